Context: an optimization exercise on an open-source flow, tuned for small area. The choices shown serve that exercise and are no tape-out recipe. The RTL was checked by simulation tests, not by an equivalence proof against the original design. The runs stand in the order in which they began. Some may have run side by side, so a run need not build on the results above it, and the first need not be the original design. Not every run is shown, and edits may drop behaviour that the tests do not exercise. The clock cells of runs 5 to 18 come from the design's own scripts or RTL, not from TritonCTS. The clock port is modelled as an ideal driver, which makes a skipped or thinned clock tree look cheaper than it is; a real chip needs a root buffer or a tree. No activity file was given, so power comes from the tool's default toggle rates.

### flow/design.v
`timescale 1ns / 1ps
module clockDivider(
    input i_clk,
    input i_reset,
    output o_clk_1kHz,
    output o_tick_1kHz
    );
    reg r_clk;
    reg [31:0] r_counter;
    assign o_clk_1kHz = r_clk;
    assign o_tick_1kHz = (r_counter == 5 - 1) && !r_clk;
    always @(posedge i_clk or posedge i_reset) begin
        if (i_reset) begin
            r_clk <= 0;
            r_counter <= 0;
        end
        else begin
            if (r_counter == 5 - 1) begin
                r_counter <= 0;
                r_clk <= ~r_clk;
            end
            else  begin
                r_counter <= r_counter + 1;
            end
        end
    end
endmodule
`timescale 1ns / 1ps
module clockDivider_10Hz(
    input i_clk,
    input i_reset,
    output o_clk_10Hz,
    output o_tick_10Hz
    );
    reg r_clk;
    reg [31:0] r_counter;
    assign o_clk_10Hz = r_clk;
    assign o_tick_10Hz = (r_counter == 100 - 1) && !r_clk;
    always @(posedge i_clk or posedge i_reset) begin
        if (i_reset) begin
            r_clk <= 0;
            r_counter <= 0;
        end
        else begin
            if (r_counter == 100 - 1) begin
                r_counter <= 0;
                r_clk <= ~r_clk;
            end
            else  begin
                r_counter <= r_counter + 1;
            end
        end
    end
endmodule
`timescale 1ns / 1ps
module counterFND(
    input i_clk,
    input i_en,
    input i_reset,
    output [1:0] o_counter
    );
    reg [1:0] r_counter;
    assign o_counter = r_counter;
    always @(posedge i_clk or posedge i_reset) begin
        if (i_reset) begin
            r_counter <= 0;
        end
        else if (i_en) begin
            r_counter <= r_counter + 1;
        end
    end
endmodule
`timescale 1ns / 1ps
module counterData(
    input i_clk,
    input i_en,
    input i_reset,
    output [13:0] o_value
    );
    reg [13:0] r_value;
    assign o_value = r_value;
    always @(posedge i_clk or posedge i_reset) begin
        if (i_reset) begin
            r_value <= 0;
        end
        else if (i_en) begin
            r_value <= r_value + 1;
        end        
    end
endmodule
`timescale 1ns / 1ps
module decoder2x4(
    input [1:0] i_counter,
    output [3:0] o_fndDigit
    );
    reg [3:0] r_fndDigit;
    assign o_fndDigit = r_fndDigit;
    always @(*) begin
        case (i_counter)
            2'b00 : r_fndDigit = 4'b1110;
            2'b01 : r_fndDigit = 4'b1101;
            2'b10 : r_fndDigit = 4'b1011;
            2'b11 : r_fndDigit = 4'b0111;
            default : r_fndDigit = 4'b1111;
        endcase
    end
endmodule
`timescale 1ns / 1ps
module digitDivider(
    input [13:0] i_value,
    output [3:0] o_1000, o_100, o_10, o_1
    );
    assign o_1 = i_value % 10;
    assign o_10 = i_value / 10 % 10;
    assign o_100 = i_value / 100 % 10;
    assign o_1000 = i_value /1000 % 10;
endmodule
`timescale 1ns / 1ps
module MUX4(
    input [3:0] i_1000, i_100, i_10, i_1,
    input [1:0] i_counter,
    output [3:0] o_data
    );
    reg [3:0] r_data;
    assign o_data = r_data;
    always @(*) begin
        case (i_counter)    
            2'b00: r_data = i_1;
            2'b01: r_data = i_10;
            2'b10: r_data = i_100;
            2'b11: r_data = i_1000;
        endcase
    end     
endmodule
`timescale 1ns / 1ps
module BCDtoFNDdecoder(
    input [3:0] i_data,
    output [7:0] o_fndData
    );
    reg [7:0] r_fndData;
    assign o_fndData = r_fndData;
    always @(*) begin
        case (i_data)
            4'h0 : r_fndData = 8'hc0;
            4'h1 : r_fndData = 8'hf9;
            4'h2 : r_fndData = 8'ha4;
            4'h3 : r_fndData = 8'hb0;
            4'h4 : r_fndData = 8'h99;
            4'h5 : r_fndData = 8'h92;
            4'h6 : r_fndData = 8'h82;
            4'h7 : r_fndData = 8'hf8;
            4'h8 : r_fndData = 8'h80;
            4'h9 : r_fndData = 8'h90;
            4'ha : r_fndData = 8'h7f; 
            default: r_fndData = 8'hff;  
        endcase
    end
endmodule
`timescale 1ns / 1ps
module upCounter(
    input i_clk,
    input i_reset,
    output [3:0] o_fndDigit,
    output [7:0] o_fndData
    );
    wire w_clk_1kHz, w_clk_10Hz;
    wire w_tick_1kHz, w_tick_10Hz;
    wire [1:0] w_counter;
    wire [13:0] w_value;
    wire [3:0] w_1000, w_100, w_10, w_1, w_data;
    clockDivider clkDiv(
        .i_clk(i_clk),
        .i_reset(i_reset),
        .o_clk_1kHz(w_clk_1kHz),
        .o_tick_1kHz(w_tick_1kHz)
    );
    counterFND cntFnd(
        .i_clk(i_clk),
        .i_en(w_tick_1kHz),
        .i_reset(i_reset),
        .o_counter(w_counter)
    );
    decoder2x4 deco2x4(
        .i_counter(w_counter),
        .o_fndDigit(o_fndDigit)
    );
    clockDivider_10Hz clkDiv10(
        .i_clk(i_clk),
        .i_reset(i_reset),
        .o_clk_10Hz(w_clk_10Hz),
        .o_tick_10Hz(w_tick_10Hz)
    );
    counterData cntData(
        .i_clk(i_clk),
        .i_en(w_tick_10Hz),
        .i_reset(i_reset),
        .o_value(w_value)
    );
    digitDivider digDiv(
        .i_value(w_value),
        .o_1(w_1),
        .o_10(w_10),
        .o_100(w_100),
        .o_1000(w_1000)
    );
    MUX4 mux(
        .i_1(w_1),
        .i_10(w_10),
        .i_100(w_100),
        .i_1000(w_1000),
        .i_counter(w_counter),
        .o_data(w_data)
    );
    BCDtoFNDdecoder bcdFndDeco(
        .i_data(w_data),
        .o_fndData(o_fndData)
    );
endmodule
### flow/run.sh
#!/bin/bash
# synth_recipe.tcl (not shown) runs the flow's synth.tcl, then flattens the netlist and writes it again
# the make line also repeats each setting of config.mk as NAME=value (left out here)
make -C /OpenROAD-flow-scripts/flow DESIGN_CONFIG=/design/flow/config.mk WORK_HOME=/design/flow/orfs CLKGATE_MAP_FILE= SYNTH_SCRIPT=/design/flow/synth_recipe.tcl finish
### flow/config.mk
export PLATFORM = sky130hd
export DESIGN_NAME = upCounter
export DESIGN_NICKNAME = upCounter
export VERILOG_FILES = /design/flow/design.v
export SDC_FILE = /design/flow/constraint.sdc
export NUM_CORES = 4
export LEC_CHECK = 0
export CAP_MARGIN = 20
export CORE_MARGIN = 2
export CORE_UTILIZATION = 40
export SLEW_MARGIN = 20
### flow/constraint.sdc
create_clock -name core_clock -period 120.0 [get_ports {i_clk}]
set_input_delay 24.0000 -clock core_clock [delete_from_list [all_inputs] [get_ports {i_clk}]]
set_output_delay 24.0000 -clock core_clock [all_outputs]
set_load 0.01 [all_outputs]
==> impl_metrics.ini, run 1 <==
[floorplanning]
dieArea_mm2 = 0.0735
initial_core_util = 0.406
core_area_mm2 = 0.0703
boundaryPins = 14
die-height_um = 271
die_w_um = 271
rows = 97

[logic_synthesis]
synth_top_area_cell = ha_1
syn_area_mm2 = 0.0285
synthCells = 4064
yosysMostFrequentCell = nor2_1
synth_area_per_cell_um2 = 7.02
synth_common_cells = nor2_1, nand2_1, a21oi_1
yosys.cell_types.count = 166
yosysSeqAreaShare = 0.0719
synth_area_leaders = ha_1, dfrtp_1, xnor2_1
yosys_warnings = 7
synth_seq_cells = 82
ys.flop_type = dfrtp_1
synthArstFlopShare = 1.00
synth_edf_count = 0
synth_top_area_share = 0.103

[worst_setup_path]
worstSetupStartpointType = flop
critPathLaunch = cntFnd.r_counter[0]
worstRegToRegCells = 12
critPathSlowestCell = nor3_1
slowest_delay_ps = 880
r2r_slack_ps = 116890
worst_path_most_repeated_cell = nor2_1
r2r_start = clkDiv10.r_counter[0]
endpoint = o_fndData[6]
critical_path.max_fanout = 37
cp-end-kind = output port
regToRegEndpoint = cntData.r_value[13]
cp.required_ps = 96000
crit_arrival_ps = 76750
worst-setup-path-type = reg2out

[cells_and_area]
layout-drive-gt1-share = 0.0807
fill_cells = 7363
antennaDiodeCount = 0
final_nets = 4236
syn2layout_area_growth_pct = 4.02

[routing]
wl_met3_um = 4590
via_per_inst = 6.20
first_pass_iters = 6
drtIter0Drc = 2620
dr_wl_met2_um = 38300
drt-total-wl_um = 86700
routedWlPerCell_um = 17.5
vias = 30647
met1_length_um = 42600
drc = 0
route.antenna.remaining_nets = 0
highest_layer = met4

[timing]
hold_viol_final = 0
setup_viol = 0
worst_pin_slew_ps = 1080
timing_max_transition_violations_final = 0
max_freq_mhz = 9.93
fin_crit_ps = 100750
tns_ps = 0
maxSlewHeadroom = 0.261
rsz0062_at_grt = false
fin_skew_ps = 12.1
period_share = 0.840

[cts]
cts.path.max_buffers = 2
clockRootBuffer = clkbuf_16
clock-sinks = 82
post_cts_resize_count = 0
cts_htree_levels = 3
path_clk_slew_ps = 70
cts_setup_buffers = 0
insertion_delay_ps = 360
cts_buffers = 9
cts_tree = built
ctsHoldBuffers = 0

[grt]
track_usage = 0.225
antenna_found_initial = 0
grt_overflow = 0
grt_max_degree = 54
grt_pass1_vias = 27718
grt_first_pass_wirelength_um = 142000

[placed_design]
port_buffers = 13
hpwlAfterDp_um = 67900
gp_congestion = 0.942

[status]
outcome = finished clean

[hold_path]
hold_class = reg2reg

[job]
max-cap-violations = 0
==> placed cells by master, fill, tap and decap left out, types with 26 or more instances in the layout <==
cell,instances
nor2_1,448
nand2_1,414
a21oi_1,301
ha_1,234
o21ai_0,227
xnor2_1,219
nand3_1,157
nor3_1,149
inv_1,112
xor2_1,87
dfrtp_1,82
o21a_1,70
a21o_1,65
nand4_1,63
and3_1,62
a31oi_1,59
or3_1,55
mux2i_1,55
nand2b_1,52
nor4_1,50
o31ai_1,50
o211ai_1,49
a211oi_1,46
nor2b_1,45
mux2_2,43
or2_2,38
and2_1,35
o21ai_1,31
o22ai_1,30
buf_4,28
and4_1,26
==> flip-flops by register name, summed over array words and instances (netlist names) <==
signal	flops
clkDiv.r_counter	32
clkDiv10.r_counter	32
cntData.r_value	14
cntFnd.r_counter	2
clkDiv.r_clk	1
clkDiv10.r_clk	1
==> cell type report <==
cell class | instances | area [um^2] | area share
Sequential cell | 82 | 2050 | 0.0692
Multi-Input combinational cell | 3746 | 25400 | 0.855
Timing Repair Buffer | 41 | 340 | 0.0115
Tap cell | 940 | 1180 | 0.0396
Inverter | 119 | 449 | 0.0151
Clock inverter | 7 | 71.3 | 0.00240
Clock buffer | 9 | 225 | 0.00759
==> cell families after synthesis <==
kind of cell,after synthesis,synth area share
buf+inv,253,0.0419
mux,106,0.0403
compound gates,1305,0.324
flops,82,0.0719
xor+xnor,308,0.0954
simple gates,1773,0.323
other cells,1,0.000131
fa+ha+maj,236,0.103
==> metrics by stage <==
step | instance area [um^2] | instances | util | hold WS [ps] | worst slack [ps]
2_1_floorplan | 28600 | 4081 | - | 443 | 33970
3_3_place_gp | 29400 | 4928 | 0.418 | 460 | 22440
3_5_place_dp | 29400 | 4928 | 0.418 | 459 | 20710
4_1_cts | 29700 | 4944 | 0.422 | 474 | 20060
5_1_grt | 29700 | 4944 | 0.422 | 481 | 11560
6_report | 29700 | 4944 | 0.422 | 471 | 19250
==> metal layers <==
| metal | vias to the layer above | track usage |
|---|---|---|
| met2 | 951 | 0.364 |
| met1 | 14298 | 0.326 |
| met3 | 103 | 0.0178 |
| met5 | - | 0 |
| li1 | 15295 | - |
| met4 | 0 | 0.0407 |
==> critical path, delay by kind of cell, from the launching register on <==
kind	cells	cell delay, ps
buffers and inverters	8	1950
AO/OA/AOI/OAI	112	24790
XOR/XNOR	1	110
AND/OR/NAND/NOR	132	35410
multiplexers	10	3780
adder cells (fa/ha/maj)	30	9830
flip-flops	1	420
==> worst min path at each step <==
| stage | from | endpoint | cells past startpoint |
|---|---|---|---|
| finish | clkDiv10.r_counter[31] | clkDiv10.r_counter[31] | 1 |
| global placement | clkDiv10.r_clk | clkDiv10.r_clk | 1 |
| detailed placement | clkDiv10.r_clk | clkDiv10.r_clk | 1 |
| global route | clkDiv10.r_clk | clkDiv10.r_clk | 1 |
| CTS | clkDiv10.r_clk | clkDiv10.r_clk | 1 |
| floorplan | clkDiv.r_clk | clkDiv.r_clk | 1 |
Power of run 1 is not shown: the default activity estimate is doubtful for this run.
==> inputs of run 2 (changes only) <==
==> flow/design.v (replaced) <==
`timescale 1ns / 1ps
module clockDivider(
    input i_clk,
    input i_reset,
    output [1:0] o_counter,
    output o_tick
    );
    reg [2:0] r_s;
    reg       r_p;
    reg [1:0] r_k;
    reg [2:0] r_c;
    wire w_sEnd  = r_s[2] & ~r_s[1];
    wire w_kStep = w_sEnd & ~r_p;
    wire w_cStep = w_kStep & r_k[1] & r_k[0];
    assign o_counter = r_k;
    assign o_tick = w_sEnd & r_p & r_k[1] & ~r_k[0] & r_c[1] & ~r_c[2];
    always @(posedge i_clk or posedge i_reset) begin
        if (i_reset) begin
            r_s <= 0;
            r_p <= 0;
            r_k <= 0;
            r_c <= 0;
        end
        else begin
            r_s <= {r_s[1:0], ~(r_s[2] | r_s[1])};
            r_p <= r_p ^ w_sEnd;
            r_k <= {r_k[1] ^ (w_kStep & r_k[0]), r_k[0] ^ w_kStep};
            if (w_cStep)
                r_c <= {r_c[1:0], ~(r_c[2] | r_c[1])};
        end
    end
endmodule
`timescale 1ns / 1ps
`timescale 1ns / 1ps
`timescale 1ns / 1ps
module bcdDigit(
    input i_clk,
    input i_reset,
    input i_en,
    input i_clr,
    output [3:0] o_d,
    output o_carry
    );
    reg [3:0] r_d;
    assign o_d = r_d;
    assign o_carry = i_en & r_d[3] & r_d[0];
    wire [3:0] w_next;
    assign w_next[0] = r_d[0] ^ i_en;
    assign w_next[1] = r_d[1] ^ (i_en & r_d[0] & ~r_d[3]);
    assign w_next[2] = r_d[2] ^ (i_en & r_d[0] & r_d[1]);
    assign w_next[3] = r_d[3] ^ (i_en & r_d[0] & (r_d[3] | (r_d[2] & r_d[1])));
    always @(posedge i_clk or posedge i_reset) begin
        if (i_reset)
            r_d <= 0;
        else
            r_d <= i_clr ? 4'd0 : w_next;
    end
endmodule
module counterData(
    input i_clk,
    input i_en,
    input i_reset,
    output [3:0] o_1000, o_100, o_10, o_1
    );
    reg  r_ov;
    wire w_c1, w_c10, w_c100, w_c1000;
    wire w_wrap = i_en & r_ov & (o_1000 == 6) & (o_100 == 3) & (o_10 == 8) & (o_1 == 3);
    bcdDigit dig1   (.i_clk(i_clk), .i_reset(i_reset), .i_en(i_en),   .i_clr(w_wrap), .o_d(o_1),    .o_carry(w_c1));
    bcdDigit dig10  (.i_clk(i_clk), .i_reset(i_reset), .i_en(w_c1),   .i_clr(w_wrap), .o_d(o_10),   .o_carry(w_c10));
    bcdDigit dig100 (.i_clk(i_clk), .i_reset(i_reset), .i_en(w_c10),  .i_clr(w_wrap), .o_d(o_100),  .o_carry(w_c100));
    bcdDigit dig1000(.i_clk(i_clk), .i_reset(i_reset), .i_en(w_c100), .i_clr(w_wrap), .o_d(o_1000), .o_carry(w_c1000));
    always @(posedge i_clk or posedge i_reset) begin
        if (i_reset)
            r_ov <= 0;
        else
            r_ov <= (r_ov | w_c1000) & ~w_wrap;
    end
endmodule
`timescale 1ns / 1ps
module decoder2x4(
    input [1:0] i_counter,
    output [3:0] o_fndDigit
    );
    reg [3:0] r_fndDigit;
    assign o_fndDigit = r_fndDigit;
    always @(*) begin
        case (i_counter)
            2'b00 : r_fndDigit = 4'b1110;
            2'b01 : r_fndDigit = 4'b1101;
            2'b10 : r_fndDigit = 4'b1011;
            2'b11 : r_fndDigit = 4'b0111;
        endcase
    end
endmodule
`timescale 1ns / 1ps
`timescale 1ns / 1ps
module MUX4(
    input [3:0] i_1000, i_100, i_10, i_1,
    input [1:0] i_counter,
    output [3:0] o_data
    );
    reg [3:0] r_data;
    assign o_data = r_data;
    always @(*) begin
        case (i_counter)
            2'b00: r_data = i_1;
            2'b01: r_data = i_10;
            2'b10: r_data = i_100;
            2'b11: r_data = i_1000;
        endcase
    end
endmodule
`timescale 1ns / 1ps
module BCDtoFNDdecoder(
    input [3:0] i_data,
    output [7:0] o_fndData
    );
    reg [7:0] r_fndData;
    assign o_fndData = r_fndData;
    always @(*) begin
        case (i_data)
            4'h0 : r_fndData = 8'hc0;
            4'h1 : r_fndData = 8'hf9;
            4'h2 : r_fndData = 8'ha4;
            4'h3 : r_fndData = 8'hb0;
            4'h4 : r_fndData = 8'h99;
            4'h5 : r_fndData = 8'h92;
            4'h6 : r_fndData = 8'h82;
            4'h7 : r_fndData = 8'hf8;
            4'h8 : r_fndData = 8'h80;
            4'h9 : r_fndData = 8'h90;
            default: r_fndData = 8'hxx;
        endcase
    end
endmodule
`timescale 1ns / 1ps
module upCounter(
    input i_clk,
    input i_reset,
    output [3:0] o_fndDigit,
    output [7:0] o_fndData
    );
    wire       w_scanTick, w_countTick;
    wire [1:0] w_counter;
    wire [3:0] w_1000, w_100, w_10, w_1, w_data;
    clockDivider clkDiv(
        .i_clk(i_clk),
        .i_reset(i_reset),
        .o_counter(w_counter),
        .o_tick(w_countTick)
    );
    decoder2x4 deco2x4(
        .i_counter(w_counter),
        .o_fndDigit(o_fndDigit)
    );
    counterData cntData(
        .i_clk(i_clk),
        .i_en(w_countTick),
        .i_reset(i_reset),
        .o_1(w_1),
        .o_10(w_10),
        .o_100(w_100),
        .o_1000(w_1000)
    );
    MUX4 mux(
        .i_1(w_1),
        .i_10(w_10),
        .i_100(w_100),
        .i_1000(w_1000),
        .i_counter(w_counter),
        .o_data(w_data)
    );
    BCDtoFNDdecoder bcdFndDeco(
        .i_data(w_data),
        .o_fndData(o_fndData)
    );
endmodule
--- a/flow/config.mk
+++ b/flow/config.mk
@@ -9,3 +9,4 @@
 export CORE_MARGIN = 2
 export CORE_UTILIZATION = 40
+export CTS_BUF_LIST = sky130_fd_sc_hd__clkbuf_16
 export SLEW_MARGIN = 20
==> run 2 against run 1 <==
Register-to-register slack improved by 930 ps. Via count decreased by 97%. Design area decreased by 94%. Synthesized cell count decreased by 97%. Clock-buffer cell count decreased by 6. Wire length decreased by 97%. Cell count decreased by 96%. Fmax increased to 3.8 times the previous value. Synthesized area decreased by 95%. Flip-flop and latch count decreased by 56. First-iteration DRC count decreased by 99.7%. Worst setup slack improved by 74000 ps. Critical path type unchanged. Largest cell class unchanged.
==> impl_metrics.ini, run 2 <==
[status]
outcome = finished clean

[timing]
timing_max_transition_violations_final = 0
max_freq_mhz = 37.6
period_share = 0.222
tns_ps = 0
setup_viol = 0
hold_viol_final = 0
rsz0062_at_grt = false
fin_skew_ps = 6.57
fin_crit_ps = 26620

[cts]
clock-sinks = 26
path_clk_slew_ps = 70
cts_buffers = 3
clockRootBuffer = clkbuf_16
cts_tree = built
cts_setup_buffers = 0
post_cts_resize_count = 0
cts_htree_levels = 1
ctsHoldBuffers = 0
insertion_delay_ps = 260
cts.path.max_buffers = 2

[worst_setup_path]
regToRegEndpoint = cntData.dig1000.r_d[1]
worstRegToRegCells = 8
crit_arrival_ps = 2620
critPathLaunch = clkDiv.r_k[1]
cp-end-kind = output port
worstSetupStartpointType = flop
cp.required_ps = 96000
r2r_start = clkDiv.r_k[1]
endpoint = o_fndData[3]
worst-setup-path-type = reg2out
r2r_slack_ps = 117820
critical_path.max_fanout = 10

[job]
max-cap-violations = 0

[logic_synthesis]
synthCells = 136
synth_edf_count = 0
yosysSeqAreaShare = 0.449
yosys_warnings = 6
ys.flop_type = dfrtp_1
synth_top_area_share = 0.449
synth_area_leaders = dfrtp_1, ha_1, mux4_2
synth_seq_cells = 26
synthArstFlopShare = 1.00
synth_top_area_cell = dfrtp_1
yosys.cell_types.count = 33
yosysMostFrequentCell = dfrtp_1
synth_common_cells = dfrtp_1, nor2_1, ha_1
syn_area_mm2 = 0.00145
synth_area_per_cell_um2 = 10.6

[placed_design]
hpwlAfterDp_um = 2010
gp_congestion = 0.845
port_buffers = 12

[routing]
via_per_inst = 5.07
drt-total-wl_um = 2770
vias = 989
drc = 0
route.antenna.remaining_nets = 0
first_pass_iters = 4
drtIter0Drc = 8
routedWlPerCell_um = 14.2

[floorplanning]
boundaryPins = 14
dieArea_mm2 = 0.00412
rows = 21
die_w_um = 64.2
initial_core_util = 0.424
die-height_um = 64.2
core_area_mm2 = 0.00342

[cells_and_area]
syn2layout_area_growth_pct = 16.4
antennaDiodeCount = 0
final_nets = 164
layout-drive-gt1-share = 0.0872
layout_commonest_cell = dfrtp_1
final_cell_mix = dfrtp_1, nor2_1, ha_1, clkdlybuf4s50_1, nand2_1

[grt]
track_usage = 0.155
grt_pass1_vias = 1044
grt_first_pass_wirelength_um = 5040
grt_max_degree = 27
grt_overflow = 0
antenna_found_initial = 0

[hold_path]
hold_class = reg2reg
whs_path_depth = 0
run 2: changes by cell type after synthesis, moves of 106 or more:
cell     before  now
nor3_1      149    2
a21oi_1     301    2
nand2_1     414   11
xnor2_1     219    5
nor2_1      448   14
o21ai_0     227    2
nand3_1     157    4
ha_1        235   12
inv_1       115    9
run 2: critical path, cell delays in order (launching register included):
cell and delay [ps]:
dfrtp_1 580, mux4_2 610, inv_1 130, ha_1 250, a211oi_1 210, clkdlybuf4s50_1 570
run 2: cell families (layout without fill, tap and decap cells):
kind of cell / after synthesis / in the layout / share of synthesized area
AND/OR/NAND/NOR: 58 / 58 / 0.212
XOR/XNOR: 9 / 9 / 0.0544
multiplexers: 9 / 9 / 0.0994
AO/OA/AOI/OAI: 8 / 8 / 0.0320
buffers and inverters: 13 / 26 / 0.0467
other: 1 / 1 / 0.00259
flip-flops: 26 / 26 / 0.449
adder cells (fa/ha/maj): 12 / 12 / 0.104
run 2: per-stage QoR:
step / cell area [um^2] / util / std cells / hold slack, ps / setup slack (ps)
floorplan: 1450 / - / 136 / 331 / 94320
finish: 1690 / 0.493 / 195 / 362 / 93380
global route: 1690 / 0.493 / 195 / 374 / 93180
detailed placement: 1590 / 0.466 / 190 / 354 / 93640
CTS: 1670 / 0.489 / 194 / 369 / 93360
global placement: 1590 / 0.466 / 190 / 342 / 93740
run 2: worst min path at each step:
| stage | startpoint | to | slack (ps) |
|---|---|---|---|
| 3_3_place_gp | clkDiv.r_s[0] | clkDiv.r_s[1] | 340 |
| 5_1_grt | clkDiv.r_s[0] | clkDiv.r_s[1] | 370 |
| 4_1_cts | clkDiv.r_s[0] | clkDiv.r_s[1] | 370 |
| 2_1_floorplan | clkDiv.r_s[0] | clkDiv.r_s[1] | 330 |
| 3_5_place_dp | clkDiv.r_s[0] | clkDiv.r_s[1] | 350 |
| 6_report | clkDiv.r_s[0] | clkDiv.r_s[1] | 360 |
run 2: per-layer routing:
layer  global-route usage  part of all wire  routed length [um]  vias up
li1                     -                 -                   -      476
met1                0.218              0.49                1350      476
met2                0.249              0.46                1280       30
met3               0.0264             0.036                  99        7
met4               0.0426             0.018                  49        0
met5                    0                 0                   0        -
run 2: layout make-up:
class                   instances  area [um^2]
clock buffers                   3         75.1
fillers                       304         1730
well taps                      46         57.6
inverters                       9         33.8
flip-flops and latches         26          651
multi-input cells              97          729
clock inverters                 1         3.75
repair buffers                 13          135
Power of run 2 is not shown: the default activity estimate is doubtful for this run.
==> inputs of run 3 (changes only) <==
--- a/flow/config.mk
+++ b/flow/config.mk
@@ -9,4 +9,4 @@
 export CORE_MARGIN = 2
 export CORE_UTILIZATION = 40
-export CTS_BUF_LIST = sky130_fd_sc_hd__clkbuf_16
+export CTS_BUF_LIST = sky130_fd_sc_hd__clkbuf_8
 export SLEW_MARGIN = 20
==> run 3 against run 2 <==
Die area is the same. Via count grew 0.20%. First-iteration DRC count grew to 3.4 times the previous value. Worst setup slack lost 22 ps. Clock skew shrank 3.8 ps. Critical path type unchanged. Still clean. Synthesized area is the same. Design area shrank 2.3%. Largest cell class unchanged. Wire length shrank 2.3%. Synthesized cell count is the same.
==> impl_metrics.ini, run 3 <==
[status]
outcome = finished clean

[floorplanning]
rows = 21
core_area_mm2 = 0.00342
initial_core_util = 0.424
die_w_um = 64.2
boundaryPins = 14
dieArea_mm2 = 0.00412
die-height_um = 64.2

[logic_synthesis]
syn_area_mm2 = 0.00145
yosys.cell_types.count = 33
synth_edf_count = 0
synth_common_cells = dfrtp_1, nor2_1, ha_1
synthArstFlopShare = 1.00
ys.flop_type = dfrtp_1
synthCells = 136
synth_seq_cells = 26
synth_area_per_cell_um2 = 10.6
synth_top_area_cell = dfrtp_1
synth_top_area_share = 0.449
yosys_warnings = 6
yosysSeqAreaShare = 0.449
yosysMostFrequentCell = dfrtp_1
synth_area_leaders = dfrtp_1, ha_1, mux4_2

[cells_and_area]
fin_cells = 194
layout-drive-gt1-share = 0.0878
layout_commonest_cell = dfrtp_1
syn2layout_area_growth_pct = 13.7
final_nets = 163
final_cell_mix = dfrtp_1, nor2_1, ha_1, clkdlybuf4s50_1, nand2_1
fill_cells = 312
antennaDiodeCount = 0

[timing]
fin_crit_ps = 26650
setup_viol = 0
period_share = 0.222
rsz0062_at_grt = false
max_freq_mhz = 37.5
fin_skew_ps = 2.75
maxSlewHeadroom = 0.372
tns_ps = 0
worst_pin_slew_ps = 937
hold_viol_final = 0
timing_max_transition_violations_final = 0

[hold_path]
whs_endpoint = clkDiv.r_s[1]
hold_class = reg2reg
whs_path_depth = 0
min-delay-start = clkDiv.r_s[0]

[worst_setup_path]
crit_chain = mux4_2, inv_1, ha_1, a211oi_1, clkdlybuf4s50_1
critical_path.max_fanout = 10
worst-setup-path-type = reg2out
critPathSlowestCell = mux4_2
crit_arrival_ps = 2650
slowest_delay_ps = 620
worstRegToRegCells = 8
r2r_start = clkDiv.r_k[1]
cp.required_ps = 96000
cp-end-kind = output port
r2r_slack_ps = 117810
worstSetupStartpointType = flop
regToRegEndpoint = cntData.dig1000.r_d[1]

[routing]
vias = 991
first_pass_iters = 4
routedWlPerCell_um = 14.0
drt-total-wl_um = 2710
drc = 0
via_per_inst = 5.11
drtIter0Drc = 27
route.antenna.remaining_nets = 0

[cts]
cts_setup_buffers = 0
path_clk_slew_ps = 90
cts_tree = built
cts.path.max_buffers = 2
clock-sinks = 26
cts_htree_levels = 1
cts_buffers = 3
insertion_delay_ps = 260
ctsHoldBuffers = 0
post_cts_resize_count = 0
clockRootBuffer = clkbuf_8

[placed_design]
hpwlAfterDp_um = 2010
dp.cells = 190
gp_congestion = 0.845
port_buffers = 12

[job]
max-cap-violations = 0

[grt]
antenna_found_initial = 0
track_usage = 0.149
grt_first_pass_wirelength_um = 4860
grt_max_degree = 27
grt_overflow = 0
grt_pass1_vias = 1049
-- run 3: worst max-delay path: cells and delay by family (launching register included) --
kind	cells	cell delay [ps]
adder cells (fa/ha/maj)	1	250
multiplexers	1	620
AO/OA/AOI/OAI	1	210
buffers and inverters	2	700
flip-flops	1	600
-- run 3: final cells by class --
cell class                 count  area (um^2)  share of cell area
sequential                    26          651               0.395
inverter                       9         33.8              0.0205
tap                           46         57.6              0.0350
multi-input combinational     97          729               0.443
timing repair buffer          12          120              0.0729
clock buffer                   4         55.1              0.0334
-- run 3: layer usage --
metal / share of wire / track usage
met5: 0 / 0
met2: 0.48 / 0.236
met1: 0.47 / 0.208
met4: 0.016 / 0.0585
met3: 0.037 / 0.0211
-- run 3: how the worst max path moves through the flow --
stage                        startpoint            to  slack [ps]  depth (start not counted)
after detailed placement  clkDiv.r_k[1]  o_fndData[3]       93640                          5
after CTS                 clkDiv.r_k[1]  o_fndData[3]       93330                          5
final                     clkDiv.r_k[1]  o_fndData[3]       93350                          5
after floorplan           clkDiv.r_k[1]  o_fndData[3]       94320                          5
after global placement    clkDiv.r_k[1]  o_fndData[3]       93740                          5
after global routing      clkDiv.r_k[1]  o_fndData[3]       93160                          5
-- run 3: through the flow --
stage               hold slack [ps]   util  cell area [um^2]  setup slack (ps)
floorplan                       331      -              1450             94320
global placement                342  0.466              1590             93740
detailed placement              354  0.466              1590             93640
CTS                             375  0.482              1650             93330
global route                    382  0.482              1650             93160
finish                          369  0.482              1650             93350
-- run 3: cells by family (layout without fill, tap and decap cells) --
family / count (synthesis) / after routing / share of synthesized area
and+or+nand+nor: 58 / 58 / 0.212
DFF: 26 / 26 / 0.449
buffers and inverters: 13 / 25 / 0.0467
adders and majority gates: 12 / 12 / 0.104
xor gates and xnor gates: 9 / 9 / 0.0544
muxes: 9 / 9 / 0.0994
AOI/OAI and AO/OA: 8 / 8 / 0.0320
other: 1 / 1 / 0.00259
Power of run 3 is not shown: the default activity estimate is doubtful for this run.
==> inputs of run 4 (changes only) <==
==> flow/flow/run.sh (new file) <==
#!/bin/bash
# Own layout flow: the standard synthesis, then the combinational logic between
# the registers re-mapped for area (every register cell and name kept), then
# the standard ORFS layout with 1x port buffers and a one-level clock tree.
set -euo pipefail
W=$(pwd)
R=$W/orfs/results/$FLOW_PLATFORM/upCounter/base
YOSYS=$(command -v yosys || echo $FLOW_HOME/../tools/install/yosys/bin/yosys)

bash standard.sh synth > synth.log 2>&1
cp "$R/1_2_yosys.v" "$W/std_synth.v"

"$YOSYS" -c flow/reopt.tcl > reopt.log 2>&1
cp "$W/reopt_synth.v" "$R/1_2_yosys.v"
rm -f "$R/1_synth.odb" "$R/1_synth.sdc"

export BUFFER_PORTS_ARGS="-buffer_cell sky130_fd_sc_hd__buf_1"
export CTS_ARGS="${CTS_ARGS_OVERRIDE:--sink_clustering_enable -repair_clock_nets -buf_list sky130_fd_sc_hd__clkbuf_8 -root_buf sky130_fd_sc_hd__clkbuf_8 -sink_clustering_size 40 -sink_clustering_max_diameter 200 -dont_use_dummy_load}"
bash standard.sh finish > finish.log 2>&1
==> flow/flow/reopt.tcl (new file) <==
# Re-map the standard synthesis's combinational logic for area. Registers are
# kept as black boxes, so their cells and instance names do not change.
set lib $::env(FLOW_HOME)/platforms/sky130hd/lib/sky130_fd_sc_hd__tt_025C_1v80.lib
yosys read_liberty -overwrite -ignore_miss_func $lib
yosys read_verilog std_synth.v
yosys hierarchy -top $::env(FLOW_TOP)
set fh [open $lib r]
set seq {}
while {[gets $fh line] >= 0} {
  if {[regexp {cell\s*\(\s*"?(sky130_fd_sc_hd__(df|dl|sdf|edf|sedf)\w+)"?\s*\)} $line -> c]} {
    lappend seq $c
  }
}
close $fh
foreach c [lsort -unique $seq] { yosys blackbox $c }
yosys flatten
yosys opt -purge
# the platform's don't-use cells, from its config.mk
set fh [open $::env(FLOW_HOME)/platforms/sky130hd/config.mk r]
set cfg [read $fh]
close $fh
regexp {DONT_USE_CELLS \+= \\(.*?)\n\s*#} $cfg -> du
set dont_use {}
foreach c [concat [regexp -all -inline {sky130_fd_sc_hd__\w+} $du] sky130_fd_sc_hd__ha_1 sky130_fd_sc_hd__fa_1] { lappend dont_use -dont_use $c }
puts "dont_use: $dont_use"
set fh [open abc_area.script w]
puts $fh "&get -n\n&st\n&deepsyn -T 20\n&put\ndch -f\namap\ntopo"
close $fh
yosys abc -liberty $lib {*}$dont_use -script abc_area.script
# cell definitions again (black boxes) so that the checks know the pin directions
yosys read_liberty -lib -overwrite $lib
yosys opt_clean -purge
yosys splitnets
yosys opt_clean -purge
yosys hilomap -singleton -hicell sky130_fd_sc_hd__conb_1 HI -locell sky130_fd_sc_hd__conb_1 LO
yosys insbuf -buf sky130_fd_sc_hd__buf_1 A X
yosys check -assert -mapped
yosys stat -liberty $lib
yosys write_verilog -noattr -nohex -nodec -selected reopt_synth.v
==> flow/standard.sh (new file) <==
#!/bin/bash
# synth_recipe.tcl (not shown) runs the flow's synth.tcl, then flattens the netlist and writes it again
# the make line also repeats each setting of config.mk as NAME=value (left out here)
make -C /OpenROAD-flow-scripts/flow DESIGN_CONFIG=/design/flow/config.mk WORK_HOME=/design/flow/orfs CLKGATE_MAP_FILE= SYNTH_SCRIPT=/design/flow/synth_recipe.tcl "${@:-finish}"
--- a/flow/config.mk
+++ b/flow/config.mk
@@ -9,4 +9,3 @@
 export CORE_MARGIN = 2
 export CORE_UTILIZATION = 40
-export CTS_BUF_LIST = sky130_fd_sc_hd__clkbuf_8
 export SLEW_MARGIN = 20
removed: flow/run.sh
==> run 4 against run 3 <==
Worst setup slack better by 300 ps. Synthesized cell count is 11% higher. Register-to-register slack worse by 450 ps. Cell count is 3.6% lower. Sequential share of layout area is 10 points higher. Critical path type unchanged.
==> impl_metrics.ini, run 4 <==
[status]
outcome = finished clean

[cts]
path_clk_slew_ps = 80
cts.path.max_buffers = 2
clockRootBuffer = clkbuf_8
post_cts_resize_count = 0
cts_buffers = 3
cts_tree = built
clock-sinks = 26
ctsHoldBuffers = 0
insertion_delay_ps = 270
cts_setup_buffers = 0
cts_htree_levels = 1

[cells_and_area]
fin_cells = 187
final_nets = 158
syn2layout_area_growth_pct = 6.72
layout-drive-gt1-share = 0.0195
layout_commonest_cell = nor2_1
antennaDiodeCount = 0
final_cell_mix = nor2_1, dfrtp_1, clkinv_1

[grt]
antenna_found_initial = 0
grt_first_pass_wirelength_um = 4040
grt_overflow = 0
grt_pass1_vias = 895
track_usage = 0.153
grt_max_degree = 27

[worst_setup_path]
critical_path.max_fanout = 6
critPathSlowestCell = dfrtp_1
worstSetupStartpointType = flop
cp.required_ps = 96000
critical-path-top-delay-family = compound AO/OA/AOI/OAI gates
worst_path_most_repeated_cell = nor2_1
worst-setup-path-type = reg2out
crit_arrival_ps = 2350
slowest_delay_ps = 380
cp-end-kind = output port
crit_chain = clkinv_1, nand2_1, o22ai_1, nor2_1, o21ai_0, o22ai_1, nor2_1, o21ai_0, clkinv_1, nor2_1, nor3_1, buf_1
crit_buf_inv = 3

[logic_synthesis]
synth_area_per_cell_um2 = 8.14
yosys_warnings = 6
synthCells = 151
syn_area_mm2 = 0.00123

[timing]
worst_pin_slew_ps = 908
timing_max_transition_violations_final = 0
hold_viol_final = 0
rsz0062_at_grt = false
fin_crit_ps = 26350
max_freq_mhz = 38.0
setup_ws_ps = 93650
maxSlewHeadroom = 0.391
tns_ps = 0
fin_skew_ps = 5.58
setup_viol = 0
period_share = 0.220

[placed_design]
gp_congestion = 0.877
port_buffers = 12
hpwlAfterDp_um = 1790
dp.cells = 184
place_ws_ps = 93950

[floorplanning]
die_w_um = 59.4
core_area_mm2 = 0.00298
initial_core_util = 0.413
boundaryPins = 14
dieArea_mm2 = 0.00353
rows = 20
die-height_um = 59.4

[routing]
drtIter0Drc = 94
routedWlPerCell_um = 12.6
drt-total-wl_um = 2350
vias = 1002
via_per_inst = 5.36
first_pass_iters = 4
route.antenna.remaining_nets = 0
drc = 0

[job]
max-cap-violations = 0

[hold_path]
hold_class = reg2reg
## run 4: per-stage QoR
stage          area (um^2)   util  hold WS (ps)
3_3_place_gp          1270  0.426           336
5_1_grt               1310  0.440           365
3_5_place_dp          1270  0.426           346
6_report              1310  0.440           357
2_1_floorplan         1230      -           331
4_1_cts               1310  0.440           360
## run 4: final cells by class
class	instances	area (um^2)
fill	311	1670
sequential	26	651
multi-input combinational	100	484
inverter	13	48.8
timing repair buffer	12	45.0
clock buffer	3	41.3
tap	33	41.3
## run 4: path summary, 6_finish.rpt
path	slack (ps)	start	to	cells past startpoint
min in group asynchronous	23780	i_reset	cntData.dig10.r_d[2]	2
max	93650	clkDiv.r_k[0]	o_fndData[6]	12
max in group asynchronous	95800	i_reset	cntData.dig100.r_d[2]	2
max reg2reg	117360	clkDiv.r_k[0]	cntData.dig1000.r_d[1]	11
min	360	clkDiv.r_s[0]	clkDiv.r_s[1]	0
min reg2reg	360	clkDiv.r_s[0]	clkDiv.r_s[1]	0
## run 4: layer usage
| layer | vias to the layer above | GRT usage | part of all wire |
|---|---|---|---|
| met2 | 38 | 0.221 | 0.41 |
| met1 | 449 | 0.220 | 0.50 |
| met3 | 5 | 0.0284 | 0.072 |
| li1 | 510 | - | - |
| met5 | - | 0 | 0 |
| met4 | 0 | 0.0682 | 0.019 |
Power of run 4 is not shown: the default activity estimate is doubtful for this run.
==> inputs of run 5 (changes only) <==
==> flow/flow/run.sh (replaced) <==
#!/bin/bash
# Own layout flow: the standard synthesis, then the combinational logic between
# the registers re-mapped for area (every register cell and name kept), then
# the standard ORFS layout with 1x port buffers and a clock tree of one buffer.
set -euo pipefail
W=$(pwd)
R=$W/orfs/results/$FLOW_PLATFORM/upCounter/base
YOSYS=$(command -v yosys || echo $FLOW_HOME/../tools/install/yosys/bin/yosys)
OPENROAD=$(command -v openroad || echo $FLOW_HOME/../tools/install/OpenROAD/bin/openroad)

bash standard.sh synth > synth.log 2>&1
cp "$R/1_2_yosys.v" "$W/std_synth.v"

"$YOSYS" -c flow/reopt.tcl > reopt.log 2>&1
cp "$W/reopt_synth.v" "$R/1_2_yosys.v"
rm -f "$R/1_synth.odb" "$R/1_synth.sdc"

export BUFFER_PORTS_ARGS="-buffer_cell sky130_fd_sc_hd__buf_1"
bash standard.sh place > place.log 2>&1

RESULTS="$R" CLOCK_PORT=i_clk CLOCK_BUF=${CLOCK_BUF:-sky130_fd_sc_hd__clkbuf_16} \
  "$OPENROAD" -no_init -exit flow/cts.tcl > cts.log 2>&1
cp "$R/4_1_cts.odb" "$R/4_cts.odb"

bash standard.sh finish > finish.log 2>&1
==> flow/flow/cts.tcl (new file) <==
# Clock tree of one buffer: the clock port drives a single clock buffer, placed
# at the centre of the registers, which drives every register's clock pin.
set plat $::env(FLOW_HOME)/platforms/sky130hd
set res $::env(RESULTS)
read_lef $plat/lef/sky130_fd_sc_hd.tlef
read_lef $plat/lef/sky130_fd_sc_hd_merged.lef
read_liberty $plat/lib/sky130_fd_sc_hd__tt_025C_1v80.lib
read_db $res/3_place.odb
read_sdc $res/3_place.sdc
source $plat/setRC.tcl

set block [ord::get_db_block]
set clknet [$block findNet $::env(CLOCK_PORT)]
set master [[ord::get_db] findMaster $::env(CLOCK_BUF)]
set inst [odb::dbInst_create $block $master clkbuf_root]
set newnet [odb::dbNet_create $block clknet_root]
$newnet setSigType CLOCK
$clknet setSigType CLOCK
set sx 0; set sy 0; set n 0
foreach it [$clknet getITerms] {
  set i [$it getInst]
  set loc [$i getLocation]
  incr sx [lindex $loc 0]; incr sy [lindex $loc 1]; incr n
  $it disconnect
  $it connect $newnet
}
[$inst findITerm A] connect $clknet
[$inst findITerm X] connect $newnet
$inst setLocation [expr {$sx / $n}] [expr {$sy / $n}]
$inst setPlacementStatus PLACED
puts "clock buffer $::env(CLOCK_BUF) drives $n sinks"

set_placement_padding -global -left 0 -right 0
detailed_placement
check_placement -verbose

set_propagated_clock [all_clocks]
estimate_parasitics -placement
set mx 0
foreach p [get_pins -hier */CLK] { set s [get_property $p slew_max]; if {$s > $mx} {set mx $s} }
puts "largest register clock slew (placement estimate): $mx"
report_checks -path_delay min -format full_clock_expanded
report_worst_slack -min
report_worst_slack -max

write_db $res/4_1_cts.odb
write_sdc -no_timestamp $res/4_cts.sdc
==> run 5 against run 4 <==
Still clean. Critical path depth unchanged. Clock skew shrank 2.7 ps. Synthesized area unchanged. First-iteration DRC count fell by 23%. Global-route usage down 1.2 points. Synthesized cell count unchanged. Critical path type unchanged. Highest routed layer is now met3.
==> impl_metrics.ini, run 5 <==
[status]
outcome = finished clean

[worst_setup_path]
critical-path-top-delay-family = compound AO/OA/AOI/OAI gates
critPathSlowestCell = dfrtp_1
cp-end-kind = output port
critical_path_depth = 12
worstSetupStartpointType = flop
critical_path.max_fanout = 6
worst-setup-path-type = reg2out
crit_arrival_ps = 2240
slowest_delay_ps = 380
worst_path_most_repeated_cell = nor2_1
worstRegToRegCells = 11
crit_buf_inv = 3
endpoint = o_fndData[6]
regToRegEndpoint = cntData.dig1000.r_d[1]
cp.required_ps = 96000
crit_chain = clkinv_1, nand2_1, o22ai_1, nor2_1, o21ai_0, o22ai_1, nor2_1, o21ai_0, clkinv_1, nor2_1, nor3_1, buf_1
r2r_slack_ps = 117370
critPathLaunch = clkDiv.r_k[0]
r2r_start = clkDiv.r_k[0]

[routing]
drt-total-wl_um = 2280
first_pass_iters = 4
route.antenna.remaining_nets = 0
vias = 994
routedWlPerCell_um = 12.3
drc = 0
via_per_inst = 5.37
drtIter0Drc = 72

[timing]
tns_ps = 0
period_share = 0.219
worst_pin_slew_ps = 927
timing_max_transition_violations_final = 0
fin_skew_ps = 2.87
setup_viol = 0
maxSlewHeadroom = 0.378
rsz0062_at_grt = false
hold_viol_final = 0
fin_crit_ps = 26240
max_freq_mhz = 38.1

[cells_and_area]
fill_cells = 313
multiInputGateArea_um2 = 484
fin_util = 0.435
regArea_um2 = 651
antennaDiodeCount = 0
layout-drive-gt1-share = 0.00658
final_cell_mix = nor2_1, dfrtp_1, clkinv_1
syn2layout_area_growth_pct = 5.40
layout_commonest_cell = nor2_1
final_nets = 156

[placed_design]
hpwlAfterDp_um = 1790
gp_congestion = 0.877
port_buffers = 12

[logic_synthesis]
synth_area_per_cell_um2 = 8.14
yosys_warnings = 6
synthCells = 151
syn_area_mm2 = 0.00123

[floorplanning]
initial_core_util = 0.413
die-height_um = 59.4
boundaryPins = 14
dieArea_mm2 = 0.00353
rows = 20
die_w_um = 59.4
core_area_mm2 = 0.00298

[grt]
track_usage = 0.141
grt_overflow = 0
antenna_found_initial = 0
grt_pass1_vias = 874
grt_max_degree = 27
grt_first_pass_wirelength_um = 4000

[job]
max-cap-violations = 0

[hold_path]
hold_class = reg2reg

[cts]
path_clk_slew_ps = 100
insertion_delay_ps = 160
run 5: cell type report:
cell class	count	area share
inverters	13	0.0377
multi-input cells	100	0.374
plain buffers	1	0.0193
well taps	33	0.0319
repair buffers	12	0.0348
flip-flops and latches	26	0.502
run 5: worst min-delay path by stage:
stage,from,end,slack (ps),cells past startpoint
global route,clkDiv.r_s[0],clkDiv.r_s[1],370,0
floorplan,clkDiv.r_s[0],clkDiv.r_s[1],330,0
global placement,clkDiv.r_s[0],clkDiv.r_s[1],340,0
finish,clkDiv.r_s[0],clkDiv.r_s[1],360,0
detailed placement,clkDiv.r_s[0],clkDiv.r_s[1],350,0
run 5: layer usage:
| metal | wire length (um) | up-vias | GRT usage |
|---|---|---|---|
| met2 | 960 | 22 | 0.226 |
| li1 | - | 508 | - |
| met1 | 1230 | 464 | 0.220 |
| met5 | 0 | - | 0 |
| met4 | 0 | 0 | 0.00325 |
| met3 | 96 | 0 | 0.00873 |
run 5: through the flow:
stage	area [um^2]	cells	setup slack [ps]	hold WS, ps
finish	1290	185	93760	360
global placement	1270	184	94100	336
floorplan	1230	151	94200	331
detailed placement	1270	184	93950	346
global route	1290	185	93470	367
Power of run 5 is not shown: the default activity estimate is doubtful for this run.
==> inputs of run 6 (changes only) <==
--- a/flow/flow/run.sh
+++ b/flow/flow/run.sh
@@ -2,5 +2,6 @@
 # Own layout flow: the standard synthesis, then the combinational logic between
 # the registers re-mapped for area (every register cell and name kept), then
-# the standard ORFS layout with 1x port buffers and a clock tree of one buffer.
+# the standard ORFS layout with 1x port buffers and a one-level clock tree
+# (the clock port drives two buffers, each driving half the registers).
 set -euo pipefail
 W=$(pwd)
@@ -19,5 +20,5 @@
 bash standard.sh place > place.log 2>&1
 
-RESULTS="$R" CLOCK_PORT=i_clk CLOCK_BUF=${CLOCK_BUF:-sky130_fd_sc_hd__clkbuf_16} \
+RESULTS="$R" CLOCK_PORT=i_clk CLOCK_BUF=sky130_fd_sc_hd__buf_12 CLOCK_NBUF=1 \
   "$OPENROAD" -no_init -exit flow/cts.tcl > cts.log 2>&1
 cp "$R/4_1_cts.odb" "$R/4_cts.odb"
==> flow/flow/cts.tcl (replaced) <==
# Clock tree of one level: the clock port drives CLOCK_NBUF clock buffers
# (cell CLOCK_BUF), each placed at the centre of its share of the registers
# (registers split into groups by position) and driving their clock pins.
set plat $::env(FLOW_HOME)/platforms/sky130hd
set res $::env(RESULTS)
read_lef $plat/lef/sky130_fd_sc_hd.tlef
read_lef $plat/lef/sky130_fd_sc_hd_merged.lef
read_liberty $plat/lib/sky130_fd_sc_hd__tt_025C_1v80.lib
read_db $res/3_place.odb
read_sdc $res/3_place.sdc
source $plat/setRC.tcl

set block [ord::get_db_block]
set clknet [$block findNet $::env(CLOCK_PORT)]
$clknet setSigType CLOCK
set master [[ord::get_db] findMaster $::env(CLOCK_BUF)]
set nbuf $::env(CLOCK_NBUF)

# sinks sorted by x (or by y for the second split), then cut into groups
set sinks {}
foreach it [$clknet getITerms] {
  set loc [[$it getInst] getLocation]
  lappend sinks [list $it [lindex $loc 0] [lindex $loc 1]]
}
set sinks [lsort -integer -index 1 $sinks]
set n [llength $sinks]
for {set b 0} {$b < $nbuf} {incr b} {
  set lo [expr {($n * $b) / $nbuf}]
  set hi [expr {($n * ($b + 1)) / $nbuf - 1}]
  set inst [odb::dbInst_create $block $master clkbuf_root_$b]
  set net [odb::dbNet_create $block clknet_root_$b]
  $net setSigType CLOCK
  set sx 0; set sy 0; set m 0
  foreach s [lrange $sinks $lo $hi] {
    set it [lindex $s 0]
    incr sx [lindex $s 1]; incr sy [lindex $s 2]; incr m
    $it disconnect
    $it connect $net
  }
  [$inst findITerm A] connect $clknet
  [$inst findITerm X] connect $net
  $inst setLocation [expr {$sx / $m}] [expr {$sy / $m}]
  $inst setPlacementStatus PLACED
  puts "clock buffer $b ($::env(CLOCK_BUF)) drives $m sinks"
}

set_placement_padding -global -left 0 -right 0
detailed_placement
check_placement -verbose

set_propagated_clock [all_clocks]
estimate_parasitics -placement
set mx 0
foreach p [get_pins -hier */CLK] { set s [get_property $p slew_max]; if {$s > $mx} {set mx $s} }
puts "largest register clock slew (placement estimate): $mx"
report_worst_slack -min
report_worst_slack -max

if {[info exists ::env(CTS_DRYRUN)]} { exit }
write_db $res/4_1_cts.odb
write_sdc -no_timestamp $res/4_cts.sdc
--- a/flow/config.mk
+++ b/flow/config.mk
@@ -8,4 +8,4 @@
 export CAP_MARGIN = 20
 export CORE_MARGIN = 2
-export CORE_UTILIZATION = 40
+export CORE_UTILIZATION = 70
 export SLEW_MARGIN = 20
==> run 6 against run 5 <==
Wire length shrank 6.0%. Hold slack gained 11 ps. Synthesized area did not move. Critical path depth did not move. Via count down 2.4%. Clock skew is 0.86 ps lower. Die area fell by 40%. Sequential share of layout area rose by 0.99 points.
==> impl_metrics.ini, run 6 <==
[job]
max-cap-violations = 0

[timing]
period_share = 0.219
maxSlewHeadroom = 0.399
timing_max_transition_violations_final = 0
tns_ps = 0
fin_skew_ps = 2.02
rsz0062_at_grt = false
hold_viol_final = 0
max_freq_mhz = 38.0
setup_ws_ps = 93710
worst_pin_slew_ps = 895
fin_crit_ps = 26290
setup_viol = 0

[placed_design]
hpwlAfterDp_um = 1690
gp_congestion = 0.885
port_buffers = 12
place_ws_ps = 93900

[cells_and_area]
layout-drive-gt1-share = 0.00658
final_cell_mix = nor2_1, dfrtp_1, clkinv_1
antennaDiodeCount = 0
final_nets = 156
multiInputGateArea_um2 = 484
regArea_um2 = 651
syn2layout_area_growth_pct = 3.36
fill_cells = 130
layout_commonest_cell = nor2_1
fin_util = 0.752

[grt]
grt_max_degree = 27
antenna_found_initial = 0
grt_pass1_vias = 828
track_usage = 0.233
grt_overflow = 0
grt_first_pass_wirelength_um = 3710

[hold_path]
hold_class = reg2reg

[floorplanning]
die-height_um = 45.9
initial_core_util = 0.727
boundaryPins = 14
dieArea_mm2 = 0.00211
core_area_mm2 = 0.00169
die_w_um = 45.9
rows = 15

[routing]
vias = 970
drt-total-wl_um = 2150
routedWlPerCell_um = 12.7
drtIter0Drc = 25
first_pass_iters = 4
route.antenna.remaining_nets = 0
via_per_inst = 5.74
drc = 0

[cts]
insertion_delay_ps = 130
path_clk_slew_ps = 100

[worst_setup_path]
worstSetupStartpointType = flop
crit_arrival_ps = 2290
critical_path.max_fanout = 6
cp.required_ps = 96000
cp-end-kind = output port
worst-setup-path-type = reg2out

[status]
outcome = finished clean

[logic_synthesis]
syn_area_mm2 = 0.00123
synthCells = 151
synth_area_per_cell_um2 = 8.14
yosys_warnings = 6
## run 6: critical path, stage by stage, from the launching register on
cell	delay [ps]
dfrtp_1	380
clkinv_1	120
nand2_1	200
o22ai_1	100
nor2_1	130
o21ai_0	150
o22ai_1	300
nor2_1	70
o21ai_0	230
clkinv_1	120
nor2_1	150
nor3_1	70
buf_1	140
## run 6: through the flow
step           cells  hold WS [ps]  instance area, um^2
5_1_grt          169           388                 1270
3_5_place_dp     168           336                 1250
2_1_floorplan    151           331                 1230
3_3_place_gp     168           341                 1250
6_report         169           371                 1270
## run 6: final timing paths
kind,from,to,slack [ps],cells after the start
setup reg to reg,clkDiv.r_k[0],cntData.dig1000.r_d[1],117340,11
setup / recovery,clkDiv.r_k[0],o_fndData[6],93710,12
hold / removal,clkDiv.r_s[0],clkDiv.r_s[1],370,0
hold reg to reg,clkDiv.r_s[0],clkDiv.r_s[1],370,0
min in group asynchronous,i_reset,clkDiv.r_s[0],23910,2
max in group asynchronous,i_reset,cntData.dig100.r_d[1],95680,2
## run 6: layout make-up
| class | count | share of cell area |
|---|---|---|
| Inverter | 13 | 0.0384 |
| Tap cell | 17 | 0.0167 |
| Sequential cell | 26 | 0.512 |
| Buffer | 1 | 0.0158 |
| Multi-Input combinational cell | 100 | 0.381 |
| Timing Repair Buffer | 12 | 0.0355 |
## run 6: routing by layer
| metal | GRT usage | vias to the layer above | wire length (um) |
|---|---|---|---|
| met4 | 0.0286 | 0 | 21 |
| li1 | - | 502 | - |
| met2 | 0.364 | 38 | 929 |
| met1 | 0.364 | 426 | 1060 |
| met5 | 0 | - | 0 |
| met3 | 0.0198 | 4 | 137 |
Power of run 6 is not shown: the default activity estimate is doubtful for this run.
==> inputs of run 7 (changes only) <==
==> flow/design.v (replaced) <==
`timescale 1ns / 1ps
module clockDivider(
    input i_clk,
    input i_reset,
    output [1:0] o_counter,
    output [1:0] o_phase,
    output o_start,
    output o_last
    );
    reg [2:0] r_s;
    reg [1:0] r_q;
    reg [1:0] r_k;
    reg [2:0] r_c;
    wire w_k2    = r_k[1] & ~r_k[0];
    wire w_kStep = r_s[2] & ~r_s[1] & ~r_q[0];
    wire w_cStep = r_s[1] & r_s[0] & ~r_q[1] & r_q[0] & w_k2;
    assign o_counter = r_k;
    assign o_phase = r_q;
    assign o_start = w_cStep & r_c[1] & r_c[0];
    assign o_last = r_s[2] & ~r_s[1] & r_q[1] & r_q[0] & w_k2 & r_c[2] & r_c[1];
    always @(posedge i_clk or posedge i_reset) begin
        if (i_reset) begin
            r_s <= 0;
            r_q <= 0;
            r_k <= 0;
            r_c <= 0;
        end
        else begin
            r_s <= {r_s[1:0], ~(r_s[2] | r_s[1])};
            r_q <= {r_q[1] ^ r_q[0], ~r_q[0]};
            r_k <= {r_k[1] ^ (w_kStep & r_k[0]), r_k[0] ^ w_kStep};
            if (w_cStep)
                r_c <= {r_c[1:0], ~(r_c[2] | r_c[1])};
        end
    end
endmodule
`timescale 1ns / 1ps
`timescale 1ns / 1ps
`timescale 1ns / 1ps
module bcdDigit(
    input [3:0] r_d,
    input i_en,
    output [3:0] o_next,
    output o_carry
    );
    wire w_t1 = i_en & r_d[0];
    wire w_x  = w_t1 & ~r_d[3];
    wire w_t2 = w_x & r_d[1];
    wire w_t3 = w_t2 & r_d[2];
    assign o_next[0] = r_d[0] ^ i_en;
    assign o_next[1] = r_d[1] ^ w_x;
    assign o_next[2] = r_d[2] ^ w_t2;
    assign o_next[3] = w_t1 ? w_t3 : r_d[3];
    assign o_carry = w_t1 & r_d[3];
endmodule
module counterData(
    input i_clk,
    input i_reset,
    input [1:0] i_phase,
    input i_start,
    input i_last,
    output [3:0] o_slot0, o_slot1, o_slot2, o_slot3
    );
    reg  [3:0] r_slot0, r_slot1, r_slot2, r_slot3;
    reg        r_carry;
    reg        r_ov;
    wire [3:0] w_next;
    wire       w_carry;
    assign o_slot0 = r_slot0;
    assign o_slot1 = r_slot1;
    assign o_slot2 = r_slot2;
    assign o_slot3 = r_slot3;
    wire w_ones = ~i_phase[1] & i_phase[0];
    wire w_cin  = i_start | (r_carry & ~w_ones);
    bcdDigit inc(.r_d(r_slot0), .i_en(w_cin), .o_next(w_next), .o_carry(w_carry));
    wire w_wrap = i_last & r_ov
                & ~r_slot0[2] & r_slot0[1] & r_slot0[0]     
                & r_slot1[2] & r_slot1[1]                   
                & r_slot2[2] & ~r_slot2[1] & ~r_slot2[0]    
                & r_slot3[3] & ~r_slot3[0];                 
    always @(posedge i_clk or posedge i_reset) begin
        if (i_reset) begin
            r_slot0 <= 0;
            r_slot1 <= 0;
            r_slot2 <= 0;
            r_slot3 <= 0;
            r_carry <= 0;
            r_ov <= 0;
        end
        else begin
            r_slot0 <= {r_slot1[3], r_slot1[2:1] & {2{~w_wrap}}, r_slot1[0]};
            r_slot1 <= {r_slot2[3], r_slot2[2] & ~w_wrap, r_slot2[1:0]};
            r_slot2 <= {r_slot3[3] & ~w_wrap, r_slot3[2:0]};
            r_slot3 <= {w_next[3:2], w_next[1:0] & {2{~w_wrap}}};
            r_carry <= w_carry;
            r_ov    <= (r_ov | (r_carry & w_ones)) & ~w_wrap;
        end
    end
endmodule
`timescale 1ns / 1ps
module decoder2x4(
    input [1:0] i_counter,
    output [3:0] o_fndDigit
    );
    reg [3:0] r_fndDigit;
    assign o_fndDigit = r_fndDigit;
    always @(*) begin
        case (i_counter)
            2'b00 : r_fndDigit = 4'b1110;
            2'b01 : r_fndDigit = 4'b1101;
            2'b10 : r_fndDigit = 4'b1011;
            2'b11 : r_fndDigit = 4'b0111;
        endcase
    end
endmodule
`timescale 1ns / 1ps
`timescale 1ns / 1ps
module MUX4(
    input [3:0] i_slot0, i_slot1, i_slot2, i_slot3,
    input [1:0] i_counter,
    input [1:0] i_phase,
    output [3:0] o_data
    );
    wire [1:0] w_sel = i_counter - i_phase + 2'd1;
    reg [3:0] r_data;
    assign o_data = r_data;
    always @(*) begin
        case (w_sel)
            2'b00: r_data = i_slot0;
            2'b01: r_data = i_slot1;
            2'b10: r_data = i_slot2;
            2'b11: r_data = i_slot3;
        endcase
    end
endmodule
`timescale 1ns / 1ps
module BCDtoFNDdecoder(
    input [3:0] i_data,
    output [7:0] o_fndData
    );
    reg [7:0] r_fndData;
    assign o_fndData = r_fndData;
    always @(*) begin
        case (i_data)
            4'h0 : r_fndData = 8'hc0;
            4'h1 : r_fndData = 8'hf9;
            4'h2 : r_fndData = 8'ha4;
            4'h3 : r_fndData = 8'hb0;
            4'h4 : r_fndData = 8'h99;
            4'h5 : r_fndData = 8'h92;
            4'h6 : r_fndData = 8'h82;
            4'h7 : r_fndData = 8'hf8;
            4'h8 : r_fndData = 8'h80;
            4'h9 : r_fndData = 8'h90;
            default: r_fndData = 8'hxx;
        endcase
    end
endmodule
`timescale 1ns / 1ps
module upCounter(
    input i_clk,
    input i_reset,
    output [3:0] o_fndDigit,
    output [7:0] o_fndData
    );
    wire       w_start, w_last;
    wire [1:0] w_counter, w_phase;
    wire [3:0] w_slot0, w_slot1, w_slot2, w_slot3, w_data;
    clockDivider clkDiv(
        .i_clk(i_clk),
        .i_reset(i_reset),
        .o_counter(w_counter),
        .o_phase(w_phase),
        .o_start(w_start),
        .o_last(w_last)
    );
    decoder2x4 deco2x4(
        .i_counter(w_counter),
        .o_fndDigit(o_fndDigit)
    );
    counterData cntData(
        .i_clk(i_clk),
        .i_reset(i_reset),
        .i_phase(w_phase),
        .i_start(w_start),
        .i_last(w_last),
        .o_slot0(w_slot0),
        .o_slot1(w_slot1),
        .o_slot2(w_slot2),
        .o_slot3(w_slot3)
    );
    MUX4 mux(
        .i_slot0(w_slot0),
        .i_slot1(w_slot1),
        .i_slot2(w_slot2),
        .i_slot3(w_slot3),
        .i_counter(w_counter),
        .i_phase(w_phase),
        .o_data(w_data)
    );
    BCDtoFNDdecoder bcdFndDeco(
        .i_data(w_data),
        .o_fndData(o_fndData)
    );
endmodule
--- a/flow/flow/run.sh
+++ b/flow/flow/run.sh
@@ -3,5 +3,5 @@
 # the registers re-mapped for area (every register cell and name kept), then
 # the standard ORFS layout with 1x port buffers and a one-level clock tree
-# (the clock port drives two buffers, each driving half the registers).
+# (the clock port drives one buffer, which drives every register).
 set -euo pipefail
 W=$(pwd)
--- a/flow/flow/reopt.tcl
+++ b/flow/flow/reopt.tcl
@@ -24,8 +24,36 @@
 foreach c [concat [regexp -all -inline {sky130_fd_sc_hd__\w+} $du] sky130_fd_sc_hd__ha_1 sky130_fd_sc_hd__fa_1] { lappend dont_use -dont_use $c }
 puts "dont_use: $dont_use"
-set fh [open abc_area.script w]
-puts $fh "&get -n\n&st\n&deepsyn -T 20\n&put\ndch -f\namap\ntopo"
-close $fh
-yosys abc -liberty $lib {*}$dont_use -script abc_area.script
+# Several ABC runs (different seeds of its deep synthesis); the smallest
+# mapping is kept. All of them compute the same logic.
+yosys design -save pre_abc
+set best_area 1e18
+set best_run ""
+set runs {}
+foreach map {amap {amap -m}} {
+  lappend runs "strash\ndch -f\n$map\ntopo"
+  foreach seed {1 2 3 4 5 6} {
+    lappend runs "&get -n\n&st\n&deepsyn -T 10 -S $seed\n&put\ndch -f\n$map\ntopo"
+  }
+}
+set i 0
+foreach script $runs {
+  yosys design -load pre_abc
+  set fh [open abc_area_$i.script w]
+  puts $fh $script
+  close $fh
+  yosys abc -liberty $lib {*}$dont_use -script abc_area_$i.script
+  yosys read_liberty -lib -overwrite $lib
+  set st [yosys tee -q -s result.string stat -liberty $lib]
+  regexp {Chip area for module '\\[^']*': ([0-9.]+)} $st -> area
+  puts "abc run $i: area $area"
+  if {$area < $best_area} {
+    set best_area $area
+    set best_run $i
+    yosys design -save best_abc
+  }
+  incr i
+}
+puts "kept abc run $best_run: area $best_area"
+yosys design -load best_abc
 # cell definitions again (black boxes) so that the checks know the pin directions
 yosys read_liberty -lib -overwrite $lib
--- a/flow/config.mk
+++ b/flow/config.mk
@@ -7,5 +7,6 @@
 export LEC_CHECK = 0
 export CAP_MARGIN = 20
-export CORE_MARGIN = 2
-export CORE_UTILIZATION = 70
+export CORE_AREA = 2.3 2.72 57.04 57.12
+export DIE_AREA = 0 0 59.42 59.42
+export PLACE_DENSITY = 0.9
 export SLEW_MARGIN = 20
==> run 7 against run 6 <==
Clock skew fell by 0.78 ps. Worst setup slack got worse by 780 ps. Cell count shrank 0.59%. First-iteration DRC count is 140% higher. Flip-flop and latch count up 2. Synthesized area decreased by 2.1%. Sequential share of layout area increased by 3.3 points. Die area up 68%.
==> impl_metrics.ini, run 7 <==
[status]
outcome = finished clean

[timing]
period_share = 0.226
timing_max_transition_violations_final = 0
hold_viol_final = 0
fin_skew_ps = 1.24
setup_ws_ps = 92920
worst_pin_slew_ps = 640
setup_viol = 0
rsz0062_at_grt = false
max_freq_mhz = 36.9
tns_ps = 0
maxSlewHeadroom = 0.572
fin_crit_ps = 27080

[grt]
antenna_found_initial = 0
grt_overflow = 0
grt_pass1_vias = 767
grt_max_degree = 29
track_usage = 0.125
grt_first_pass_wirelength_um = 3450

[cells_and_area]
final_cell_mix = dfrtp_1, clkinv_1, nor2_1
layout-drive-gt1-share = 0.0222
fin_util = 0.432
final_cell_area_mm2 = 0.00128
antennaDiodeCount = 0
final_nets = 139
layout_commonest_cell = dfrtp_1
syn2layout_area_growth_pct = 6.87

[power_and_ir_drop]
power-per-cell-area_mw_per_mm2 = 10.3
p_clk_frac = 0.265
combPwrFrac = 0.019
power.internal_uw = 10.8
p_sw_frac = 0.177
power.total_uw = 13.2
p_leak_nw = 0.551
switching_power_uw = 2.34
seqPwrFrac = 0.715
peakVddDrop_v = 0.00000537

[logic_synthesis]
syn_area_mm2 = 0.00120
synth_area_per_cell_um2 = 9.04
yosys_warnings = 5
synthCells = 133

[worst_setup_path]
worstRegToRegCells = 11
cp.required_ps = 96000
crit_arrival_ps = 3080
worst_path_most_repeated_cell = o21ai_0
crit_chain = o21ai_0, clkinv_1, a32oi_1, clkinv_1, a222oi_1, o21ai_0, nor2b_1, nor2_1, nor3_1, nand2_1, o21ai_0, nor3_1, buf_1
critical_path.max_fanout = 7
worstSetupStartpointType = flop
cp-end-kind = output port
regToRegEndpoint = cntData.r_slot3[2]
worst-setup-path-type = reg2out
crit_buf_inv = 3
critical-path-top-delay-family = compound AO/OA/AOI/OAI gates
r2r_start = clkDiv.r_q[0]
slowest_delay_ps = 450
critPathSlowestCell = dfrtp_1
r2r_slack_ps = 117880

[routing]
via_per_inst = 5.10
first_pass_iters = 4
drc = 0
routedWlPerCell_um = 12.4
route.antenna.remaining_nets = 0
drt-total-wl_um = 2080
drtIter0Drc = 59
vias = 857

[hold_path]
whs_endpoint = cntData.r_slot2[1]
whs_path_depth = 0
hold_class = reg2reg
min-delay-start = cntData.r_slot3[1]

[placed_design]
post_dp_cell_area_mm2 = 0.00124
place_ws_ps = 93140
hpwlAfterDp_um = 1670
port_buffers = 12
gp_congestion = 0.847

[floorplanning]
core_area_mm2 = 0.00298
dieArea_mm2 = 0.00353
boundaryPins = 14
initial_core_util = 0.404
die-height_um = 59.4
rows = 20
die_w_um = 59.4

[cts]
insertion_delay_ps = 130
path_clk_slew_ps = 100

[job]
max-cap-violations = 0
run 7: cell count changes in the layout (fill, tap and decap cells not counted), sizes merged, moves of 2 or more:
| cell | previous run | this run |
|---|---|---|
| a21oi | 7 | 2 |
| a222oi | 0 | 2 |
| a22oi | 0 | 3 |
| clkinv | 13 | 20 |
| dfrtp | 26 | 28 |
| nand2b | 2 | 0 |
| nor2 | 37 | 19 |
| nor2b | 2 | 6 |
| nor3 | 8 | 5 |
| o21a | 3 | 0 |
| o21ai | 6 | 8 |
| o22ai | 9 | 3 |
run 7: final cells by class:
cell class	count	area, um^2
fill	266	1690
sequential	28	701
multi-input combinational	73	388
inverter	20	75.1
timing repair buffer	13	60.1
tap	33	41.3
buffer	1	20.0
run 7: worst reg2reg max path: stages, from the launching register on:
cell and delay [ps]:
dfrtp_1 400, clkinv_1 160, nor2_1 270, nand3_1 110, nor2_1 240, nand2_1 110, o22ai_1 200, nand2_1 120
nor2_1 130, nand2_1 100, clkinv_1 70, a22oi_1 80
run 7: how the worst max path moves through the flow:
stage	start	end	depth (start not counted)
after global placement	clkDiv.r_k[1]	o_fndData[1]	13
after global routing	clkDiv.r_k[1]	o_fndData[1]	13
final	clkDiv.r_k[1]	o_fndData[1]	13
after floorplan	clkDiv.r_k[1]	o_fndData[1]	13
after detailed placement	clkDiv.r_k[1]	o_fndData[1]	13
run 7: layer usage:
metal / vias to the layer above / part of all wire / track usage
li1: 435 / - / -
met1: 398 / 0.46 / 0.168
met2: 18 / 0.49 / 0.212
met3: 6 / 0.033 / 0.0109
met4: 0 / 0.021 / 0.0390
met5: - / 0 / 0
run 7: metrics by stage:
stage	hold WS (ps)	std cells
final	384	168
after global routing	403	168
after detailed placement	362	166
after global placement	358	166
after floorplan	353	133
run 7: power groups by stage:
stage | logic [mW] | registers (mW) | clock network [mW]
after detailed placement | 0.000212 | 0.00962 | 0
after floorplan | 0.000164 | 0.00962 | 0
after global routing | 0.000298 | 0.00943 | 0.00395
final | 0.000255 | 0.00943 | 0.00350
after global placement | 0.000208 | 0.00962 | 0
==> inputs of run 8 (changes only) <==
--- a/flow/flow/run.sh
+++ b/flow/flow/run.sh
@@ -20,5 +20,5 @@
 bash standard.sh place > place.log 2>&1
 
-RESULTS="$R" CLOCK_PORT=i_clk CLOCK_BUF=sky130_fd_sc_hd__buf_12 CLOCK_NBUF=1 \
+RESULTS="$R" CLOCK_PORT=i_clk CLOCK_BUF=sky130_fd_sc_hd__buf_4 CLOCK_NBUF=2 \
   "$OPENROAD" -no_init -exit flow/cts.tcl > cts.log 2>&1
 cp "$R/4_1_cts.odb" "$R/4_cts.odb"
==> run 8 against run 7 <==
Global-route usage rose by 0.32 points. Wire length rose by 2.6%. Clock skew rose by 1.4 ps. Cell count rose by 0.60%. Core utilization fell by 0.17 points. Largest power group unchanged.
==> impl_metrics.ini, run 8 <==
[worst_setup_path]
cp-end-kind = output port
crit_arrival_ps = 3120
worst-setup-path-type = reg2out
cp.required_ps = 96000
worstSetupStartpointType = flop
worstRegToRegCells = 11
r2r_slack_ps = 117860
critical_path.max_fanout = 7
r2r_start = clkDiv.r_q[0]
regToRegEndpoint = cntData.r_slot3[2]

[hold_path]
whs_path_depth = 0
whs_endpoint = cntData.r_slot2[1]
min-delay-start = cntData.r_slot3[1]
hold_class = reg2reg

[job]
max-cap-violations = 0

[cells_and_area]
final_cell_area_mm2 = 0.00128
layout_commonest_cell = dfrtp_1
syn2layout_area_growth_pct = 6.45
regArea_um2 = 701
multiInputGateArea_um2 = 388
fill_cells = 268
layout-drive-gt1-share = 0.0294
final_nets = 140
antennaDiodeCount = 0
final_cell_mix = dfrtp_1, clkinv_1, nor2_1

[timing]
fin_crit_ps = 27120
fin_skew_ps = 2.64
maxSlewHeadroom = 0.553
worst_pin_slew_ps = 668
setup_viol = 0
whs_ps = 387
period_share = 0.226
tns_ps = 0
max_freq_mhz = 36.9
hold_viol_final = 0
timing_max_transition_violations_final = 0
rsz0062_at_grt = false

[grt]
track_usage = 0.128
antenna_found_initial = 0
grt_most_used_layer = met2
grtUsageMet2 = 0.218
grt_overflow = 0
met1_usage = 0.170
grt_pass1_vias = 806
grt_first_pass_wirelength_um = 3570
grt_use_met3 = 0.0131
grt_max_degree = 29

[cts]
insertion_delay_ps = 150
path_clk_slew_ps = 120

[routing]
via_per_inst = 5.13
route.antenna.remaining_nets = 0
routedWlPerCell_um = 12.6
drt-total-wl_um = 2140
vias = 867
first_pass_iters = 4
drtIter0Drc = 31
drc = 0

[power_and_ir_drop]
p_leak_nw = 0.551
power.total_uw = 12.8
power-per-cell-area_mw_per_mm2 = 9.97
peakVddDrop_v = 0.00000348

[floorplanning]
die_w_um = 59.4
rows = 20
core_area_mm2 = 0.00298
dieArea_mm2 = 0.00353
initial_core_util = 0.404
die-height_um = 59.4
boundaryPins = 14

[placed_design]
post_dp_cell_area_mm2 = 0.00124
port_buffers = 12
gp_congestion = 0.847
hpwlAfterDp_um = 1670

[status]
outcome = finished clean

[logic_synthesis]
yosys_warnings = 5
synth_area_per_cell_um2 = 9.04
syn_area_mm2 = 0.00120
synthCells = 133
## run 8: cell count changes in the layout (fill, tap and decap cells not counted), sizes merged
cell	previous run	this run
buf	14	15
## run 8: routing by layer
layer | share of wire | wire [um]
met5 | 0 | 0
met4 | 0.018 | 38
met3 | 0.035 | 74
met2 | 0.50 | 1060
met1 | 0.45 | 961
## run 8: power breakdown
| part | internal, mW | switching [mW] | total, mW |
|---|---|---|---|
| sequential | 0.00943 | 0 | 0.00943 |
| clock | 0.000885 | 0.00219 | 0.00307 |
| combinational | 0.0000545 | 0.000201 | 0.000255 |
## run 8: layout make-up
cell class | count | area share
flip-flops and latches | 28 | 0.547
repair buffers | 13 | 0.0469
multi-input cells | 73 | 0.303
plain buffers | 2 | 0.0117
inverters | 20 | 0.0587
well taps | 33 | 0.0323
## run 8: per-stage QoR
step           utilization  setup slack (ps)  cells
3_3_place_gp         0.418             93300    166
2_1_floorplan            -             93590    133
3_5_place_dp         0.418             93140    166
5_1_grt              0.430             92610    169
6_report             0.430             92880    169
## run 8: worst max path at each step
stage / from / endpoint
2_1_floorplan: clkDiv.r_k[1] / o_fndData[1]
3_3_place_gp: clkDiv.r_k[1] / o_fndData[1]
3_5_place_dp: clkDiv.r_k[1] / o_fndData[1]
5_1_grt: clkDiv.r_k[1] / o_fndData[1]
6_report: clkDiv.r_k[1] / o_fndData[1]
## run 8: critical path, stage by stage (launching register included)
cell	delay (ps)
dfrtp_1	460
o21ai_0	330
clkinv_1	140
a32oi_1	370
clkinv_1	170
a222oi_1	340
o21ai_0	250
nor2b_1	190
nor2_1	60
nor3_1	230
nand2_1	100
o21ai_0	120
nor3_1	70
buf_1	140
==> inputs of run 9 (changes only) <==
--- a/flow/flow/run.sh
+++ b/flow/flow/run.sh
@@ -13,5 +13,5 @@
 cp "$R/1_2_yosys.v" "$W/std_synth.v"
 
-"$YOSYS" -c flow/reopt.tcl > reopt.log 2>&1
+FLOW_RESET=i_reset "$YOSYS" -c flow/reopt.tcl > reopt.log 2>&1
 cp "$W/reopt_synth.v" "$R/1_2_yosys.v"
 rm -f "$R/1_synth.odb" "$R/1_synth.sdc"
@@ -20,5 +20,5 @@
 bash standard.sh place > place.log 2>&1
 
-RESULTS="$R" CLOCK_PORT=i_clk CLOCK_BUF=sky130_fd_sc_hd__buf_4 CLOCK_NBUF=2 \
+RESULTS="$R" CLOCK_PORT=i_clk CLOCK_BUF=sky130_fd_sc_hd__buf_12 CLOCK_NBUF=1 \
   "$OPENROAD" -no_init -exit flow/cts.tcl > cts.log 2>&1
 cp "$R/4_1_cts.odb" "$R/4_cts.odb"
--- a/flow/flow/reopt.tcl
+++ b/flow/flow/reopt.tcl
@@ -66,2 +66,15 @@
 yosys stat -liberty $lib
 yosys write_verilog -noattr -nohex -nodec -selected reopt_synth.v
+
+# Inverters: inv_2 has the area of clkinv_1 and drives more. The inverter of the
+# reset input drives every register's reset pin, so it gets inv_4.
+set fh [open reopt_synth.v r]
+set net [read $fh]
+close $fh
+set net [string map {"sky130_fd_sc_hd__clkinv_1 " "sky130_fd_sc_hd__inv_2 "} $net]
+set rst $::env(FLOW_RESET)
+set n [regsub -all "sky130_fd_sc_hd__inv_2 (\\S+\\s*\\(\\s*\\.A\\($rst\\)\\s*,)" $net {sky130_fd_sc_hd__inv_4 \1} net]
+puts "reset inverters resized: $n"
+set fh [open reopt_synth.v w]
+puts -nonewline $fh $net
+close $fh
==> run 9 against run 8 <==
Still clean on timing, DRC and antenna. Clock skew about the same. Wire length decreased by 3.3%. Global-route usage decreased by 0.86 points. Critical path depth unchanged. Clock power increased by 14%. Total power increased by 3.0%. Critical endpoint unchanged.
==> impl_metrics.ini, run 9 <==
[status]
outcome = finished clean

[timing]
period_share = 0.225
fin_crit_ps = 27010
hold_viol_final = 0
max_freq_mhz = 37.0
maxSlewHeadroom = 0.574
worst_pin_slew_ps = 638
setup_viol = 0
timing_max_transition_violations_final = 0
fin_skew_ps = 3.12
tns_ps = 0
rsz0062_at_grt = false

[logic_synthesis]
syn_area_mm2 = 0.00120
yosys_warnings = 5
synthCells = 133
synth_area_per_cell_um2 = 9.06

[cells_and_area]
fill_cells = 293
final_nets = 138
layout-drive-gt1-share = 0.164
antennaDiodeCount = 0
final_cell_mix = dfrtp_1, inv_2, nor2_1
fin_util = 0.427
layout_commonest_cell = dfrtp_1
syn2layout_area_growth_pct = 5.61

[hold_path]
hold_class = reg2reg
min-delay-start = clkDiv.r_s[0]

[floorplanning]
die_w_um = 59.4
boundaryPins = 14
dieArea_mm2 = 0.00353
core_area_mm2 = 0.00298
rows = 20
initial_core_util = 0.405
die-height_um = 59.4

[power_and_ir_drop]
power-per-cell-area_mw_per_mm2 = 10.3
peakVddDrop_v = 0.00000459
p_leak_nw = 0.581
power.total_uw = 13.1

[cts]
path_clk_slew_ps = 100
insertion_delay_ps = 130

[job]
max-cap-violations = 0

[grt]
grt_first_pass_wirelength_um = 3380
grt_overflow = 0
antenna_found_initial = 0
grt_pass1_vias = 785
grt_max_degree = 29
track_usage = 0.119

[worst_setup_path]
cp.required_ps = 96000
critical_path.max_fanout = 7
r2r_start = clkDiv.r_k[1]
critPathLaunch = clkDiv.r_k[1]
worstSetupStartpointType = flop
crit_arrival_ps = 3010
cp-end-kind = output port
worst-setup-path-type = reg2out

[routing]
vias = 887
routedWlPerCell_um = 12.4
drt-total-wl_um = 2060
route.antenna.remaining_nets = 0
drc = 0
first_pass_iters = 4
via_per_inst = 5.31
drtIter0Drc = 46

[placed_design]
port_buffers = 12
gp_congestion = 0.855
hpwlAfterDp_um = 1560
## run 9: routing by layer
metal  wire [um]  vias to the layer above  global-route usage
met5           0                        -                   0
met4          26                        0              0.0162
met3         115                        2              0.0109
met2        1010                       30               0.210
met1         910                      422               0.163
li1            -                      433                   -
## run 9: final cells by class
type	count	area, um^2	area share
Multi-Input combinational cell	73	388	0.305
Inverter	20	77.6	0.0610
Buffer	1	20.0	0.0157
Tap cell	33	41.3	0.0324
Timing Repair Buffer	12	45.0	0.0354
Sequential cell	28	701	0.551
## run 9: worst max-delay path, cell delays in order (launching register included)
cell and delay (ps):
dfrtp_1 450, o21ai_0 370, inv_2 60, a32oi_1 380
inv_2 80, a222oi_1 310, o21ai_0 280, nor2b_1 210
nor2_1 60, nor3_1 240, nand2_1 110, o21ai_0 130
nor3_1 70, buf_1 130
## run 9: through the flow
stage               worst slack, ps  hold slack [ps]  instance area [um^2]  cells
global route                  92760              398                  1270    167
finish                        92990              393                  1270    167
floorplan                     93670              353                  1200    133
global placement              93380              355                  1250    166
detailed placement            93270              367                  1250    166
## run 9: worst paths after layout
check                           cells after the start  slack [ps]                 end
worst max register to register                      5      117900  cntData.r_slot1[2]
worst min register to register                      0         390       clkDiv.r_s[1]
min in group asynchronous                           2       23820        cntData.r_ov
max in group asynchronous                           2       95930  cntData.r_slot0[0]
worst min-delay path                                0         390       clkDiv.r_s[1]
worst max-delay path                               13       92990        o_fndData[1]
## run 9: report_power, final
part | total (mW) | switching [mW] | leakage (nW) | internal (mW)
clock network | 0.00350 | 0.00214 | 0.00940 | 0.00136
logic | 0.000210 | 0.000195 | 0.199 | 0.0000151
registers | 0.00943 | 0 | 0.372 | 0.00943
==> inputs of run 10 (changes only) <==
--- a/flow/design.v
+++ b/flow/design.v
@@ -5,6 +5,5 @@
     output [1:0] o_counter,
     output [1:0] o_phase,
-    output o_start,
-    output o_last
+    output o_start
     );
     reg [2:0] r_s;
@@ -18,5 +17,4 @@
     assign o_phase = r_q;
     assign o_start = w_cStep & r_c[1] & r_c[0];
-    assign o_last = r_s[2] & ~r_s[1] & r_q[1] & r_q[0] & w_k2 & r_c[2] & r_c[1];
     always @(posedge i_clk or posedge i_reset) begin
         if (i_reset) begin
@@ -59,5 +57,4 @@
     input [1:0] i_phase,
     input i_start,
-    input i_last,
     output [3:0] o_slot0, o_slot1, o_slot2, o_slot3
     );
@@ -74,5 +71,5 @@
     wire w_cin  = i_start | (r_carry & ~w_ones);
     bcdDigit inc(.r_d(r_slot0), .i_en(w_cin), .o_next(w_next), .o_carry(w_carry));
-    wire w_wrap = i_last & r_ov
+    wire w_wrap = i_phase[1] & i_phase[0] & r_ov
                 & ~r_slot0[2] & r_slot0[1] & r_slot0[0]     
                 & r_slot1[2] & r_slot1[1]                   
@@ -139,21 +136,16 @@
     output [7:0] o_fndData
     );
-    reg [7:0] r_fndData;
-    assign o_fndData = r_fndData;
-    always @(*) begin
-        case (i_data)
-            4'h0 : r_fndData = 8'hc0;
-            4'h1 : r_fndData = 8'hf9;
-            4'h2 : r_fndData = 8'ha4;
-            4'h3 : r_fndData = 8'hb0;
-            4'h4 : r_fndData = 8'h99;
-            4'h5 : r_fndData = 8'h92;
-            4'h6 : r_fndData = 8'h82;
-            4'h7 : r_fndData = 8'hf8;
-            4'h8 : r_fndData = 8'h80;
-            4'h9 : r_fndData = 8'h90;
-            default: r_fndData = 8'hxx;
-        endcase
-    end
+    wire [3:0] d = i_data;
+    wire w_low = ~d[3] & ~d[2] & ~d[1];    
+    wire w_7   = d[2] & d[1] & d[0];       
+    wire w_a   = (w_low & d[0]) | (d[2] & ~d[1] & ~d[0]);    
+    assign o_fndData[0] = w_a;                                
+    assign o_fndData[1] = d[2] & (d[1] ^ d[0]);               
+    assign o_fndData[2] = ~d[2] & d[1] & ~d[0];               
+    assign o_fndData[3] = w_a | w_7;                          
+    assign o_fndData[4] = d[0] | (d[2] & ~d[1]);              
+    assign o_fndData[5] = (d[1] & d[0]) | (~d[3] & ~d[2] & (d[1] | d[0]));   
+    assign o_fndData[6] = w_low | w_7;                        
+    assign o_fndData[7] = 1'b1;                               
 endmodule
 `timescale 1ns / 1ps
@@ -164,5 +156,5 @@
     output [7:0] o_fndData
     );
-    wire       w_start, w_last;
+    wire       w_start;
     wire [1:0] w_counter, w_phase;
     wire [3:0] w_slot0, w_slot1, w_slot2, w_slot3, w_data;
@@ -172,6 +164,5 @@
         .o_counter(w_counter),
         .o_phase(w_phase),
-        .o_start(w_start),
-        .o_last(w_last)
+        .o_start(w_start)
     );
     decoder2x4 deco2x4(
@@ -184,5 +175,4 @@
         .i_phase(w_phase),
         .i_start(w_start),
-        .i_last(w_last),
         .o_slot0(w_slot0),
         .o_slot1(w_slot1),
--- a/flow/flow/reopt.tcl
+++ b/flow/flow/reopt.tcl
@@ -30,6 +30,7 @@
 set best_run ""
 set runs {}
-foreach map {amap {amap -m}} {
+foreach map {amap {amap -m} {amap -A 50 -F 10} {amap -m -A 50 -F 10}} {
   lappend runs "strash\ndch -f\n$map\ntopo"
+  lappend runs "strash\ndch -f -p\n$map\ntopo"
   foreach seed {1 2 3 4 5 6} {
     lappend runs "&get -n\n&st\n&deepsyn -T 10 -S $seed\n&put\ndch -f\n$map\ntopo"
==> run 10 against run 9 <==
Still clean. Global-route usage is 0.57 points higher. Sequential share of layout area is 1.1 points higher. Synthesized area is 2.1% lower.
==> impl_metrics.ini, run 10 <==
[power_and_ir_drop]
switching_power_uw = 2.45
p_sw_frac = 0.185
p_clk_frac = 0.273
combPwrFrac = 0.016
power.internal_uw = 10.8
p_leak_nw = 0.564
power-per-cell-area_mw_per_mm2 = 10.6
peakVddDrop_v = 0.00000621
seqPwrFrac = 0.711

[status]
outcome = finished clean

[grt]
grt_pass1_vias = 769
track_usage = 0.125
grt_max_degree = 29
grt_overflow = 0
antenna_found_initial = 0
grt_first_pass_wirelength_um = 3520

[cts]
path_clk_slew_ps = 100
insertion_delay_ps = 140

[timing]
max_freq_mhz = 37.4
hold_viol_final = 0
maxSlewHeadroom = 0.550
worst_pin_slew_ps = 670
fin_crit_ps = 26750
timing_max_transition_violations_final = 0
fin_skew_ps = 2.34
period_share = 0.223
rsz0062_at_grt = false
whs_ps = 389
tns_ps = 0
setup_viol = 0

[routing]
via_per_inst = 5.16
drtIter0Drc = 34
drt-total-wl_um = 2010
routedWlPerCell_um = 12.2
route.antenna.remaining_nets = 0
vias = 851
first_pass_iters = 4
drc = 0

[cells_and_area]
final_cell_area_mm2 = 0.00125
final_cell_mix = dfrtp_1, nor2_1, inv_2
layout-drive-gt1-share = 0.174
layout_commonest_cell = dfrtp_1
syn2layout_area_growth_pct = 5.73
final_nets = 136
antennaDiodeCount = 0
fin_cells = 165

[worst_setup_path]
critical_path.max_fanout = 5
cp-end-kind = output port
worstSetupStartpointType = flop
worst-setup-path-type = reg2out
crit_arrival_ps = 2750
r2r_slack_ps = 117750
cp.required_ps = 96000

[floorplanning]
die-height_um = 59.4
dieArea_mm2 = 0.00353
die_w_um = 59.4
boundaryPins = 14
initial_core_util = 0.396
core_area_mm2 = 0.00298
rows = 20

[placed_design]
post_dp_cell_area_mm2 = 0.00122
dp.cells = 164
port_buffers = 12
gp_congestion = 0.807
hpwlAfterDp_um = 1540

[logic_synthesis]
synthCells = 131
yosys_warnings = 4
syn_area_mm2 = 0.00118
synth_area_per_cell_um2 = 9.01

[hold_path]
hold_class = reg2reg

[job]
max-cap-violations = 0
run 10: changes by cell type in the layout (fill, tap and decap cells not counted), sizes merged, moves of 2 or more:
cell and delta:
a21oi +2, a222oi +2, a22oi -3, nand3 -2, nor2 +2, nor2b -5
nor4 +2, o21a +2, or2 -2
run 10: critical path, stage by stage, from the launching register on:
cell      delay (ps)
dfrtp_1          420
inv_2             80
o22ai_1          250
inv_2             70
a31o_1           270
nand2b_1         200
o21ai_0          490
inv_2             70
nor2_1           150
nor2_1            80
a21oi_1          140
o21ai_0          140
nor2_1           110
buf_1            150
run 10: path summary, 6_finish.rpt:
path,startpoint,depth (start not counted),end
max,clkDiv.r_k[1],13,o_fndData[0]
min,clkDiv.r_s[0],0,clkDiv.r_s[1]
max reg2reg,clkDiv.r_q[0],10,cntData.r_slot3[1]
min reg2reg,clkDiv.r_s[0],0,clkDiv.r_s[1]
max in group asynchronous,i_reset,2,cntData.r_slot0[0]
min in group asynchronous,i_reset,2,clkDiv.r_c[2]
run 10: layout make-up:
type	count	area [um^2]
buffer	1	20.0
fill	295	1730
inverter	21	81.3
multi-input combinational	70	359
sequential	28	701
tap	33	41.3
timing repair buffer	12	45.0
run 10: per-layer routing:
metal | up-vias | wire (um) | global-route usage
met4 | 0 | 13 | 0.00649
met3 | 2 | 120 | 0.00655
met1 | 404 | 948 | 0.202
met5 | - | 0 | 0
met2 | 24 | 926 | 0.195
li1 | 421 | - | -
run 10: metrics by stage:
| stage | setup WS (ps) | power [mW] | util |
|---|---|---|---|
| after floorplan | 93750 | 0.00978 | - |
| after global placement | 93510 | 0.00983 | 0.410 |
| after detailed placement | 93460 | 0.00984 | 0.410 |
| after global routing | 92900 | 0.0138 | 0.419 |
| final | 93250 | 0.0133 | 0.419 |
run 10: power groups by stage:
stage / Combinational (mW) / Sequential [mW] / Clock [mW]
2_1_floorplan: 0.000170 / 0.00961 / 0
3_3_place_gp: 0.000219 / 0.00961 / 0
3_5_place_dp: 0.000224 / 0.00961 / 0
5_1_grt: 0.000256 / 0.00943 / 0.00408
6_report: 0.000208 / 0.00943 / 0.00362
==> inputs of run 11 (changes only) <==
--- a/flow/design.v
+++ b/flow/design.v
@@ -13,5 +13,5 @@
     wire w_k2    = r_k[1] & ~r_k[0];
     wire w_kStep = r_s[2] & ~r_s[1] & ~r_q[0];
-    wire w_cStep = r_s[1] & r_s[0] & ~r_q[1] & r_q[0] & w_k2;
+    wire w_cStep = r_s[1] & r_s[0] & r_q[0] & w_k2;
     assign o_counter = r_k;
     assign o_phase = r_q;
@@ -72,8 +72,8 @@
     bcdDigit inc(.r_d(r_slot0), .i_en(w_cin), .o_next(w_next), .o_carry(w_carry));
     wire w_wrap = i_phase[1] & i_phase[0] & r_ov
-                & ~r_slot0[2] & r_slot0[1] & r_slot0[0]     
-                & r_slot1[2] & r_slot1[1]                   
-                & r_slot2[2] & ~r_slot2[1] & ~r_slot2[0]    
-                & r_slot3[3] & ~r_slot3[0];                 
+                & r_slot0[1] & r_slot0[0]      
+                & r_slot1[2] & r_slot1[1]      
+                & r_slot2[2]                   
+                & r_slot3[3];                  
     always @(posedge i_clk or posedge i_reset) begin
         if (i_reset) begin
==> run 11 against run 10 <==
Critical path type unchanged. Register-to-register slack improved by 400 ps. Cell count fell by 1.8%. Critical endpoint unchanged. Global-route usage fell by 1.5 points. Clock skew rose by 0.63 ps. Still clean on timing, DRC and antenna. Largest power group unchanged. Flip-flop and latch count did not move. Worst setup slack got worse by 150 ps.
==> impl_metrics.ini, run 11 <==
[power_and_ir_drop]
peakVddDrop_v = 0.00000487
power.total_uw = 13.2
power-per-cell-area_mw_per_mm2 = 10.7
p_leak_nw = 0.582

[timing]
fin_crit_ps = 26900
setup_ws_ps = 93100
hold_viol_final = 0
max_freq_mhz = 37.2
period_share = 0.224
maxSlewHeadroom = 0.652
worst_pin_slew_ps = 516
timing_max_transition_violations_final = 0
fin_skew_ps = 2.97
setup_viol = 0
tns_ps = 0
rsz0062_at_grt = false

[logic_synthesis]
synthCells = 128
synth_area_per_cell_um2 = 9.17
syn_area_mm2 = 0.00117
yosys_warnings = 4

[grt]
met1_usage = 0.149
grt_pass1_vias = 746
grt_most_used_layer = met2
grt_max_degree = 29
grt_overflow = 0
grt_use_met3 = 0.00655
track_usage = 0.110
grt_first_pass_wirelength_um = 3140
antenna_found_initial = 0
grtUsageMet2 = 0.195

[worst_setup_path]
crit_arrival_ps = 2900
r2r_start = clkDiv.r_k[0]
critical_path.max_fanout = 5
worstSetupStartpointType = flop
worstRegToRegCells = 12
worst-setup-path-type = reg2out
critPathLaunch = clkDiv.r_k[1]
cp.required_ps = 96000
cp-end-kind = output port

[cells_and_area]
layout_commonest_cell = dfrtp_1
antennaDiodeCount = 0
fin_cells = 162
final_nets = 133
syn2layout_area_growth_pct = 5.22
layout-drive-gt1-share = 0.186
final_cell_mix = dfrtp_1, inv_2, nor2_1

[floorplanning]
die-height_um = 59.4
dieArea_mm2 = 0.00353
core_area_mm2 = 0.00298
initial_core_util = 0.394
rows = 20
boundaryPins = 14
die_w_um = 59.4

[placed_design]
place_ws_ps = 93290
hpwlAfterDp_um = 1490
gp_congestion = 0.798
dp.cells = 161
port_buffers = 12

[routing]
drt-total-wl_um = 1870
route.antenna.remaining_nets = 0
drc = 0
first_pass_iters = 4
drtIter0Drc = 49
vias = 830
via_per_inst = 5.12
routedWlPerCell_um = 11.5

[cts]
path_clk_slew_ps = 100
insertion_delay_ps = 130

[job]
max-cap-violations = 0

[hold_path]
min-delay-start = cntData.r_slot2[3]
whs_path_depth = 0
hold_class = reg2reg

[status]
outcome = finished clean
## run 11: final timing paths
path | to | slack [ps]
max in group asynchronous | clkDiv.r_s[1] | 95950
setup reg to reg | cntData.r_slot3[2] | 118150
hold / removal | cntData.r_slot1[3] | 380
setup / recovery | o_fndData[0] | 93100
min in group asynchronous | cntData.r_slot1[1] | 23810
hold reg to reg | cntData.r_slot1[3] | 380
## run 11: worst max-delay path: stages, from the launching register on
cell      delay, ps
dfrtp_1         430
inv_2            70
o22ai_1         280
nor3_1           80
a31oi_1         260
inv_2            80
a222oi_1        240
o21ai_0         270
inv_2           110
nor2_1           70
o32ai_1         300
a21oi_1         100
o21ai_0         280
nor2_1           70
buf_1           140
## run 11: stage by stage
stage | instance area, um^2 | utilization | hold slack [ps]
finish | 1230 | 0.415 | 378
global route | 1230 | 0.415 | 400
detailed placement | 1210 | 0.408 | 357
global placement | 1210 | 0.408 | 355
floorplan | 1170 | - | 349
## run 11: power by group
group | internal, mW | switching [mW] | total (mW) | leakage, nW
clock network | 0.00136 | 0.00216 | 0.00352 | 0.00940
registers | 0.00943 | 0 | 0.00943 | 0.372
logic | 0.0000151 | 0.000190 | 0.000206 | 0.200
total | 0.0108 | 0.00235 | 0.0132 | 0.582
## run 11: final cells by class
| type | count | area, um^2 |
|---|---|---|
| fillers | 293 | 1740 |
| flip-flops and latches | 28 | 701 |
| multi-input cells | 65 | 339 |
| inverters | 23 | 88.8 |
| repair buffers | 12 | 45.0 |
| well taps | 33 | 41.3 |
| plain buffers | 1 | 20.0 |
## run 11: routing by layer
metal,wire (um),vias up
met5,0,-
met4,28,0
met3,47,2
met2,857,18
met1,934,387
li1,-,423
==> inputs of run 12 (changes only) <==
--- a/flow/design.v
+++ b/flow/design.v
@@ -4,21 +4,26 @@
     input i_reset,
     output [1:0] o_counter,
-    output [1:0] o_phase,
+    output [1:0] o_sel,
+    output o_thou,
+    output o_wrapt,
     output o_start
     );
     reg [2:0] r_s;
-    reg [1:0] r_q;
+    reg       r_p;
     reg [1:0] r_k;
     reg [2:0] r_c;
-    wire w_k2    = r_k[1] & ~r_k[0];
-    wire w_kStep = r_s[2] & ~r_s[1] & ~r_q[0];
-    wire w_cStep = r_s[1] & r_s[0] & r_q[0] & w_k2;
+    wire w_kStep = r_s[2] & ~r_s[1] & ~r_p;
+    wire w_cStep = r_s[1] & r_s[0] & r_p & r_k[1] & ~r_k[0];
+    wire w_x0 = ~(r_k[0] ^ r_s[0]);
+    wire w_x1 = ~(r_k[0] ^ r_s[1]);
+    assign o_thou  = ~r_p & w_x1;
+    assign o_wrapt = r_p & w_x0;
+    assign o_sel   = {r_k[1] ^ (r_p ? w_x0 : r_s[1]), ~(r_k[0] ^ r_p)};
     assign o_counter = r_k;
-    assign o_phase = r_q;
     assign o_start = w_cStep & r_c[1] & r_c[0];
     always @(posedge i_clk or posedge i_reset) begin
         if (i_reset) begin
             r_s <= 0;
-            r_q <= 0;
+            r_p <= 0;
             r_k <= 0;
             r_c <= 0;
@@ -26,5 +31,5 @@
         else begin
             r_s <= {r_s[1:0], ~(r_s[2] | r_s[1])};
-            r_q <= {r_q[1] ^ r_q[0], ~r_q[0]};
+            r_p <= ~r_p;
             r_k <= {r_k[1] ^ (w_kStep & r_k[0]), r_k[0] ^ w_kStep};
             if (w_cStep)
@@ -55,5 +60,6 @@
     input i_clk,
     input i_reset,
-    input [1:0] i_phase,
+    input i_thou,
+    input i_wrapt,
     input i_start,
     output [3:0] o_slot0, o_slot1, o_slot2, o_slot3
@@ -68,8 +74,8 @@
     assign o_slot2 = r_slot2;
     assign o_slot3 = r_slot3;
-    wire w_ones = ~i_phase[1] & i_phase[0];
-    wire w_cin  = i_start | (r_carry & ~w_ones);
+    wire w_thou = i_thou;
+    wire w_cin  = i_start | r_carry;
     bcdDigit inc(.r_d(r_slot0), .i_en(w_cin), .o_next(w_next), .o_carry(w_carry));
-    wire w_wrap = i_phase[1] & i_phase[0] & r_ov
+    wire w_wrap = i_wrapt & r_ov
                 & r_slot0[1] & r_slot0[0]      
                 & r_slot1[2] & r_slot1[1]      
@@ -90,6 +96,6 @@
             r_slot2 <= {r_slot3[3] & ~w_wrap, r_slot3[2:0]};
             r_slot3 <= {w_next[3:2], w_next[1:0] & {2{~w_wrap}}};
-            r_carry <= w_carry;
-            r_ov    <= (r_ov | (r_carry & w_ones)) & ~w_wrap;
+            r_carry <= w_carry & ~w_thou;
+            r_ov    <= (r_ov | (w_carry & w_thou)) & ~w_wrap;
         end
     end
@@ -115,9 +121,8 @@
 module MUX4(
     input [3:0] i_slot0, i_slot1, i_slot2, i_slot3,
-    input [1:0] i_counter,
-    input [1:0] i_phase,
+    input [1:0] i_sel,
     output [3:0] o_data
     );
-    wire [1:0] w_sel = i_counter - i_phase + 2'd1;
+    wire [1:0] w_sel = i_sel;
     reg [3:0] r_data;
     assign o_data = r_data;
@@ -156,6 +161,6 @@
     output [7:0] o_fndData
     );
-    wire       w_start;
-    wire [1:0] w_counter, w_phase;
+    wire       w_start, w_thou, w_wrapt;
+    wire [1:0] w_counter, w_sel;
     wire [3:0] w_slot0, w_slot1, w_slot2, w_slot3, w_data;
     clockDivider clkDiv(
@@ -163,5 +168,7 @@
         .i_reset(i_reset),
         .o_counter(w_counter),
-        .o_phase(w_phase),
+        .o_sel(w_sel),
+        .o_thou(w_thou),
+        .o_wrapt(w_wrapt),
         .o_start(w_start)
     );
@@ -173,5 +180,6 @@
         .i_clk(i_clk),
         .i_reset(i_reset),
-        .i_phase(w_phase),
+        .i_thou(w_thou),
+        .i_wrapt(w_wrapt),
         .i_start(w_start),
         .o_slot0(w_slot0),
@@ -185,6 +193,5 @@
         .i_slot2(w_slot2),
         .i_slot3(w_slot3),
-        .i_counter(w_counter),
-        .i_phase(w_phase),
+        .i_sel(w_sel),
         .o_data(w_data)
     );
==> run 12 against run 11 <==
Sequential share of layout area down 1.1 points. Combinational power is essentially flat. Largest power group unchanged. Still clean on timing, DRC and antenna. Cell count down 3.1%. Clock power hardly changed. Total power decreased by 2.6%.
==> impl_metrics.ini, run 12 <==
[status]
outcome = finished clean

[grt]
grt_max_degree = 28
grt_first_pass_wirelength_um = 3380
grt_overflow = 0
track_usage = 0.119
grt_pass1_vias = 779
antenna_found_initial = 0

[floorplanning]
initial_core_util = 0.387
rows = 20
dieArea_mm2 = 0.00353
boundaryPins = 14
die_w_um = 59.4
die-height_um = 59.4
core_area_mm2 = 0.00298

[job]
max-cap-violations = 0

[power_and_ir_drop]
p_clk_frac = 0.274
peakVddDrop_v = 0.00000499
p_sw_frac = 0.183
combPwrFrac = 0.016
power-per-cell-area_mw_per_mm2 = 10.6
power.internal_uw = 10.5
seqPwrFrac = 0.710
switching_power_uw = 2.34
p_leak_nw = 0.566

[worst_setup_path]
worstSetupStartpointType = flop
cp-end-kind = output port
worst-setup-path-type = reg2out
critical_path.max_fanout = 8
crit_arrival_ps = 3270
cp.required_ps = 96000

[logic_synthesis]
synthCells = 123
syn_area_mm2 = 0.00115
synth_area_per_cell_um2 = 9.37
yosys_warnings = 4

[timing]
fin_skew_ps = 2.29
setup_viol = 0
worst_pin_slew_ps = 650
whs_ps = 384
max_freq_mhz = 36.7
period_share = 0.227
tns_ps = 0
timing_max_transition_violations_final = 0
maxSlewHeadroom = 0.555
hold_viol_final = 0
fin_crit_ps = 27270
rsz0062_at_grt = false

[cts]
insertion_delay_ps = 130
path_clk_slew_ps = 100

[cells_and_area]
layout-drive-gt1-share = 0.153
fill_cells = 289
syn2layout_area_growth_pct = 5.32
layout_commonest_cell = dfrtp_1
final_cell_mix = dfrtp_1, inv_2, nor2_1
final_nets = 128
antennaDiodeCount = 0

[routing]
first_pass_iters = 4
drt-total-wl_um = 1990
drtIter0Drc = 49
routedWlPerCell_um = 12.7
drc = 0
route.antenna.remaining_nets = 0
vias = 838
via_per_inst = 5.34

[placed_design]
port_buffers = 12
hpwlAfterDp_um = 1560
gp_congestion = 0.893

[hold_path]
hold_class = reg2reg
==> run 12: final cells by class <==
class                      instances  area [um^2]  share of cell area
buffer                             1         20.0              0.0165
inverter                          18         70.1              0.0577
multi-input combinational         66          362               0.298
sequential                        27          676               0.557
tap                               33         41.3              0.0340
timing repair buffer              12         45.0              0.0371
==> run 12: critical path, cell delays in order, from the launching register on <==
cell and delay [ps]:
dfrtp_1 490, nor2_1 80, a21oi_1 200, o22ai_1 140
o21ai_0 360, inv_2 80, or2_0 280, o221ai_1 260
nor2_1 110, a2111oi_0 530, a21oi_1 120, o21ai_0 290
nor2_1 70, buf_1 130
==> run 12: routing by layer <==
layer	global-route usage	routed length [um]
met4	0.00974	19
met1	0.154	900
met3	0.00655	73
met2	0.226	994
met5	0	0
==> run 12: final timing paths <==
path / from / end / slack, ps / cells past startpoint
setup / recovery: clkDiv.r_k[0] / o_fndData[0] / 92730 / 13
hold / removal: cntData.r_slot3[0] / cntData.r_slot2[0] / 380 / 0
setup reg to reg: clkDiv.r_k[0] / cntData.r_slot3[2] / 117670 / 9
hold reg to reg: cntData.r_slot3[0] / cntData.r_slot2[0] / 380 / 0
max in group asynchronous: i_reset / cntData.r_slot3[3] / 95940 / 2
min in group asynchronous: i_reset / cntData.r_slot2[3] / 23810 / 2
==> run 12: power groups by stage <==
| stage | sequential [mW] | clock, mW | combinational [mW] |
|---|---|---|---|
| after global placement | 0.00927 | 0 | 0.000215 |
| after global routing | 0.00909 | 0.00381 | 0.000251 |
| final | 0.00909 | 0.00351 | 0.000208 |
| after detailed placement | 0.00927 | 0 | 0.000218 |
| after floorplan | 0.00927 | 0 | 0.000165 |
==> run 12: metrics by stage <==
| step | cell area [um^2] | power (mW) | util | std cells | worst slack, ps |
|---|---|---|---|---|---|
| 2_1_floorplan | 1150 | 0.00944 | - | 123 | 93450 |
| 5_1_grt | 1210 | 0.0132 | 0.408 | 157 | 92420 |
| 3_3_place_gp | 1190 | 0.00949 | 0.401 | 156 | 93050 |
| 3_5_place_dp | 1190 | 0.00949 | 0.401 | 156 | 92960 |
| 6_report | 1210 | 0.0128 | 0.408 | 157 | 92730 |
==> inputs of run 13 (changes only) <==
--- a/flow/design.v
+++ b/flow/design.v
@@ -14,5 +14,4 @@
     reg [2:0] r_c;
     wire w_kStep = r_s[2] & ~r_s[1] & ~r_p;
-    wire w_cStep = r_s[1] & r_s[0] & r_p & r_k[1] & ~r_k[0];
     wire w_x0 = ~(r_k[0] ^ r_s[0]);
     wire w_x1 = ~(r_k[0] ^ r_s[1]);
@@ -21,5 +20,5 @@
     assign o_sel   = {r_k[1] ^ (r_p ? w_x0 : r_s[1]), ~(r_k[0] ^ r_p)};
     assign o_counter = r_k;
-    assign o_start = w_cStep & r_c[1] & r_c[0];
+    assign o_start = r_s[1] & r_s[0] & r_p & r_k[1] & ~r_k[0] & ~r_c[2] & ~r_c[0];
     always @(posedge i_clk or posedge i_reset) begin
         if (i_reset) begin
@@ -33,5 +32,5 @@
             r_p <= ~r_p;
             r_k <= {r_k[1] ^ (w_kStep & r_k[0]), r_k[0] ^ w_kStep};
-            if (w_cStep)
+            if (w_kStep)
                 r_c <= {r_c[1:0], ~(r_c[2] | r_c[1])};
         end
==> run 13 against run 12 <==
Synthesized area stayed put. Sequential share of layout area stayed put. Total power is 0.77% lower. Hold slack better by 7.4 ps. Worst setup slack better by 140 ps. Via count is 1.1% lower.
==> impl_metrics.ini, run 13 <==
[grt]
grt_overflow = 0
grt_max_degree = 28
grt_first_pass_wirelength_um = 3260
track_usage = 0.115
antenna_found_initial = 0
grt_pass1_vias = 797

[routing]
via_per_inst = 5.25
vias = 829
route.antenna.remaining_nets = 0
drt-total-wl_um = 1920
drtIter0Drc = 53
routedWlPerCell_um = 12.2
drc = 0
first_pass_iters = 4

[cells_and_area]
syn2layout_area_growth_pct = 5.32
fill_cells = 284
final_nets = 129
final_cell_mix = dfrtp_1, inv_2, nor2_1
layout_commonest_cell = dfrtp_1
antennaDiodeCount = 0
final_cell_area_mm2 = 0.00121
layout-drive-gt1-share = 0.160

[worst_setup_path]
crit_arrival_ps = 3140
critical_path.max_fanout = 8
critPathSlowestCell = a2111oi_0
cp-end-kind = output port
critical-path-top-delay-family = compound AO/OA/AOI/OAI gates
slowest_delay_ps = 500
r2r_start = clkDiv.r_k[0]
crit_chain = inv_2, o221ai_1, o21ai_0, o22ai_1, nand2_1, o221ai_1, nor3_1, a2111oi_0, a21oi_1, o21ai_0, nor2_1, buf_1
worst-setup-path-type = reg2out
crit_buf_inv = 2
cp.required_ps = 96000
worstSetupStartpointType = flop
critPathLaunch = clkDiv.r_k[0]

[floorplanning]
core_area_mm2 = 0.00298
die_w_um = 59.4
initial_core_util = 0.387
boundaryPins = 14
die-height_um = 59.4
rows = 20
dieArea_mm2 = 0.00353

[cts]
path_clk_slew_ps = 100
insertion_delay_ps = 130

[timing]
hold_viol_final = 0
max_freq_mhz = 36.9
fin_skew_ps = 1.24
setup_viol = 0
rsz0062_at_grt = false
maxSlewHeadroom = 0.587
period_share = 0.226
tns_ps = 0
fin_crit_ps = 27140
timing_max_transition_violations_final = 0
worst_pin_slew_ps = 604

[placed_design]
hpwlAfterDp_um = 1470
gp_congestion = 0.865
post_dp_cell_area_mm2 = 0.00119
port_buffers = 12

[power_and_ir_drop]
power-per-cell-area_mw_per_mm2 = 10.5
peakVddDrop_v = 0.00000531
power.total_uw = 12.7
p_leak_nw = 0.574

[hold_path]
min-delay-start = cntData.r_slot1[0]
hold_class = reg2reg

[status]
outcome = finished clean

[logic_synthesis]
yosys_warnings = 4
syn_area_mm2 = 0.00115
synth_area_per_cell_um2 = 9.29
synthCells = 124

[job]
max-cap-violations = 0
[run 13: worst reg2reg max path: stages (launching register included)]
cell,delay [ps]
dfrtp_1,490
inv_2,100
o221ai_1,230
o21ai_0,180
inv_2,90
a31oi_1,110
nor2_1,260
inv_2,60
nor2_1,130
nand2_1,120
o22ai_1,180
[run 13: where the power goes]
part	leakage [nW]	internal, mW	switching [mW]
clock network	0.00940	0.00136	0.00205
logic	0.202	0.0000151	0.000187
registers	0.363	0.00909	0
total	0.574	0.0105	0.00224
[run 13: cell type report]
cell class | instances | area [um^2] | share of cell area
multi-input combinational | 66 | 358 | 0.295
tap | 33 | 41.3 | 0.0340
inverter | 19 | 73.8 | 0.0608
buffer | 1 | 20.0 | 0.0165
timing repair buffer | 12 | 45.0 | 0.0371
sequential | 27 | 676 | 0.557
[run 13: worst paths after layout]
check / to / cells past startpoint / slack [ps]
min reg2reg: cntData.r_slot0[0] / 0 / 390
min: cntData.r_slot0[0] / 0 / 390
max in group asynchronous: cntData.r_slot1[1] / 2 / 95940
min in group asynchronous: clkDiv.r_s[2] / 2 / 23820
max: o_fndData[0] / 12 / 92860
max reg2reg: cntData.r_slot3[3] / 10 / 117970
[run 13: per-stage QoR]
stage	hold slack (ps)	util	cells	worst slack, ps
after detailed placement	365	0.401	157	93110
final	392	0.408	158	92860
after global placement	367	0.401	157	93230
after floorplan	354	-	124	93510
after global routing	409	0.408	158	92420
[run 13: routing by layer]
metal  GRT usage  vias up  share of wire
li1            -      419              -
met1       0.148      391           0.50
met2       0.212       17           0.45
met3     0.00873        2          0.042
met4      0.0162        0          0.011
met5           0        -              0
==> inputs of run 14 (changes only) <==
--- a/flow/flow/run.sh
+++ b/flow/flow/run.sh
@@ -13,5 +13,5 @@
 cp "$R/1_2_yosys.v" "$W/std_synth.v"
 
-FLOW_RESET=i_reset "$YOSYS" -c flow/reopt.tcl > reopt.log 2>&1
+"$YOSYS" -c flow/reopt.tcl > reopt.log 2>&1
 cp "$W/reopt_synth.v" "$R/1_2_yosys.v"
 rm -f "$R/1_synth.odb" "$R/1_synth.sdc"
--- a/flow/flow/reopt.tcl
+++ b/flow/flow/reopt.tcl
@@ -68,13 +68,10 @@
 yosys write_verilog -noattr -nohex -nodec -selected reopt_synth.v
 
-# Inverters: inv_2 has the area of clkinv_1 and drives more. The inverter of the
-# reset input drives every register's reset pin, so it gets inv_4.
+# Inverters: inv_2 has the area of clkinv_1 and inv_1 and drives more (the inverter of
+# the reset input drives every register's reset pin).
 set fh [open reopt_synth.v r]
 set net [read $fh]
 close $fh
-set net [string map {"sky130_fd_sc_hd__clkinv_1 " "sky130_fd_sc_hd__inv_2 "} $net]
-set rst $::env(FLOW_RESET)
-set n [regsub -all "sky130_fd_sc_hd__inv_2 (\\S+\\s*\\(\\s*\\.A\\($rst\\)\\s*,)" $net {sky130_fd_sc_hd__inv_4 \1} net]
-puts "reset inverters resized: $n"
+set net [string map {"sky130_fd_sc_hd__clkinv_1 " "sky130_fd_sc_hd__inv_2 " "sky130_fd_sc_hd__inv_1 " "sky130_fd_sc_hd__inv_2 "} $net]
 set fh [open reopt_synth.v w]
 puts -nonewline $fh $net
==> run 14 against run 13 <==
Still clean on timing, DRC and antenna. Cell count unchanged. Via count increased by 3.0%. Register-to-register slack got worse by 60 ps. Critical endpoint unchanged. Highest routed layer unchanged.
==> impl_metrics.ini, run 14 <==
[status]
outcome = finished clean

[cells_and_area]
layout-drive-gt1-share = 0.160
antennaDiodeCount = 0
final_nets = 129
syn2layout_area_growth_pct = 5.33
final_cell_mix = dfrtp_1, inv_2, nor2_1
layout_commonest_cell = dfrtp_1
final_cell_area_mm2 = 0.00121

[power_and_ir_drop]
power-per-cell-area_mw_per_mm2 = 10.6
p_leak_nw = 0.574
power.total_uw = 12.8
peakVddDrop_v = 0.00000576

[timing]
worst_pin_slew_ps = 612
hold_viol_final = 0
fin_crit_ps = 27240
max_freq_mhz = 36.7
timing_max_transition_violations_final = 0
maxSlewHeadroom = 0.581
period_share = 0.227
tns_ps = 0
rsz0062_at_grt = false
setup_viol = 0
fin_skew_ps = 0.908

[routing]
met1_length_um = 936
highest_layer = met4
drtIter0Drc = 58
wl_met3_um = 81
vias = 854
routedWlPerCell_um = 12.5
via_per_inst = 5.41
first_pass_iters = 4
drt-total-wl_um = 1980
dr_wl_met2_um = 939
drc = 0
route.antenna.remaining_nets = 0

[worst_setup_path]
critical-path-top-delay-family = compound AO/OA/AOI/OAI gates
r2r_slack_ps = 117910
critical_path.max_fanout = 8
worstSetupStartpointType = flop
crit_chain = inv_2, o221ai_1, o21ai_0, o22ai_1, nand2_1, o221ai_1, nor3_1, a2111oi_0, a21oi_1, o21ai_0, nor2_1, buf_1
critPathLaunch = clkDiv.r_k[0]
crit_buf_inv = 2
slowest_delay_ps = 510
crit_arrival_ps = 3240
r2r_start = clkDiv.r_k[0]
cp.required_ps = 96000
cp-end-kind = output port
worst-setup-path-type = reg2out
critPathSlowestCell = a2111oi_0

[floorplanning]
die-height_um = 59.4
core_area_mm2 = 0.00298
dieArea_mm2 = 0.00353
boundaryPins = 14
die_w_um = 59.4
initial_core_util = 0.386
rows = 20

[cts]
path_clk_slew_ps = 100
insertion_delay_ps = 130

[grt]
grt_first_pass_wirelength_um = 3340
track_usage = 0.115
grt_pass1_vias = 768
grt_overflow = 0
antenna_found_initial = 0
grt_max_degree = 28

[hold_path]
min-delay-start = cntData.r_slot3[2]
hold_class = reg2reg

[logic_synthesis]
syn_area_mm2 = 0.00115
synthCells = 124
yosys_warnings = 4
synth_area_per_cell_um2 = 9.27

[placed_design]
gp_congestion = 0.894
post_dp_cell_area_mm2 = 0.00119
port_buffers = 12
hpwlAfterDp_um = 1470

[job]
max-cap-violations = 0
run 14: final cells by class:
cell class | count | area (um^2)
Fill cell | 278 | 1770
Sequential cell | 27 | 676
Inverter | 19 | 71.3
Multi-Input combinational cell | 66 | 358
Buffer | 1 | 20.0
Tap cell | 33 | 41.3
Timing Repair Buffer | 12 | 45.0
run 14: worst reg2reg max path, delay by kind of cell, from the launching register on:
| kind | cells | cell delay [ps] |
|---|---|---|
| AO/OA/AOI/OAI | 4 | 640 |
| flip-flops | 1 | 490 |
| AND/OR/NAND/NOR | 3 | 530 |
| buffers and inverters | 4 | 320 |
run 14: path summary, 6_finish.rpt:
check / end / cells past startpoint
worst max-delay path: o_fndData[0] / 12
worst min-delay path: cntData.r_slot2[2] / 0
worst max register to register: cntData.r_slot3[2] / 11
worst min register to register: cntData.r_slot2[2] / 0
max in group asynchronous: cntData.r_slot0[2] / 2
min in group asynchronous: clkDiv.r_s[0] / 2
run 14: routing by layer:
metal | up-vias | GRT usage
met5 | - | 0
met4 | 0 | 0.0130
met3 | 2 | 0.00218
met2 | 31 | 0.210
met1 | 409 | 0.156
li1 | 412 | -
run 14: report_power, final:
| group | switching [mW] | total, mW | internal [mW] | leakage, nW |
|---|---|---|---|---|
| combinational | 0.000180 | 0.000191 | 0.0000107 | 0.202 |
| clock | 0.00218 | 0.00354 | 0.00136 | 0.00940 |
| sequential | 0 | 0.00909 | 0.00909 | 0.363 |
| total | 0.00236 | 0.0128 | 0.0105 | 0.574 |
run 14: through the flow:
stage                     hold slack [ps]  utilization  std cells  worst slack, ps
final                                 387        0.407        158            92760
after global routing                  407        0.407        158            92470
after detailed placement              364        0.400        157            93050
after global placement                362        0.400        157            93180
after floorplan                       354            -        124            93510
==> inputs of run 15 (changes only) <==
--- a/flow/design.v
+++ b/flow/design.v
@@ -3,9 +3,11 @@
     input i_clk,
     input i_reset,
+    input i_carry,
     output [1:0] o_counter,
     output [1:0] o_sel,
     output o_thou,
     output o_wrapt,
-    output o_start
+    output o_start,
+    output o_carry
     );
     reg [2:0] r_s;
@@ -21,4 +23,5 @@
     assign o_counter = r_k;
     assign o_start = r_s[1] & r_s[0] & r_p & r_k[1] & ~r_k[0] & ~r_c[2] & ~r_c[0];
+    assign o_carry = ~r_c[2] & r_c[1] & ~r_c[0];
     always @(posedge i_clk or posedge i_reset) begin
         if (i_reset) begin
@@ -34,4 +37,6 @@
             if (w_kStep)
                 r_c <= {r_c[1:0], ~(r_c[2] | r_c[1])};
+            else
+                r_c <= {r_c[2], i_carry | (r_c[1] & (r_c[2] | r_c[0])), r_c[0]};
         end
     end
@@ -62,8 +67,9 @@
     input i_wrapt,
     input i_start,
-    output [3:0] o_slot0, o_slot1, o_slot2, o_slot3
+    input i_carry,
+    output [3:0] o_slot0, o_slot1, o_slot2, o_slot3,
+    output o_carry
     );
     reg  [3:0] r_slot0, r_slot1, r_slot2, r_slot3;
-    reg        r_carry;
     reg        r_ov;
     wire [3:0] w_next;
@@ -74,6 +80,7 @@
     assign o_slot3 = r_slot3;
     wire w_thou = i_thou;
-    wire w_cin  = i_start | r_carry;
+    wire w_cin  = i_start | i_carry;
     bcdDigit inc(.r_d(r_slot0), .i_en(w_cin), .o_next(w_next), .o_carry(w_carry));
+    assign o_carry = w_carry & ~w_thou;
     wire w_wrap = i_wrapt & r_ov
                 & r_slot0[1] & r_slot0[0]      
@@ -87,5 +94,4 @@
             r_slot2 <= 0;
             r_slot3 <= 0;
-            r_carry <= 0;
             r_ov <= 0;
         end
@@ -95,5 +101,4 @@
             r_slot2 <= {r_slot3[3] & ~w_wrap, r_slot3[2:0]};
             r_slot3 <= {w_next[3:2], w_next[1:0] & {2{~w_wrap}}};
-            r_carry <= w_carry & ~w_thou;
             r_ov    <= (r_ov | (w_carry & w_thou)) & ~w_wrap;
         end
@@ -160,5 +165,5 @@
     output [7:0] o_fndData
     );
-    wire       w_start, w_thou, w_wrapt;
+    wire       w_start, w_thou, w_wrapt, w_carryIn, w_carryOut;
     wire [1:0] w_counter, w_sel;
     wire [3:0] w_slot0, w_slot1, w_slot2, w_slot3, w_data;
@@ -166,9 +171,11 @@
         .i_clk(i_clk),
         .i_reset(i_reset),
+        .i_carry(w_carryOut),
         .o_counter(w_counter),
         .o_sel(w_sel),
         .o_thou(w_thou),
         .o_wrapt(w_wrapt),
-        .o_start(w_start)
+        .o_start(w_start),
+        .o_carry(w_carryIn)
     );
     decoder2x4 deco2x4(
@@ -182,8 +189,10 @@
         .i_wrapt(w_wrapt),
         .i_start(w_start),
+        .i_carry(w_carryIn),
         .o_slot0(w_slot0),
         .o_slot1(w_slot1),
         .o_slot2(w_slot2),
-        .o_slot3(w_slot3)
+        .o_slot3(w_slot3),
+        .o_carry(w_carryOut)
     );
     MUX4 mux(
==> run 15 against run 14 <==
Design area down 1.3%. Synthesized cell count up 3.2%. Sequential share of layout area down 1.3 points. Global-route usage up 0.37 points.
==> impl_metrics.ini, run 15 <==
[status]
outcome = finished clean

[routing]
first_pass_iters = 5
routedWlPerCell_um = 12.0
drc = 0
route.antenna.remaining_nets = 0
drtIter0Drc = 56
vias = 845
drt-total-wl_um = 1940
via_per_inst = 5.22

[floorplanning]
die-height_um = 59.4
initial_core_util = 0.381
die_w_um = 59.4
boundaryPins = 14
core_area_mm2 = 0.00298
dieArea_mm2 = 0.00353
rows = 20

[grt]
grt_pass1_vias = 807
grtUsageMet2 = 0.198
grt_use_met3 = 0.0153
antenna_found_initial = 0
grt_max_degree = 27
track_usage = 0.119
grt_first_pass_wirelength_um = 3360
met1_usage = 0.166
grt_most_used_layer = met2
grt_overflow = 0

[logic_synthesis]
syn_area_mm2 = 0.00113
synthCells = 128
yosys_warnings = 4
synth_area_per_cell_um2 = 8.86

[worst_setup_path]
cp-end-kind = output port
critPathSlowestCell = dfrtp_1
crit_buf_inv = 3
cp.required_ps = 96000
slowest_delay_ps = 470
crit_arrival_ps = 2940
critical_path.max_fanout = 7
worstSetupStartpointType = flop
critical-path-top-delay-family = compound AO/OA/AOI/OAI gates
worst-setup-path-type = reg2out
crit_chain = inv_2, o221ai_1, o21ai_0, a21oi_1, inv_2, nand2_1, o22ai_1, a221oi_1, nor2_1, a31oi_1, a21oi_1, o21ai_0, nor2_1, buf_1

[timing]
maxSlewHeadroom = 0.625
fin_crit_ps = 26940
rsz0062_at_grt = false
tns_ps = 0
worst_pin_slew_ps = 563
hold_viol_final = 0
fin_skew_ps = 1.24
period_share = 0.225
max_freq_mhz = 37.1
timing_max_transition_violations_final = 0
setup_viol = 0

[cells_and_area]
layout-drive-gt1-share = 0.163
layout_commonest_cell = dfrtp_1
final_nets = 133
fin_util = 0.401
final_cell_mix = dfrtp_1, inv_2, nor2_1
antennaDiodeCount = 0
final_cell_area_mm2 = 0.00119
syn2layout_area_growth_pct = 5.41

[power_and_ir_drop]
p_leak_nw = 0.561
peakVddDrop_v = 0.00000505
power-per-cell-area_mw_per_mm2 = 10.3

[hold_path]
hold_class = reg2reg

[job]
max-cap-violations = 0

[placed_design]
gp_congestion = 0.893
post_dp_cell_area_mm2 = 0.00117
port_buffers = 12
hpwlAfterDp_um = 1480

[cts]
path_clk_slew_ps = 100
insertion_delay_ps = 130
-- run 15: layout make-up --
type	count	area [um^2]
inverter	20	75.1
sequential	26	651
buffer	1	20.0
timing repair buffer	12	45.0
tap	33	41.3
multi-input combinational	70	363
fill	290	1780
-- run 15: worst paths after layout --
path	slack, ps	to	depth (start not counted)	start
max reg2reg	117860	cntData.r_slot3[3]	10	clkDiv.r_k[0]
max	93060	o_fndData[0]	14	clkDiv.r_k[0]
min in group asynchronous	23880	clkDiv.r_k[1]	2	i_reset
min	390	cntData.r_slot1[3]	0	cntData.r_slot2[3]
max in group asynchronous	95770	cntData.r_slot1[2]	2	i_reset
min reg2reg	390	cntData.r_slot1[3]	0	cntData.r_slot2[3]
-- run 15: through the flow --
| step | hold slack, ps | std cells | setup slack [ps] | power [mW] |
|---|---|---|---|---|
| 2_1_floorplan | 354 | 128 | 93630 | 0.00908 |
| 5_1_grt | 411 | 162 | 92700 | 0.0126 |
| 3_5_place_dp | 371 | 161 | 93270 | 0.00913 |
| 6_report | 395 | 162 | 93060 | 0.0124 |
| 3_3_place_gp | 367 | 161 | 93410 | 0.00912 |
-- run 15: power by group --
group / internal (mW) / switching (mW)
clock network: 0.00136 / 0.00206
logic: 0.0000107 / 0.000180
registers: 0.00876 / 0
-- run 15: worst register-to-register path, cell delays in order (launching register included) --
cell      delay, ps
dfrtp_1         470
inv_2           100
o221ai_1        210
o21ai_0         150
nor2_1          150
a31oi_1         110
nor3_1          240
nand2_1         160
nor2_1          150
nand2_1         120
o22ai_1         200
-- run 15: per-layer routing --
metal | vias to the layer above | wire (um) | part of all wire
met3 | 4 | 105 | 0.054
li1 | 425 | - | -
met5 | - | 0 | 0
met1 | 391 | 923 | 0.48
met4 | 0 | 24 | 0.012
met2 | 25 | 882 | 0.46
==> inputs of run 16 (changes only) <==
--- a/flow/design.v
+++ b/flow/design.v
@@ -7,5 +7,5 @@
     output [1:0] o_sel,
     output o_thou,
-    output o_wrapt,
+    output o_odd,
     output o_start,
     output o_carry
@@ -17,7 +17,6 @@
     wire w_kStep = r_s[2] & ~r_s[1] & ~r_p;
     wire w_x0 = ~(r_k[0] ^ r_s[0]);
-    wire w_x1 = ~(r_k[0] ^ r_s[1]);
-    assign o_thou  = ~r_p & w_x1;
-    assign o_wrapt = r_p & w_x0;
+    assign o_thou  = ~r_p & ~r_s[1];
+    assign o_odd   = r_p;
     assign o_sel   = {r_k[1] ^ (r_p ? w_x0 : r_s[1]), ~(r_k[0] ^ r_p)};
     assign o_counter = r_k;
@@ -65,5 +64,5 @@
     input i_reset,
     input i_thou,
-    input i_wrapt,
+    input i_odd,
     input i_start,
     input i_carry,
@@ -83,5 +82,5 @@
     bcdDigit inc(.r_d(r_slot0), .i_en(w_cin), .o_next(w_next), .o_carry(w_carry));
     assign o_carry = w_carry & ~w_thou;
-    wire w_wrap = i_wrapt & r_ov
+    wire w_wrap = i_odd & r_ov
                 & r_slot0[1] & r_slot0[0]      
                 & r_slot1[2] & r_slot1[1]      
@@ -165,5 +164,5 @@
     output [7:0] o_fndData
     );
-    wire       w_start, w_thou, w_wrapt, w_carryIn, w_carryOut;
+    wire       w_start, w_thou, w_odd, w_carryIn, w_carryOut;
     wire [1:0] w_counter, w_sel;
     wire [3:0] w_slot0, w_slot1, w_slot2, w_slot3, w_data;
@@ -175,5 +174,5 @@
         .o_sel(w_sel),
         .o_thou(w_thou),
-        .o_wrapt(w_wrapt),
+        .o_odd(w_odd),
         .o_start(w_start),
         .o_carry(w_carryIn)
@@ -187,5 +186,5 @@
         .i_reset(i_reset),
         .i_thou(w_thou),
-        .i_wrapt(w_wrapt),
+        .i_odd(w_odd),
         .i_start(w_start),
         .i_carry(w_carryIn),
==> run 16 against run 15 <==
Critical endpoint is now o_fndData[3]. Register-to-register slack improved by 500 ps. Hold slack got worse by 14 ps. Sequential power about the same. Wire length decreased by 1.4%. Still clean on timing, DRC and antenna. Via count decreased by 1.4%. Worst setup slack improved by 300 ps. Critical path depth decreased by 4. Cell count decreased by 1.2%. Sequential share of layout area increased by 0.52 points. Combinational power decreased by 3%.
==> impl_metrics.ini, run 16 <==
[timing]
fin_crit_ps = 26640
timing_max_transition_violations_final = 0
period_share = 0.222
hold_viol_final = 0
setup_ws_ps = 93360
max_freq_mhz = 37.5
fin_skew_ps = 1.55
tns_ps = 0
maxSlewHeadroom = 0.563
worst_pin_slew_ps = 649
setup_viol = 0
rsz0062_at_grt = false

[grt]
grt_first_pass_wirelength_um = 3140
grt_max_degree = 27
grt_pass1_vias = 741
track_usage = 0.110
antenna_found_initial = 0
grt_overflow = 0

[routing]
route.antenna.remaining_nets = 0
drc = 0
drt-total-wl_um = 1910
first_pass_iters = 4
vias = 833
drtIter0Drc = 46
via_per_inst = 5.21
routedWlPerCell_um = 11.9

[placed_design]
dp.cells = 159
port_buffers = 12
hpwlAfterDp_um = 1440
place_ws_ps = 93570
gp_congestion = 0.833

[cts]
path_clk_slew_ps = 90
insertion_delay_ps = 130

[worst_setup_path]
critPathSlowestCell = o21ai_0
critical_path.max_fanout = 6
cp.required_ps = 96000
crit_arrival_ps = 2640
worst_path_most_repeated_cell = nor2_1
slowest_delay_ps = 540
worst-setup-path-type = reg2out
r2r_slack_ps = 118360
crit_chain = nor2_1, a31oi_1, o21ai_0, inv_2, a221oi_1, a21oi_1, nor2_1, a32o_1, a21o_1, buf_1
worstSetupStartpointType = flop
cp-end-kind = output port

[power_and_ir_drop]
peakVddDrop_v = 0.00000487
power-per-cell-area_mw_per_mm2 = 10.4
power.total_uw = 12.3
p_leak_nw = 0.547

[floorplanning]
core_area_mm2 = 0.00298
rows = 20
die-height_um = 59.4
initial_core_util = 0.377
boundaryPins = 14
dieArea_mm2 = 0.00353
die_w_um = 59.4

[cells_and_area]
layout_commonest_cell = dfrtp_1
antennaDiodeCount = 0
syn2layout_area_growth_pct = 5.46
final_cell_mix = dfrtp_1, inv_2, nor2_1
fin_util = 0.397
fin_cells = 160
layout-drive-gt1-share = 0.173
final_nets = 131

[job]
max-cap-violations = 0

[logic_synthesis]
syn_area_mm2 = 0.00112
yosys_warnings = 4
synthCells = 126
synth_area_per_cell_um2 = 8.91

[status]
outcome = finished clean

[hold_path]
hold_class = reg2reg
==> run 16: cell type report <==
| cell class | count | area [um^2] |
|---|---|---|
| Inverter | 21 | 78.8 |
| Timing Repair Buffer | 12 | 45.0 |
| Sequential cell | 26 | 651 |
| Fill cell | 271 | 1790 |
| Multi-Input combinational cell | 67 | 348 |
| Buffer | 1 | 20.0 |
| Tap cell | 33 | 41.3 |
==> run 16: routing by layer <==
metal	wire [um]	track usage	vias up	share of wire
met1	868	0.133	399	0.45
met2	948	0.214	18	0.50
met4	20	0.0130	0	0.010
met5	0	0	-	0
met3	71	0.00873	2	0.037
li1	-	-	414	-
==> run 16: where the power goes <==
part,switching (mW),internal (mW)
logic,0.000175,0.0000107
clock network,0.00199,0.00136
registers,0,0.00876
==> run 16: worst max-delay path, delay by kind of cell, from the launching register on <==
family	cells	cell delay (ps)
flip-flops	1	440
AND/OR/NAND/NOR	2	440
buffers and inverters	2	280
AO/OA/AOI/OAI	6	1350
==> run 16: path summary, 6_finish.rpt <==
kind | from | endpoint | depth (start not counted)
worst max-delay path | clkDiv.r_p | o_fndData[3] | 10
min in group asynchronous | i_reset | clkDiv.r_c[0] | 2
worst min register to register | cntData.r_slot3[0] | cntData.r_slot2[0] | 0
worst min-delay path | cntData.r_slot3[0] | cntData.r_slot2[0] | 0
max in group asynchronous | i_reset | clkDiv.r_p | 2
worst max register to register | clkDiv.r_k[0] | cntData.r_slot3[2] | 9
==> run 16: per-stage QoR <==
| step | cell area (um^2) | hold slack (ps) |
|---|---|---|
| 6_report | 1180 | 381 |
| 2_1_floorplan | 1120 | 354 |
| 5_1_grt | 1180 | 399 |
| 3_5_place_dp | 1160 | 364 |
| 3_3_place_gp | 1160 | 357 |
==> inputs of run 17 (changes only) <==
--- a/flow/design.v
+++ b/flow/design.v
@@ -50,13 +50,11 @@
     output o_carry
     );
-    wire w_t1 = i_en & r_d[0];
-    wire w_x  = w_t1 & ~r_d[3];
-    wire w_t2 = w_x & r_d[1];
-    wire w_t3 = w_t2 & r_d[2];
-    assign o_next[0] = r_d[0] ^ i_en;
-    assign o_next[1] = r_d[1] ^ w_x;
-    assign o_next[2] = r_d[2] ^ w_t2;
-    assign o_next[3] = w_t1 ? w_t3 : r_d[3];
-    assign o_carry = w_t1 & r_d[3];
+    wire [3:0] w_inc;
+    assign w_inc[0] = ~r_d[0];
+    assign w_inc[1] = (r_d[1] & ~r_d[0]) | (~r_d[3] & ~r_d[2] & r_d[0]);
+    assign w_inc[2] = (r_d[2] & ~r_d[0]) | (r_d[1] & r_d[0]);
+    assign w_inc[3] = (r_d[2] & r_d[0]) | (r_d[3] & ~r_d[2] & ~r_d[0]);
+    assign o_next = i_en ? w_inc : r_d;
+    assign o_carry = i_en & r_d[3] & r_d[0];      
 endmodule
 module counterData(
@@ -84,7 +82,7 @@
     wire w_wrap = i_odd & r_ov
                 & r_slot0[1] & r_slot0[0]      
-                & r_slot1[2] & r_slot1[1]      
+                & r_slot1[3]                   
                 & r_slot2[2]                   
-                & r_slot3[3];                  
+                & r_slot3[3] & ~r_slot3[2];    
     always @(posedge i_clk or posedge i_reset) begin
         if (i_reset) begin
@@ -96,6 +94,6 @@
         end
         else begin
-            r_slot0 <= {r_slot1[3], r_slot1[2:1] & {2{~w_wrap}}, r_slot1[0]};
-            r_slot1 <= {r_slot2[3], r_slot2[2] & ~w_wrap, r_slot2[1:0]};
+            r_slot0 <= {r_slot1[3:2] & {2{~w_wrap}}, r_slot1[1:0]};
+            r_slot1 <= {r_slot2[3], r_slot2[2:1] & {2{~w_wrap}}, r_slot2[0]};
             r_slot2 <= {r_slot3[3] & ~w_wrap, r_slot3[2:0]};
             r_slot3 <= {w_next[3:2], w_next[1:0] & {2{~w_wrap}}};
@@ -145,15 +143,12 @@
     );
     wire [3:0] d = i_data;
-    wire w_low = ~d[3] & ~d[2] & ~d[1];    
-    wire w_7   = d[2] & d[1] & d[0];       
-    wire w_a   = (w_low & d[0]) | (d[2] & ~d[1] & ~d[0]);    
-    assign o_fndData[0] = w_a;                                
-    assign o_fndData[1] = d[2] & (d[1] ^ d[0]);               
-    assign o_fndData[2] = ~d[2] & d[1] & ~d[0];               
-    assign o_fndData[3] = w_a | w_7;                          
-    assign o_fndData[4] = d[0] | (d[2] & ~d[1]);              
-    assign o_fndData[5] = (d[1] & d[0]) | (~d[3] & ~d[2] & (d[1] | d[0]));   
-    assign o_fndData[6] = w_low | w_7;                        
-    assign o_fndData[7] = 1'b1;                               
+    assign o_fndData[0] = (d[2] & d[1] & ~d[0]) | (~d[3] & ~d[2] & ~d[1] & d[0]);   
+    assign o_fndData[1] = (d[2] & d[1] & d[0]) | (d[3] & d[2]);                       
+    assign o_fndData[2] = ~d[2] & d[1] & ~d[0];                                       
+    assign o_fndData[3] = (~d[3] & ~d[1] & d[0]) | (d[2] & d[1] & ~d[0]);             
+    assign o_fndData[4] = (~d[3] & d[2]) | d[0];                                      
+    assign o_fndData[5] = (~d[3] & ~d[1] & d[0]) | (~d[2] & d[1]);                    
+    assign o_fndData[6] = ~d[3] & ~d[1];                                              
+    assign o_fndData[7] = 1'b1;                                                       
 endmodule
 `timescale 1ns / 1ps
==> run 17 against run 16 <==
Global-route usage increased by 0.66 points. Sequential share of layout area rose by 0.23 points. Design area down 0.42%. Critical path depth rose by 2. Synthesized cell count is 3.2% lower. Worst setup slack worse by 110 ps. Total power up 1.1%. Clock power up 4%. Cell count is 2.5% lower. First-iteration DRC count up 20%.
==> impl_metrics.ini, run 17 <==
[status]
outcome = finished clean

[routing]
route.antenna.remaining_nets = 0
via_per_inst = 5.46
met1_length_um = 877
routedWlPerCell_um = 13.0
wl_met3_um = 96
drc = 0
drt-total-wl_um = 2020
vias = 851
highest_layer = met4
dr_wl_met2_um = 1010
drtIter0Drc = 55
first_pass_iters = 4

[timing]
fin_crit_ps = 26750
worst_pin_slew_ps = 836
hold_viol_final = 0
timing_max_transition_violations_final = 0
setup_viol = 0
tns_ps = 0
fin_skew_ps = 2.79
rsz0062_at_grt = false
max_freq_mhz = 37.4
period_share = 0.223
maxSlewHeadroom = 0.438

[power_and_ir_drop]
peakVddDrop_v = 0.00000630
switching_power_uw = 2.30
seqPwrFrac = 0.705
power.internal_uw = 10.1
power-per-cell-area_mw_per_mm2 = 10.5
combPwrFrac = 0.015
p_sw_frac = 0.185
p_leak_nw = 0.537
p_clk_frac = 0.280

[floorplanning]
dieArea_mm2 = 0.00353
boundaryPins = 14
die_w_um = 59.4
rows = 20
core_area_mm2 = 0.00298
initial_core_util = 0.375
die-height_um = 59.4

[cts]
path_clk_slew_ps = 100
insertion_delay_ps = 130

[cells_and_area]
syn2layout_area_growth_pct = 5.49
layout_commonest_cell = dfrtp_1
layout-drive-gt1-share = 0.114
antennaDiodeCount = 0
fin_util = 0.396
fin_cells = 156
final_cell_mix = dfrtp_1, nor2_1, inv_2, o22ai_1, buf_1
final_nets = 127

[grt]
grt_max_degree = 27
grt_first_pass_wirelength_um = 3300
track_usage = 0.116
antenna_found_initial = 0
grt_pass1_vias = 756
grt_overflow = 0

[hold_path]
hold_class = reg2reg

[worst_setup_path]
worstSetupStartpointType = flop
cp.required_ps = 96000
critical_path.max_fanout = 7
worst-setup-path-type = reg2out
crit_arrival_ps = 2750
cp-end-kind = output port

[logic_synthesis]
synthCells = 122
syn_area_mm2 = 0.00112
yosys_warnings = 4
synth_area_per_cell_um2 = 9.16

[placed_design]
gp_congestion = 0.816
port_buffers = 12
dp.cells = 155
hpwlAfterDp_um = 1540

[job]
max-cap-violations = 0
[run 17: final cells by class]
cell class	count	area (um^2)
buffer	1	20.0
fill	286	1800
inverter	13	48.8
multi-input combinational	71	373
sequential	26	651
tap	33	41.3
timing repair buffer	12	45.0
[run 17: layer usage]
metal	up-vias	track usage
met3	4	0.00437
li1	410	-
met1	409	0.152
met4	0	0.0162
met2	28	0.217
met5	-	0
[run 17: stage by stage]
stage	hold slack, ps	area [um^2]	setup WS [ps]	power, mW
after floorplan	354	1120	93790	0.00908
after global placement	359	1160	93630	0.00912
after detailed placement	370	1160	93440	0.00913
after global routing	415	1180	93040	0.0128
final	388	1180	93250	0.0124
[run 17: final timing paths]
path | end | start | slack [ps] | cells past startpoint
max | o_fndData[0] | clkDiv.r_k[0] | 93250 | 12
min | cntData.r_slot2[1] | cntData.r_slot3[1] | 390 | 0
max reg2reg | cntData.r_ov | clkDiv.r_k[0] | 118380 | 8
min reg2reg | cntData.r_slot2[1] | cntData.r_slot3[1] | 390 | 0
max in group asynchronous | cntData.r_slot2[0] | i_reset | 95770 | 2
min in group asynchronous | cntData.r_slot1[0] | i_reset | 23870 | 2
[run 17: worst max-delay path, stage by stage (launching register included)]
cell,delay (ps)
dfrtp_1,420
inv_2,120
nand2_1,80
o21a_1,120
o21ai_0,220
nor2_1,60
a21oi_1,400
inv_2,130
o22ai_1,350
inv_2,80
or3_1,370
o21ai_0,90
buf_1,170
[run 17: power by group through the flow]
stage                     logic (mW)  clock network (mW)  registers [mW]
final                       0.000192             0.00348         0.00875
after global routing        0.000226             0.00384         0.00875
after detailed placement    0.000202                   0         0.00893
after global placement      0.000197                   0         0.00893
after floorplan             0.000155                   0         0.00893
==> inputs of run 18 (changes only) <==
--- a/flow/design.v
+++ b/flow/design.v
@@ -51,7 +51,7 @@
     );
     wire [3:0] w_inc;
-    assign w_inc[0] = ~r_d[0];
-    assign w_inc[1] = (r_d[1] & ~r_d[0]) | (~r_d[3] & ~r_d[2] & r_d[0]);
-    assign w_inc[2] = (r_d[2] & ~r_d[0]) | (r_d[1] & r_d[0]);
+    assign w_inc[0] = (~r_d[0]);
+    assign w_inc[1] = (~r_d[3] & ~r_d[2] & r_d[0]) | (r_d[1] & ~r_d[0]);
+    assign w_inc[2] = (r_d[1] & r_d[0]) | (r_d[2] & ~r_d[0]);
     assign w_inc[3] = (r_d[2] & r_d[0]) | (r_d[3] & ~r_d[2] & ~r_d[0]);
     assign o_next = i_en ? w_inc : r_d;
@@ -94,8 +94,8 @@
         end
         else begin
-            r_slot0 <= {r_slot1[3:2] & {2{~w_wrap}}, r_slot1[1:0]};
-            r_slot1 <= {r_slot2[3], r_slot2[2:1] & {2{~w_wrap}}, r_slot2[0]};
-            r_slot2 <= {r_slot3[3] & ~w_wrap, r_slot3[2:0]};
-            r_slot3 <= {w_next[3:2], w_next[1:0] & {2{~w_wrap}}};
+            r_slot0 <= {r_slot1[3] & ~w_wrap, r_slot1[2] & ~w_wrap, r_slot1[1], r_slot1[0]};
+            r_slot1 <= {r_slot2[3], r_slot2[2] & ~w_wrap, r_slot2[1] & ~w_wrap, r_slot2[0]};
+            r_slot2 <= {r_slot3[3] & ~w_wrap, r_slot3[2], r_slot3[1], r_slot3[0]};
+            r_slot3 <= {w_next[3], w_next[2], w_next[1] & ~w_wrap, w_next[0] & ~w_wrap};
             r_ov    <= (r_ov | (w_carry & w_thou)) & ~w_wrap;
         end
@@ -143,11 +143,11 @@
     );
     wire [3:0] d = i_data;
-    assign o_fndData[0] = (d[2] & d[1] & ~d[0]) | (~d[3] & ~d[2] & ~d[1] & d[0]);   
-    assign o_fndData[1] = (d[2] & d[1] & d[0]) | (d[3] & d[2]);                       
-    assign o_fndData[2] = ~d[2] & d[1] & ~d[0];                                       
-    assign o_fndData[3] = (~d[3] & ~d[1] & d[0]) | (d[2] & d[1] & ~d[0]);             
-    assign o_fndData[4] = (~d[3] & d[2]) | d[0];                                      
-    assign o_fndData[5] = (~d[3] & ~d[1] & d[0]) | (~d[2] & d[1]);                    
-    assign o_fndData[6] = ~d[3] & ~d[1];                                              
+    assign o_fndData[0] = (d[2] & d[1] & ~d[0]) | (~d[3] & ~d[2] & ~d[1] & d[0]);    
+    assign o_fndData[1] = (d[2] & d[1] & d[0]) | (d[3] & d[2]);    
+    assign o_fndData[2] = (~d[2] & d[1] & ~d[0]);    
+    assign o_fndData[3] = (d[2] & d[1] & ~d[0]) | (~d[3] & ~d[1] & d[0]);    
+    assign o_fndData[4] = (d[0]) | (~d[3] & d[2]);    
+    assign o_fndData[5] = (~d[3] & ~d[1] & d[0]) | (~d[2] & d[1]);    
+    assign o_fndData[6] = (~d[3] & ~d[1]);    
     assign o_fndData[7] = 1'b1;                                                       
 endmodule
==> run 18 against run 17 <==
Hold slack worse by 3.8 ps. Core utilization is 0.13 points lower. Global-route usage is 0.40 points lower. Design area is 0.32% lower. Via count is 7.6% lower. First-iteration DRC count is 29% lower. Synthesized cell count is 1.6% higher. Worst setup slack better by 400 ps. Clock skew is 4.5 ps higher. Sequential power hardly changed. Critical path depth stayed put. Critical endpoint unchanged. Largest cell class unchanged. Largest power group unchanged.
==> impl_metrics.ini, run 18 <==
[status]
outcome = finished clean

[timing]
max_freq_mhz = 38.0
period_share = 0.220
rsz0062_at_grt = false
hold_viol_final = 0
whs_ps = 385
timing_max_transition_violations_final = 0
worst_pin_slew_ps = 712
tns_ps = 0
setup_ws_ps = 93650
maxSlewHeadroom = 0.521
fin_skew_ps = 7.31
fin_crit_ps = 26350
setup_viol = 0

[placed_design]
port_buffers = 12
dp.cells = 157
post_dp_cell_area_mm2 = 0.00115
hpwlAfterDp_um = 1470
place_ws_ps = 93820
gp_congestion = 0.787

[routing]
drtIter0Drc = 39
drc = 0
route.antenna.remaining_nets = 0
routedWlPerCell_um = 12.1
via_per_inst = 4.97
drt-total-wl_um = 1920
vias = 786
first_pass_iters = 4

[worst_setup_path]
critical-path-top-delay-family = simple AND/OR/NAND/NOR gates
crit_buf_inv = 1
crit_arrival_ps = 2350
critPathLaunch = clkDiv.r_k[0]
crit_chain = o21ai_0, a21oi_1, nor2_1, nor2_1, a21oi_1, nand2_1, o22ai_1, nor2_1, nor2_1, nand2_1, o22ai_1, buf_1
worstSetupStartpointType = flop
critical_path.max_fanout = 7
slowest_delay_ps = 460
cp.required_ps = 96000
cp-end-kind = output port
r2r_start = clkDiv.r_k[0]
worst_path_most_repeated_cell = nor2_1
worst-setup-path-type = reg2out
critPathSlowestCell = dfrtp_1

[logic_synthesis]
synth_area_per_cell_um2 = 8.93
yosys_warnings = 4
synthCells = 124
syn_area_mm2 = 0.00111

[job]
max-cap-violations = 0

[cells_and_area]
final_nets = 129
final_cell_area_mm2 = 0.00117
syn2layout_area_growth_pct = 6.10
final_cell_mix = dfrtp_1, nor2_1, nand2_1
layout-drive-gt1-share = 0.112
fin_cells = 158
layout_commonest_cell = dfrtp_1
antennaDiodeCount = 0
fin_util = 0.395
fill_cells = 285

[hold_path]
min-delay-start = cntData.r_slot1[1]
hold_class = reg2reg

[floorplanning]
initial_core_util = 0.372
dieArea_mm2 = 0.00353
core_area_mm2 = 0.00298
boundaryPins = 14
die-height_um = 59.4
rows = 20
die_w_um = 59.4

[cts]
path_clk_slew_ps = 90
insertion_delay_ps = 130

[power_and_ir_drop]
power-per-cell-area_mw_per_mm2 = 10.4
peakVddDrop_v = 0.00000550
power.total_uw = 12.2
p_leak_nw = 0.568

[grt]
grt_max_degree = 27
grt_pass1_vias = 734
grt_overflow = 0
antenna_found_initial = 0
track_usage = 0.112
grt_first_pass_wirelength_um = 3210
==> run 18: per-layer routing <==
layer,global-route usage,vias up,part of all wire
met1,0.164,373,0.48
li1,-,402,-
met3,0.00873,0,0.032
met5,0,-,0
met4,0.00974,0,0
met2,0.188,11,0.49
==> run 18: power breakdown <==
| group | switching (mW) | leakage [nW] | internal, mW |
|---|---|---|---|
| Sequential | 0 | 0.349 | 0.00876 |
| Combinational | 0.000175 | 0.209 | 0.0000107 |
| Clock | 0.00195 | 0.00940 | 0.00136 |
| Total | 0.00212 | 0.568 | 0.0101 |
==> run 18: area by class of cell <==
class                           count  area (um^2)  share of cell area
Timing Repair Buffer               12         45.0              0.0383
Multi-Input combinational cell     74          373               0.317
Sequential cell                    26          651               0.554
Buffer                              1         20.0              0.0170
Tap cell                           33         41.3              0.0351
Inverter                           12         45.0              0.0383
==> run 18: path summary, 6_finish.rpt <==
kind,endpoint,slack [ps],cells past startpoint
max,o_fndData[0],93650,12
min,cntData.r_slot0[1],380,0
max reg2reg,cntData.r_slot3[1],117970,8
min reg2reg,cntData.r_slot0[1],380,0
max in group asynchronous,cntData.r_slot2[3],95780,2
min in group asynchronous,clkDiv.r_s[1],23870,2

[what the ideal ports hide]
How much do the figures lean on ideal ports? The routed layouts below were timed once more, with nothing changed but the port constraints. Step 1 sets driving cells, clkbuf_16 on the clock port and buf_2 on the other inputs (assumed; they add their load-dependent delay and slew). Step 2 times the ports against the registers' clock, not the clock port: input delays grow and output delays shrink by t, the midpoint of the rising clock arrivals with the driver on. Three values: ideal ports, drivers, drivers and shift; two values: the first two.
run | t (ns) | setup slack, ns | slew at the worst register clock pin (ns) | worst slew at a driven data input, ns
run 1 | 0.407 | 19.251 / 19.199 / 19.606 | 0.08 / 0.08 | 0.04
run 2 | 0.285 | 93.377 / 93.350 / 93.635 | 0.07 / 0.07 | 0.03
run 3 | 0.287 | 93.354 / 93.330 / 93.617 | 0.09 / 0.09 | 0.03
run 4 | 0.288 | 93.652 / 93.628 / 93.916 | 0.08 / 0.08 | 0.03
run 5 | 0.182 | 93.759 / 93.734 / 93.917 | 0.10 / 0.10 | 0.03
run 6 | 0.157 | 93.708 / 93.680 / 93.837 | 0.10 / 0.10 | 0.03
run 7 | 0.161 | 92.924 / 92.894 / 93.054 | 0.10 / 0.10 | 0.03
run 8 | 0.180 | 92.879 / 92.850 / 93.031 | 0.12 / 0.12 | 0.03
run 9 | 0.162 | 92.991 / 92.961 / 93.123 | 0.10 / 0.10 | 0.03
run 10 | 0.165 | 93.254 / 93.224 / 93.389 | 0.10 / 0.10 | 0.03
run 11 | 0.166 | 93.099 / 93.067 / 93.232 | 0.10 / 0.10 | 0.03
run 12 | 0.162 | 92.728 / 92.698 / 92.860 | 0.10 / 0.10 | 0.03
run 13 | 0.160 | 92.864 / 92.833 / 92.993 | 0.10 / 0.10 | 0.03
run 14 | 0.164 | 92.758 / 92.728 / 92.891 | 0.10 / 0.10 | 0.03
run 15 | 0.162 | 93.057 / 93.024 / 93.186 | 0.10 / 0.10 | 0.03
run 16 | 0.157 | 93.362 / 93.332 / 93.489 | 0.09 / 0.09 | 0.03
run 17 | 0.159 | 93.252 / 93.224 / 93.382 | 0.10 / 0.10 | 0.03
run 18 | 0.154 | 93.652 / 93.625 / 93.779 | 0.09 / 0.09 | 0.03
After both steps every run listed still meets setup and hold.
